Source: an optimization exercise on an open RTL-to-GDS flow (aim: small area, a short achievable clock period and few clock cycles per item). Production flows keep margins and buffers that such runs may drop.
RTL that was checked went through simulation tests only; none was proved equivalent to the original.
Runs are listed by start time; runs that overlapped did not see each other's results, and the first one shown may already differ from the original design.
Not every run is shown, and edits may drop behaviour that the tests do not exercise.
Function not checked in runs 12 and 16 to 22: the RTL went through the layout flow alone.

### design/flow/run.sh
#!/bin/bash
# synth_recipe.tcl (not shown) runs the flow's synth.tcl, then flattens the netlist and writes it again
# the make line also repeats each setting of config.mk as NAME=value (left out here)
make -C /OpenROAD-flow-scripts/flow DESIGN_CONFIG=/design/flow/config.mk WORK_HOME=/design/flow/orfs CLKGATE_MAP_FILE= SYNTH_SCRIPT=/design/flow/synth_recipe.tcl finish
### design/flow/config.mk
export PLATFORM = sky130hd
export DESIGN_NAME = SME
export DESIGN_NICKNAME = SME
export VERILOG_FILES = /design/flow/design.v
export SDC_FILE = /design/flow/constraint.sdc
export NUM_CORES = 4
export LEC_CHECK = 0
export CAP_MARGIN = 20
export CORE_MARGIN = 2
export CORE_UTILIZATION = 40
export SLEW_MARGIN = 20
### design/flow/constraint.sdc
create_clock -name core_clock -period 5.0 [get_ports {clk}]
set_input_delay 1.0000 -clock core_clock [delete_from_list [all_inputs] [get_ports {clk}]]
set_output_delay 1.0000 -clock core_clock [all_outputs]
set_load 0.01 [all_outputs]
### design/flow/design.v
module SME(clk,reset,chardata,isstring,ispattern,valid,match,match_index);
input clk;
input reset;
input [7:0] chardata;
input isstring;
input ispattern;
output reg match;
output reg [4:0] match_index;
output reg valid;
reg [7:0]string_reg[33:0];
reg [7:0]pattern_reg[7:0];
reg string_reg_e,pattern_reg_e;
reg [3:0]fsm,fsm_next;
reg [5:0]st_conter,st_conter_next;
reg [2:0]pa_conter,pa_conter_next;
reg [5:0]st_conter_reg,st_conter_reg_next;
reg [2:0]pa_conter_reg,pa_conter_reg_next;
reg [5:0]st_reg,st_reg_next;
reg [2:0]pa_reg,pa_reg_next;
reg [5:0]dataA,dataA_next;
reg clear;
reg pa_any;
always@(posedge clk,posedge reset)
begin
	if(reset)
	begin
		fsm <= 4'd1;
		st_conter <= 6'd0;
		pa_conter <= 3'd0;
		st_reg <= 6'd0;
		pa_reg <= 3'd0;
		st_conter_reg <= 6'd0;
		pa_conter_reg <= 3'd0;
		dataA <= 6'd0;
		pa_any <= 1'b0;
	end
	else
	begin
		fsm <= fsm_next;
		st_reg <= st_reg_next;
		pa_reg <= pa_reg_next;
		st_conter_reg <= st_conter_reg_next;
		pa_conter_reg <= pa_conter_reg_next;
		dataA <= dataA_next;
		if(isstring)
		begin
			string_reg[st_conter] <= chardata;
			st_conter <= st_conter + 6'd1;
		end
		if(ispattern)
		begin
			pattern_reg[pa_conter] <= chardata;
			pa_conter <= pa_conter + 3'd1;
			pa_any <= 1'b1;
		end
		if(clear)
		begin
			st_conter <= 6'd0;
			pa_conter <= 3'd0;
			pa_any <= 1'b0;
		end
	end
end
always@(*)
begin
	case(fsm)
		4'd1:  
		begin
			fsm_next = fsm;
			st_reg_next = 6'd0;
			pa_reg_next = 3'd0;
			st_conter_reg_next = st_conter_reg;
			pa_conter_reg_next = pa_conter_reg;
			clear = 1'b0;
			dataA_next = dataA;
			valid = 1'b0;
			match = 1'b0;
			match_index = 5'd0;
			if(!(isstring | ispattern) && pa_any)
			begin
				fsm_next = 4'd2;
				if(st_conter != 6'd0)
					st_conter_reg_next = st_conter;
				pa_conter_reg_next = pa_conter;
				clear = 1'b1;
			end
		end
		4'd2:
		begin
			fsm_next = fsm;
			st_reg_next = st_reg + 6'd1;
			pa_reg_next = pa_reg;
			st_conter_reg_next = st_conter_reg;
			pa_conter_reg_next = pa_conter_reg;
			clear = 1'b0;
			dataA_next = dataA;
			valid = 1'b0;
			match = 1'b0;
			match_index = 5'd0;
			if(st_reg == st_conter_reg)
			begin
				fsm_next = 4'd10;  
			end
			else
			begin
				if(pattern_reg[pa_reg] == 8'h5E && st_reg == 6'd0)   
				begin
					fsm_next = 4'd3;
					pa_reg_next = pa_reg + 3'd1;
					st_reg_next = st_reg;
					dataA_next = st_reg;
				end
				else if(pattern_reg[pa_reg] == 8'h5E && string_reg[st_reg] == 8'h20)   
				begin
					fsm_next = 4'd3;
					st_reg_next = st_reg + 6'd1;
					pa_reg_next = pa_reg + 3'd1;
					dataA_next = st_reg + 6'd1;
				end
				else if(pattern_reg[pa_reg] == 8'h2E)   
				begin
					fsm_next = 4'd3;
					st_reg_next = st_reg;
					dataA_next = st_reg;
				end
				else if(pattern_reg[pa_reg] == string_reg[st_reg])
				begin
					fsm_next = 4'd3;
					st_reg_next = st_reg;
					dataA_next = st_reg;
				end
			end
		end
		4'd3:
		begin
			fsm_next = fsm;
			st_reg_next = st_reg + 6'd1;
			pa_reg_next = pa_reg + 3'd1;
			st_conter_reg_next = st_conter_reg;
			pa_conter_reg_next = pa_conter_reg;
			clear = 1'b0;
			dataA_next = dataA;
			valid = 1'b0;
			match = 1'b0;
			match_index = 5'd0;
			if(pattern_reg[pa_reg] == 8'h24 && st_reg == st_conter_reg)   
			begin
				fsm_next = 4'd11;  
			end
			else if(pattern_reg[pa_reg] == 8'h24 && string_reg[st_reg] == 8'h20)   
			begin
				fsm_next = 4'd11;  
			end
			else if(pattern_reg[pa_reg] == 8'h24 && string_reg[st_reg] == 8'h20)   
			begin
				fsm_next = 4'd11;  
			end
			else if(st_reg == st_conter_reg)
			begin
				fsm_next = 4'd10;  
			end
			else if(pattern_reg[pa_reg] == 8'h2E && pa_reg + 3'd1 == pa_conter_reg)   
			begin
				fsm_next = 4'd11;
			end
			else if(pattern_reg[pa_reg] == 8'h2E)   
			begin
				fsm_next = fsm;
			end
			else if(pattern_reg[pa_reg] != string_reg[st_reg])  
			begin
				fsm_next = 4'd2;
				st_reg_next = dataA + 6'd1;
				pa_reg_next = 3'd0;
			end
			else if(pa_reg + 3'd1 == pa_conter_reg)
			begin
				fsm_next = 4'd11;   
			end
		end
		4'd10:		 
		begin
			fsm_next = 4'd1;
			st_reg_next = 6'd0;
			pa_reg_next = 3'd0;
			st_conter_reg_next = st_conter_reg;
			pa_conter_reg_next = pa_conter_reg;
			clear = 1'b0;
			dataA_next = dataA;
			valid = 1'b1;
			match = 1'b0;
			match_index = 5'd0;
		end
		4'd11:		 
		begin
			fsm_next = 4'd1;
			st_reg_next = 6'd0;
			pa_reg_next = 3'd0;
			st_conter_reg_next = st_conter_reg;
			pa_conter_reg_next = pa_conter_reg;
			clear = 1'b0;
			dataA_next = dataA;
			valid = 1'b1;
			match = 1'b1;
			match_index = dataA[4:0];
		end
		default:
		begin
			fsm_next = 4'd0;
			st_reg_next = 6'd0;
			pa_reg_next = 3'd0;
			st_conter_reg_next = st_conter_reg;
			pa_conter_reg_next = pa_conter_reg;
			clear = 1'b0;
			dataA_next = dataA;
			valid = 1'b0;
			match = 1'b0;
			match_index = 5'd0;
		end
	endcase
end
endmodule
==> impl_summary.log, run 1 <==
[metrics] Hold-fix buffers, CTS: 0
[metrics] fraction of layout instances using a drive strength above 1: 0.1327
[metrics] detailed-route DRC error count: 0
[metrics] Final Hold Violating Endpoints: 0
[metrics] clock tree from TritonCTS: done
[metrics] count of routing violations after the opening detailed-route iteration: ~1300
[metrics] core outline area: ~41000 um^2
[metrics] post-detailed-route via-to-cell ratio: a little over 6
[metrics] remaining global-route overflow: 0
[metrics] Via Count: 10780
[metrics] Syn Inst Count: 1189
[metrics] required time of the worst setup path: 5.46 ns
[metrics] number of post-CTS setup repair buffers: 0
[metrics] post-synthesis net count: approximately 1200
[metrics] Final min period: 4.417 ns
[metrics] global placer's final weighted congestion: just under 0.9
[metrics] summed negative setup slack over all endpoints: 0 ns
[metrics] number of enable-type register cells in the synthesized netlist: around 340
[metrics] number of max-capacitance violations reported: 0
[metrics] flip-flop count of the largest register, all copies and words added: ~270
[metrics] Global Route met1 Usage: 0.3206
[metrics] antenna-violating nets left: 0
[metrics] routed length per instance: between 20 and 30 um
[metrics] Num CTS Buffers: 39
[metrics] path type of the worst setup path: reg -> reg
[metrics] average instance area after synthesis: approximately 14 um^2
[metrics] area growth from synthesis to layout: 12.59%
[metrics] setup repair after global routing missed its margin: no
[metrics] Worst Path Max Fanout: 39
[metrics] antenna violations before repair: 0
[metrics] net total in the final layout: 1245
[metrics] Starting Density: 0.4026
[metrics] path category of the worst min-delay check: reg -> reg
[metrics] footprint of the flip-flops and latches: 11020 um^2
[metrics] overall fraction of global-route tracks in use: 0.2295
[metrics] flip-flop cell with the highest count after synthesis: edfxtp_1
[metrics] element type at the critical path end: flop
[metrics] busiest layer in global routing: met2
[metrics] sequential cell area fraction in the yosys report: 0.6748
[metrics] total wire length: ~48000 um
[metrics] clock transition at the registers of the reported paths: approximately 0.060 ns
[metrics] Final setup violation count: 0
[metrics] status: complete, no violations
[metrics] Worst Path Arrival: roughly 4.9 ns
[metrics] max-slew headroom at the worst pin: 0.2833
[metrics] setup slack after layout: slightly below 0.6 ns
[metrics] count of buffers from port buffering: 18
[metrics] Antenna Diode Count: 0
[metrics] Synth Register Bits: 373
[metrics] startpoint type of the worst setup path: flop
[metrics] yosys warns: 3
[metrics] Max Clock Freq: about 230 MHz
[metrics] Tightest Pin Transition: 1.075 ns
[metrics] worst-skew pair later-pin latency: approximately 0.55 ns
[metrics] deepest level of the CTS H-tree: 2
[metrics] number of top-level pins: 19
[metrics] pin count of the biggest net entering global routing: 54
[metrics] met2 Track Usage GR: 0.3496
[metrics] die height: slightly above 200 um
[metrics] count of unique library cells instantiated by Yosys: 93
[metrics] dpl hpwl: 30430 um
[metrics] met3 capacity usage during global routing: 0.05519
[metrics] maximum clock path buffer count: 3
[metrics] fillcell total: about 3600
[metrics] Max Slew Vio Count: 0
[metrics] area used by multi-input combinational logic: 4827 um^2
[metrics] final worst path period share: 0.8834
[metrics] length of the first detailed-routing pass in iterations: 6
[metrics] number of standard-cell rows in the floorplan: 74
[metrics] Worst Skew: around 0.024 ns
[metrics] clock net sink count: roughly 370
[metrics] hold slack: 0.5019 ns
[metrics] Die Area: 42450 um^2
[metrics] die width: a little over 200 um
[metrics] CTS root buffer: clkbuf_16
[metrics] number of instances resized during post-cts repair: 0
[metrics] global-route wire length before repair: between 70000 and 80000 um
[metrics] worst setup slack after placement: between 0.5 and 0.6 ns
[metrics] number of global-route vias before repair: between 10000 and 15000
[metrics] cell area after synthesis: around 16000 um^2
[metrics] ys async rst share: 0.09920
[final timing paths]
kind                            startpoint               end  slack, ns  cells after the start
worst max-delay path             st_reg[3]         pa_reg[0]       0.58                     13
worst min-delay path              dataA[5]          dataA[5]       0.50                      2
worst max register to register   st_reg[3]         pa_reg[0]       0.58                     13
worst min register to register    dataA[5]          dataA[5]       0.50                      2
max in group asynchronous            reset  st_conter_reg[4]       3.29                      3
min in group asynchronous            reset      pa_conter[1]       1.11                      2
[layout by cell type, fill, tap and decap left out, drive strengths merged, types with 12 or more instances in the layout]
master    n
clkinv   19
a22oi    23
a21oi    21
nor4     23
edfxtp  336
inv      22
ha       21
o21ai    26
and2     27
xnor2    19
buf      50
clkbuf   49
nor3     18
mux2     19
dfrtp    36
nor2     55
nand4    42
nand2    51
a31oi    12
nand3   164
and3     20
[worst max-delay path: stages (launching register included)]
cell	delay, ns
dfrtp_1	0.68
and2_1	0.45
buf_12	0.26
a22oi_1	0.44
o32ai_1	0.26
nor4_1	0.49
buf_4	0.21
and3_1	0.16
a31o_2	0.17
o211ai_1	0.14
a21o_1	0.25
o21a_1	0.22
or3b_1	0.40
o21ai_1	0.14
[per-layer routing]
metal	share of wire	wire, um
met1	0.41	19970
met2	0.46	22010
met5	0	0
met3	0.097	4687
met4	0.032	1566
[cells in the mapped netlist, types with 11 or more instances]
cell	number	area (um^2)
inv_1	21	78.83
nand3_1	163	815.8
a22o_1	11	96.34
edfxtp_1	336	10090
and3_1	20	125.1
nor2_1	55	206.5
xnor2_1	19	166.4
a22oi_1	23	172.7
a21oi_1	19	95.09
buf_2	31	155.2
o21ai_0	17	85.08
ha_1	21	262.8
dfrtp_1	36	900.9
buf_1	12	45.04
nand4_1	42	262.8
mux2_2	14	157.7
nand2_1	51	191.4
nor3_1	18	90.09
nand2b_1	11	68.82
mux2i_1	11	110.1
nor4_1	17	106.4
clkbuf_1	21	78.83
and2_1	26	162.7
[area by class of cell]
cell class	count	area share
Sequential cell	373	0.5994
Multi-Input combinational cell	716	0.2626
Clock buffer	49	0.05799
Tap cell	532	0.03621
Timing Repair Buffer	61	0.02859
Clock inverter	23	0.01096
Inverter	21	0.004288
[kinds of logic after synthesis]
kind of cell / after synthesis / share of synthesized area
compound gates: 170 / 0.08154
xor+xnor: 29 / 0.01556
fa+ha+maj: 21 / 0.01609
buf+inv: 100 / 0.03088
flops: 373 / 0.6748
mux: 30 / 0.02054
simple gates: 466 / 0.1606
[metrics by stage]
stage                     instances  cell area, um^2    util
after detailed placement       1702            17100  0.4216
after global routing           1775            18380  0.4533
after global placement         1702            17100  0.4216
after floorplan                1189            16330       -
after CTS                      1774            18370  0.4529
final                          1775            18380  0.4533
Testbench counts, summed over its fixed seeds: cycles 80,284, items 2,412.
Power of run 1 is not shown: the default activity estimate is doubtful for this run.
==> inputs of run 2 (changes only) <==
==> design/flow/design.v (replaced) <==
module SME(clk,reset,chardata,isstring,ispattern,valid,match,match_index);
input clk;
input reset;
input [7:0] chardata;
input isstring;
input ispattern;
output reg match;
output reg [4:0] match_index;
output reg valid;
reg [6:0] s [0:31];    
reg [5:0] len;         
reg       ps;          
reg       pp;          
reg       pc;          
reg [31:0] d;          
reg [2:0] blm1;        
wire [6:0] c = chardata[6:0];
wire is_dot    = (chardata == 8'h2E);
wire is_caret  = (chardata == 8'h5E);
wire is_dollar = (chardata == 8'h24);
integer k;
reg [31:0] eq, sp, startok, endok, prev, dnext;
reg [5:0] waddr;
always @(*) begin
	for (k = 0; k < 32; k = k + 1) begin
		eq[k] = (s[k] == c);
		sp[k] = (s[k] == 7'h20);
	end
	startok[0] = 1'b1;
	for (k = 1; k < 32; k = k + 1) startok[k] = sp[k-1];
	for (k = 0; k < 31; k = k + 1) endok[k] = sp[k+1] | (len == k + 1);
	endok[31] = 1'b1;
	if (!pp)      prev = 32'hFFFFFFFF;
	else if (pc)  prev = startok;
	else          prev = {d[30:0], 1'b0};
	if (is_dollar) dnext = d & endok;
	else           dnext = prev & (eq | {32{is_dot}});
end
reg [4:0] pe;
reg       any;
always @(*) begin
	pe = 5'd0;
	any = 1'b0;
	for (k = 31; k >= 0; k = k - 1)
		if (d[k]) begin
			pe = k;
			any = 1'b1;
		end
end
always @(posedge clk) begin
	if (isstring)
		for (k = 0; k < 32; k = k + 1)
			if ((ps ? len[4:0] : 5'd0) == k)
				s[k] <= c;
	if (ispattern && !(!pp && is_caret)) begin
		d <= dnext;
		if (!is_dollar)
			blm1 <= (!pp || pc) ? 3'd0 : blm1 + 3'd1;
	end
	match <= any && ({1'b0, pe} < len);
	match_index <= pe - {2'b00, blm1};
end
always @(posedge clk or posedge reset) begin
	if (reset) begin
		len <= 6'd0;
		ps <= 1'b0;
		pp <= 1'b0;
		pc <= 1'b0;
		valid <= 1'b0;
	end else begin
		ps <= isstring;
		pp <= ispattern;
		if (isstring)
			len <= (ps ? len : 6'd0) + 6'd1;
		if (ispattern)
			pc <= !pp && is_caret;
		valid <= pp && !ispattern;
	end
end
endmodule
==> impl_summary.log, run 2 <==
[metrics] flip-flop cell with the highest count after synthesis: edfxtp_1
[metrics] footprint of the flip-flops and latches: a little over 8000 um^2
[metrics] detailed-route DRC error count: 0
[metrics] area used by multi-input combinational logic: between 5000 and 6000 um^2
[metrics] maximum clock path buffer count: 3
[metrics] number of global-route vias before repair: around 8700
[metrics] Worst Path Arrival: 3.44 ns
[metrics] number of post-CTS setup repair buffers: 0
[metrics] post-detailed-route via-to-cell ratio: roughly 5.5
[metrics] Final min period: about 2.9 ns
[metrics] die width: ~190 um
[metrics] CTS root buffer: clkbuf_16
[metrics] net total in the final layout: 1123
[metrics] Worst Path Max Fanout: 6
[metrics] count of routing violations after the opening detailed-route iteration: 840
[metrics] clock transition at the registers of the reported paths: 0.06 ns
[metrics] routed length per instance: approximately 20 um
[metrics] clock tree from TritonCTS: done
[metrics] Hold-fix buffers, CTS: 0
[metrics] yosys warns: 2
[metrics] Via Count: 8650
[metrics] largest area contributor in the netlist: edfxtp_1
[metrics] count of unique library cells instantiated by Yosys: 54
[metrics] source of the worst register-to-register timing path: d[16]
[metrics] worst-skew pair later-pin latency: between 0.5 and 0.6 ns
[metrics] total wire length: approximately 32000 um
[metrics] flip-flop count of the largest register, all copies and words added: approximately 220
[metrics] fillcell total: approximately 3000
[metrics] global placer's final weighted congestion: around 0.86
[metrics] Max Clock Freq: ~340 MHz
[metrics] max incr delay on CP: approximately 0.63 ns
[metrics] Final Hold Violating Endpoints: 0
[metrics] ranking of synthesized cells by instance count: 259 x edfxtp_1, 127 x xor2_1, 101 x xnor2_1, 77 x nand2_1, 69 x o21ai_0
[metrics] commonest cells after routing, fill and taps aside: 259 x edfxtp_1, 127 x xor2_1, 101 x xnor2_1
[metrics] sequential cell area fraction in the yosys report: 0.6042
[metrics] number of max-capacitance violations reported: 0
[metrics] ys async rst share: 0.03636
[metrics] Syn Inst Count: between 1000 and 1500
[metrics] number of top-level pins: 19
[metrics] Num CTS Buffers: 30
[metrics] count of buffers from port buffering: 18
[metrics] antenna-violating nets left: 0
[metrics] antenna violations before repair: 0
[metrics] length of the first detailed-routing pass in iterations: 5
[metrics] critical-path cell with the highest stage delay: or4_1
[metrics] summed negative setup slack over all endpoints: 0 ns
[metrics] overall fraction of global-route tracks in use: 0.1796
[metrics] cell breakdown of the critical path: or4_1, nor2_1, nand2_1, a21oi_1, ha_1, a21o_1, a21oi_1, o22ai_1, nor3_1, a21o_1
[metrics] number of instances resized during post-cts repair: 0
[metrics] dpl hpwl: approximately 20000 um
[metrics] max-slew headroom at the worst pin: 0.3375
[metrics] path type of the worst setup path: reg -> reg
[metrics] cell area after synthesis: between 10000 and 15000 um^2
[metrics] top-area cell type share of the netlist area: 0.5768
[metrics] setup repair after global routing missed its margin: no
[metrics] path category of the worst min-delay check: reg -> reg
[metrics] Tightest Pin Transition: just under 1 ns
[metrics] hold slack: around 0.6 ns
[metrics] Worst Skew: around 0.010 ns
[metrics] most used standard cell by instance count after synthesis: edfxtp_1
[metrics] core outline area: 33360 um^2
[metrics] average instance area after synthesis: 12.43 um^2
[metrics] source of the critical timing path: d[16]
[metrics] deepest level of the CTS H-tree: 1
[metrics] area growth from synthesis to layout: 11.26%
[metrics] global-route wire length before repair: around 50000 um
[metrics] leading cell type in the layout, fill and taps excluded: edfxtp_1
[metrics] Max Slew Vio Count: 0
[metrics] number of standard-cell rows in the floorplan: 67
[metrics] startpoint type of the worst setup path: flop
[metrics] post-synthesis net count: 1112
[metrics] fraction of layout instances using a drive strength above 1: 0.06071
[metrics] final worst path period share: 0.5896
[metrics] die height: about 190 um
[metrics] Starting Density: 0.4041
[metrics] launch point of the worst hold path: len[5]
[metrics] Antenna Diode Count: 0
[metrics] Die Area: approximately 35000 um^2
[metrics] remaining global-route overflow: 0
[metrics] Final setup violation count: 0
[metrics] element type at the critical path end: flop
[metrics] Synth Register Bits: 275
[metrics] clock net sink count: ~280
[metrics] status: complete, no violations
[metrics] pin count of the biggest net entering global routing: 65
[metrics] number of enable-type register cells in the synthesized netlist: about 260
[metrics] top cells by area in the synthesized netlist: edfxtp_1 58%, xor2_1 8.2%, xnor2_1 6.6%
[metrics] required time of the worst setup path: 5.49 ns
## run 2: layout make-up
class / count / share of cell area
inverters: 25 / 0.006255
repair buffers: 33 / 0.01835
flip-flops and latches: 275 / 0.5432
multi-input cells: 731 / 0.3345
clock inverters: 15 / 0.006088
clock buffers: 41 / 0.05421
well taps: 448 / 0.03736
## run 2: logic make-up (layout without fill, tap and decap cells)
kind of cell    after synthesis  after routing  synth area share
compound gates              171            171           0.08407
xor+xnor                    228            228            0.1481
simple gates                316            316            0.1248
buf+inv                      79            114           0.02357
mux                           1              1         0.0007424
flops                       275            275            0.6043
fa+ha+maj                    15             15           0.01448
## run 2: per-layer routing
metal  GRT usage  wire (um)
met1      0.2563      14760
met2      0.2866      14570
met3     0.02602       1683
met4     0.05027        623
met5           0          0
## run 2: final timing paths
| check | endpoint | slack (ns) | cells after the start |
|---|---|---|---|
| setup / recovery | match | 2.05 | 10 |
| hold / removal | len[5] | 0.61 | 1 |
| setup reg to reg | match | 2.05 | 10 |
| hold reg to reg | len[5] | 0.61 | 1 |
| max in group asynchronous | pc | 3.91 | 2 |
| min in group asynchronous | valid | 0.75 | 2 |
## run 2: per-stage QoR
step | setup WS [ns] | cell area (um^2) | utilization | cells
floorplan | 2.007 | 13480 | - | 1085
global placement | 1.631 | 14100 | 0.4225 | 1512
detailed placement | 1.624 | 14100 | 0.4225 | 1512
CTS | 2.088 | 15000 | 0.4496 | 1568
global route | 1.899 | 15000 | 0.4496 | 1568
finish | 2.052 | 15000 | 0.4496 | 1568
## run 2: worst max-delay path: cells and delay by family, from the launching register on
family                   cells  cell delay (ns)
AO/OA/AOI/OAI                5             0.98
flip-flops                   1             0.49
adder cells (fa/ha/maj)      1             0.33
AND/OR/NAND/NOR              4             1.08
Testbench counts for the RTL of run 2, summed over its fixed seeds: cycles 21,057, items 2,412.
Power of run 2 is not shown: the default activity estimate is doubtful for this run.
==> inputs of run 3 (changes only) <==
--- a/design/flow/design.v
+++ b/design/flow/design.v
@@ -21,4 +21,3 @@
 integer k;
-reg [31:0] eq, sp, startok, endok, prev, dnext;
-reg [5:0] waddr;
+reg [31:0] eq, sp, lenis, mask, startok, endok, prev, dnext;
 always @(*) begin
@@ -27,2 +26,4 @@
 		sp[k] = (s[k] == 7'h20);
+		lenis[k] = (len[4:0] == k);
+		mask[k] = (len > k);
 	end
@@ -30,20 +31,14 @@
 	for (k = 1; k < 32; k = k + 1) startok[k] = sp[k-1];
-	for (k = 0; k < 31; k = k + 1) endok[k] = sp[k+1] | (len == k + 1);
+	for (k = 0; k < 31; k = k + 1) endok[k] = sp[k+1] | lenis[k+1];
 	endok[31] = 1'b1;
-	if (!pp)      prev = 32'hFFFFFFFF;
-	else if (pc)  prev = startok;
-	else          prev = {d[30:0], 1'b0};
-	if (is_dollar) dnext = d & endok;
-	else           dnext = prev & (eq | {32{is_dot}});
+	if (!pp)      prev = mask;
+	else if (pc)  prev = startok & mask;
+	else          prev = {d[30:0], 1'b0} & mask;
+	dnext = (prev & (eq | {32{is_dot}})) | ({32{is_dollar}} & d & endok);
 end
 reg [4:0] pe;
-reg       any;
 always @(*) begin
 	pe = 5'd0;
-	any = 1'b0;
 	for (k = 31; k >= 0; k = k - 1)
-		if (d[k]) begin
-			pe = k;
-			any = 1'b1;
-		end
+		if (d[k]) pe = k;
 end
@@ -52,10 +47,8 @@
 		for (k = 0; k < 32; k = k + 1)
-			if ((ps ? len[4:0] : 5'd0) == k)
+			if ((ps ? lenis[k] : (k == 0)))
 				s[k] <= c;
-	if (ispattern && !(!pp && is_caret)) begin
-		d <= dnext;
-		if (!is_dollar)
-			blm1 <= (!pp || pc) ? 3'd0 : blm1 + 3'd1;
-	end
-	match <= any && ({1'b0, pe} < len);
+	d <= dnext;
+	if (!is_dollar)
+		blm1 <= (!pp || pc) ? 3'd0 : blm1 + 3'd1;
+	match <= |d;
 	match_index <= pe - {2'b00, blm1};
@@ -74,4 +67,3 @@
 			len <= (ps ? len : 6'd0) + 6'd1;
-		if (ispattern)
-			pc <= !pp && is_caret;
+		pc <= ispattern && !pp && is_caret;
 		valid <= pp && !ispattern;
==> impl_summary.log, run 3 <==
[metrics] die width: about 190 um
[metrics] critical-path cell with the highest stage delay: clkdlybuf4s50_1
[metrics] ys async rst share: 0.03636
[metrics] startpoint type of the worst setup path: input pin
[metrics] number of max-capacitance violations reported: 0
[metrics] number of post-CTS setup repair buffers: 0
[metrics] Starting Density: 0.4030
[metrics] dpl cell area: about 14000 um^2
[metrics] Worst Skew: 0.02059 ns
[metrics] status: complete, no violations
[metrics] pin count of the biggest net entering global routing: 43
[metrics] setup slack, reg-to-reg: between 2 and 2.5 ns
[metrics] count of buffers from port buffering: 18
[metrics] flip-flop count of the largest register, all copies and words added: approximately 220
[metrics] Tightest Pin Transition: 0.9319 ns
[metrics] detailed-route DRC error count: 0
[metrics] maximum clock path buffer count: 3
[metrics] launch point of the worst hold path: d[0]
[metrics] path type of the worst setup path: in -> reg
[metrics] number of instances resized during post-cts repair: 0
[metrics] Top Family by Delay on Critical Path: simple AND/OR/NAND/NOR gates
[metrics] Syn Inst Count: between 1000 and 1500
[metrics] CTS root buffer: clkbuf_16
[metrics] dpl hpwl: roughly 23000 um
[metrics] Max Clock Freq: between 300 and 400 MHz
[metrics] global placer's final weighted congestion: 0.9198
[metrics] average instance area after synthesis: between 10 and 15 um^2
[metrics] final worst path period share: 0.6313
[metrics] Worst Path Arrival: roughly 3.3 ns
[metrics] cell area after synthesis: about 13000 um^2
[metrics] number of global-route vias before repair: about 9000
[metrics] antenna violations before repair: 0
[metrics] worst-skew pair later-pin latency: 0.56 ns
[metrics] path category of the worst min-delay check: reg -> reg
[metrics] count of routing violations after the opening detailed-route iteration: about 850
[metrics] reg2reg path depth: 3
[metrics] commonest cells after routing, fill and taps aside: 227 x edfxtp_1, 119 x xor2_1, 108 x xnor2_1
[metrics] Die Area: between 30000 and 40000 um^2
[metrics] cell breakdown of the critical path: clkdlybuf4s50_1, nand3_1, or3_1, nor2_1
[metrics] Synth Register Bits: between 200 and 300
[metrics] clock transition at the registers of the reported paths: 0.07 ns
[metrics] Final min period: between 3 and 4 ns
[metrics] setup repair after global routing missed its margin: no
[metrics] Final setup violation count: 0
[metrics] number of cells on the worst hold path: 2
[metrics] number of top-level pins: 19
[metrics] post-synthesis net count: between 1000 and 1500
[metrics] number of buffers and inverters on the critical path: 1
[metrics] flip-flop cell with the highest count after synthesis: edfxtp_1
[metrics] die height: 187.1 um
[metrics] number of standard-cell rows in the floorplan: 67
[metrics] count of unique library cells instantiated by Yosys: 66
[metrics] net total in the final layout: around 1100
[metrics] area growth from synthesis to layout: 12.07%
[metrics] required time of the worst setup path: a little over 5 ns
[metrics] Hold-fix buffers, CTS: 0
[metrics] Via Count: 8992
[metrics] element type at the critical path end: flop
[metrics] routed length per instance: roughly 22 um
[metrics] clock tree from TritonCTS: done
[metrics] total wire length: between 30000 and 40000 um
[metrics] length of the first detailed-routing pass in iterations: 5
[metrics] ranking of synthesized cells by instance count: 227 x edfxtp_1, 119 x xor2_1, 108 x xnor2_1, 66 x nor2_1, 49 x nor4_1
[metrics] top cells by area in the synthesized netlist: edfxtp_1 51%, xor2_1 7.8%, xnor2_1 7.1%
[metrics] Num CTS Buffers: 30
[metrics] endpoint of the worst-slack reg-to-reg timing path: s[22][2]
[metrics] final design area excluding fillers: between 15000 and 20000 um^2
[metrics] Worst Path Max Fanout: 15
[metrics] fraction of layout instances using a drive strength above 1: 0.07841
[metrics] global-route wire length before repair: 53370 um
[metrics] largest area contributor in the netlist: edfxtp_1
[metrics] max incr delay on CP: 0.79 ns
[metrics] sequential cell area fraction in the yosys report: 0.5836
[metrics] remaining global-route overflow: 0
[metrics] core outline area: around 33000 um^2
[metrics] deepest level of the CTS H-tree: 1
[metrics] number of enable-type register cells in the synthesized netlist: 227
[metrics] hold endpoint: d[0]
[metrics] Antenna Diode Count: 0
[metrics] most used standard cell by instance count after synthesis: edfxtp_1
[metrics] Final Hold Violating Endpoints: 0
[metrics] post-detailed-route via-to-cell ratio: between 5 and 6
[metrics] Max Slew Vio Count: 0
[metrics] top-area cell type share of the netlist area: 0.5082
[metrics] summed negative setup slack over all endpoints: 0 ns
[metrics] max-slew headroom at the worst pin: 0.3739
[metrics] leading cell type in the layout, fill and taps excluded: edfxtp_1
[metrics] clock net sink count: ~280
[metrics] yosys warns: 2
[metrics] overall fraction of global-route tracks in use: 0.1956
[metrics] antenna-violating nets left: 0
[metrics] source of the worst register-to-register timing path: len[4]
run 3: logic make-up after synthesis:
kind of cell             after synthesis  synth area share
multiplexers                           7          0.005410
buffers and inverters                 83           0.02966
flip-flops                           275            0.5836
AND/OR/NAND/NOR                      306            0.1297
XOR/XNOR                             227            0.1482
AO/OA/AOI/OAI                        197           0.09729
adder cells (fa/ha/maj)                6          0.006157
run 3: worst max path at each step:
stage	from	end	slack, ns	cells after the start
floorplan	isstring	s[26][0]	2.65	3
global placement	isstring	s[22][2]	1.32	4
detailed placement	isstring	s[22][2]	1.27	4
CTS	isstring	s[22][2]	1.87	4
global route	isstring	s[10][1]	1.74	6
finish	isstring	s[22][2]	1.84	4
run 3: worst register-to-register path, cell delays in order (launching register included):
cell	delay, ns
dfrtp_1	0.94
nand3_1	0.55
or3_1	0.60
nor2_1	0.49
run 3: per-stage QoR:
step | hold slack (ns) | worst slack, ns | util | instances
after floorplan | 0.4627 | 2.648 | - | 1101
after global placement | 0.4837 | 1.316 | 0.4203 | 1527
after detailed placement | 0.4954 | 1.273 | 0.4203 | 1527
after CTS | 0.5027 | 1.871 | 0.4515 | 1583
after global routing | 0.5463 | 1.738 | 0.4517 | 1583
final | 0.4959 | 1.844 | 0.4517 | 1583
run 3: layout make-up:
class,count,area (um^2)
Inverter,21,78.83
Fill cell,3036,18250
Sequential cell,275,7828
Tap cell,448,560.5
Clock buffer,42,867.1
Timing Repair Buffer,40,327.8
Multi-Input combinational cell,743,5199
Clock inverter,14,171.4
run 3: per-layer routing:
layer	wire length, um	global-route usage
met1	15660	0.2832
met3	2145	0.02627
met5	0	0
met4	737	0.05617
met2	15700	0.3081
Testbench counts for the RTL of run 3, summed over its fixed seeds: cycles 21,057, items 2,412.
Power of run 3 is not shown: the default activity estimate is doubtful for this run.
==> inputs of run 4 (changes only) <==
--- a/design/flow/config.mk
+++ b/design/flow/config.mk
@@ -10,2 +10,3 @@
 export CORE_UTILIZATION = 40
+export SETUP_SLACK_MARGIN = 3.0
 export SLEW_MARGIN = 20
==> impl_summary.log, run 4 <==
[metrics] final worst path period share: 0.4774
[metrics] number of standard-cell rows in the floorplan: 67
[metrics] global placer's final weighted congestion: 0.8894
[metrics] Worst Path Max Fanout: 2
[metrics] post-synthesis net count: about 1100
[metrics] flip-flop count of the largest register, all copies and words added: 224
[metrics] die height: 187.1 um
[metrics] number of top-level pins: 19
[metrics] detailed-route DRC error count: 0
[metrics] dpl hpwl: approximately 23000 um
[metrics] most used standard cell by instance count after synthesis: edfxtp_1
[metrics] final design area excluding fillers: 16740 um^2
[metrics] area growth from synthesis to layout: 24.80%
[metrics] startpoint type of the worst setup path: flop
[metrics] Final min period: approximately 2.4 ns
[metrics] path type of the worst setup path: reg -> reg
[metrics] clock net sink count: 275
[metrics] non-filler cells, final: ~1600
[metrics] Max Clock Freq: between 400 and 500 MHz
[metrics] fraction of layout instances using a drive strength above 1: 0.2347
[metrics] number of max-capacitance violations reported: 0
[metrics] Worst Skew: about 0.014 ns
[metrics] status: complete, no violations
[metrics] total wire length: ~40000 um
[metrics] Starting Density: 0.4030
[metrics] Die Area: 35010 um^2
[metrics] Tightest Pin Transition: 0.7754 ns
[metrics] Synth Register Bits: 275
[metrics] core outline area: around 33000 um^2
[metrics] ys async rst share: 0.03636
[metrics] top cells by area in the synthesized netlist: edfxtp_1 51%, xor2_1 7.8%, xnor2_1 7.1%
[metrics] Final setup violation count: 0
[metrics] maximum clock path buffer count: 3
[metrics] Antenna Diode Count: 0
[metrics] clock transition at the registers of the reported paths: approximately 0.060 ns
[metrics] leading cell type in the layout, fill and taps excluded: edfxtp_1
[metrics] number of enable-type register cells in the synthesized netlist: about 230
[metrics] net total in the final layout: around 1200
[metrics] routed length per instance: between 20 and 25 um
[metrics] average instance area after synthesis: approximately 12 um^2
[metrics] Worst Path Arrival: 2.82 ns
[metrics] required time of the worst setup path: about 5.4 ns
[metrics] overall fraction of global-route tracks in use: 0.2085
[metrics] area used by multi-input combinational logic: about 6000 um^2
[metrics] cell area after synthesis: 13410 um^2
[metrics] Num CTS Buffers: 29
[metrics] Max Slew Vio Count: 0
[metrics] antenna-violating nets left: 0
[metrics] max-slew headroom at the worst pin: 0.4831
[metrics] total instance count after detailed placement: about 1500
[metrics] count of unique library cells instantiated by Yosys: 66
[metrics] fillcell total: between 2000 and 3000
[metrics] worst-skew pair later-pin latency: 0.55 ns
[metrics] Final Hold Violating Endpoints: 0
[metrics] commonest cells after routing, fill and taps aside: 227 x edfxtp_1, 119 x xor2_1, 102 x xnor2_1
[metrics] flip-flop cell with the highest count after synthesis: edfxtp_1
[metrics] count of routing violations after the opening detailed-route iteration: 970
[metrics] number of global-route vias before repair: between 9000 and 10000
[metrics] global-route wire length before repair: roughly 56000 um
[metrics] ranking of synthesized cells by instance count: 227 x edfxtp_1, 119 x xor2_1, 108 x xnor2_1, 66 x nor2_1, 49 x nor4_1
[metrics] dpl cell area: 14220 um^2
[metrics] Syn Inst Count: 1101
[metrics] path category of the worst min-delay check: reg -> reg
[metrics] post-detailed-route via-to-cell ratio: 5.844
[metrics] count of buffers from port buffering: 18
[metrics] sequential cell area fraction in the yosys report: 0.5836
[metrics] footprint of the flip-flops and latches: roughly 8000 um^2
[metrics] summed negative setup slack over all endpoints: 0 ns
[metrics] clock tree from TritonCTS: done
[metrics] Via Count: 9566
[metrics] CTS root buffer: clkbuf_16
[metrics] yosys warns: 2
[metrics] element type at the critical path end: flop
[metrics] setup repair after global routing missed its margin: yes
[metrics] largest area contributor in the netlist: edfxtp_1
[metrics] remaining global-route overflow: 0
[metrics] pin count of the biggest net entering global routing: 43
[metrics] deepest level of the CTS H-tree: 1
[metrics] die width: roughly 190 um
[metrics] antenna violations before repair: 0
[metrics] top-area cell type share of the netlist area: 0.5082
[metrics] length of the first detailed-routing pass in iterations: 8
==> run 4: cell count changes in the layout (fill, tap and decap cells not counted), sizes merged <==
cell / before / now
bufinv: 4 / 3
buf: 29 / 83
clkbuf: 42 / 52
bufbuf: 0 / 4
inv: 21 / 20
clkdlybuf4s50: 11 / 2
clkinv: 8 / 5
==> run 4: worst paths after layout <==
path / from / endpoint / slack, ns / cells after the start
min in group asynchronous: reset / len[4] / 0.76 / 2
min: d[22] / d[22] / 0.50 / 2
max in group asynchronous: reset / len[0] / 3.92 / 2
max reg2reg: d[13] / match_index[4] / 2.61 / 11
max: d[13] / match_index[4] / 2.61 / 11
min reg2reg: d[22] / d[22] / 0.50 / 2
==> run 4: final cells by class <==
type,count,share of cell area
Clock buffer,44,0.04970
Clock inverter,9,0.007250
Inverter,21,0.005083
Multi-Input combinational cell,743,0.3545
Sequential cell,275,0.4698
Tap cell,448,0.03349
Timing Repair Buffer,97,0.08020
==> run 4: repair_timing <==
item                                    CTS  global route
hold buffers                              0             0
endpoints found under the setup margin  271           142
hold endpoints to repair                  0             0
setup buffers                            26            24
resized for setup                       160            68
pin swaps                                18            33
cloned                                    4             6
==> run 4: routing by layer <==
metal  track usage  vias to the layer above  share of wire
met1        0.2942                     4746           0.42
met2        0.3353                      428           0.46
met3       0.02777                       99          0.073
li1              -                     4293              -
met4       0.06502                        0          0.039
met5             0                        -              0
==> run 4: stage by stage <==
stage               utilization  hold WS [ns]  setup slack (ns)
finish                   0.5030        0.5006             2.613
global route             0.5030        0.5240             2.546
detailed placement       0.4274        0.5016             1.462
global placement         0.4274        0.4948             1.518
CTS                      0.4823        0.5099             2.677
floorplan                     -        0.4627             2.784
==> run 4: cell families (layout without fill, tap and decap cells) <==
| logic type | Yosys count | in the layout | synth area share |
|---|---|---|---|
| xor+xnor | 227 | 227 | 0.1482 |
| flops | 275 | 275 | 0.5836 |
| buf+inv | 83 | 171 | 0.02966 |
| fa+ha+maj | 6 | 6 | 0.006157 |
| compound gates | 197 | 197 | 0.09729 |
| simple gates | 306 | 306 | 0.1297 |
| mux | 7 | 7 | 0.005410 |
==> run 4: critical path, cell delays in order (launching register included) <==
cell	delay, ns
dfxtp_4	0.36
nor3_2	0.21
o21ai_2	0.12
a2111oi_2	0.38
a221o_1	0.24
ha_2	0.19
inv_2	0.04
fa_2	0.34
a21oi_2	0.16
a21oi_1	0.08
nor2_1	0.09
nor2_1	0.06
Power of run 4 is not shown: the default activity estimate is doubtful for this run.
==> inputs of run 5 (changes only) <==
==> design/flow/design.v (replaced) <==
module SME(clk,reset,chardata,isstring,ispattern,valid,match,match_index);
input clk;
input reset;
input [7:0] chardata;
input isstring;
input ispattern;
output reg match;
output reg [4:0] match_index;
output reg valid;
reg [6:0] s [0:31];    
reg [4:0] o;           
reg       ps;          
reg       pp;          
reg       pc;          
reg [31:0] d;          
reg [2:0] blm1;        
wire [6:0] c = chardata[6:0];
wire is_dot    = (chardata == 8'h2E);
wire is_caret  = (chardata == 8'h5E);
wire is_dollar = (chardata == 8'h24);
wire clr = isstring && !ps;    
integer k;
reg [31:0] eq, sp, vl, mk, startok, endok, prev, dnext;
always @(*) begin
	for (k = 0; k < 32; k = k + 1) begin
		eq[k] = (s[k] == c);
		sp[k] = (s[k] == 7'h20);
		vl[k] = s[k][6] | s[k][5];
		mk[k] = (o == k);
	end
	for (k = 0; k < 32; k = k + 1) begin
		startok[k] = sp[(k + 31) % 32] | mk[k];
		endok[k]   = sp[k] | !vl[k] | mk[k];
	end
	if (!pp)      prev = 32'hFFFFFFFF;
	else if (pc)  prev = startok;
	else          prev = d & ~mk;    
	dnext = (prev & (eq | ({32{is_dot}} & vl))) |
	        ({32{is_dollar}} & {d[0] & endok[0], d[31:1] & endok[31:1]});
end
reg [31:0] up;
reg [4:0] pu, pa;
always @(*) begin
	for (k = 0; k < 32; k = k + 1) up[k] = d[k] && (k > o);
	pu = 5'd0;
	pa = 5'd0;
	for (k = 31; k >= 0; k = k - 1) begin
		if (up[k]) pu = k;
		if (d[k]) pa = k;
	end
end
wire [4:0] pfirst = (|up) ? pu : pa;
always @(posedge clk) begin
	for (k = 0; k < 31; k = k + 1)
		s[k] <= clr ? {2'b00, s[k+1][4:0]} : s[k+1];
	if (isstring)
		s[31] <= c;
	else
		s[31] <= clr ? {2'b00, s[0][4:0]} : s[0];
	o <= clr ? 5'd31 : o - 5'd1;
	d <= dnext;
	if (!is_dollar)
		blm1 <= (!pp || pc) ? 3'd0 : blm1 + 3'd1;
	match <= |d;
	match_index <= pfirst - o - 5'd1 - {2'b00, blm1};
end
always @(posedge clk or posedge reset) begin
	if (reset) begin
		ps <= 1'b0;
		pp <= 1'b0;
		pc <= 1'b0;
		valid <= 1'b0;
	end else begin
		ps <= isstring;
		pp <= ispattern;
		pc <= ispattern && !pp && is_caret;
		valid <= pp && !ispattern;
	end
end
endmodule
--- a/design/flow/config.mk
+++ b/design/flow/config.mk
@@ -10,3 +10,2 @@
 export CORE_UTILIZATION = 40
-export SETUP_SLACK_MARGIN = 3.0
 export SLEW_MARGIN = 20
==> impl_summary.log, run 5 <==
[metrics] antenna-violating nets left: 0
[metrics] most used standard cell by instance count after synthesis: dfxtp_1
[metrics] net total in the final layout: ~1400
[metrics] source of the worst register-to-register timing path: o[0]
[metrics] die height: 182.5 um
[metrics] element type at the critical path end: flop
[metrics] Worst Path Arrival: 4.80 ns
[metrics] number of max-capacitance violations reported: 0
[metrics] dpl hpwl: about 26000 um
[metrics] flip-flop cell with the highest count after synthesis: dfxtp_1
[metrics] leading cell type in the layout, fill and taps excluded: dfxtp_1
[metrics] number of enable-type register cells in the synthesized netlist: 3
[metrics] core outline area: 31470 um^2
[metrics] pin count of the biggest net entering global routing: between 60 and 70
[metrics] post-synthesis net count: ~1400
[metrics] final worst path period share: 0.8676
[metrics] Tightest Pin Transition: about 0.99 ns
[metrics] summed negative setup slack over all endpoints: 0 ns
[metrics] Critical path destination: match_index[4]
[metrics] number of global-route vias before repair: roughly 10000
[metrics] startpoint type of the worst setup path: flop
[metrics] length of the first detailed-routing pass in iterations: 5
[metrics] cell breakdown of the critical path: inv_1, ha_1, nor3_2, buf_4, a211oi_1, nand4_1, nor4_2, nand3_1, o21a_1, fa_1, fa_1, inv_1, a21o_1, a21oi_1, xnor2_1, xnor2_1
[metrics] average instance area after synthesis: roughly 9.4 um^2
[metrics] number of instances resized during post-cts repair: 0
[metrics] count of buffers from port buffering: 18
[metrics] worst-skew pair later-pin latency: 0.57 ns
[metrics] routed length per instance: between 20 and 25 um
[metrics] Final setup violation count: 0
[metrics] setup repair after global routing missed its margin: no
[metrics] global-route wire length before repair: 59680 um
[metrics] count of unique library cells instantiated by Yosys: around 80
[metrics] global placer's final weighted congestion: between 0.9 and 1
[metrics] number of cells on the worst hold path: 0
[metrics] Antenna Diode Count: 0
[metrics] fraction of layout instances using a drive strength above 1: 0.07988
[metrics] Num CTS Buffers: 29
[metrics] count of routing violations after the opening detailed-route iteration: ~900
[metrics] top-area cell type share of the netlist area: 0.4193
[metrics] clock tree from TritonCTS: done
[metrics] overall fraction of global-route tracks in use: 0.2263
[metrics] Syn Inst Count: about 1400
[metrics] remaining global-route overflow: 0
[metrics] antenna violations before repair: 0
[metrics] top cells by area in the synthesized netlist: dfxtp_1 42%, xnor2_1 13%, xor2_1 3.3%
[metrics] number of standard-cell rows in the floorplan: 65
[metrics] CTS root buffer: clkbuf_16
[metrics] max incr delay on CP: ~0.53 ns
[metrics] flip-flop count of the largest register, all copies and words added: around 220
[metrics] largest area contributor in the netlist: dfxtp_1
[metrics] clock transition at the registers of the reported paths: roughly 0.070 ns
[metrics] status: complete, no violations
[metrics] Die Area: 33320 um^2
[metrics] Via Count: just over 10000
[metrics] number of post-CTS setup repair buffers: 0
[metrics] Worst Skew: 0.02815 ns
[metrics] area growth from synthesis to layout: 10.99%
[metrics] Max Slew Vio Count: 0
[metrics] deepest level of the CTS H-tree: 1
[metrics] ranking of synthesized cells by instance count: 267 x dfxtp_1, 183 x xnor2_1, 72 x o21ai_0, 70 x nand2_1, 64 x and2_1
[metrics] required time of the worst setup path: between 5 and 6 ns
[metrics] die width: approximately 180 um
[metrics] maximum clock path buffer count: 3
[metrics] Final min period: ~4.3 ns
[metrics] reg2reg path depth: 16
[metrics] cell area after synthesis: ~13000 um^2
[metrics] ys async rst share: 0.01460
[metrics] endpoint of the worst-slack reg-to-reg timing path: match_index[4]
[metrics] max-slew headroom at the worst pin: 0.3394
[metrics] Worst Path Max Fanout: 12
[metrics] total wire length: between 30000 and 40000 um
[metrics] source of the critical timing path: o[0]
[metrics] clock net sink count: about 270
[metrics] number of top-level pins: 19
[metrics] Final Hold Violating Endpoints: 0
[metrics] Starting Density: 0.4050
[metrics] Hold-fix buffers, CTS: 0
[metrics] yosys warns: 2
[metrics] critical-path cell with the highest stage delay: ha_1
[metrics] Synth Register Bits: around 270
[metrics] path type of the worst setup path: reg -> reg
[metrics] detailed-route DRC error count: 0
[metrics] Max Clock Freq: around 230 MHz
[metrics] post-detailed-route via-to-cell ratio: around 5.7
[metrics] commonest cells after routing, fill and taps aside: 267 x dfxtp_1, 183 x xnor2_1, 72 x o21ai_0
[metrics] setup slack, reg-to-reg: approximately 0.66 ns
[metrics] path category of the worst min-delay check: reg -> reg
[metrics] sequential cell area fraction in the yosys report: 0.4342
## run 5: cell count changes in the layout (fill, tap and decap cells not counted), sizes merged, moves of 49 or more
cell,delta
and2,+61
buf,-49
xor2,-71
dfxtp,+229
xnor2,+75
edfxtp,-224
o21ai,+52
## run 5: cell families after synthesis
kind of cell | after synthesis | share of synthesized area
XOR/XNOR | 231 | 0.1587
AO/OA/AOI/OAI | 311 | 0.1588
buffers and inverters | 106 | 0.03720
adder cells (fa/ha/maj) | 15 | 0.01649
flip-flops | 274 | 0.4342
AND/OR/NAND/NOR | 417 | 0.1876
multiplexers | 8 | 0.007067
## run 5: layout make-up
class / count / area, um^2
flip-flops and latches: 274 / 5539
fillers: 2991 / 17320
clock buffers: 38 / 799.5
well taps: 402 / 503.0
multi-input cells: 982 / 6741
clock inverters: 10 / 113.9
repair buffers: 45 / 347.8
inverters: 28 / 105.1
## run 5: per-layer routing
layer | global-route usage | vias up | share of wire
li1 | - | 4865 | -
met5 | 0 | - | 0
met2 | 0.3515 | 314 | 0.44
met3 | 0.03452 | 56 | 0.060
met1 | 0.3273 | 4983 | 0.48
met4 | 0.05935 | 0 | 0.020
## run 5: critical path: cells and delay by family (launching register included)
family | cells | cell delay (ns)
compound gates | 4 | 0.76
xor+xnor | 2 | 0.26
fa+ha+maj | 3 | 1.51
flops | 1 | 0.32
buf+inv | 3 | 0.38
simple gates | 4 | 1.01
## run 5: stage by stage
stage / instances / utilization / setup slack, ns / hold WS, ns / cell area, um^2
after floorplan: 1362 / - / 1.016 / 0.3573 / 12750
after global placement: 1731 / 0.4205 / 0.7684 / 0.3722 / 13230
after detailed placement: 1731 / 0.4205 / 0.6712 / 0.3713 / 13230
after CTS: 1779 / 0.4495 / 0.7022 / 0.3666 / 14150
after global routing: 1779 / 0.4496 / 0.3346 / 0.3774 / 14150
final: 1779 / 0.4496 / 0.6619 / 0.3644 / 14150
## run 5: worst min-delay path by stage
| stage | to | startpoint | slack [ns] |
|---|---|---|---|
| 2_1_floorplan | s[10][2] | s[11][2] | 0.36 |
| 3_3_place_gp | s[16][0] | s[17][0] | 0.37 |
| 3_5_place_dp | s[17][3] | s[18][3] | 0.37 |
| 4_1_cts | s[24][3] | s[25][3] | 0.37 |
| 5_1_grt | s[24][3] | s[25][3] | 0.38 |
| 6_report | s[24][3] | s[25][3] | 0.36 |
Testbench counts for the RTL of run 5, summed over its fixed seeds: cycles 21,057, items 2,412.
Power of run 5 is not shown: the default activity estimate is doubtful for this run.
==> inputs of run 6 (changes only) <==
==> design/flow/design.v (replaced) <==
module SME(clk,reset,chardata,isstring,ispattern,valid,match,match_index);
input clk;
input reset;
input [7:0] chardata;
input isstring;
input ispattern;
output reg match;
output reg [4:0] match_index;
output reg valid;
reg [6:0] s [0:31];    
reg [5:0] len;         
reg       ps;          
reg       pp;          
reg       pc;          
reg [31:0] d;          
reg [2:0] blm1;        
wire [6:0] c = chardata[6:0];
wire is_dot    = (chardata == 8'h2E);
wire is_caret  = (chardata == 8'h5E);
wire is_dollar = (chardata == 8'h24);
integer k;
reg [31:0] eq, sp, lenis, mask, startok, endok, prev, dnext;
always @(*) begin
	for (k = 0; k < 32; k = k + 1) begin
		eq[k] = (s[k] == c);
		sp[k] = (s[k] == 7'h20);
		lenis[k] = (len[4:0] == k);
		mask[k] = (len > k);
	end
	startok[0] = 1'b1;
	for (k = 1; k < 32; k = k + 1) startok[k] = sp[k-1];
	for (k = 0; k < 31; k = k + 1) endok[k] = sp[k+1] | lenis[k+1];
	endok[31] = 1'b1;
	if (!pp)      prev = mask;
	else if (pc)  prev = startok & mask;
	else          prev = {d[30:0], 1'b0} & mask;
	dnext = (prev & (eq | {32{is_dot}})) | ({32{is_dollar}} & d & endok);
end
function [2:0] pe8;
	input [7:0] x;
	begin
		if (x[0])      pe8 = 3'd0;
		else if (x[1]) pe8 = 3'd1;
		else if (x[2]) pe8 = 3'd2;
		else if (x[3]) pe8 = 3'd3;
		else if (x[4]) pe8 = 3'd4;
		else if (x[5]) pe8 = 3'd5;
		else if (x[6]) pe8 = 3'd6;
		else           pe8 = 3'd7;
	end
endfunction
reg [3:0] anyg, selg;
reg [4:0] idxg [0:3];
reg [4:0] idx;
reg [3:0] dif;
always @(*) begin
	for (k = 0; k < 4; k = k + 1) begin
		anyg[k] = |d[8*k +: 8];
		dif = {1'b0, pe8(d[8*k +: 8])} - {1'b0, blm1};
		idxg[k] = {k[1:0] - {1'b0, dif[3]}, dif[2:0]};
	end
	selg[0] = anyg[0];
	selg[1] = !anyg[0] && anyg[1];
	selg[2] = !anyg[0] && !anyg[1] && anyg[2];
	selg[3] = !anyg[0] && !anyg[1] && !anyg[2];
	idx = ({5{selg[0]}} & idxg[0]) | ({5{selg[1]}} & idxg[1]) |
	      ({5{selg[2]}} & idxg[2]) | ({5{selg[3]}} & idxg[3]);
end
always @(posedge clk) begin
	if (isstring)
		for (k = 0; k < 32; k = k + 1)
			if ((ps ? lenis[k] : (k == 0)))
				s[k] <= c;
	d <= dnext;
	if (!is_dollar)
		blm1 <= (!pp || pc) ? 3'd0 : blm1 + 3'd1;
	match <= |anyg;
	match_index <= idx;
end
always @(posedge clk or posedge reset) begin
	if (reset) begin
		len <= 6'd0;
		ps <= 1'b0;
		pp <= 1'b0;
		pc <= 1'b0;
		valid <= 1'b0;
	end else begin
		ps <= isstring;
		pp <= ispattern;
		if (isstring)
			len <= (ps ? len : 6'd0) + 6'd1;
		pc <= ispattern && !pp && is_caret;
		valid <= pp && !ispattern;
	end
end
endmodule
--- a/design/flow/config.mk
+++ b/design/flow/config.mk
@@ -10,2 +10,3 @@
 export CORE_UTILIZATION = 40
+export SETUP_SLACK_MARGIN = 2.9
 export SLEW_MARGIN = 20
==> impl_summary.log, run 6 <==
[metrics] status: complete, no violations
[metrics] summed negative setup slack over all endpoints: 0 ns
[metrics] busiest layer in global routing: met2
[metrics] die height: between 150 and 200 um
[metrics] max-slew headroom at the worst pin: 0.5480
[metrics] Num CTS Buffers: 34
[metrics] die width: ~190 um
[metrics] routed length per instance: approximately 23 um
[metrics] leading cell type in the layout, fill and taps excluded: edfxtp_1
[metrics] detailed-route DRC error count: 0
[metrics] Die Area: 35450 um^2
[metrics] number of global-route vias before repair: 9143
[metrics] dpl cell area: approximately 14000 um^2
[metrics] clock transition at the registers of the reported paths: 0.06 ns
[metrics] deepest level of the CTS H-tree: 2
[metrics] number of standard-cell rows in the floorplan: 67
[metrics] global placer's final weighted congestion: 0.8305
[metrics] top cells by area in the synthesized netlist: edfxtp_1 50%, xor2_1 8.3%, xnor2_1 6.5%
[metrics] Tightest Pin Transition: around 0.67 ns
[metrics] number of max-capacitance violations reported: 0
[metrics] total wire length: about 37000 um
[metrics] sequential cell area fraction in the yosys report: 0.5762
[metrics] Synth Register Bits: 275
[metrics] CTS root buffer: clkbuf_16
[metrics] clock net sink count: 275
[metrics] Starting Density: 0.4062
[metrics] met2 Track Usage GR: 0.3036
[metrics] pin count of the biggest net entering global routing: 41
[metrics] Via Count: between 9000 and 10000
[metrics] core outline area: approximately 33000 um^2
[metrics] clock tree from TritonCTS: done
[metrics] Worst Skew: roughly 0.0096 ns
[metrics] Hold-fix buffers, CTS: 0
[metrics] remaining global-route overflow: 0
[metrics] number of top-level pins: 19
[metrics] ys async rst share: 0.03636
[metrics] Global Route met1 Usage: 0.2750
[metrics] global-route wire length before repair: 53790 um
[metrics] ranking of synthesized cells by instance count: 227 x edfxtp_1, 129 x xor2_1, 101 x xnor2_1, 84 x nor2_1, 70 x nor4_1
[metrics] count of unique library cells instantiated by Yosys: 64
[metrics] Worst Path Max Fanout: 7
[metrics] antenna violations before repair: 0
[metrics] top-area cell type share of the netlist area: 0.5017
[metrics] setup repair after global routing missed its margin: yes
[metrics] count of buffers from port buffering: 18
[metrics] cell area after synthesis: roughly 14000 um^2
[metrics] met3 capacity usage during global routing: 0.03595
[metrics] Worst Path Arrival: between 2 and 3 ns
[metrics] fraction of layout instances using a drive strength above 1: 0.1968
[metrics] Max Slew Vio Count: 0
[metrics] flip-flop cell with the highest count after synthesis: edfxtp_1
[metrics] number of enable-type register cells in the synthesized netlist: 227
[metrics] flip-flop count of the largest register, all copies and words added: ~220
[metrics] post-synthesis net count: around 1100
[metrics] worst-skew pair later-pin latency: slightly above 0.5 ns
[metrics] Final Hold Violating Endpoints: 0
[metrics] startpoint type of the worst setup path: input pin
[metrics] Syn Inst Count: 1091
[metrics] length of the first detailed-routing pass in iterations: 5
[metrics] area growth from synthesis to layout: 22.28%
[metrics] post-detailed-route via-to-cell ratio: between 5 and 6
[metrics] final design area excluding fillers: about 17000 um^2
[metrics] overall fraction of global-route tracks in use: 0.1954
[metrics] largest area contributor in the netlist: edfxtp_1
[metrics] dpl hpwl: ~22000 um
[metrics] required time of the worst setup path: 5.41 ns
[metrics] net total in the final layout: between 1000 and 1500
[metrics] path category of the worst min-delay check: reg -> reg
[metrics] average instance area after synthesis: around 12 um^2
[metrics] maximum clock path buffer count: 3
[metrics] antenna-violating nets left: 0
[metrics] Final setup violation count: 0
[metrics] most used standard cell by instance count after synthesis: edfxtp_1
[metrics] count of routing violations after the opening detailed-route iteration: just under 700
[metrics] final worst path period share: 0.4282
[metrics] commonest cells after routing, fill and taps aside: 227 x edfxtp_1, 129 x xor2_1, 101 x xnor2_1
[metrics] path type of the worst setup path: in -> reg
[metrics] Max Clock Freq: between 400 and 500 MHz
[metrics] Final min period: about 2.1 ns
[metrics] element type at the critical path end: flop
[metrics] Antenna Diode Count: 0
[metrics] yosys warns: 3
==> run 6: cell count changes after synthesis, sizes merged, moves of 33 or more <==
cell / delta
dfxtp: -229
edfxtp: +224
o21ai: -84
xnor2: -82
xor2: +81
and2: -60
nand2: -51
nor4: +46
nor2: +43
nand3: -36
nand4: -33
==> run 6: cell families after synthesis <==
group	share of synthesized area
simple gates	0.1233
flops	0.5762
xor+xnor	0.1483
compound gates	0.1046
buf+inv	0.02800
fa+ha+maj	0.01879
mux	0.0008288
==> run 6: worst paths after layout <==
kind	cells after the start	endpoint	from	slack [ns]
max	8	d[12]	chardata[0]	2.86
min in group asynchronous	2	pc	reset	0.83
min reg2reg	1	d[31]	d[31]	0.51
max reg2reg	10	match_index[2]	d[13]	2.89
max in group asynchronous	2	len[4]	reset	3.81
min	1	d[31]	d[31]	0.51
==> run 6: timing repair <==
| item | in CTS | in global routing |
|---|---|---|
| endpoints found under the setup margin | 271 | 180 |
| setup buffers | 17 | 31 |
| gates cloned | 2 | 7 |
| pin swaps | 11 | 23 |
| gates resized for setup | 71 | 62 |
==> run 6: per-stage QoR <==
| stage | hold WS (ns) | cells | utilization | setup slack (ns) |
|---|---|---|---|---|
| 6_report | 0.5089 | 1632 | 0.4967 | 2.859 |
| 2_1_floorplan | 0.4363 | 1091 | - | 2.624 |
| 3_5_place_dp | 0.4907 | 1514 | 0.4309 | 1.583 |
| 4_1_cts | 0.5038 | 1594 | 0.4776 | 2.866 |
| 3_3_place_gp | 0.4611 | 1514 | 0.4309 | 1.585 |
| 5_1_grt | 0.5203 | 1632 | 0.4967 | 2.820 |
==> run 6: cell type report <==
class                      instances  area (um^2)
timing repair buffer              95         1176
sequential                       275         7840
clock inverter                    19        203.9
tap                              448        560.5
clock buffer                      42        944.7
fill                            2916        16840
inverter                          20        78.83
multi-input combinational        733         5808
==> run 6: worst max-delay path, stage by stage <==
cell     delay, ns
buf_16        0.12
or3b_4        0.40
buf_6         0.14
nor3_4        0.22
buf_6         0.18
buf_12        0.14
a41oi_1       0.06
o32ai_1       0.29
==> run 6: metal layers <==
layer,vias up,wire [um]
met5,-,0
met4,0,904
met3,76,2161
met2,298,16830
met1,4630,17070
li1,4265,-
Testbench counts for the RTL of run 6, summed over its fixed seeds: cycles 21,057, items 2,412.
Power of run 6 is not shown: the default activity estimate is doubtful for this run.
==> inputs of run 7 (changes only) <==
--- a/design/flow/config.mk
+++ b/design/flow/config.mk
@@ -10,2 +10,3 @@
 export CORE_UTILIZATION = 40
+export CTS_BUF_LIST = sky130_fd_sc_hd__clkbuf_4 sky130_fd_sc_hd__clkbuf_8
 export SETUP_SLACK_MARGIN = 2.9
==> impl_summary.log, run 7 <==
[metrics] status: complete, no violations
[metrics] clock net sink count: between 200 and 300
[metrics] number of standard-cell rows in the floorplan: 67
[metrics] most used standard cell by instance count after synthesis: edfxtp_1
[metrics] antenna violations before repair: 0
[metrics] Final Hold Violating Endpoints: 0
[metrics] worst-skew pair later-pin latency: around 0.57 ns
[metrics] core outline area: 33450 um^2
[metrics] top-area cell type share of the netlist area: 0.5017
[metrics] count of unique library cells instantiated by Yosys: 64
[metrics] ys async rst share: 0.03636
[metrics] antenna-violating nets left: 0
[metrics] CTS root buffer: clkbuf_8
[metrics] Max Clock Freq: 470.5 MHz
[metrics] area growth from synthesis to layout: 18.26%
[metrics] cell area after synthesis: roughly 14000 um^2
[metrics] Via Count: 9087
[metrics] setup repair after global routing missed its margin: yes
[metrics] max incr delay on CP: roughly 0.33 ns
[metrics] startpoint type of the worst setup path: flop
[metrics] ranking of synthesized cells by instance count: 227 x edfxtp_1, 129 x xor2_1, 101 x xnor2_1, 84 x nor2_1, 70 x nor4_1
[metrics] Worst Path Max Fanout: 3
[metrics] Starting Density: 0.4062
[metrics] Top Family by Delay on Critical Path: compound AO/OA/AOI/OAI gates
[metrics] count of routing violations after the opening detailed-route iteration: 548
[metrics] maximum clock path buffer count: 3
[metrics] element type at the critical path end: flop
[metrics] clock transition at the registers of the reported paths: approximately 0.07 ns
[metrics] deepest level of the CTS H-tree: 2
[metrics] Syn Inst Count: roughly 1100
[metrics] Antenna Diode Count: 0
[metrics] Num CTS Buffers: 49
[metrics] sequential cell area fraction in the yosys report: 0.5762
[metrics] Final min period: ~2.1 ns
[metrics] Tightest Pin Transition: 0.6811 ns
[metrics] length of the first detailed-routing pass in iterations: 4
[metrics] flip-flop count of the largest register, all copies and words added: 224
[metrics] Hold-fix buffers, CTS: 0
[metrics] fraction of layout instances using a drive strength above 1: 0.1935
[metrics] commonest cells after routing, fill and taps aside: 227 x edfxtp_1, 129 x xor2_1, 101 x xnor2_1
[metrics] total wire length: around 35000 um
[metrics] detailed-route DRC error count: 0
[metrics] number of enable-type register cells in the synthesized netlist: 227
[metrics] path type of the worst setup path: reg -> reg
[metrics] summed negative setup slack over all endpoints: 0 ns
[metrics] Worst Skew: about 0.018 ns
[metrics] post-synthesis net count: between 1000 and 1500
[metrics] clock tree from TritonCTS: done
[metrics] critical-path cell with the highest stage delay: dfxtp_2
[metrics] routed length per instance: about 21 um
[metrics] Die Area: around 35000 um^2
[metrics] worst setup slack after placement: 1.583 ns
[metrics] yosys warns: 3
[metrics] Synth Register Bits: approximately 280
[metrics] overall fraction of global-route tracks in use: 0.1943
[metrics] net total in the final layout: approximately 1200
[metrics] number of global-route vias before repair: slightly above 9000
[metrics] average instance area after synthesis: between 10 and 15 um^2
[metrics] top cells by area in the synthesized netlist: edfxtp_1 50%, xor2_1 8.3%, xnor2_1 6.5%
[metrics] global placer's final weighted congestion: 0.8305
[metrics] die height: roughly 190 um
[metrics] required time of the worst setup path: 5.42 ns
[metrics] remaining global-route overflow: 0
[metrics] die width: ~190 um
[metrics] post-detailed-route via-to-cell ratio: 5.589
[metrics] largest area contributor in the netlist: edfxtp_1
[metrics] dpl hpwl: about 22000 um
[metrics] number of max-capacitance violations reported: 0
[metrics] max-slew headroom at the worst pin: 0.5418
[metrics] Worst Path Arrival: ~2.6 ns
[metrics] pin count of the biggest net entering global routing: between 40 and 50
[metrics] count of buffers from port buffering: 18
[metrics] global-route wire length before repair: 53610 um
[metrics] Final setup violation count: 0
[metrics] cell breakdown of the critical path: nand2b_4, a21oi_2, nor2_1, o21bai_1, ha_2, inv_2, fa_2, xor2_1, a31oi_1, o221ai_2
[metrics] path category of the worst min-delay check: reg -> reg
[metrics] Max Slew Vio Count: 0
[metrics] number of top-level pins: 19
[metrics] leading cell type in the layout, fill and taps excluded: edfxtp_1
[metrics] setup slack after layout: 2.874 ns
[metrics] flip-flop cell with the highest count after synthesis: edfxtp_1
[metrics] final worst path period share: 0.4251
[metrics] number of buffers and inverters on the critical path: 1
run 7: routing by layer:
metal / routed length, um / vias up / global-route usage
li1: - / 4234 / -
met1: 15840 / 4485 / 0.2720
met2: 15780 / 298 / 0.3063
met3: 2264 / 70 / 0.03557
met4: 824 / 0 / 0.06310
met5: 0 / - / 0
run 7: cell type report:
cell class	instances	area (um^2)
clock buffers	68	854.6
clock inverters	23	230.2
well taps	448	560.5
flip-flops and latches	275	7840
repair buffers	59	742.0
fillers	2985	17380
multi-input cells	733	5761
inverters	20	78.83
run 7: worst paths after layout:
path | depth (start not counted) | endpoint | slack, ns | startpoint
worst max-delay path | 10 | match_index[2] | 2.87 | d[13]
worst min-delay path | 1 | d[31] | 0.51 | d[31]
worst max register to register | 10 | match_index[2] | 2.87 | d[13]
worst min register to register | 1 | d[31] | 0.51 | d[31]
max in group asynchronous | 2 | len[4] | 3.86 | reset
min in group asynchronous | 2 | ps | 0.76 | reset
run 7: cell families (layout without fill, tap and decap cells):
kind of cell               Yosys count  in the layout  synth area share
adders and majority gates           18             18           0.01879
buffers and inverters               83            170           0.02800
DFF                                275            275            0.5762
and+or+nand+nor                    283            283            0.1233
muxes                                1              1         0.0008288
xor gates and xnor gates           230            230            0.1483
AOI/OAI and AO/OA                  201            201            0.1046
run 7: worst register-to-register path, cell delays in order, from the launching register on:
cell      delay (ns)
dfxtp_2         0.33
nand2b_4        0.14
a21oi_2         0.13
nor2_1          0.06
o21bai_1        0.23
ha_2            0.24
inv_2           0.04
fa_2            0.33
xor2_1          0.15
a31oi_1         0.20
o221ai_2        0.14
run 7: timing repair:
| item | 4_1_cts | 5_1_grt |
|---|---|---|
| endpoints found under the setup margin | 270 | 136 |
| endpoints found under the hold margin | 0 | 0 |
| gates cloned | 1 | 2 |
| resized for setup | 80 | 46 |
| buffers inserted | 13 | 5 |
| pin swaps | 8 | 21 |
run 7: through the flow:
step / util / instances / hold slack (ns) / area (um^2)
finish: 0.4803 / 1626 / 0.5062 / 16070
global route: 0.4803 / 1626 / 0.5209 / 16070
CTS: 0.4729 / 1619 / 0.5043 / 15820
detailed placement: 0.4309 / 1514 / 0.4907 / 14410
global placement: 0.4309 / 1514 / 0.4611 / 14410
floorplan: - / 1091 / 0.4363 / 13840
Power of run 7 is not shown: the default activity estimate is doubtful for this run.
==> inputs of run 8 (changes only) <==
--- a/design/flow/config.mk
+++ b/design/flow/config.mk
@@ -11,3 +11,3 @@
 export CTS_BUF_LIST = sky130_fd_sc_hd__clkbuf_4 sky130_fd_sc_hd__clkbuf_8
-export SETUP_SLACK_MARGIN = 2.9
+export SETUP_SLACK_MARGIN = 2.8
 export SLEW_MARGIN = 20
==> impl_summary.log, run 8 <==
[metrics] Tightest Pin Transition: between 0.8 and 0.9 ns
[metrics] Max Slew Vio Count: 0
[metrics] leading cell type in the layout, fill and taps excluded: edfxtp_1
[metrics] number of standard-cell rows in the floorplan: 67
[metrics] count of routing violations after the opening detailed-route iteration: 804
[metrics] Final setup violation count: 0
[metrics] area growth from synthesis to layout: 15.18%
[metrics] setup repair after global routing missed its margin: yes
[metrics] number of top-level pins: 19
[metrics] Die Area: between 30000 and 40000 um^2
[metrics] post-detailed-route via-to-cell ratio: between 5 and 6
[metrics] top-area cell type share of the netlist area: 0.5017
[metrics] Antenna Diode Count: 0
[metrics] Final Hold Violating Endpoints: 0
[metrics] sequential cell area fraction in the yosys report: 0.5762
[metrics] largest area contributor in the netlist: edfxtp_1
[metrics] maximum clock path buffer count: 3
[metrics] Worst Path Max Fanout: 19
[metrics] clock transition at the registers of the reported paths: about 0.06 ns
[metrics] Via Count: 8897
[metrics] length of the first detailed-routing pass in iterations: 5
[metrics] dpl cell area: 14170 um^2
[metrics] clock tree from TritonCTS: done
[metrics] Syn Inst Count: around 1100
[metrics] M1 wire length: between 15000 and 20000 um
[metrics] die height: between 150 and 200 um
[metrics] detailed-route DRC error count: 0
[metrics] commonest cells after routing, fill and taps aside: 227 x edfxtp_1, 129 x xor2_1, 101 x xnor2_1
[metrics] startpoint type of the worst setup path: flop
[metrics] fraction of layout instances using a drive strength above 1: 0.1616
[metrics] element type at the critical path end: flop
[metrics] summed negative setup slack over all endpoints: 0 ns
[metrics] Num CTS Buffers: 44
[metrics] max-slew headroom at the worst pin: 0.4346
[metrics] Max Clock Freq: 448.9 MHz
[metrics] final design area excluding fillers: 15650 um^2
[metrics] most used standard cell by instance count after synthesis: edfxtp_1
[metrics] pin count of the biggest net entering global routing: between 40 and 50
[metrics] Synth Register Bits: between 200 and 300
[metrics] cell area after synthesis: approximately 14000 um^2
[metrics] path type of the worst setup path: reg -> reg
[metrics] ys async rst share: 0.03636
[metrics] average instance area after synthesis: around 12 um^2
[metrics] worst-skew pair later-pin latency: ~0.56 ns
[metrics] top cells by area in the synthesized netlist: edfxtp_1 50%, xor2_1 8.3%, xnor2_1 6.5%
[metrics] ranking of synthesized cells by instance count: 227 x edfxtp_1, 129 x xor2_1, 101 x xnor2_1, 84 x nor2_1, 70 x nor4_1
[metrics] status: complete, no violations
[metrics] clock net sink count: around 280
[metrics] core outline area: about 33000 um^2
[metrics] path category of the worst min-delay check: reg -> reg
[metrics] Final min period: ~2.2 ns
[metrics] total wire length: between 30000 and 40000 um
[metrics] deepest level of the CTS H-tree: 2
[metrics] required time of the worst setup path: between 5 and 6 ns
[metrics] yosys warns: 3
[metrics] overall fraction of global-route tracks in use: 0.1910
[metrics] flip-flop cell with the highest count after synthesis: edfxtp_1
[metrics] Met2 Wirelength: about 16000 um
[metrics] dpl hpwl: between 20000 and 25000 um
[metrics] setup slack, reg-to-reg: 2.77 ns
[metrics] remaining global-route overflow: 0
[metrics] number of enable-type register cells in the synthesized netlist: 227
[metrics] net total in the final layout: approximately 1100
[metrics] antenna-violating nets left: 0
[metrics] post-synthesis net count: about 1100
[metrics] Worst Path Arrival: 2.41 ns
[metrics] Starting Density: 0.4062
[metrics] CTS root buffer: clkbuf_8
[metrics] count of unique library cells instantiated by Yosys: 64
[metrics] global placer's final weighted congestion: about 0.88
[metrics] number of max-capacitance violations reported: 0
[metrics] routed length on met3: 1650 um
[metrics] die width: roughly 190 um
[metrics] global-route wire length before repair: 52850 um
[metrics] Worst Skew: roughly 0.021 ns
[metrics] count of buffers from port buffering: 18
[metrics] highest metal layer with signal wires: met4
[metrics] number of global-route vias before repair: 9186
[metrics] final worst path period share: 0.4456
[metrics] antenna violations before repair: 0
[metrics] routed length per instance: roughly 21 um
[metrics] flip-flop count of the largest register, all copies and words added: between 200 and 250
[metrics] Hold-fix buffers, CTS: 0
==> run 8: cell count changes in the layout (fill, tap and decap cells not counted), moves of 4 or more <==
| cell | delta |
|---|---|
| nor2_2 | +5 |
| bufinv_16 | -4 |
| dlygate4sd2_1 | +7 |
| clkinv_1 | -5 |
| buf_2 | -7 |
| buf_6 | -5 |
| buf_4 | -7 |
| clkbuf_4 | +6 |
| buf_12 | -5 |
| clkbuf_8 | -7 |
==> run 8: repair_timing <==
| action | in CTS | in global routing |
|---|---|---|
| buffers inserted | 7 | 2 |
| resized for setup | 93 | 41 |
| endpoints found under the setup margin | 269 | 95 |
| pin swaps | 8 | 10 |
| gates cloned | 1 | 2 |
==> run 8: kinds of logic (layout without fill, tap and decap cells) <==
kind of cell / Yosys count / count (layout) / synth area share
compound gates: 201 / 201 / 0.1046
flops: 275 / 275 / 0.5762
xor+xnor: 230 / 230 / 0.1483
fa+ha+maj: 18 / 18 / 0.01879
mux: 1 / 1 / 0.0008288
simple gates: 283 / 283 / 0.1233
buf+inv: 83 / 143 / 0.02800
==> run 8: routing by layer <==
| metal | global-route usage | up-vias |
|---|---|---|
| li1 | - | 4184 |
| met1 | 0.2651 | 4413 |
| met2 | 0.3084 | 239 |
| met3 | 0.02943 | 61 |
| met4 | 0.06130 | 0 |
| met5 | 0 | - |
==> run 8: critical path: stages (launching register included) <==
cell     delay, ns
dfrtp_2       0.55
or2_2         0.63
o21a_1        0.29
nor2_2        0.39
==> run 8: layout make-up <==
| type | instances | area, um^2 |
|---|---|---|
| Timing Repair Buffer | 45 | 596.8 |
| Sequential cell | 275 | 7843 |
| Inverter | 20 | 75.07 |
| Multi-Input combinational cell | 733 | 5707 |
| Tap cell | 448 | 560.5 |
| Clock inverter | 12 | 76.32 |
| Clock buffer | 66 | 789.5 |
| Fill cell | 2963 | 17800 |
==> run 8: through the flow <==
stage	utilization	worst slack, ns	std cells	hold WS, ns
floorplan	-	2.612	1091	0.4363
global placement	0.4238	1.707	1509	0.4519
detailed placement	0.4238	1.666	1509	0.4535
CTS	0.4614	2.793	1595	0.4677
global route	0.4678	2.689	1599	0.4992
finish	0.4678	2.772	1599	0.4767
==> run 8: final timing paths <==
| kind | from | end | cells after the start |
|---|---|---|---|
| worst max-delay path | len[1] | s[0][0] | 3 |
| worst min-delay path | d[31] | d[31] | 1 |
| worst max register to register | len[1] | s[0][0] | 3 |
| worst min register to register | d[31] | d[31] | 1 |
| max in group asynchronous | reset | len[4] | 2 |
| min in group asynchronous | reset | len[4] | 2 |
Power of run 8 is not shown: the default activity estimate is doubtful for this run.
==> inputs of run 9 (changes only) <==
==> design/flow/flow/run.sh (new file) <==
#!/bin/bash
set -euo pipefail
cp config.mk my_config.mk
cat >> my_config.mk <<'EOC'
export CTS_ARGS = -sink_clustering_enable -repair_clock_nets -dont_use_dummy_load -sink_clustering_size 16 -sink_clustering_max_diameter 50 -buf_list {sky130_fd_sc_hd__clkbuf_8 sky130_fd_sc_hd__clkbuf_16}
EOC
sed "s#DESIGN_CONFIG=[^ ]*#DESIGN_CONFIG=$PWD/my_config.mk#" standard.sh > my_standard.sh
bash my_standard.sh > standard.log 2>&1
==> design/flow/standard.sh (new file) <==
#!/bin/bash
# synth_recipe.tcl (not shown) runs the flow's synth.tcl, then flattens the netlist and writes it again
# the make line also repeats each setting of config.mk as NAME=value (left out here)
make -C /OpenROAD-flow-scripts/flow DESIGN_CONFIG=/design/flow/config.mk WORK_HOME=/design/flow/orfs CLKGATE_MAP_FILE= SYNTH_SCRIPT=/design/flow/synth_recipe.tcl "${@:-finish}"
--- a/design/flow/config.mk
+++ b/design/flow/config.mk
@@ -11,3 +11,3 @@
 export CTS_BUF_LIST = sky130_fd_sc_hd__clkbuf_4 sky130_fd_sc_hd__clkbuf_8
-export SETUP_SLACK_MARGIN = 2.8
+export SETUP_SLACK_MARGIN = 2.9
 export SLEW_MARGIN = 20
removed: design/flow/run.sh
==> impl_summary.log, run 9 <==
[metrics] status: complete, no violations
[metrics] worst-skew pair later-pin latency: just under 0.6 ns
[metrics] number of top-level pins: 19
[metrics] Syn Inst Count: around 1100
[metrics] maximum clock path buffer count: 3
[metrics] core outline area: 33450 um^2
[metrics] clock tree from TritonCTS: done
[metrics] commonest cells after routing, fill and taps aside: 227 x edfxtp_1, 129 x xor2_1, 101 x xnor2_1
[metrics] sequential cell area fraction in the yosys report: 0.5762
[metrics] fillcell total: between 2000 and 3000
[metrics] Antenna Diode Count: 0
[metrics] Final Hold Violating Endpoints: 0
[metrics] count of routing violations after the opening detailed-route iteration: between 700 and 800
[metrics] total wire length: 36420 um
[metrics] yosys warns: 3
[metrics] number of max-capacitance violations reported: 0
[metrics] post-detailed-route via-to-cell ratio: between 5 and 6
[metrics] max-slew headroom at the worst pin: 0.5357
[metrics] number of enable-type register cells in the synthesized netlist: about 230
[metrics] critical-path cell with the highest stage delay: dfxtp_2
[metrics] flip-flop count of the largest register, all copies and words added: 224
[metrics] Top Family by Delay on Critical Path: compound AO/OA/AOI/OAI gates
[metrics] antenna-violating nets left: 0
[metrics] clock transition at the registers of the reported paths: roughly 0.06 ns
[metrics] path category of the worst min-delay check: reg -> reg
[metrics] Max Slew Vio Count: 0
[metrics] leading cell type in the layout, fill and taps excluded: edfxtp_1
[metrics] cell area after synthesis: 13590 um^2
[metrics] global placer's final weighted congestion: between 0.8 and 0.9
[metrics] ys async rst share: 0.03636
[metrics] clock net sink count: 275
[metrics] detailed-route DRC error count: 0
[metrics] Die Area: between 30000 and 40000 um^2
[metrics] Starting Density: 0.4062
[metrics] number of global-route vias before repair: around 9000
[metrics] ranking of synthesized cells by instance count: 227 x edfxtp_1, 129 x xor2_1, 101 x xnor2_1, 84 x nor2_1, 70 x nor4_1
[metrics] Worst Path Arrival: between 2 and 3 ns
[metrics] average instance area after synthesis: 12.45 um^2
[metrics] count of unique library cells instantiated by Yosys: between 60 and 70
[metrics] area growth from synthesis to layout: 18.07%
[metrics] antenna violations before repair: 0
[metrics] path type of the worst setup path: reg -> reg
[metrics] Num CTS Buffers: 31
[metrics] deepest level of the CTS H-tree: 1
[metrics] pin count of the biggest net entering global routing: 41
[metrics] setup repair after global routing missed its margin: yes
[metrics] cell breakdown of the critical path: nand2b_4, a21oi_2, nor2_1, o21bai_1, ha_2, inv_1, fa_2, xor2_1, a31oi_1, o221ai_2
[metrics] net total in the final layout: around 1200
[metrics] final worst path period share: 0.4341
[metrics] top cells by area in the synthesized netlist: edfxtp_1 50%, xor2_1 8.3%, xnor2_1 6.5%
[metrics] required time of the worst setup path: 5.42 ns
[metrics] post-synthesis net count: 1121
[metrics] die height: around 190 um
[metrics] summed negative setup slack over all endpoints: 0 ns
[metrics] remaining global-route overflow: 0
[metrics] flip-flop cell with the highest count after synthesis: edfxtp_1
[metrics] dpl hpwl: 21880 um
[metrics] fraction of layout instances using a drive strength above 1: 0.1735
[metrics] CTS root buffer: clkbuf_16
[metrics] routed length per instance: ~23 um
[metrics] overall fraction of global-route tracks in use: 0.1922
[metrics] global-route wire length before repair: between 50000 and 60000 um
[metrics] Via Count: 9168
[metrics] max incr delay on CP: approximately 0.34 ns
[metrics] length of the first detailed-routing pass in iterations: 5
[metrics] Synth Register Bits: around 280
[metrics] Worst Skew: between 0.05 and 0.06 ns
[metrics] Tightest Pin Transition: just under 0.7 ns
[metrics] count of buffers from port buffering: 18
[metrics] number of buffers and inverters on the critical path: 1
[metrics] startpoint type of the worst setup path: flop
[metrics] largest area contributor in the netlist: edfxtp_1
[metrics] Final min period: approximately 2.2 ns
[metrics] number of standard-cell rows in the floorplan: 67
[metrics] Max Clock Freq: 460.7 MHz
[metrics] Worst Path Max Fanout: 5
[metrics] Final setup violation count: 0
[metrics] die width: between 150 and 200 um
[metrics] most used standard cell by instance count after synthesis: edfxtp_1
[metrics] top-area cell type share of the netlist area: 0.5017
[metrics] element type at the critical path end: flop
==> run 9: cell count changes in the layout (fill, tap and decap cells not counted), moves of 5 or more <==
cell           delta
clkinv_1          -7
clkbuf_16        +34
clkbuf_8         -48
nor2_2            -9
buf_4            +26
clkbuf_4         -19
buf_2             +5
buf_6             +8
buf_8             -5
nor2_4            +6
dlygate4sd2_1     -7
==> run 9: worst paths after layout <==
kind / start / end / slack, ns / cells after the start
min reg2reg: d[31] / d[31] / 0.49 / 1
min: d[31] / d[31] / 0.49 / 1
min in group asynchronous: reset / valid / 0.78 / 2
max in group asynchronous: reset / len[4] / 3.85 / 2
max reg2reg: d[13] / match_index[2] / 2.83 / 10
max: d[13] / match_index[2] / 2.83 / 10
==> run 9: metrics by stage <==
stage | cell area [um^2] | hold WS, ns | cells | setup slack [ns] | utilization
after global placement | 14410 | 0.4611 | 1514 | 1.585 | 0.4309
after floorplan | 13840 | 0.4363 | 1091 | 2.624 | -
after detailed placement | 14410 | 0.4907 | 1514 | 1.583 | 0.4309
after global routing | 16040 | 0.5218 | 1589 | 2.796 | 0.4796
final | 16040 | 0.4908 | 1589 | 2.829 | 0.4796
after CTS | 15570 | 0.5030 | 1560 | 2.848 | 0.4655
==> run 9: worst reg2reg max path, cell delays in order (launching register included) <==
cell      delay, ns
dfxtp_2        0.34
nand2b_4       0.14
a21oi_2        0.13
nor2_1         0.06
o21bai_1       0.23
ha_2           0.23
inv_1          0.05
fa_2           0.33
xor2_1         0.16
a31oi_1        0.21
o221ai_2       0.14
==> run 9: cell families (layout without fill, tap and decap cells) <==
logic type	Yosys count	in the layout	share of synthesized area
mux	1	1	0.0008288
compound gates	201	201	0.1046
xor+xnor	230	230	0.1483
flops	275	275	0.5762
simple gates	283	283	0.1233
buf+inv	83	133	0.02800
fa+ha+maj	18	18	0.01879
==> run 9: metal layers <==
layer | vias up | track usage | routed length, um
met5 | - | 0.006868 | 0
met4 | 0 | 0.05379 | 986
met3 | 61 | 0.03204 | 2131
met2 | 297 | 0.3053 | 16660
met1 | 4590 | 0.2720 | 16650
li1 | 4220 | - | -
==> run 9: cell type report <==
type,count,area (um^2),share of cell area
inverters,20,78.83,0.004914
repair buffers,82,1016,0.06334
well taps,448,560.5,0.03495
flip-flops and latches,275,7840,0.4888
multi-input cells,733,5769,0.3597
clock buffers,31,775.7,0.04836
==> run 9: timing repair <==
item / 4_1_cts / 5_1_grt
resized for setup: 77 / 51
pin swaps: 8 / 15
setup endpoints to repair: 271 / 146
cloned: 2 / 5
hold buffers: 0 / 0
setup buffers: 13 / 24
Power of run 9 is not shown: the default activity estimate is doubtful for this run.
==> inputs of run 10 (changes only) <==
==> design/flow/flow/run.sh (replaced) <==
#!/bin/bash
set -euo pipefail
cp config.mk my_config.mk
cat >> my_config.mk <<'EOC'
export CTS_ARGS = -sink_clustering_enable -repair_clock_nets -dont_use_dummy_load -sink_clustering_size 12 -sink_clustering_max_diameter 40 -buf_list {sky130_fd_sc_hd__clkbuf_4 sky130_fd_sc_hd__clkbuf_8}
EOC
sed "s#DESIGN_CONFIG=[^ ]*#DESIGN_CONFIG=$PWD/my_config.mk#" standard.sh > my_standard.sh
bash my_standard.sh > standard.log 2>&1
==> impl_summary.log, run 10 <==
[metrics] status: complete, no violations
[metrics] Final setup violation count: 0
[metrics] hold slack: ~0.5 ns
[metrics] Compound-Gate Fraction of Synth Area: 0.1046
[metrics] ranking of synthesized cells by instance count: 227 x edfxtp_1, 129 x xor2_1, 101 x xnor2_1, 84 x nor2_1, 70 x nor4_1
[metrics] path type of the worst setup path: reg -> reg
[metrics] most used standard cell by instance count after synthesis: edfxtp_1
[metrics] Final Hold Violating Endpoints: 0
[metrics] required time of the worst setup path: ~5.4 ns
[metrics] Synth Register Bits: 275
[metrics] fillcell total: approximately 3000
[metrics] worst-skew pair later-pin latency: between 0.5 and 0.6 ns
[metrics] path category of the worst min-delay check: reg -> reg
[metrics] combinational family with the most area after synthesis: XOR/XNOR gates
[metrics] count of routing violations after the opening detailed-route iteration: between 600 and 700
[metrics] area used by multi-input combinational logic: between 5000 and 6000 um^2
[metrics] routed length per instance: 22.60 um
[metrics] final worst path period share: 0.4307
[metrics] overall fraction of global-route tracks in use: 0.1922
[metrics] antenna violations before repair: 0
[metrics] count of unique library cells instantiated by Yosys: between 60 and 70
[metrics] ys async rst share: 0.03636
[metrics] Max Slew Vio Count: 0
[metrics] setup repair after global routing missed its margin: yes
[metrics] die width: about 190 um
[metrics] Worst Path Max Fanout: 5
[metrics] length of the first detailed-routing pass in iterations: 4
[metrics] cell breakdown of the critical path: nor4_1, nand3_1, or2_1, o221ai_1
[metrics] Final min period: 2.153 ns
[metrics] sequential cell area fraction in the yosys report: 0.5762
[metrics] summed negative setup slack over all endpoints: 0 ns
[metrics] Post-Synth Simple-Gate Area: 0.1233
[metrics] die height: 188.3 um
[metrics] area growth from synthesis to layout: 14.85%
[metrics] flip-flop cell with the highest count after synthesis: edfxtp_1
[metrics] core outline area: 33450 um^2
[metrics] share of cell area taken by muxes after synthesis: 0.0008289
[metrics] clock transition at the registers of the reported paths: about 0.070 ns
[metrics] number of enable-type register cells in the synthesized netlist: roughly 230
[metrics] clock tree from TritonCTS: done
[metrics] setup slack after layout: between 2 and 3 ns
[metrics] pin count of the biggest net entering global routing: just over 40
[metrics] remaining global-route overflow: 0
[metrics] number of top-level pins: 19
[metrics] net total in the final layout: 1160
[metrics] count of buffers from port buffering: 18
[metrics] commonest cells after routing, fill and taps aside: 227 x edfxtp_1, 129 x xor2_1, 101 x xnor2_1
[metrics] dpl cell area: approximately 14000 um^2
[metrics] average instance area after synthesis: 12.45 um^2
[metrics] deepest level of the CTS H-tree: 2
[metrics] largest area contributor in the netlist: edfxtp_1
[metrics] number of standard-cell rows in the floorplan: 67
[metrics] leading cell type in the layout, fill and taps excluded: edfxtp_1
[metrics] footprint of the flip-flops and latches: ~8000 um^2
[metrics] dpl hpwl: ~22000 um
[metrics] Die Area: around 35000 um^2
[metrics] worst setup slack after placement: 1.583 ns
[metrics] yosys warns: 3
[metrics] Max Clock Freq: approximately 460 MHz
[metrics] startpoint type of the worst setup path: flop
[metrics] Num CTS Buffers: around 40
[metrics] post-synthesis net count: between 1000 and 1500
[metrics] total wire length: between 30000 and 40000 um
[metrics] fraction of layout instances using a drive strength above 1: 0.1578
[metrics] number of global-route vias before repair: approximately 9000
[metrics] Via Count: ~9000
[metrics] CTS root buffer: clkbuf_8
[metrics] critical-path cell with the highest stage delay: nor4_1
[metrics] Starting Density: 0.4062
[metrics] maximum clock path buffer count: 3
[metrics] final design area excluding fillers: 15600 um^2
[metrics] post-synthesis adder-cell area fraction: 0.01879
[metrics] detailed-route DRC error count: 0
[metrics] max-slew headroom at the worst pin: 0.5180
[metrics] Syn Inst Count: about 1100
[metrics] top-area cell type share of the netlist area: 0.5017
[metrics] top cells by area in the synthesized netlist: edfxtp_1 50%, xor2_1 8.3%, xnor2_1 6.5%
[metrics] number of max-capacitance violations reported: 0
[metrics] global-route wire length before repair: approximately 53000 um
[metrics] Worst Path Arrival: ~2.6 ns
[metrics] cell area after synthesis: approximately 14000 um^2
[metrics] element type at the critical path end: flop
[metrics] Antenna Diode Count: 0
[metrics] antenna-violating nets left: 0
[metrics] post-detailed-route via-to-cell ratio: 5.732
[metrics] share of the synthesized netlist area taken by xor and xnor gates: 0.1483
[metrics] max incr delay on CP: roughly 0.62 ns
[metrics] clock net sink count: 275
[metrics] Tightest Pin Transition: just over 0.7 ns
[metrics] Worst Skew: between 0.05 and 0.06 ns
[metrics] flip-flop count of the largest register, all copies and words added: 224
[metrics] global placer's final weighted congestion: around 0.83
-- run 10: changes by cell type in the layout (fill, tap and decap cells not counted), moves of 3 or more --
| cell | change |
|---|---|
| clkbuf_8 | +41 |
| buf_4 | -21 |
| nor4_1 | +3 |
| nor4_2 | -3 |
| clkbuf_16 | -31 |
| buf_12 | +4 |
| buf_6 | -3 |
-- run 10: timing repair --
item / in CTS / in global routing
endpoints found under the setup margin: 271 / 105
cloned: 1 / 5
resized for setup: 75 / 38
buffers inserted: 12 / 3
hold buffers: 0 / 0
pin swaps: 9 / 15
-- run 10: layer usage --
metal,vias up,share of wire,global-route usage
li1,4179,-,-
met1,4473,0.46,0.2731
met2,311,0.45,0.2948
met3,71,0.063,0.03725
met4,0,0.027,0.06671
met5,-,0,0
-- run 10: through the flow --
step / utilization / std cells
6_report: 0.4665 / 1576
5_1_grt: 0.4665 / 1576
4_1_cts: 0.4583 / 1568
3_5_place_dp: 0.4309 / 1514
3_3_place_gp: 0.4309 / 1514
2_1_floorplan: - / 1091
-- run 10: area by class of cell --
cell class / instances / area share
Multi-Input combinational cell: 733 / 0.3678
Sequential cell: 275 / 0.5024
Clock buffer: 41 / 0.03617
Timing Repair Buffer: 59 / 0.05269
Tap cell: 448 / 0.03593
Inverter: 20 / 0.005052
-- run 10: cell families (layout without fill, tap and decap cells) --
family          Yosys count  after routing
fa+ha+maj                18             18
flops                   275            275
mux                       1              1
xor+xnor                230            230
compound gates          201            201
buf+inv                  83            120
simple gates            283            283
-- run 10: critical path: cells and delay by family, from the launching register on --
family             cells  cell delay [ns]
and+or+nand+nor        3             1.36
DFF                    1             0.35
AOI/OAI and AO/OA      1             0.32
-- run 10: final timing paths --
path / start / end / slack, ns / depth (start not counted)
worst max-delay path: d[17] / match_index[0] / 2.85 / 4
max in group asynchronous: reset / len[4] / 3.84 / 2
worst min register to register: d[31] / d[31] / 0.49 / 1
min in group asynchronous: reset / ps / 0.79 / 2
worst max register to register: d[17] / match_index[0] / 2.85 / 4
worst min-delay path: d[31] / d[31] / 0.49 / 1
Power of run 10 is not shown: the default activity estimate is doubtful for this run.
==> inputs of run 11 (changes only) <==
==> design/flow/flow/run.sh (replaced) <==
#!/bin/bash
set -euo pipefail
cp config.mk my_config.mk
cat >> my_config.mk <<'EOC'
export CTS_ARGS = -sink_clustering_enable -repair_clock_nets -dont_use_dummy_load -buf_list {sky130_fd_sc_hd__clkbuf_4 sky130_fd_sc_hd__clkbuf_8}
EOC
sed "s#DESIGN_CONFIG=[^ ]*#DESIGN_CONFIG=$PWD/my_config.mk#" standard.sh > my_standard.sh
bash my_standard.sh > standard.log 2>&1
==> impl_summary.log, run 11 <==
[metrics] ranking of synthesized cells by instance count: 227 x edfxtp_1, 129 x xor2_1, 101 x xnor2_1, 84 x nor2_1, 70 x nor4_1
[metrics] average instance area after synthesis: 12.45 um^2
[metrics] top cells by area in the synthesized netlist: edfxtp_1 50%, xor2_1 8.3%, xnor2_1 6.5%
[metrics] Synth Register Bits: between 200 and 300
[metrics] max incr delay on CP: ~0.33 ns
[metrics] clock net sink count: between 200 and 300
[metrics] critical-path cell with the highest stage delay: dfxtp_2
[metrics] die height: about 190 um
[metrics] post-detailed-route via-to-cell ratio: 5.666
[metrics] flip-flop count of the largest register, all copies and words added: approximately 220
[metrics] Via Count: about 9000
[metrics] final worst path period share: 0.4221
[metrics] leading cell type in the layout, fill and taps excluded: edfxtp_1
[metrics] deepest level of the CTS H-tree: 2
[metrics] largest area contributor in the netlist: edfxtp_1
[metrics] Final min period: about 2.1 ns
[metrics] number of top-level pins: 19
[metrics] detailed-route DRC error count: 0
[metrics] commonest cells after routing, fill and taps aside: 227 x edfxtp_1, 129 x xor2_1, 101 x xnor2_1
[metrics] fraction of layout instances using a drive strength above 1: 0.1725
[metrics] CTS root buffer: clkbuf_8
[metrics] number of buffers and inverters on the critical path: 1
[metrics] Max Clock Freq: roughly 470 MHz
[metrics] status: complete, no violations
[metrics] pin count of the biggest net entering global routing: between 40 and 50
[metrics] startpoint type of the worst setup path: flop
[metrics] Antenna Diode Count: 0
[metrics] setup slack, reg-to-reg: between 2 and 3 ns
[metrics] Hold-fix buffers, CTS: 0
[metrics] fillcell total: 3012
[metrics] core outline area: ~33000 um^2
[metrics] count of unique library cells instantiated by Yosys: 64
[metrics] Top Family by Delay on Critical Path: compound AO/OA/AOI/OAI gates
[metrics] die width: ~190 um
[metrics] overall fraction of global-route tracks in use: 0.1934
[metrics] maximum clock path buffer count: 3
[metrics] sequential cell area fraction in the yosys report: 0.5762
[metrics] number of standard-cell rows in the floorplan: 67
[metrics] clock tree from TritonCTS: done
[metrics] routed length per instance: 22.18 um
[metrics] area growth from synthesis to layout: 15.25%
[metrics] count of routing violations after the opening detailed-route iteration: roughly 630
[metrics] number of global-route vias before repair: between 9000 and 10000
[metrics] Max Slew Vio Count: 0
[metrics] cell breakdown of the critical path: nand2b_4, a21oi_2, nor2_1, o21bai_1, ha_2, inv_2, fa_2, xor2_1, a31oi_1, o221ai_2
[metrics] post-synthesis net count: around 1100
[metrics] path type of the worst setup path: reg -> reg
[metrics] global placer's final weighted congestion: 0.8305
[metrics] worst-skew pair later-pin latency: ~0.57 ns
[metrics] remaining global-route overflow: 0
[metrics] flip-flop cell with the highest count after synthesis: edfxtp_1
[metrics] Worst Path Arrival: between 2 and 3 ns
[metrics] top-area cell type share of the netlist area: 0.5017
[metrics] net total in the final layout: around 1200
[metrics] Tightest Pin Transition: 0.6873 ns
[metrics] Die Area: 35450 um^2
[metrics] required time of the worst setup path: 5.41 ns
[metrics] antenna violations before repair: 0
[metrics] Worst Path Max Fanout: 3
[metrics] cell area after synthesis: approximately 14000 um^2
[metrics] setup repair after global routing missed its margin: yes
[metrics] Syn Inst Count: approximately 1100
[metrics] global-route wire length before repair: 53300 um
[metrics] summed negative setup slack over all endpoints: 0 ns
[metrics] most used standard cell by instance count after synthesis: edfxtp_1
[metrics] dpl hpwl: 21880 um
[metrics] Num CTS Buffers: 49
[metrics] antenna-violating nets left: 0
[metrics] length of the first detailed-routing pass in iterations: 7
[metrics] Worst Skew: between 0.03 and 0.04 ns
[metrics] Final setup violation count: 0
[metrics] element type at the critical path end: flop
[metrics] count of buffers from port buffering: 18
[metrics] max-slew headroom at the worst pin: 0.5376
[metrics] clock transition at the registers of the reported paths: roughly 0.060 ns
[metrics] number of max-capacitance violations reported: 0
[metrics] utilization after layout: 0.4681
[metrics] total wire length: 35140 um
[metrics] number of enable-type register cells in the synthesized netlist: about 230
[metrics] Final Hold Violating Endpoints: 0
[metrics] ys async rst share: 0.03636
[metrics] path category of the worst min-delay check: reg -> reg
[metrics] yosys warns: 3
[metrics] Starting Density: 0.4062
==> run 11: cell counts after synthesis <==
Identical to the previous run, type by type.
==> run 11: kinds of logic after synthesis <==
logic type,synth area share
adder cells (fa/ha/maj),0.01879
flip-flops,0.5762
buffers and inverters,0.02800
multiplexers,0.0008288
XOR/XNOR,0.1483
AO/OA/AOI/OAI,0.1046
AND/OR/NAND/NOR,0.1233
==> run 11: worst paths after layout <==
check | from | to | cells after the start
worst min-delay path | d[31] | d[31] | 1
worst min register to register | d[31] | d[31] | 1
max in group asynchronous | reset | len[1] | 2
worst max register to register | d[13] | match_index[2] | 10
worst max-delay path | d[13] | match_index[2] | 10
min in group asynchronous | reset | ps | 2
==> run 11: repair_timing <==
| item | 4_1_cts | 5_1_grt |
|---|---|---|
| buffers inserted | 13 | 4 |
| gates resized for setup | 75 | 51 |
| setup endpoints to repair | 271 | 139 |
| pin swaps | 8 | 15 |
| gates cloned | 1 | 3 |
==> run 11: layout make-up <==
type	instances	area, um^2	share of cell area
Clock buffer	49	674.4	0.04307
Multi-Input combinational cell	733	5756	0.3676
Timing Repair Buffer	59	745.7	0.04763
Inverter	20	78.83	0.005034
Sequential cell	275	7843	0.5009
Tap cell	448	560.5	0.03580
==> run 11: stage by stage <==
stage / std cells / cell area, um^2 / hold WS (ns) / worst slack (ns)
after global routing: 1584 / 15660 / 0.5226 / 2.792
after CTS: 1577 / 15420 / 0.5034 / 2.847
after global placement: 1514 / 14410 / 0.4611 / 1.585
after floorplan: 1091 / 13840 / 0.4363 / 2.624
after detailed placement: 1514 / 14410 / 0.4907 / 1.583
final: 1584 / 15660 / 0.4927 / 2.890
==> run 11: routing by layer <==
layer	wire length (um)	up-vias	track usage
li1	-	4192	-
met1	16080	4420	0.2725
met2	16130	296	0.3040
met3	2169	67	0.03576
met4	761	0	0.06010
met5	0	-	0
Power of run 11 is not shown: the default activity estimate is doubtful for this run.
==> inputs of run 12 (changes only) <==
--- a/design/flow/design.v
+++ b/design/flow/design.v
@@ -17,5 +17,5 @@
 wire [6:0] c = chardata[6:0];
-wire is_dot    = (chardata == 8'h2E);
-wire is_caret  = (chardata == 8'h5E);
-wire is_dollar = (chardata == 8'h24);
+wire is_dot    = (c == 7'h2E);
+wire is_caret  = (c == 7'h5E);
+wire is_dollar = (c == 7'h24);
 integer k;
@@ -25,3 +25,3 @@
 		eq[k] = (s[k] == c);
-		sp[k] = (s[k] == 7'h20);
+		sp[k] = !(s[k][6] | (|s[k][4:0]));
 		lenis[k] = (len[4:0] == k);
@@ -33,6 +33,5 @@
 	endok[31] = 1'b1;
-	if (!pp)      prev = mask;
-	else if (pc)  prev = startok & mask;
-	else          prev = {d[30:0], 1'b0} & mask;
-	dnext = (prev & (eq | {32{is_dot}})) | ({32{is_dollar}} & d & endok);
+	prev = (pp ? {d[30:0], pc} : 32'hFFFFFFFF) & mask;
+	dnext = (prev & (eq | {32{is_dot}})) | ({32{is_dollar}} & d & endok) |
+	        ({32{is_caret && !pp}} & sp);
 end
--- a/design/flow/config.mk
+++ b/design/flow/config.mk
@@ -11,3 +11,3 @@
 export CTS_BUF_LIST = sky130_fd_sc_hd__clkbuf_4 sky130_fd_sc_hd__clkbuf_8
-export SETUP_SLACK_MARGIN = 2.9
+export SETUP_SLACK_MARGIN = 3.0
 export SLEW_MARGIN = 20
==> impl_summary.log, run 12 <==
[metrics] global placer's final weighted congestion: roughly 0.81
[metrics] count of routing violations after the opening detailed-route iteration: between 700 and 800
[metrics] area growth from synthesis to layout: 15.32%
[metrics] launch point of the worst hold path: d[31]
[metrics] deepest level of the CTS H-tree: 2
[metrics] max-slew headroom at the worst pin: 0.4603
[metrics] count of buffers from port buffering: 17
[metrics] yosys warns: 3
[metrics] length of the first detailed-routing pass in iterations: 5
[metrics] Via Count: between 8000 and 9000
[metrics] clock transition at the registers of the reported paths: about 0.050 ns
[metrics] CTS root buffer: clkbuf_8
[metrics] Starting Density: 0.4086
[metrics] net total in the final layout: 1129
[metrics] setup slack, reg-to-reg: around 2.9 ns
[metrics] Final setup violation count: 0
[metrics] summed negative setup slack over all endpoints: 0 ns
[metrics] clock net sink count: around 280
[metrics] post-detailed-route via-to-cell ratio: ~5.7
[metrics] Max Clock Freq: between 400 and 500 MHz
[metrics] Final Hold Violating Endpoints: 0
[metrics] number of top-level pins: 19
[metrics] sequential cell area fraction in the yosys report: 0.5858
[metrics] source of the critical timing path: d[5]
[metrics] number of max-capacitance violations reported: 0
[metrics] element type at the critical path end: flop
[metrics] post-synthesis net count: 1093
[metrics] status: complete, no violations
[metrics] most used standard cell by instance count after synthesis: edfxtp_1
[metrics] source of the worst register-to-register timing path: d[5]
[metrics] flip-flop count of the largest register, all copies and words added: 224
[metrics] pin count of the biggest net entering global routing: 47
[metrics] routed length per instance: between 20 and 25 um
[metrics] global-route wire length before repair: 50560 um
[metrics] number of global-route vias before repair: roughly 8700
[metrics] path type of the worst setup path: reg -> reg
[metrics] detailed-route DRC error count: 0
[metrics] Num CTS Buffers: between 40 and 50
[metrics] endpoint of the worst-slack reg-to-reg timing path: match_index[1]
[metrics] Synth Register Bits: about 280
[metrics] Worst Skew: between 0.03 and 0.04 ns
[metrics] reg2reg path depth: 10
[metrics] Final min period: 2.139 ns
[metrics] path category of the worst min-delay check: reg -> reg
[metrics] die height: roughly 190 um
[metrics] Syn Inst Count: approximately 1100
[metrics] core outline area: 32700 um^2
[metrics] top-area cell type share of the netlist area: 0.5102
[metrics] number of enable-type register cells in the synthesized netlist: 227
[metrics] Critical path destination: match_index[1]
[metrics] antenna-violating nets left: 0
[metrics] die width: 186.8 um
[metrics] final worst path period share: 0.4279
[metrics] Max Slew Vio Count: 0
[metrics] top cells by area in the synthesized netlist: edfxtp_1 51%, xor2_1 8.5%, xnor2_1 6.6%
[metrics] ys async rst share: 0.03636
[metrics] Tightest Pin Transition: around 0.81 ns
[metrics] antenna violations before repair: 0
[metrics] Antenna Diode Count: 0
[metrics] commonest cells after routing, fill and taps aside: 227 x edfxtp_1, 129 x xor2_1, 101 x xnor2_1
[metrics] cell area after synthesis: between 10000 and 15000 um^2
[metrics] count of unique library cells instantiated by Yosys: 63
[metrics] remaining global-route overflow: 0
[metrics] setup repair after global routing missed its margin: yes
[metrics] average instance area after synthesis: 12.57 um^2
[metrics] largest area contributor in the netlist: edfxtp_1
[metrics] clock tree from TritonCTS: done
[metrics] leading cell type in the layout, fill and taps excluded: edfxtp_1
[metrics] Worst Path Max Fanout: 3
[metrics] Die Area: ~35000 um^2
[metrics] required time of the worst setup path: ~5.4 ns
[metrics] maximum clock path buffer count: 3
[metrics] ranking of synthesized cells by instance count: 227 x edfxtp_1, 129 x xor2_1, 101 x xnor2_1, 86 x nor2_1, 47 x nor4_1
[metrics] worst-skew pair later-pin latency: approximately 0.57 ns
[metrics] fraction of layout instances using a drive strength above 1: 0.1714
[metrics] dpl hpwl: 19990 um
[metrics] startpoint type of the worst setup path: flop
[metrics] total wire length: approximately 34000 um
[metrics] Worst Path Arrival: between 2 and 3 ns
[metrics] Hold-fix buffers, CTS: 0
[metrics] flip-flop cell with the highest count after synthesis: edfxtp_1
[metrics] number of standard-cell rows in the floorplan: 66
[metrics] overall fraction of global-route tracks in use: 0.1852
-- run 12: worst min-delay path by stage --
stage | to | slack, ns | cells past startpoint
2_1_floorplan | match | 0.44 | 2
5_1_grt | d[31] | 0.56 | 2
3_5_place_dp | d[31] | 0.50 | 2
3_3_place_gp | d[31] | 0.51 | 2
4_1_cts | d[31] | 0.51 | 2
6_report | d[31] | 0.50 | 2
-- run 12: stage by stage --
step / area (um^2) / hold WS, ns / cells / setup WS (ns) / util
after CTS: 15070 / 0.5087 / 1531 / 2.802 / 0.4610
after global routing: 15410 / 0.5619 / 1539 / 2.771 / 0.4712
final: 15410 / 0.5013 / 1539 / 2.861 / 0.4712
after floorplan: 13660 / 0.4362 / 1063 / 2.720 / -
after global placement: 14110 / 0.5071 / 1475 / 1.614 / 0.4314
after detailed placement: 14110 / 0.4962 / 1475 / 1.638 / 0.4314
-- run 12: worst max-delay path: stages, from the launching register on --
cell      delay (ns)
dfxtp_4         0.35
nand2b_4        0.13
a21oi_2         0.10
nor2_1          0.05
o21bai_1        0.18
ha_2            0.21
inv_2           0.04
fa_2            0.39
a21boi_2        0.16
a31oi_1         0.22
o221ai_2        0.14
-- run 12: logic make-up after synthesis --
logic type / Yosys count / share of synthesized area
flip-flops: 275 / 0.5858
adder cells (fa/ha/maj): 18 / 0.01910
buffers and inverters: 81 / 0.02762
AO/OA/AOI/OAI: 191 / 0.1056
XOR/XNOR: 230 / 0.1508
AND/OR/NAND/NOR: 266 / 0.1095
multiplexers: 2 / 0.001592
-- run 12: layout make-up --
| class | instances | area, um^2 |
|---|---|---|
| fillers | 2941 | 17290 |
| flip-flops and latches | 275 | 7851 |
| multi-input cells | 707 | 5577 |
| repair buffers | 51 | 730.7 |
| clock buffers | 45 | 619.3 |
| well taps | 442 | 553.0 |
| inverters | 19 | 77.57 |
-- run 12: metal layers --
layer / wire length, um / share of wire / global-route usage / vias up
met5: 0 / 0 / 0 / -
met4: 688 / 0.020 / 0.05006 / 0
met3: 2007 / 0.059 / 0.02840 / 54
met2: 15640 / 0.46 / 0.2928 / 279
met1: 15790 / 0.46 / 0.2659 / 4404
li1: - / - / - / 4082
-- run 12: repair_timing --
item	4_1_cts	5_1_grt
resized for setup	99	50
pin swaps	7	12
setup buffers	11	3
gates cloned	0	4
setup endpoints to repair	275	131
endpoints found under the hold margin	0	0
Power of run 12 is not shown: the default activity estimate is doubtful for this run.
==> inputs of run 13 (changes only) <==
--- a/design/flow/design.v
+++ b/design/flow/design.v
@@ -75,3 +75,3 @@
 		blm1 <= (!pp || pc) ? 3'd0 : blm1 + 3'd1;
-	match <= |anyg;
+	match <= pp && !ispattern && (|anyg);    
 	match_index <= idx;
--- a/design/flow/config.mk
+++ b/design/flow/config.mk
@@ -11,3 +11,3 @@
 export CTS_BUF_LIST = sky130_fd_sc_hd__clkbuf_4 sky130_fd_sc_hd__clkbuf_8
-export SETUP_SLACK_MARGIN = 3.0
+export SETUP_SLACK_MARGIN = 2.9
 export SLEW_MARGIN = 20
==> impl_summary.log, run 13 <==
[metrics] total instance count after detailed placement: 1496
[metrics] path type of the worst setup path: reg -> reg
[metrics] average instance area after synthesis: about 12 um^2
[metrics] deepest level of the CTS H-tree: 2
[metrics] Hold-fix buffers, CTS: 0
[metrics] CTS root buffer: clkbuf_8
[metrics] Syn Inst Count: between 1000 and 1500
[metrics] startpoint type of the worst setup path: flop
[metrics] pin count of the biggest net entering global routing: 43
[metrics] setup repair after global routing missed its margin: yes
[metrics] count of routing violations after the opening detailed-route iteration: around 660
[metrics] Num CTS Buffers: 45
[metrics] overall fraction of global-route tracks in use: 0.1887
[metrics] sequential cell area fraction in the yosys report: 0.5834
[metrics] detailed-route DRC error count: 0
[metrics] leading cell type in the layout, fill and taps excluded: edfxtp_1
[metrics] core outline area: around 33000 um^2
[metrics] global placer's final weighted congestion: 0.8421
[metrics] Worst Path Max Fanout: 4
[metrics] setup slack after layout: ~2.9 ns
[metrics] Worst Path Arrival: 2.54 ns
[metrics] yosys warns: 3
[metrics] top cells by area in the synthesized netlist: edfxtp_1 51%, xor2_1 8.4%, xnor2_1 6.6%
[metrics] ys async rst share: 0.03636
[metrics] fillcell total: 3006
[metrics] remaining global-route overflow: 0
[metrics] number of top-level pins: 19
[metrics] die width: between 150 and 200 um
[metrics] antenna-violating nets left: 0
[metrics] flip-flop cell with the highest count after synthesis: edfxtp_1
[metrics] routed length per instance: approximately 21 um
[metrics] final worst path period share: 0.4292
[metrics] summed negative setup slack over all endpoints: 0 ns
[metrics] commonest cells after routing, fill and taps aside: 227 x edfxtp_1, 129 x xor2_1, 101 x xnor2_1
[metrics] net total in the final layout: 1149
[metrics] clock tree from TritonCTS: done
[metrics] Via Count: ~8900
[metrics] dpl hpwl: roughly 21000 um
[metrics] count of buffers from port buffering: 17
[metrics] global-route wire length before repair: approximately 52000 um
[metrics] worst-skew pair later-pin latency: ~0.56 ns
[metrics] Worst Skew: 0.04084 ns
[metrics] length of the first detailed-routing pass in iterations: 5
[metrics] count of unique library cells instantiated by Yosys: 62
[metrics] Die Area: ~35000 um^2
[metrics] required time of the worst setup path: around 5.4 ns
[metrics] worst setup slack after placement: approximately 1.5 ns
[metrics] utilization after layout: 0.4637
[metrics] antenna violations before repair: 0
[metrics] number of max-capacitance violations reported: 0
[metrics] fraction of layout instances using a drive strength above 1: 0.1719
[metrics] Starting Density: 0.4031
[metrics] largest area contributor in the netlist: edfxtp_1
[metrics] status: complete, no violations
[metrics] max-slew headroom at the worst pin: 0.4396
[metrics] post-synthesis net count: around 1100
[metrics] Final setup violation count: 0
[metrics] clock transition at the registers of the reported paths: 0.06 ns
[metrics] total wire length: between 30000 and 40000 um
[metrics] number of standard-cell rows in the floorplan: between 60 and 70
[metrics] maximum clock path buffer count: 3
[metrics] Antenna Diode Count: 0
[metrics] non-filler cells, final: 1565
[metrics] post-detailed-route via-to-cell ratio: roughly 5.7
[metrics] clock net sink count: 275
[metrics] most used standard cell by instance count after synthesis: edfxtp_1
[metrics] Final min period: approximately 2.1 ns
[metrics] path category of the worst min-delay check: reg -> reg
[metrics] ranking of synthesized cells by instance count: 227 x edfxtp_1, 129 x xor2_1, 101 x xnor2_1, 68 x nor2_1, 48 x nor4_1
[metrics] area growth from synthesis to layout: 15.01%
[metrics] Tightest Pin Transition: roughly 0.84 ns
[metrics] die height: approximately 190 um
[metrics] flip-flop count of the largest register, all copies and words added: ~220
[metrics] cell area after synthesis: 13420 um^2
[metrics] Final Hold Violating Endpoints: 0
[metrics] number of global-route vias before repair: 9140
[metrics] Synth Register Bits: approximately 280
[metrics] Max Slew Vio Count: 0
[metrics] top-area cell type share of the netlist area: 0.5081
[metrics] number of enable-type register cells in the synthesized netlist: ~230
[metrics] Max Clock Freq: ~470 MHz
[metrics] element type at the critical path end: flop
[run 13: final timing paths]
check,slack [ns],cells after the start,start,endpoint
setup reg to reg,2.85,10,d[13],match_index[2]
min in group asynchronous,0.77,2,reset,len[4]
max in group asynchronous,3.85,2,reset,len[1]
hold reg to reg,0.52,2,d[31],d[31]
hold / removal,0.52,2,d[31],d[31]
setup / recovery,2.85,10,d[13],match_index[2]
[run 13: metrics by stage]
stage          hold slack, ns  instance area, um^2
6_report               0.5151                15430
5_1_grt                0.5590                15430
4_1_cts                0.5183                15150
3_5_place_dp           0.5033                14150
3_3_place_gp           0.4897                14150
2_1_floorplan          0.4737                13670
[run 13: layout make-up]
| class | instances | area [um^2] | share of cell area |
|---|---|---|---|
| Clock buffer | 45 | 619.3 | 0.04014 |
| Inverter | 21 | 88.84 | 0.005757 |
| Tap cell | 448 | 560.5 | 0.03633 |
| Multi-Input combinational cell | 716 | 5625 | 0.3646 |
| Sequential cell | 275 | 7845 | 0.5084 |
| Timing Repair Buffer | 60 | 691.9 | 0.04484 |
[run 13: critical path, cell delays in order, from the launching register on]
cell      delay [ns]
dfxtp_4         0.36
nand2b_1        0.15
a21oi_2         0.12
nor2_1          0.06
o21bai_2        0.20
ha_2            0.22
inv_1           0.05
fa_2            0.33
xor2_1          0.15
a31oi_1         0.19
o221ai_1        0.15
[run 13: cell families (layout without fill, tap and decap cells)]
group,after synthesis,count (layout),share of synthesized area
flops,275,275,0.5834
compound gates,191,191,0.1048
buf+inv,84,126,0.02872
mux,1,1,0.0008393
simple gates,276,276,0.1130
xor+xnor,230,230,0.1501
fa+ha+maj,18,18,0.01902
[run 13: timing repair]
action                                  4_1_cts  5_1_grt
gates resized for setup                      98       39
setup buffers                                12       10
cloned                                        0        1
pin swaps                                     8       13
endpoints found under the setup margin      273       88
[run 13: per-layer routing]
metal,GRT usage,vias to the layer above,part of all wire
met2,0.3058,271,0.47
met3,0.03227,66,0.054
li1,-,4133,-
met4,0.07021,0,0.029
met5,0,-,0
met1,0.2549,4478,0.45
Testbench counts for the RTL of run 13, summed over its fixed seeds: cycles 21,057, items 2,412.
Power of run 13 is not shown: the default activity estimate is doubtful for this run.
==> inputs of run 14 (changes only) <==
==> design/flow/flow/run.sh (replaced) <==
#!/bin/bash
set -euo pipefail
cp config.mk my_config.mk
cat >> my_config.mk <<'EOC'
export CTS_ARGS = -sink_clustering_enable -repair_clock_nets -dont_use_dummy_load -sink_clustering_size 20 -sink_clustering_max_diameter 60 -buf_list {sky130_fd_sc_hd__clkbuf_8}
EOC
sed "s#DESIGN_CONFIG=[^ ]*#DESIGN_CONFIG=$PWD/my_config.mk#" standard.sh > my_standard.sh
bash my_standard.sh > standard.log 2>&1
==> impl_summary.log, run 14 <==
[metrics] clock tree from TritonCTS: done
[metrics] source of the critical timing path: d[5]
[metrics] share of the synthesized netlist area taken by xor and xnor gates: 0.1501
[metrics] Syn Inst Count: roughly 1100
[metrics] dpl hpwl: roughly 21000 um
[metrics] Compound-Gate Fraction of Synth Area: 0.1048
[metrics] post-synthesis net count: 1105
[metrics] average instance area after synthesis: around 12 um^2
[metrics] post-detailed-route via-to-cell ratio: 5.733
[metrics] Die Area: approximately 35000 um^2
[metrics] Final setup violation count: 0
[metrics] ys async rst share: 0.03636
[metrics] number of global-route vias before repair: around 8900
[metrics] count of buffers from port buffering: 17
[metrics] routed length per instance: 21.70 um
[metrics] Final Hold Violating Endpoints: 0
[metrics] sequential cell area fraction in the yosys report: 0.5834
[metrics] clock net sink count: about 280
[metrics] length of the first detailed-routing pass in iterations: 5
[metrics] path type of the worst setup path: reg -> reg
[metrics] source of the worst register-to-register timing path: d[5]
[metrics] maximum clock path buffer count: 3
[metrics] core outline area: 33280 um^2
[metrics] Via Count: 8811
[metrics] Antenna Diode Count: 0
[metrics] ranking of synthesized cells by instance count: 227 x edfxtp_1, 129 x xor2_1, 101 x xnor2_1, 68 x nor2_1, 48 x nor4_1
[metrics] detailed-route DRC error count: 0
[metrics] setup slack after layout: 2.842 ns
[metrics] Post-Synth Simple-Gate Area: 0.1130
[metrics] share of cell area taken by muxes after synthesis: 0.0008393
[metrics] cell area after synthesis: between 10000 and 15000 um^2
[metrics] Worst Skew: about 0.07 ns
[metrics] most used standard cell by instance count after synthesis: edfxtp_1
[metrics] top cells by area in the synthesized netlist: edfxtp_1 51%, xor2_1 8.4%, xnor2_1 6.6%
[metrics] Tightest Pin Transition: slightly above 0.8 ns
[metrics] commonest cells after routing, fill and taps aside: 227 x edfxtp_1, 129 x xor2_1, 101 x xnor2_1
[metrics] worst-skew pair later-pin latency: about 0.57 ns
[metrics] clock transition at the registers of the reported paths: roughly 0.11 ns
[metrics] required time of the worst setup path: about 5.4 ns
[metrics] reg2reg path depth: 11
[metrics] overall fraction of global-route tracks in use: 0.1848
[metrics] Final min period: 2.158 ns
[metrics] CTS root buffer: clkbuf_8
[metrics] combinational family with the most area after synthesis: XOR/XNOR gates
[metrics] final design area excluding fillers: approximately 15000 um^2
[metrics] element type at the critical path end: flop
[metrics] Critical path destination: match_index[2]
[metrics] area growth from synthesis to layout: 11.68%
[metrics] global-route wire length before repair: around 51000 um
[metrics] count of unique library cells instantiated by Yosys: 62
[metrics] antenna-violating nets left: 0
[metrics] Max Slew Vio Count: 0
[metrics] endpoint of the worst-slack reg-to-reg timing path: match_index[2]
[metrics] top-area cell type share of the netlist area: 0.5081
[metrics] max-slew headroom at the worst pin: 0.4535
[metrics] final worst path period share: 0.4317
[metrics] fraction of layout instances using a drive strength above 1: 0.1469
[metrics] remaining global-route overflow: 0
[metrics] utilization after layout: 0.4502
[metrics] leading cell type in the layout, fill and taps excluded: edfxtp_1
[metrics] startpoint type of the worst setup path: flop
[metrics] Worst Path Arrival: about 2.6 ns
[metrics] status: complete, no violations
[metrics] dpl cell area: around 14000 um^2
[metrics] deepest level of the CTS H-tree: 1
[metrics] global placer's final weighted congestion: 0.8421
[metrics] Worst Path Max Fanout: 5
[metrics] Synth Register Bits: approximately 280
[metrics] number of enable-type register cells in the synthesized netlist: roughly 230
[metrics] flip-flop count of the largest register, all copies and words added: approximately 220
[metrics] Max Clock Freq: approximately 460 MHz
[metrics] number of standard-cell rows in the floorplan: 67
[metrics] flip-flop cell with the highest count after synthesis: edfxtp_1
[metrics] Starting Density: 0.4031
[metrics] worst setup slack after placement: 1.533 ns
[metrics] pin count of the biggest net entering global routing: 43
[metrics] net total in the final layout: between 1000 and 1500
[metrics] yosys warns: 3
[metrics] count of routing violations after the opening detailed-route iteration: ~600
[metrics] Num CTS Buffers: 21
[metrics] total wire length: 33350 um
[metrics] setup slack, reg-to-reg: ~2.8 ns
[metrics] summed negative setup slack over all endpoints: 0 ns
[metrics] die height: ~190 um
[metrics] number of top-level pins: 19
[metrics] path category of the worst min-delay check: reg -> reg
[metrics] antenna violations before repair: 0
[metrics] number of max-capacitance violations reported: 0
[metrics] largest area contributor in the netlist: edfxtp_1
[metrics] die width: between 150 and 200 um
[metrics] setup repair after global routing missed its margin: yes
[metrics] post-synthesis adder-cell area fraction: 0.01902
==> run 14: cell types whose count changed in the layout (fill, tap and decap cells not counted), sizes merged <==
cell | before | now
clkbuf | 47 | 23
clkdlybuf4s15 | 4 | 0
clkinv | 1 | 0
inv | 18 | 19
==> run 14: worst min path at each step <==
stage | end | from | cells past startpoint
after floorplan | d[31] | d[31] | 2
after global placement | d[31] | d[31] | 2
after detailed placement | d[31] | d[31] | 2
after CTS | d[31] | d[31] | 2
after global routing | d[31] | d[31] | 2
final | d[31] | d[31] | 2
==> run 14: per-stage QoR <==
step | cells | hold WS, ns
floorplan | 1075 | 0.4737
global placement | 1496 | 0.4897
detailed placement | 1496 | 0.5033
CTS | 1529 | 0.5314
global route | 1537 | 0.5843
finish | 1537 | 0.5258
==> run 14: metal layers <==
metal	track usage	vias up	routed length, um
met2	0.3096	231	15660
met1	0.2585	4459	15500
met4	0.04182	0	634
met3	0.02120	49	1568
li1	-	4072	-
met5	0	-	0
==> run 14: critical path, cell delays in order (launching register included) <==
cell and delay [ns]:
dfxtp_2 0.36, nand2b_1 0.16, a21oi_2 0.16, nor2_1 0.07, o21bai_1 0.13, ha_1 0.16, inv_1 0.06, fa_1 0.37
xnor2_1 0.17, a21oi_1 0.06, a31oi_1 0.19, o221ai_1 0.16
==> run 14: repair_timing <==
action / in CTS / in global routing
gates cloned: 0 / 2
hold buffers: 0 / 0
gates resized for setup: 108 / 25
pin swaps: 8 / 8
endpoints found under the setup margin: 273 / 85
setup buffers: 12 / 6
==> run 14: logic make-up (layout without fill, tap and decap cells) <==
logic type / Yosys count / after routing
AND/OR/NAND/NOR: 276 / 276
flip-flops: 275 / 275
adder cells (fa/ha/maj): 18 / 18
AO/OA/AOI/OAI: 191 / 191
XOR/XNOR: 230 / 230
multiplexers: 1 / 1
buffers and inverters: 84 / 98
==> run 14: cell type report <==
| cell class | instances | area [um^2] |
|---|---|---|
| Fill cell | 3041 | 18300 |
| Sequential cell | 275 | 7840 |
| Multi-Input combinational cell | 716 | 5597 |
| Timing Repair Buffer | 56 | 608.1 |
| Tap cell | 448 | 560.5 |
| Clock buffer | 21 | 289.0 |
| Inverter | 21 | 88.84 |
Power of run 14 is not shown: the default activity estimate is doubtful for this run.
==> inputs of run 15 (changes only) <==
==> design/flow/flow/run.sh (replaced) <==
#!/bin/bash
set -euo pipefail
cp config.mk my_config.mk
cat >> my_config.mk <<'EOC'
export CTS_ARGS = -sink_clustering_enable -repair_clock_nets -dont_use_dummy_load -buf_list {sky130_fd_sc_hd__clkbuf_4 sky130_fd_sc_hd__clkbuf_8}
EOC
sed "s#DESIGN_CONFIG=[^ ]*#DESIGN_CONFIG=$PWD/my_config.mk#" standard.sh > my_standard.sh
bash my_standard.sh > standard.log 2>&1
--- a/design/flow/config.mk
+++ b/design/flow/config.mk
@@ -9,4 +9,5 @@
 export CORE_MARGIN = 2
-export CORE_UTILIZATION = 40
+export CORE_UTILIZATION = 60
 export CTS_BUF_LIST = sky130_fd_sc_hd__clkbuf_4 sky130_fd_sc_hd__clkbuf_8
+export PLACE_DENSITY = 0.75
 export SETUP_SLACK_MARGIN = 2.9
==> impl_summary.log, run 15 <==
[metrics] combinational family with the most area after synthesis: XOR/XNOR gates
[metrics] clock transition at the registers of the reported paths: 0.06 ns
[metrics] max-slew headroom at the worst pin: 0.2806
[metrics] number of max-capacitance violations reported: 0
[metrics] core outline area: 21890 um^2
[metrics] path type of the worst setup path: reg -> reg
[metrics] Synth Register Bits: approximately 280
[metrics] deepest level of the CTS H-tree: 2
[metrics] largest area contributor in the netlist: edfxtp_1
[metrics] total instance count after detailed placement: approximately 1300
[metrics] fraction of layout instances using a drive strength above 1: 0.1593
[metrics] area growth from synthesis to layout: 12.55%
[metrics] source of the worst register-to-register timing path: d[5]
[metrics] post-synthesis adder-cell area fraction: 0.01902
[metrics] flip-flop cell with the highest count after synthesis: edfxtp_1
[metrics] Final setup violation count: 0
[metrics] remaining global-route overflow: 0
[metrics] highest metal layer with signal wires: met4
[metrics] routed length per instance: 23.78 um
[metrics] die width: 153.5 um
[metrics] number of standard-cell rows in the floorplan: 54
[metrics] die height: about 150 um
[metrics] length of the first detailed-routing pass in iterations: 5
[metrics] utilization after layout: 0.6898
[metrics] Worst Path Max Fanout: 4
[metrics] element type at the critical path end: flop
[metrics] required time of the worst setup path: between 5 and 6 ns
[metrics] count of buffers from port buffering: 17
[metrics] Final min period: about 2.2 ns
[metrics] share of cell area taken by muxes after synthesis: 0.0008393
[metrics] reg2reg path depth: 11
[metrics] Post-Synth Simple-Gate Area: 0.1130
[metrics] number of top-level pins: 19
[metrics] clock tree from TritonCTS: done
[metrics] M1 wire length: 13980 um
[metrics] Compound-Gate Fraction of Synth Area: 0.1048
[metrics] routed length on met3: a little under 3000 um
[metrics] startpoint type of the worst setup path: flop
[metrics] Starting Density: 0.6129
[metrics] setup repair after global routing missed its margin: yes
[metrics] status: complete, no violations
[metrics] maximum clock path buffer count: 3
[metrics] Max Slew Vio Count: 0
[metrics] Hold-fix buffers, CTS: 0
[metrics] Via Count: between 8000 and 9000
[metrics] total wire length: around 33000 um
[metrics] Die Area: ~24000 um^2
[metrics] overall fraction of global-route tracks in use: 0.2709
[metrics] Num CTS Buffers: between 40 and 50
[metrics] Met2 Wirelength: roughly 15000 um
[metrics] Tightest Pin Transition: 1.078 ns
[metrics] detailed-route DRC error count: 0
[metrics] setup slack, reg-to-reg: between 2 and 3 ns
[metrics] worst-skew pair later-pin latency: 0.55 ns
[metrics] path category of the worst min-delay check: reg -> reg
[metrics] non-filler cells, final: around 1400
[metrics] yosys warns: 3
[metrics] top-area cell type share of the netlist area: 0.5081
[metrics] most used standard cell by instance count after synthesis: edfxtp_1
[metrics] fillcell total: roughly 1500
[metrics] net total in the final layout: around 1100
[metrics] global placer's final weighted congestion: ~0.87
[metrics] sequential cell area fraction in the yosys report: 0.5834
[metrics] pin count of the biggest net entering global routing: 53
[metrics] endpoint of the worst-slack reg-to-reg timing path: match_index[2]
[metrics] summed negative setup slack over all endpoints: 0 ns
[metrics] commonest cells after routing, fill and taps aside: 227 x edfxtp_1, 129 x xor2_1, 100 x xnor2_1
[metrics] antenna-violating nets left: 0
[metrics] Worst Skew: roughly 0.037 ns
[metrics] share of the synthesized netlist area taken by xor and xnor gates: 0.1501
[metrics] clock net sink count: 275
[metrics] final worst path period share: 0.4328
[metrics] ys async rst share: 0.03636
[metrics] average instance area after synthesis: approximately 12 um^2
[metrics] launch point of the worst hold path: d[7]
[metrics] global-route wire length before repair: between 40000 and 50000 um
[metrics] CTS root buffer: clkbuf_8
[metrics] Final Hold Violating Endpoints: 0
[metrics] number of cells on the worst hold path: 2
[metrics] post-detailed-route via-to-cell ratio: about 6.5
[metrics] Max Clock Freq: approximately 460 MHz
[metrics] area used by multi-input combinational logic: approximately 5600 um^2
[metrics] cell area after synthesis: roughly 13000 um^2
[metrics] post-synthesis net count: about 1100
[metrics] Worst Path Arrival: ~2.6 ns
[metrics] antenna violations before repair: 0
[metrics] top cells by area in the synthesized netlist: edfxtp_1 51%, xor2_1 8.4%, xnor2_1 6.6%
[metrics] flip-flop count of the largest register, all copies and words added: approximately 220
[metrics] Syn Inst Count: around 1100
[metrics] footprint of the flip-flops and latches: approximately 7800 um^2
[metrics] Antenna Diode Count: 0
[metrics] count of routing violations after the opening detailed-route iteration: roughly 1000
[metrics] ranking of synthesized cells by instance count: 227 x edfxtp_1, 129 x xor2_1, 101 x xnor2_1, 68 x nor2_1, 48 x nor4_1
[metrics] hold slack: about 0.55 ns
[metrics] leading cell type in the layout, fill and taps excluded: edfxtp_1
[metrics] number of global-route vias before repair: between 8000 and 9000
[metrics] hold endpoint: d[7]
[metrics] dpl hpwl: about 20000 um
[metrics] number of enable-type register cells in the synthesized netlist: around 230
[metrics] count of unique library cells instantiated by Yosys: a little over 60
run 15: layout make-up:
| type | instances | share of cell area |
|---|---|---|
| tap | 280 | 0.02320 |
| inverter | 21 | 0.005634 |
| multi-input combinational | 716 | 0.3723 |
| sequential | 275 | 0.5198 |
| timing repair buffer | 50 | 0.03994 |
| clock buffer | 43 | 0.03919 |
run 15: layer usage:
metal,vias up,GRT usage
met2,414,0.4239
li1,4108,-
met3,78,0.06116
met1,4371,0.3814
met4,0,0.08737
met5,-,0
run 15: logic make-up after synthesis:
| kind of cell | Yosys count |
|---|---|
| flip-flops | 275 |
| adder cells (fa/ha/maj) | 18 |
| AND/OR/NAND/NOR | 276 |
| buffers and inverters | 84 |
| multiplexers | 1 |
| AO/OA/AOI/OAI | 191 |
| XOR/XNOR | 230 |
run 15: worst max-delay path by stage:
stage          slack [ns]  depth (start not counted)        endpoint        start
2_1_floorplan        2.72                          5         blm1[0]  chardata[6]
3_3_place_gp         1.69                          6           d[15]  chardata[5]
3_5_place_dp         1.63                          6            d[1]  chardata[5]
4_1_cts              2.87                         10  match_index[1]         d[5]
5_1_grt              2.71                         11  match_index[2]         d[5]
6_report             2.84                         11  match_index[2]         d[5]
run 15: critical path, cell delays in order, from the launching register on:
cell      delay, ns
dfxtp_4        0.35
nand2b_4       0.14
a21oi_4        0.20
nor2_2         0.05
o21bai_1       0.13
ha_2           0.20
inv_2          0.05
fa_2           0.35
xnor2_2        0.18
a21oi_2        0.04
a31oi_1        0.19
o221ai_1       0.16
run 15: timing repair:
action	in CTS	in global routing
hold endpoints to repair	0	0
setup buffers	7	6
pin swaps	8	13
resized for setup	91	47
setup endpoints to repair	272	111
cloned	0	3
run 15: stage by stage:
stage / setup slack [ns] / area (um^2)
after floorplan: 2.720 / 13670
after global placement: 1.691 / 13920
after detailed placement: 1.628 / 13920
after CTS: 2.866 / 14830
after global routing: 2.707 / 15100
final: 2.836 / 15100
Power of run 15 is not shown: the default activity estimate is doubtful for this run.
==> inputs of run 16 (changes only) <==
--- a/design/flow/design.v
+++ b/design/flow/design.v
@@ -37,24 +37,25 @@
 end
-function [2:0] pe8;
-	input [7:0] x;
-	begin
-		if (x[0])      pe8 = 3'd0;
-		else if (x[1]) pe8 = 3'd1;
-		else if (x[2]) pe8 = 3'd2;
-		else if (x[3]) pe8 = 3'd3;
-		else if (x[4]) pe8 = 3'd4;
-		else if (x[5]) pe8 = 3'd5;
-		else if (x[6]) pe8 = 3'd6;
-		else           pe8 = 3'd7;
+reg [2:0] tb [0:7];
+reg [7:0] bb;
+reg [3:0] anyg, selg;
+reg [7:0] oh;
+reg [2:0] lo [0:3];
+reg [3:0] br;
+reg [4:0] idx;
+integer j;
+always @(*) begin
+	for (j = 0; j < 8; j = j + 1) begin
+		tb[j] = j - blm1;
+		bb[j] = (j < blm1);
 	end
-endfunction
-reg [3:0] anyg, selg;
-reg [4:0] idxg [0:3];
-reg [4:0] idx;
-reg [3:0] dif;
-always @(*) begin
 	for (k = 0; k < 4; k = k + 1) begin
 		anyg[k] = |d[8*k +: 8];
-		dif = {1'b0, pe8(d[8*k +: 8])} - {1'b0, blm1};
-		idxg[k] = {k[1:0] - {1'b0, dif[3]}, dif[2:0]};
+		for (j = 0; j < 8; j = j + 1)
+			oh[j] = d[8*k + j] && !(|(d[8*k +: 8] & ((8'd1 << j) - 8'd1)));
+		lo[k] = 3'd0;
+		br[k] = 1'b0;
+		for (j = 0; j < 8; j = j + 1) begin
+			lo[k] = lo[k] | ({3{oh[j]}} & tb[j]);
+			br[k] = br[k] | (oh[j] & bb[j]);
+		end
 	end
@@ -64,4 +65,8 @@
 	selg[3] = !anyg[0] && !anyg[1] && !anyg[2];
-	idx = ({5{selg[0]}} & idxg[0]) | ({5{selg[1]}} & idxg[1]) |
-	      ({5{selg[2]}} & idxg[2]) | ({5{selg[3]}} & idxg[3]);
+	idx[2:0] = ({3{selg[0]}} & lo[0]) | ({3{selg[1]}} & lo[1]) |
+	           ({3{selg[2]}} & lo[2]) | ({3{selg[3]}} & lo[3]);
+	idx[4:3] = ({2{selg[0]}} & (br[0] ? 2'd3 : 2'd0)) |
+	           ({2{selg[1]}} & (br[1] ? 2'd0 : 2'd1)) |
+	           ({2{selg[2]}} & (br[2] ? 2'd1 : 2'd2)) |
+	           ({2{selg[3]}} & (br[3] ? 2'd2 : 2'd3));
 end
==> design/flow/flow/run.sh (replaced) <==
#!/bin/bash
set -euo pipefail
cp config.mk my_config.mk
cat >> my_config.mk <<'EOC'
export CTS_ARGS = -sink_clustering_enable -repair_clock_nets -dont_use_dummy_load -sink_clustering_size 16 -sink_clustering_max_diameter 50 -buf_list {sky130_fd_sc_hd__clkbuf_8}
EOC
sed "s#DESIGN_CONFIG=[^ ]*#DESIGN_CONFIG=$PWD/my_config.mk#" standard.sh > my_standard.sh
bash my_standard.sh > standard.log 2>&1
==> design/flow/config.mk (replaced) <==
export PLATFORM = sky130hd
export DESIGN_NAME = SME
export DESIGN_NICKNAME = SME
export VERILOG_FILES = /design/flow/design.v
export SDC_FILE = /design/flow/constraint.sdc
export NUM_CORES = 4
export LEC_CHECK = 0
export CAP_MARGIN = 10
export CORE_MARGIN = 2
export CORE_UTILIZATION = 40
export CTS_BUF_LIST = sky130_fd_sc_hd__clkbuf_8
export SETUP_SLACK_MARGIN = 3.0
export SLEW_MARGIN = 10
==> impl_summary.log, run 16 <==
[metrics] worst-skew pair later-pin latency: approximately 0.60 ns
[metrics] source of the worst register-to-register timing path: blm1[0]
[metrics] Syn Inst Count: around 1200
[metrics] number of cells on the worst hold path: 1
[metrics] remaining global-route overflow: 0
[metrics] global placer's final weighted congestion: between 0.9 and 1
[metrics] final design area excluding fillers: about 16000 um^2
[metrics] required time of the worst setup path: 4.00 ns
[metrics] dpl hpwl: ~23000 um
[metrics] footprint of the flip-flops and latches: 7850 um^2
[metrics] CTS root buffer: clkbuf_8
[metrics] fraction of layout instances using a drive strength above 1: 0.1637
[metrics] highest metal layer with signal wires: met5
[metrics] core outline area: approximately 34000 um^2
[metrics] combinational family with the most area after synthesis: XOR/XNOR gates
[metrics] Worst Path Max Fanout: 1
[metrics] summed negative setup slack over all endpoints: 0 ns
[metrics] Compound-Gate Fraction of Synth Area: 0.1067
[metrics] net total in the final layout: 1274
[metrics] number of buffers and inverters on the critical path: 1
[metrics] routed length on met3: approximately 2600 um
[metrics] number of enable-type register cells in the synthesized netlist: around 230
[metrics] number of max-capacitance violations reported: 0
[metrics] leading cell type in the layout, fill and taps excluded: edfxtp_1
[metrics] overall fraction of global-route tracks in use: 0.1956
[metrics] startpoint type of the worst setup path: flop
[metrics] number of standard-cell rows in the floorplan: 68
[metrics] fillcell total: around 3100
[metrics] antenna-violating nets left: 0
[metrics] count of buffers from port buffering: 17
[metrics] total wire length: roughly 37000 um
[metrics] critical-path cell with the highest stage delay: dfrtp_1
[metrics] top-area cell type share of the netlist area: 0.4909
[metrics] Met2 Wirelength: 16900 um
[metrics] Via Count: 9920
[metrics] flip-flop count of the largest register, all copies and words added: between 200 and 250
[metrics] count of unique library cells instantiated by Yosys: just under 80
[metrics] maximum clock path buffer count: 3
[metrics] M1 wire length: about 17000 um
[metrics] number of top-level pins: 19
[metrics] Tightest Pin Transition: 0.7661 ns
[metrics] instance count on the critical path: 1
[metrics] path category of the worst min-delay check: reg -> reg
[metrics] Starting Density: 0.4039
[metrics] die height: ~190 um
[metrics] Synth Register Bits: around 280
[metrics] die width: 190.3 um
[metrics] Num CTS Buffers: 28
[metrics] flip-flop cell with the highest count after synthesis: edfxtp_1
[metrics] Final min period: roughly 2.1 ns
[metrics] reg2reg path depth: 9
[metrics] share of cell area taken by muxes after synthesis: 0.003064
[metrics] post-synthesis adder-cell area fraction: 0.007209
[metrics] average instance area after synthesis: approximately 11 um^2
[metrics] final worst path period share: 0.4178
[metrics] commonest cells after routing, fill and taps aside: 227 x edfxtp_1, 114 x xor2_1, 111 x xnor2_1
[metrics] Top Family by Delay on Critical Path: flip-flops
[metrics] post-synthesis net count: around 1300
[metrics] area used by multi-input combinational logic: about 6100 um^2
[metrics] clock tree from TritonCTS: done
[metrics] status: complete, no violations
[metrics] deepest level of the CTS H-tree: 1
[metrics] antenna violations before repair: 1
[metrics] cell breakdown of the critical path: buf_2
[metrics] global-route wire length before repair: ~56000 um
[metrics] detailed-route DRC error count: 0
[metrics] post-detailed-route via-to-cell ratio: between 5 and 6
[metrics] length of the first detailed-routing pass in iterations: 5
[metrics] max-slew headroom at the worst pin: 0.4893
[metrics] setup slack, reg-to-reg: ~3 ns
[metrics] sequential cell area fraction in the yosys report: 0.5638
[metrics] share of the synthesized netlist area taken by xor and xnor gates: 0.1432
[metrics] number of global-route vias before repair: roughly 9600
[metrics] pin count of the biggest net entering global routing: 48
[metrics] max incr delay on CP: roughly 0.36 ns
[metrics] largest area contributor in the netlist: edfxtp_1
[metrics] most used standard cell by instance count after synthesis: edfxtp_1
[metrics] routed length per instance: approximately 22 um
[metrics] setup repair after global routing missed its margin: yes
[metrics] launch point of the worst hold path: s[0][1]
[metrics] Worst Path Arrival: between 1 and 1.5 ns
[metrics] Max Clock Freq: around 480 MHz
[metrics] clock net sink count: 275
[metrics] Antenna Diode Count: 0
[metrics] Worst Skew: between 0.08 and 0.09 ns
[metrics] ys async rst share: 0.03636
[metrics] area growth from synthesis to layout: 14.93%
[metrics] element type at the critical path end: primary output
[metrics] path type of the worst setup path: reg -> out
[metrics] dpl cell area: approximately 15000 um^2
[metrics] Die Area: 36220 um^2
[metrics] Max Slew Vio Count: 0
[metrics] Final setup violation count: 0
[metrics] hold endpoint: d[0]
[metrics] Final Hold Violating Endpoints: 0
[metrics] top cells by area in the synthesized netlist: edfxtp_1 49%, xor2_1 7.3%, xnor2_1 7.1%
[metrics] endpoint of the worst-slack reg-to-reg timing path: match_index[2]
[metrics] count of routing violations after the opening detailed-route iteration: roughly 1200
[metrics] ranking of synthesized cells by instance count: 227 x edfxtp_1, 115 x xor2_1, 112 x xnor2_1, 108 x nor2_1, 87 x nand2_1
[metrics] clock transition at the registers of the reported paths: roughly 0.090 ns
[metrics] Post-Synth Simple-Gate Area: 0.1417
[metrics] yosys warns: 4
[metrics] cell area after synthesis: approximately 14000 um^2
## run 16: cell count changes after synthesis, sizes merged, moves of 15 or more
cell / before / now
clkbuf: 23 / 38
a31oi: 4 / 22
nor2: 69 / 108
nand4: 2 / 34
o21ai: 32 / 72
a21oi: 23 / 43
nand2: 21 / 87
nor3: 46 / 18
a41oi: 32 / 3
or4: 21 / 1
## run 16: cells by family (layout without fill, tap and decap cells)
| logic type | count (synthesis) | after routing |
|---|---|---|
| mux | 4 | 4 |
| buf+inv | 106 | 124 |
| fa+ha+maj | 8 | 8 |
| simple gates | 385 | 385 |
| xor+xnor | 227 | 227 |
| flops | 275 | 275 |
| compound gates | 229 | 229 |
## run 16: area by class of cell
| type | count | share of cell area |
|---|---|---|
| clock buffer | 28 | 0.02415 |
| inverter | 28 | 0.007919 |
| multi-input combinational | 853 | 0.3839 |
| sequential | 275 | 0.4919 |
| tap | 455 | 0.03568 |
| timing repair buffer | 68 | 0.05645 |
## run 16: layer usage
layer / GRT usage / up-vias
met4: 0.04681 / 2
met2: 0.3084 / 366
met1: 0.2807 / 4916
met3: 0.03441 / 60
met5: 0 / -
li1: - / 4576
## run 16: worst max path at each step
stage / from / to / slack (ns)
2_1_floorplan: chardata[0] / blm1[0] / 2.73
3_3_place_gp: isstring / s[6][5] / 1.67
3_5_place_dp: isstring / s[6][2] / 1.64
4_1_cts: valid / valid / 2.87
5_1_grt: valid / valid / 2.85
6_report: valid / valid / 2.91
## run 16: repair_timing
item / in CTS / in global routing
endpoints found under the hold margin: 0 / 0
pin swaps: 6 / 11
setup endpoints to repair: 273 / 62
resized for setup: 118 / 51
hold buffers: 0 / 0
buffers inserted: 20 / 9
gates cloned: 0 / 6
## run 16: stage by stage
step           cells  worst slack (ns)  utilization  hold WS (ns)
3_3_place_gp    1644             1.674       0.4263        0.4746
6_report        1707             2.911       0.4643        0.5139
4_1_cts         1692             2.874       0.4513        0.5110
2_1_floorplan   1234             2.735            -        0.4509
5_1_grt         1707             2.853       0.4643        0.5611
3_5_place_dp    1644             1.640       0.4263        0.4787
Power of run 16 is not shown: the default activity estimate is doubtful for this run.
==> inputs of run 17 (changes only) <==
--- a/design/flow/design.v
+++ b/design/flow/design.v
@@ -37,25 +37,96 @@
 end
-reg [2:0] tb [0:7];
-reg [7:0] bb;
+function [2:0] pe8;
+	input [7:0] x;
+	begin
+		if (x[0])      pe8 = 3'd0;
+		else if (x[1]) pe8 = 3'd1;
+		else if (x[2]) pe8 = 3'd2;
+		else if (x[3]) pe8 = 3'd3;
+		else if (x[4]) pe8 = 3'd4;
+		else if (x[5]) pe8 = 3'd5;
+		else if (x[6]) pe8 = 3'd6;
+		else           pe8 = 3'd7;
+	end
+endfunction
+function [3:0] sub8;
+	input [2:0] q, b;
+	begin
+		case ({q, b})
+		6'd0: sub8 = 4'b0000;
+		6'd1: sub8 = 4'b1111;
+		6'd2: sub8 = 4'b1110;
+		6'd3: sub8 = 4'b1101;
+		6'd4: sub8 = 4'b1100;
+		6'd5: sub8 = 4'b1011;
+		6'd6: sub8 = 4'b1010;
+		6'd7: sub8 = 4'b1001;
+		6'd8: sub8 = 4'b0001;
+		6'd9: sub8 = 4'b0000;
+		6'd10: sub8 = 4'b1111;
+		6'd11: sub8 = 4'b1110;
+		6'd12: sub8 = 4'b1101;
+		6'd13: sub8 = 4'b1100;
+		6'd14: sub8 = 4'b1011;
+		6'd15: sub8 = 4'b1010;
+		6'd16: sub8 = 4'b0010;
+		6'd17: sub8 = 4'b0001;
+		6'd18: sub8 = 4'b0000;
+		6'd19: sub8 = 4'b1111;
+		6'd20: sub8 = 4'b1110;
+		6'd21: sub8 = 4'b1101;
+		6'd22: sub8 = 4'b1100;
+		6'd23: sub8 = 4'b1011;
+		6'd24: sub8 = 4'b0011;
+		6'd25: sub8 = 4'b0010;
+		6'd26: sub8 = 4'b0001;
+		6'd27: sub8 = 4'b0000;
+		6'd28: sub8 = 4'b1111;
+		6'd29: sub8 = 4'b1110;
+		6'd30: sub8 = 4'b1101;
+		6'd31: sub8 = 4'b1100;
+		6'd32: sub8 = 4'b0100;
+		6'd33: sub8 = 4'b0011;
+		6'd34: sub8 = 4'b0010;
+		6'd35: sub8 = 4'b0001;
+		6'd36: sub8 = 4'b0000;
+		6'd37: sub8 = 4'b1111;
+		6'd38: sub8 = 4'b1110;
+		6'd39: sub8 = 4'b1101;
+		6'd40: sub8 = 4'b0101;
+		6'd41: sub8 = 4'b0100;
+		6'd42: sub8 = 4'b0011;
+		6'd43: sub8 = 4'b0010;
+		6'd44: sub8 = 4'b0001;
+		6'd45: sub8 = 4'b0000;
+		6'd46: sub8 = 4'b1111;
+		6'd47: sub8 = 4'b1110;
+		6'd48: sub8 = 4'b0110;
+		6'd49: sub8 = 4'b0101;
+		6'd50: sub8 = 4'b0100;
+		6'd51: sub8 = 4'b0011;
+		6'd52: sub8 = 4'b0010;
+		6'd53: sub8 = 4'b0001;
+		6'd54: sub8 = 4'b0000;
+		6'd55: sub8 = 4'b1111;
+		6'd56: sub8 = 4'b0111;
+		6'd57: sub8 = 4'b0110;
+		6'd58: sub8 = 4'b0101;
+		6'd59: sub8 = 4'b0100;
+		6'd60: sub8 = 4'b0011;
+		6'd61: sub8 = 4'b0010;
+		6'd62: sub8 = 4'b0001;
+		6'd63: sub8 = 4'b0000;
+		default: sub8 = 4'd0;
+		endcase
+	end
+endfunction
 reg [3:0] anyg, selg;
-reg [7:0] oh;
-reg [2:0] lo [0:3];
-reg [3:0] br;
+reg [4:0] idxg [0:3];
 reg [4:0] idx;
-integer j;
+reg [3:0] dif;
 always @(*) begin
-	for (j = 0; j < 8; j = j + 1) begin
-		tb[j] = j - blm1;
-		bb[j] = (j < blm1);
-	end
 	for (k = 0; k < 4; k = k + 1) begin
 		anyg[k] = |d[8*k +: 8];
-		for (j = 0; j < 8; j = j + 1)
-			oh[j] = d[8*k + j] && !(|(d[8*k +: 8] & ((8'd1 << j) - 8'd1)));
-		lo[k] = 3'd0;
-		br[k] = 1'b0;
-		for (j = 0; j < 8; j = j + 1) begin
-			lo[k] = lo[k] | ({3{oh[j]}} & tb[j]);
-			br[k] = br[k] | (oh[j] & bb[j]);
-		end
+		dif = sub8(pe8(d[8*k +: 8]), blm1);
+		idxg[k] = {k[1:0] - {1'b0, dif[3]}, dif[2:0]};
 	end
@@ -65,8 +136,4 @@
 	selg[3] = !anyg[0] && !anyg[1] && !anyg[2];
-	idx[2:0] = ({3{selg[0]}} & lo[0]) | ({3{selg[1]}} & lo[1]) |
-	           ({3{selg[2]}} & lo[2]) | ({3{selg[3]}} & lo[3]);
-	idx[4:3] = ({2{selg[0]}} & (br[0] ? 2'd3 : 2'd0)) |
-	           ({2{selg[1]}} & (br[1] ? 2'd0 : 2'd1)) |
-	           ({2{selg[2]}} & (br[2] ? 2'd1 : 2'd2)) |
-	           ({2{selg[3]}} & (br[3] ? 2'd2 : 2'd3));
+	idx = ({5{selg[0]}} & idxg[0]) | ({5{selg[1]}} & idxg[1]) |
+	      ({5{selg[2]}} & idxg[2]) | ({5{selg[3]}} & idxg[3]);
 end
==> impl_summary.log, run 17 <==
[metrics] most used standard cell by instance count after synthesis: edfxtp_1
[metrics] critical-path cell with the highest stage delay: or4_4
[metrics] Final Hold Violating Endpoints: 0
[metrics] count of routing violations after the opening detailed-route iteration: 844
[metrics] max incr delay on CP: 0.54 ns
[metrics] dpl hpwl: around 23000 um
[metrics] commonest cells after routing, fill and taps aside: 227 x edfxtp_1, 127 x xor2_1, 108 x xnor2_1
[metrics] clock transition at the registers of the reported paths: roughly 0.09 ns
[metrics] footprint of the flip-flops and latches: between 7000 and 8000 um^2
[metrics] crit-path most repeated cell: or4_4
[metrics] core outline area: 33620 um^2
[metrics] number of enable-type register cells in the synthesized netlist: 227
[metrics] setup repair after global routing missed its margin: yes
[metrics] path category of the worst min-delay check: reg -> reg
[metrics] startpoint type of the worst setup path: flop
[metrics] leading cell type in the layout, fill and taps excluded: edfxtp_1
[metrics] reg2reg path depth: 6
[metrics] max-slew headroom at the worst pin: 0.4048
[metrics] number of max-capacitance violations reported: 0
[metrics] flip-flop count of the largest register, all copies and words added: about 220
[metrics] cell breakdown of the critical path: or4_4, or4_4, nor2_4, nand2_1, o22ai_2, a211o_1
[metrics] utilization after layout: 0.4664
[metrics] largest area contributor in the netlist: edfxtp_1
[metrics] worst-skew pair later-pin latency: approximately 0.60 ns
[metrics] setup slack after layout: between 2 and 3 ns
[metrics] post-detailed-route via-to-cell ratio: ~5.8
[metrics] area used by multi-input combinational logic: about 6000 um^2
[metrics] final worst path period share: 0.4226
[metrics] overall fraction of global-route tracks in use: 0.1906
[metrics] number of top-level pins: 19
[metrics] sequential cell area fraction in the yosys report: 0.5723
[metrics] launch point of the worst hold path: d[31]
[metrics] deepest level of the CTS H-tree: 1
[metrics] routed length per instance: roughly 23 um
[metrics] status: complete, no violations
[metrics] total wire length: 37170 um
[metrics] pin count of the biggest net entering global routing: 57
[metrics] Starting Density: 0.4069
[metrics] top-area cell type share of the netlist area: 0.4984
[metrics] antenna-violating nets left: 0
[metrics] hold endpoint: d[31]
[metrics] setup slack, reg-to-reg: 2.89 ns
[metrics] length of the first detailed-routing pass in iterations: 5
[metrics] Tightest Pin Transition: roughly 0.9 ns
[metrics] count of buffers from port buffering: 17
[metrics] Final setup violation count: 0
[metrics] Num CTS Buffers: 31
[metrics] net total in the final layout: about 1200
[metrics] worst setup slack after placement: 1.518 ns
[metrics] Synth Register Bits: ~280
[metrics] Antenna Diode Count: 0
[metrics] clock tree from TritonCTS: done
[metrics] cell area after synthesis: between 10000 and 15000 um^2
[metrics] Syn Inst Count: 1171
[metrics] summed negative setup slack over all endpoints: 0 ns
[metrics] Top Family by Delay on Critical Path: simple AND/OR/NAND/NOR gates
[metrics] yosys warns: 3
[metrics] ranking of synthesized cells by instance count: 227 x edfxtp_1, 127 x xor2_1, 108 x xnor2_1, 92 x nor2_1, 67 x nor4_1
[metrics] count of unique library cells instantiated by Yosys: 69
[metrics] CTS root buffer: clkbuf_8
[metrics] ys async rst share: 0.03636
[metrics] antenna violations before repair: 0
[metrics] fraction of layout instances using a drive strength above 1: 0.1557
[metrics] top cells by area in the synthesized netlist: edfxtp_1 50%, xor2_1 8.1%, xnor2_1 6.9%
[metrics] die height: approximately 190 um
[metrics] Final min period: about 2.1 ns
[metrics] Hold-fix buffers, CTS: 0
[metrics] non-filler cells, final: approximately 1600
[metrics] number of global-route vias before repair: 9120
[metrics] number of cells on the worst hold path: 2
[metrics] path type of the worst setup path: reg -> reg
[metrics] required time of the worst setup path: 5.50 ns
[metrics] area growth from synthesis to layout: 14.65%
[metrics] post-synthesis net count: 1191
[metrics] number of buffers and inverters on the critical path: 0
[metrics] fillcell total: between 3000 and 4000
[metrics] Max Clock Freq: ~470 MHz
[metrics] Via Count: around 9600
[metrics] global-route wire length before repair: 53250 um
[metrics] average instance area after synthesis: approximately 12 um^2
[metrics] element type at the critical path end: flop
[metrics] detailed-route DRC error count: 0
[metrics] Die Area: between 30000 and 40000 um^2
[metrics] source of the worst register-to-register timing path: d[1]
[metrics] flip-flop cell with the highest count after synthesis: edfxtp_1
[metrics] maximum clock path buffer count: 3
[metrics] Worst Path Max Fanout: 5
[metrics] number of standard-cell rows in the floorplan: 67
[metrics] endpoint of the worst-slack reg-to-reg timing path: match_index[2]
[metrics] global placer's final weighted congestion: around 0.92
[metrics] Max Slew Vio Count: 0
[metrics] remaining global-route overflow: 0
[metrics] total instance count after detailed placement: 1586
[metrics] die width: 188.9 um
[metrics] clock net sink count: 275
[metrics] Worst Skew: 0.05071 ns
[metrics] Worst Path Arrival: between 2 and 3 ns
## run 17: worst reg2reg max path, delay by kind of cell (launching register included)
family / cells / cell delay, ns
flops: 1 / 0.36
compound gates: 2 / 0.36
simple gates: 4 / 1.29
## run 17: final cells by class
cell class                      instances  area share
Clock buffer                           31     0.02721
Inverter                               24    0.006144
Multi-Input combinational cell        803      0.3760
Sequential cell                       275      0.4999
Tap cell                              448     0.03575
Timing Repair Buffer                   67     0.05450
Timing Repair inverter                  1   0.0004788
## run 17: worst max path at each step
stage | endpoint | from | slack, ns | depth (start not counted)
after CTS | match_index[0] | d[1] | 2.84 | 7
final | match_index[2] | d[1] | 2.89 | 6
after detailed placement | d[14] | chardata[5] | 1.52 | 6
after global placement | s[7][2] | isstring | 1.53 | 4
after floorplan | blm1[0] | chardata[6] | 2.58 | 5
after global routing | match_index[2] | d[10] | 2.83 | 7
## run 17: kinds of logic (layout without fill, tap and decap cells)
group | Yosys count | in the layout | share of synthesized area
AND/OR/NAND/NOR | 329 | 329 | 0.1208
flip-flops | 275 | 275 | 0.5723
XOR/XNOR | 235 | 235 | 0.1505
AO/OA/AOI/OAI | 221 | 221 | 0.1132
buffers and inverters | 93 | 123 | 0.02836
multiplexers | 10 | 10 | 0.007593
adder cells (fa/ha/maj) | 8 | 8 | 0.007319
## run 17: layer usage
metal / vias to the layer above / GRT usage / part of all wire
met3: 66 / 0.02762 / 0.064
met2: 357 / 0.2918 / 0.45
met4: 0 / 0.06010 / 0.027
met1: 4718 / 0.2795 / 0.46
met5: - / 0 / 0
li1: 4419 / - / -
## run 17: timing repair
action / 4_1_cts / 5_1_grt
gates resized for setup: 97 / 47
setup endpoints to repair: 274 / 107
buffers inserted: 23 / 2
cloned: 0 / 7
pin swaps: 7 / 9
## run 17: metrics by stage
| step | hold slack, ns | area, um^2 |
|---|---|---|
| after global routing | 0.5481 | 15680 |
| after detailed placement | 0.5056 | 14460 |
| after CTS | 0.5233 | 15310 |
| final | 0.5211 | 15680 |
| after floorplan | 0.4741 | 13990 |
| after global placement | 0.4923 | 14460 |
Power of run 17 is not shown: the default activity estimate is doubtful for this run.
==> inputs of run 18 (changes only) <==
==> design/flow/design.v (replaced) <==
module SME(clk,reset,chardata,isstring,ispattern,valid,match,match_index);
input clk;
input reset;
input [7:0] chardata;
input isstring;
input ispattern;
output reg match;
output reg [4:0] match_index;
output reg valid;
reg [6:0] s [0:31];    
reg [5:0] len;         
reg       ps;          
reg       pp;          
reg       pc;          
reg [31:0] d;          
reg [2:0] blm1;        
wire [6:0] c = chardata[6:0];
wire is_dot    = (c == 7'h2E);
wire is_caret  = (c == 7'h5E);
wire is_dollar = (c == 7'h24);
integer k;
reg [31:0] eq, sp, lenis, mask, startok, endok, prev, dnext;
always @(*) begin
	for (k = 0; k < 32; k = k + 1) begin
		eq[k] = (s[k] == c);
		sp[k] = !(s[k][6] | (|s[k][4:0]));
		lenis[k] = (len[4:0] == k);
		mask[k] = (len > k);
	end
	startok[0] = 1'b1;
	for (k = 1; k < 32; k = k + 1) startok[k] = sp[k-1];
	for (k = 0; k < 31; k = k + 1) endok[k] = sp[k+1] | lenis[k+1];
	endok[31] = 1'b1;
	prev = (pp ? {d[30:0], pc} : 32'hFFFFFFFF) & mask;
	dnext = (prev & (eq | {32{is_dot}})) | ({32{is_dollar}} & d & endok) |
	        ({32{is_caret && !pp}} & sp);
end
reg [2:0] tb [0:7];
reg [7:0] bb;
reg [3:0] anyg, selg;
reg [7:0] grp, oh;
reg [2:0] lo;
reg       br;
reg [1:0] g;
reg [4:0] idx;
integer j;
always @(*) begin
	for (j = 0; j < 8; j = j + 1) begin
		tb[j] = j - blm1;
		bb[j] = (j < blm1);
	end
	for (k = 0; k < 4; k = k + 1)
		anyg[k] = |d[8*k +: 8];
	selg[0] = anyg[0];
	selg[1] = !anyg[0] && anyg[1];
	selg[2] = !anyg[0] && !anyg[1] && anyg[2];
	selg[3] = !anyg[0] && !anyg[1] && !anyg[2];
	g = {selg[2] | selg[3], selg[1] | selg[3]};
	grp = ({8{selg[0]}} & d[7:0]) | ({8{selg[1]}} & d[15:8]) |
	      ({8{selg[2]}} & d[23:16]) | ({8{selg[3]}} & d[31:24]);
	for (j = 0; j < 8; j = j + 1)
		oh[j] = grp[j] && !(|(grp & ((8'd1 << j) - 8'd1)));
	lo = 3'd0;
	br = 1'b0;
	for (j = 0; j < 8; j = j + 1) begin
		lo = lo | ({3{oh[j]}} & tb[j]);
		br = br | (oh[j] & bb[j]);
	end
	idx = {g - {1'b0, br}, lo};
end
always @(posedge clk) begin
	if (isstring)
		for (k = 0; k < 32; k = k + 1)
			if ((ps ? lenis[k] : (k == 0)))
				s[k] <= c;
	d <= dnext;
	if (!is_dollar)
		blm1 <= (!pp || pc) ? 3'd0 : blm1 + 3'd1;
	match <= pp && !ispattern && (|anyg);    
	match_index <= idx;
end
always @(posedge clk or posedge reset) begin
	if (reset) begin
		len <= 6'd0;
		ps <= 1'b0;
		pp <= 1'b0;
		pc <= 1'b0;
		valid <= 1'b0;
	end else begin
		ps <= isstring;
		pp <= ispattern;
		if (isstring)
			len <= (ps ? len : 6'd0) + 6'd1;
		pc <= ispattern && !pp && is_caret;
		valid <= pp && !ispattern;
	end
end
endmodule
==> impl_summary.log, run 18 <==
[metrics] Final min period: 2.305 ns
[metrics] fraction of layout instances using a drive strength above 1: 0.2095
[metrics] final worst path period share: 0.4610
[metrics] core outline area: around 33000 um^2
[metrics] cell area after synthesis: 13270 um^2
[metrics] length of the first detailed-routing pass in iterations: 5
[metrics] startpoint type of the worst setup path: flop
[metrics] Starting Density: 0.4069
[metrics] clock transition at the registers of the reported paths: about 0.070 ns
[metrics] Num CTS Buffers: 28
[metrics] die width: approximately 190 um
[metrics] Worst Path Arrival: 2.81 ns
[metrics] flip-flop count of the largest register, all copies and words added: 224
[metrics] reg2reg path depth: 8
[metrics] launch point of the worst hold path: d[31]
[metrics] post-detailed-route via-to-cell ratio: between 5 and 6
[metrics] number of standard-cell rows in the floorplan: 66
[metrics] die height: between 150 and 200 um
[metrics] hold endpoint: d[31]
[metrics] status: complete, no violations
[metrics] flip-flop cell with the highest count after synthesis: edfxtp_1
[metrics] count of unique library cells instantiated by Yosys: 66
[metrics] Hold-fix buffers, CTS: 0
[metrics] average instance area after synthesis: approximately 12 um^2
[metrics] ys async rst share: 0.03636
[metrics] largest area contributor in the netlist: edfxtp_1
[metrics] max-slew headroom at the worst pin: 0.4544
[metrics] count of routing violations after the opening detailed-route iteration: 885
[metrics] number of top-level pins: 19
[metrics] summed negative setup slack over all endpoints: 0 ns
[metrics] top-area cell type share of the netlist area: 0.5135
[metrics] overall fraction of global-route tracks in use: 0.2012
[metrics] yosys warns: 3
[metrics] path category of the worst min-delay check: reg -> reg
[metrics] endpoint of the worst-slack reg-to-reg timing path: match_index[4]
[metrics] sequential cell area fraction in the yosys report: 0.5897
[metrics] count of buffers from port buffering: 17
[metrics] clock tree from TritonCTS: done
[metrics] leading cell type in the layout, fill and taps excluded: edfxtp_1
[metrics] Final setup violation count: 0
[metrics] total wire length: between 30000 and 40000 um
[metrics] footprint of the flip-flops and latches: around 7900 um^2
[metrics] element type at the critical path end: flop
[metrics] clock net sink count: 275
[metrics] area used by multi-input combinational logic: 5644 um^2
[metrics] source of the worst register-to-register timing path: d[17]
[metrics] setup repair after global routing missed its margin: yes
[metrics] fillcell total: approximately 2900
[metrics] most used standard cell by instance count after synthesis: edfxtp_1
[metrics] path type of the worst setup path: reg -> reg
[metrics] Syn Inst Count: 1102
[metrics] CTS root buffer: clkbuf_8
[metrics] detailed-route DRC error count: 0
[metrics] Synth Register Bits: around 280
[metrics] area growth from synthesis to layout: 19.96%
[metrics] global-route wire length before repair: roughly 53000 um
[metrics] Max Slew Vio Count: 0
[metrics] Tightest Pin Transition: 0.8183 ns
[metrics] worst-skew pair later-pin latency: 0.59 ns
[metrics] routed length per instance: 22.36 um
[metrics] net total in the final layout: roughly 1200
[metrics] Final Hold Violating Endpoints: 0
[metrics] antenna violations before repair: 1
[metrics] pin count of the biggest net entering global routing: 42
[metrics] deepest level of the CTS H-tree: 1
[metrics] maximum clock path buffer count: 3
[metrics] setup slack, reg-to-reg: between 2 and 3 ns
[metrics] number of max-capacitance violations reported: 0
[metrics] Via Count: approximately 9300
[metrics] required time of the worst setup path: between 5 and 6 ns
[metrics] Worst Skew: approximately 0.044 ns
[metrics] ranking of synthesized cells by instance count: 227 x edfxtp_1, 124 x xor2_1, 102 x xnor2_1, 87 x nor2_1, 68 x nand2_1
[metrics] top cells by area in the synthesized netlist: edfxtp_1 51%, xor2_1 8.2%, xnor2_1 6.7%
[metrics] commonest cells after routing, fill and taps aside: 227 x edfxtp_1, 124 x xor2_1, 102 x xnor2_1
[metrics] Max Clock Freq: roughly 430 MHz
[metrics] global placer's final weighted congestion: 0.8815
[metrics] Worst Path Max Fanout: 7
[metrics] number of cells on the worst hold path: 2
[metrics] number of global-route vias before repair: roughly 9100
[metrics] number of enable-type register cells in the synthesized netlist: around 230
[metrics] remaining global-route overflow: 0
[metrics] Die Area: 34660 um^2
[metrics] post-synthesis net count: 1122
[metrics] antenna-violating nets left: 0
[metrics] dpl hpwl: 20820 um
## run 18: cell types whose count changed in the layout (fill, tap and decap cells not counted), sizes merged, moves of 4 or more
cell    change
buf        +32
or4         -7
xnor2       -6
nor4        +6
nor3        -8
o31ai       -4
nor2        -7
o22ai       -6
bufbuf      +4
o211ai      -5
inv         -5
a32oi       -4
mux2i       -4
o221ai      +6
## run 18: final cells by class
cell class,instances,share of cell area
multi-input cells,748,0.3544
inverters,19,0.004714
well taps,442,0.03473
flip-flops and latches,275,0.4958
clock buffers,28,0.02420
diodes,1,0.0001571
repair buffers,104,0.08596
## run 18: per-stage QoR
| stage | instance area [um^2] | setup slack, ns | util | hold WS, ns | cells |
|---|---|---|---|---|---|
| after floorplan | 13680 | 2.697 | - | 0.4609 | 1102 |
| after global placement | 14140 | 1.547 | 0.4335 | 0.5278 | 1518 |
| after detailed placement | 14140 | 1.553 | 0.4335 | 0.5415 | 1518 |
| after CTS | 15280 | 2.708 | 0.4685 | 0.5539 | 1581 |
| after global routing | 15920 | 2.578 | 0.4881 | 0.5791 | 1616 |
| final | 15920 | 2.695 | 0.4882 | 0.5533 | 1617 |
## run 18: critical path: stages (launching register included)
cell,delay (ns)
dfxtp_2,0.44
nor4_4,0.09
a41o_2,0.30
a221oi_4,0.35
inv_1,0.11
o41a_1,0.42
o41ai_2,0.21
ha_1,0.20
xnor2_1,0.12
## run 18: worst max path at each step
stage | from | endpoint | slack, ns | cells past startpoint
finish | d[17] | match_index[4] | 2.69 | 8
global route | d[19] | match_index[4] | 2.58 | 8
CTS | d[8] | match_index[4] | 2.71 | 8
detailed placement | isstring | s[11][2] | 1.55 | 3
global placement | isstring | s[11][2] | 1.55 | 3
floorplan | chardata[6] | blm1[0] | 2.70 | 5
## run 18: layer usage
| layer | vias to the layer above | global-route usage | routed length (um) |
|---|---|---|---|
| li1 | 4253 | - | - |
| met1 | 4656 | 0.2888 | 16430 |
| met2 | 325 | 0.3230 | 16610 |
| met3 | 69 | 0.02356 | 2227 |
| met4 | 0 | 0.05827 | 891 |
| met5 | - | 0 | 0 |
## run 18: cells by family (layout without fill, tap and decap cells)
logic type	Yosys count	count (layout)	synth area share
xor gates and xnor gates	226	226	0.1491
buffers and inverters	79	151	0.02347
and+or+nand+nor	312	312	0.1217
other	0	1	0
DFF	275	275	0.5897
AOI/OAI and AO/OA	198	198	0.1054
adders and majority gates	8	8	0.007541
muxes	4	4	0.003111
## run 18: repair_timing
action | CTS | global route
cloned | 4 | 6
gates resized for setup | 133 | 49
hold endpoints to repair | 0 | 0
pin swaps | 19 | 15
setup buffers | 31 | 29
endpoints found under the setup margin | 274 | 120
Power of run 18 is not shown: the default activity estimate is doubtful for this run.
==> inputs of run 19 (changes only) <==
--- a/design/flow/design.v
+++ b/design/flow/design.v
@@ -81,8 +81,11 @@
 end
+always @(posedge clk) begin
+	if (isstring)
+		len <= (ps ? len : 6'd0) + 6'd1;
+	pc <= ispattern && !pp && is_caret;
+end
 always @(posedge clk or posedge reset) begin
 	if (reset) begin
-		len <= 6'd0;
 		ps <= 1'b0;
 		pp <= 1'b0;
-		pc <= 1'b0;
 		valid <= 1'b0;
@@ -91,5 +94,2 @@
 		pp <= ispattern;
-		if (isstring)
-			len <= (ps ? len : 6'd0) + 6'd1;
-		pc <= ispattern && !pp && is_caret;
 		valid <= pp && !ispattern;
==> impl_summary.log, run 19 <==
[metrics] required time of the worst setup path: around 5.5 ns
[metrics] net total in the final layout: about 1200
[metrics] status: complete, no violations
[metrics] total wire length: roughly 35000 um
[metrics] maximum clock path buffer count: 3
[metrics] dpl hpwl: 20550 um
[metrics] max-slew headroom at the worst pin: 0.5037
[metrics] clock transition at the registers of the reported paths: roughly 0.070 ns
[metrics] clock net sink count: around 280
[metrics] fillcell total: 2861
[metrics] antenna violations before repair: 1
[metrics] Final setup violation count: 0
[metrics] core outline area: 32540 um^2
[metrics] deepest level of the CTS H-tree: 1
[metrics] path category of the worst min-delay check: reg -> reg
[metrics] number of global-route vias before repair: 8848
[metrics] path type of the worst setup path: reg -> reg
[metrics] utilization after layout: 0.4923
[metrics] summed negative setup slack over all endpoints: 0 ns
[metrics] startpoint type of the worst setup path: flop
[metrics] Die Area: approximately 35000 um^2
[metrics] setup repair after global routing missed its margin: yes
[metrics] average instance area after synthesis: between 10 and 15 um^2
[metrics] routed length per instance: 21.64 um
[metrics] worst-skew pair later-pin latency: 0.62 ns
[metrics] die height: 186.0 um
[metrics] length of the first detailed-routing pass in iterations: 6
[metrics] post-synthesis net count: 1103
[metrics] Max Clock Freq: roughly 460 MHz
[metrics] die width: about 190 um
[metrics] area growth from synthesis to layout: 20.94%
[metrics] count of buffers from port buffering: 17
[metrics] overall fraction of global-route tracks in use: 0.1947
[metrics] number of standard-cell rows in the floorplan: between 60 and 70
[metrics] Max Slew Vio Count: 0
[metrics] Via Count: 9225
[metrics] Worst Skew: just over 0.07 ns
[metrics] pin count of the biggest net entering global routing: 42
[metrics] yosys warns: 3
[metrics] sequential cell area fraction in the yosys report: 0.5929
[metrics] Tightest Pin Transition: ~0.74 ns
[metrics] element type at the critical path end: flop
[metrics] final design area excluding fillers: 16020 um^2
[metrics] count of unique library cells instantiated by Yosys: ~70
[metrics] largest area contributor in the netlist: edfxtp_1
[metrics] post-detailed-route via-to-cell ratio: 5.670
[metrics] Final Hold Violating Endpoints: 0
[metrics] CTS root buffer: clkbuf_8
[metrics] global-route wire length before repair: a little over 50000 um
[metrics] Final min period: approximately 2.2 ns
[metrics] top-area cell type share of the netlist area: 0.5283
[metrics] Num CTS Buffers: 30
[metrics] antenna-violating nets left: 0
[metrics] leading cell type in the layout, fill and taps excluded: edfxtp_1
[metrics] Syn Inst Count: about 1100
[metrics] Worst Path Max Fanout: 4
[metrics] fraction of layout instances using a drive strength above 1: 0.2264
[metrics] global placer's final weighted congestion: approximately 0.87
[metrics] final worst path period share: 0.4383
[metrics] flip-flop count of the largest register, all copies and words added: 224
[metrics] ranking of synthesized cells by instance count: 233 x edfxtp_1, 127 x xor2_1, 103 x xnor2_1, 92 x nor2_1, 64 x nor4_1
[metrics] detailed-route DRC error count: 0
[metrics] dpl cell area: about 14000 um^2
[metrics] number of max-capacitance violations reported: 0
[metrics] commonest cells after routing, fill and taps aside: 233 x edfxtp_1, 127 x xor2_1, 103 x xnor2_1
[metrics] ys async rst share: 0.01091
[metrics] number of top-level pins: 19
[metrics] Synth Register Bits: 275
[metrics] flip-flop cell with the highest count after synthesis: edfxtp_1
[metrics] remaining global-route overflow: 0
[metrics] worst setup slack after placement: 1.664 ns
[metrics] cell area after synthesis: 13240 um^2
[metrics] Worst Path Arrival: approximately 2.7 ns
[metrics] most used standard cell by instance count after synthesis: edfxtp_1
[metrics] clock tree from TritonCTS: done
[metrics] number of enable-type register cells in the synthesized netlist: 233
[metrics] count of routing violations after the opening detailed-route iteration: ~810
[metrics] Starting Density: 0.4071
[metrics] setup slack after layout: approximately 2.8 ns
[metrics] top cells by area in the synthesized netlist: edfxtp_1 53%, xor2_1 8.4%, xnor2_1 6.8%
[run 19: changes by cell type after synthesis, sizes merged, moves of 7 or more]
cell    before  now
o221ai      33   26
nand2       68   51
a21oi       25   12
dfrtp       10    3
clkbuf      40   32
buf         20   27
[run 19: cell families after synthesis]
group           count (synthesis)  synth area share
compound gates                190            0.1046
mux                             1         0.0007558
fa+ha+maj                       8          0.007558
simple gates                  300            0.1176
xor+xnor                      230            0.1521
flops                         275            0.5929
buf+inv                        79           0.02447
[run 19: repair_timing]
action | in CTS | in global routing
setup endpoints to repair | 266 | 120
setup buffers | 49 | 39
pin swaps | 27 | 19
gates resized for setup | 163 | 50
hold buffers | 0 | 0
cloned | 3 | 5
[run 19: final timing paths]
path                        from             end  slack (ns)  cells past startpoint
max                         d[8]  match_index[3]        2.81                     11
min                        d[31]           d[31]        0.54                      2
max reg2reg                 d[8]  match_index[3]        2.81                     11
min reg2reg                d[31]           d[31]        0.54                      2
max in group asynchronous  reset              ps        4.22                      2
min in group asynchronous  reset           valid        0.59                      2
[run 19: final cells by class]
cell class | instances | area (um^2) | area share
flip-flops and latches | 275 | 7906 | 0.4936
multi-input cells | 729 | 5609 | 0.3502
repair buffers | 130 | 1454 | 0.09077
well taps | 442 | 553.0 | 0.03453
clock buffers | 30 | 412.9 | 0.02578
inverters | 20 | 78.83 | 0.004921
diodes | 1 | 2.502 | 0.0001562
[run 19: metal layers]
layer	wire length (um)	global-route usage	up-vias
li1	-	-	4259
met1	15740	0.2746	4554
met5	0	0	-
met3	2272	0.03287	72
met4	936	0.05543	0
met2	16250	0.3099	340
[run 19: metrics by stage]
stage,instances,hold slack [ns]
after global placement,1500,0.5235
after floorplan,1083,0.4609
after detailed placement,1500,0.5278
after CTS,1582,0.5413
final,1627,0.5411
after global routing,1626,0.5399
[run 19: worst max-delay path, cell delays in order, from the launching register on]
cell and delay (ns):
dfxtp_4 0.37, nor4_4 0.39, buf_4 0.18, nand4_1 0.16
o21ai_4 0.25, buf_4 0.15, nor2_1 0.04, nor2_1 0.09
o22ai_1 0.10, o41ai_2 0.07, ha_2 0.32, inv_1 0.05
Power of run 19 is not shown: the default activity estimate is doubtful for this run.
==> inputs of run 20 (changes only) <==
--- a/design/flow/design.v
+++ b/design/flow/design.v
@@ -40,6 +40,5 @@
 reg [3:0] anyg, selg;
-reg [7:0] grp, oh;
-reg [2:0] lo;
-reg       br;
-reg [1:0] g;
+reg [7:0] oh;
+reg [2:0] lo [0:3];
+reg [3:0] br;
 reg [4:0] idx;
@@ -51,4 +50,13 @@
 	end
-	for (k = 0; k < 4; k = k + 1)
+	for (k = 0; k < 4; k = k + 1) begin
 		anyg[k] = |d[8*k +: 8];
+		for (j = 0; j < 8; j = j + 1)
+			oh[j] = d[8*k + j] && !(|(d[8*k +: 8] & ((8'd1 << j) - 8'd1)));
+		lo[k] = 3'd0;
+		br[k] = 1'b0;
+		for (j = 0; j < 8; j = j + 1) begin
+			lo[k] = lo[k] | ({3{oh[j]}} & tb[j]);
+			br[k] = br[k] | (oh[j] & bb[j]);
+		end
+	end
 	selg[0] = anyg[0];
@@ -57,14 +65,8 @@
 	selg[3] = !anyg[0] && !anyg[1] && !anyg[2];
-	g = {selg[2] | selg[3], selg[1] | selg[3]};
-	grp = ({8{selg[0]}} & d[7:0]) | ({8{selg[1]}} & d[15:8]) |
-	      ({8{selg[2]}} & d[23:16]) | ({8{selg[3]}} & d[31:24]);
-	for (j = 0; j < 8; j = j + 1)
-		oh[j] = grp[j] && !(|(grp & ((8'd1 << j) - 8'd1)));
-	lo = 3'd0;
-	br = 1'b0;
-	for (j = 0; j < 8; j = j + 1) begin
-		lo = lo | ({3{oh[j]}} & tb[j]);
-		br = br | (oh[j] & bb[j]);
-	end
-	idx = {g - {1'b0, br}, lo};
+	idx[2:0] = ({3{selg[0]}} & lo[0]) | ({3{selg[1]}} & lo[1]) |
+	           ({3{selg[2]}} & lo[2]) | ({3{selg[3]}} & lo[3]);
+	idx[4:3] = ({2{selg[0]}} & (br[0] ? 2'd3 : 2'd0)) |
+	           ({2{selg[1]}} & (br[1] ? 2'd0 : 2'd1)) |
+	           ({2{selg[2]}} & (br[2] ? 2'd1 : 2'd2)) |
+	           ({2{selg[3]}} & (br[3] ? 2'd2 : 2'd3));
 end
@@ -81,11 +83,8 @@
 end
-always @(posedge clk) begin
-	if (isstring)
-		len <= (ps ? len : 6'd0) + 6'd1;
-	pc <= ispattern && !pp && is_caret;
-end
 always @(posedge clk or posedge reset) begin
 	if (reset) begin
+		len <= 6'd0;
 		ps <= 1'b0;
 		pp <= 1'b0;
+		pc <= 1'b0;
 		valid <= 1'b0;
@@ -94,2 +93,5 @@
 		pp <= ispattern;
+		if (isstring)
+			len <= (ps ? len : 6'd0) + 6'd1;
+		pc <= ispattern && !pp && is_caret;
 		valid <= pp && !ispattern;
--- a/design/flow/config.mk
+++ b/design/flow/config.mk
@@ -11,3 +11,3 @@
 export CTS_BUF_LIST = sky130_fd_sc_hd__clkbuf_8
-export SETUP_SLACK_MARGIN = 3.0
+export SETUP_SLACK_MARGIN = 2.9
 export SLEW_MARGIN = 10
==> impl_summary.log, run 20 <==
[metrics] number of enable-type register cells in the synthesized netlist: approximately 230
[metrics] length of the first detailed-routing pass in iterations: 5
[metrics] sequential cell area fraction in the yosys report: 0.5638
[metrics] clock tree from TritonCTS: done
[metrics] final design area excluding fillers: roughly 16000 um^2
[metrics] path category of the worst min-delay check: reg -> reg
[metrics] antenna violations before repair: 0
[metrics] global-route wire length before repair: about 55000 um
[metrics] number of top-level pins: 19
[metrics] required time of the worst setup path: 5.34 ns
[metrics] net total in the final layout: 1270
[metrics] dpl cell area: around 15000 um^2
[metrics] Worst Path Max Fanout: 24
[metrics] Final min period: approximately 2.1 ns
[metrics] Num CTS Buffers: 30
[metrics] Via Count: between 9000 and 10000
[metrics] Starting Density: 0.4039
[metrics] Final Hold Violating Endpoints: 0
[metrics] antenna-violating nets left: 0
[metrics] post-detailed-route via-to-cell ratio: roughly 5.8
[metrics] count of unique library cells instantiated by Yosys: 78
[metrics] Synth Register Bits: around 280
[metrics] routed length per instance: 22.14 um
[metrics] Worst Path Arrival: roughly 2.4 ns
[metrics] dpl hpwl: 22920 um
[metrics] busiest layer in global routing: met2
[metrics] die width: roughly 190 um
[metrics] most used standard cell by instance count after synthesis: edfxtp_1
[metrics] yosys warns: 4
[metrics] detailed-route DRC error count: 0
[metrics] fraction of layout instances using a drive strength above 1: 0.1450
[metrics] status: complete, no violations
[metrics] core outline area: between 30000 and 40000 um^2
[metrics] fillcell total: ~3100
[metrics] max-slew headroom at the worst pin: 0.4443
[metrics] clock transition at the registers of the reported paths: around 0.070 ns
[metrics] Antenna Diode Count: 0
[metrics] top cells by area in the synthesized netlist: edfxtp_1 49%, xor2_1 7.3%, xnor2_1 7.1%
[metrics] cell area after synthesis: roughly 14000 um^2
[metrics] Max Clock Freq: ~480 MHz
[metrics] number of global-route vias before repair: roughly 9500
[metrics] top-area cell type share of the netlist area: 0.4909
[metrics] ys async rst share: 0.03636
[metrics] flip-flop cell with the highest count after synthesis: edfxtp_1
[metrics] number of max-capacitance violations reported: 0
[metrics] Tightest Pin Transition: roughly 0.83 ns
[metrics] overall fraction of global-route tracks in use: 0.1972
[metrics] number of standard-cell rows in the floorplan: between 60 and 70
[metrics] flip-flop count of the largest register, all copies and words added: between 200 and 250
[metrics] Final setup violation count: 0
[metrics] pin count of the biggest net entering global routing: 44
[metrics] ranking of synthesized cells by instance count: 227 x edfxtp_1, 115 x xor2_1, 112 x xnor2_1, 108 x nor2_1, 87 x nand2_1
[metrics] total wire length: approximately 38000 um
[metrics] worst-skew pair later-pin latency: 0.61 ns
[metrics] maximum clock path buffer count: 3
[metrics] post-synthesis net count: about 1300
[metrics] Global Route met1 Usage: 0.2856
[metrics] deepest level of the CTS H-tree: 1
[metrics] path type of the worst setup path: in -> reg
[metrics] summed negative setup slack over all endpoints: 0 ns
[metrics] largest area contributor in the netlist: edfxtp_1
[metrics] count of routing violations after the opening detailed-route iteration: 1017
[metrics] utilization after layout: 0.4625
[metrics] Max Slew Vio Count: 0
[metrics] count of buffers from port buffering: 17
[metrics] global placer's final weighted congestion: roughly 0.90
[metrics] CTS root buffer: clkbuf_8
[metrics] setup repair after global routing missed its margin: yes
[metrics] average instance area after synthesis: ~11 um^2
[metrics] clock net sink count: between 200 and 300
[metrics] remaining global-route overflow: 0
[metrics] area used by multi-input combinational logic: between 6000 and 7000 um^2
[metrics] Worst Skew: between 0.05 and 0.06 ns
[metrics] area growth from synthesis to layout: 14.49%
[metrics] setup slack after layout: slightly below 3 ns
[metrics] Die Area: about 36000 um^2
[metrics] met3 capacity usage during global routing: 0.02760
[metrics] worst setup slack after placement: around 1.6 ns
[metrics] final worst path period share: 0.4177
[metrics] element type at the critical path end: flop
[metrics] footprint of the flip-flops and latches: a little under 8000 um^2
[metrics] met2 Track Usage GR: 0.3110
[metrics] die height: 190.3 um
[metrics] Syn Inst Count: about 1200
[metrics] leading cell type in the layout, fill and taps excluded: edfxtp_1
[metrics] commonest cells after routing, fill and taps aside: 227 x edfxtp_1, 114 x xor2_1, 111 x xnor2_1
[metrics] Hold-fix buffers, CTS: 0
[metrics] startpoint type of the worst setup path: input pin
==> run 20: changes by cell type after synthesis, sizes merged, moves of 16 or more <==
cell | before | now
a21oi | 12 | 43
a41oi | 33 | 3
nand4 | 7 | 34
nand2 | 51 | 87
o221ai | 26 | 8
o21ai | 52 | 72
nor2 | 92 | 108
==> run 20: logic make-up after synthesis <==
| kind of cell | Yosys count | synth area share |
|---|---|---|
| adder cells (fa/ha/maj) | 8 | 0.007209 |
| AND/OR/NAND/NOR | 385 | 0.1417 |
| buffers and inverters | 106 | 0.03442 |
| AO/OA/AOI/OAI | 229 | 0.1067 |
| multiplexers | 4 | 0.003064 |
| flip-flops | 275 | 0.5638 |
| XOR/XNOR | 227 | 0.1432 |
==> run 20: path summary, 6_finish.rpt <==
check                      depth (start not counted)        endpoint  slack (ns)   startpoint
min reg2reg                                        2           d[31]        0.50        d[31]
max                                                8         blm1[1]        2.91  chardata[0]
min                                                2           d[31]        0.50        d[31]
min in group asynchronous                          2          len[0]        0.74        reset
max reg2reg                                        7  match_index[2]        2.95      blm1[2]
max in group asynchronous                          2          len[3]        3.86        reset
==> run 20: layer usage <==
metal / wire length [um] / part of all wire
met1: 16860 / 0.45
met2: 17340 / 0.46
met3: 2593 / 0.069
met4: 907 / 0.024
met5: 0 / 0
==> run 20: worst max-delay path, stage by stage <==
cell and delay (ns):
buf_12 0.14, nand2b_4 0.17, nor4b_4 0.30, buf_6 0.17, nor3b_4 0.22, buf_4 0.18
clkbuf_16 0.17, inv_4 0.04
==> run 20: stage by stage <==
step                std cells  hold slack [ns]
floorplan                1234           0.4509
global placement         1641           0.4721
detailed placement       1641           0.4751
CTS                      1688           0.4889
global route             1703           0.5069
finish                   1703           0.4962
==> run 20: cell type report <==
| cell class | count | area share |
|---|---|---|
| multi-input cells | 854 | 0.3827 |
| repair buffers | 61 | 0.05525 |
| clock buffers | 30 | 0.02597 |
| inverters | 28 | 0.007477 |
| flip-flops and latches | 275 | 0.4928 |
| well taps | 455 | 0.03581 |
==> run 20: timing repair <==
item                                    CTS  global route
gates resized for setup                 128            36
endpoints found under the setup margin  270            68
pin swaps                                 5             7
gates cloned                              2             9
setup buffers                            15             6
Power of run 20 is not shown: the default activity estimate is doubtful for this run.
==> inputs of run 21 (changes only) <==
--- a/design/flow/design.v
+++ b/design/flow/design.v
@@ -37,25 +37,24 @@
 end
-reg [2:0] tb [0:7];
-reg [7:0] bb;
+function [2:0] pe8;
+	input [7:0] x;
+	begin
+		if (x[0])      pe8 = 3'd0;
+		else if (x[1]) pe8 = 3'd1;
+		else if (x[2]) pe8 = 3'd2;
+		else if (x[3]) pe8 = 3'd3;
+		else if (x[4]) pe8 = 3'd4;
+		else if (x[5]) pe8 = 3'd5;
+		else if (x[6]) pe8 = 3'd6;
+		else           pe8 = 3'd7;
+	end
+endfunction
 reg [3:0] anyg, selg;
-reg [7:0] oh;
-reg [2:0] lo [0:3];
-reg [3:0] br;
+reg [4:0] idxg [0:3];
 reg [4:0] idx;
-integer j;
+reg [3:0] dif;
 always @(*) begin
-	for (j = 0; j < 8; j = j + 1) begin
-		tb[j] = j - blm1;
-		bb[j] = (j < blm1);
-	end
 	for (k = 0; k < 4; k = k + 1) begin
 		anyg[k] = |d[8*k +: 8];
-		for (j = 0; j < 8; j = j + 1)
-			oh[j] = d[8*k + j] && !(|(d[8*k +: 8] & ((8'd1 << j) - 8'd1)));
-		lo[k] = 3'd0;
-		br[k] = 1'b0;
-		for (j = 0; j < 8; j = j + 1) begin
-			lo[k] = lo[k] | ({3{oh[j]}} & tb[j]);
-			br[k] = br[k] | (oh[j] & bb[j]);
-		end
+		dif = {1'b0, pe8(d[8*k +: 8])} - {1'b0, blm1};
+		idxg[k] = {k[1:0] - {1'b0, dif[3]}, dif[2:0]};
 	end
@@ -65,8 +64,4 @@
 	selg[3] = !anyg[0] && !anyg[1] && !anyg[2];
-	idx[2:0] = ({3{selg[0]}} & lo[0]) | ({3{selg[1]}} & lo[1]) |
-	           ({3{selg[2]}} & lo[2]) | ({3{selg[3]}} & lo[3]);
-	idx[4:3] = ({2{selg[0]}} & (br[0] ? 2'd3 : 2'd0)) |
-	           ({2{selg[1]}} & (br[1] ? 2'd0 : 2'd1)) |
-	           ({2{selg[2]}} & (br[2] ? 2'd1 : 2'd2)) |
-	           ({2{selg[3]}} & (br[3] ? 2'd2 : 2'd3));
+	idx = ({5{selg[0]}} & idxg[0]) | ({5{selg[1]}} & idxg[1]) |
+	      ({5{selg[2]}} & idxg[2]) | ({5{selg[3]}} & idxg[3]);
 end
@@ -83,8 +78,11 @@
 end
+always @(posedge clk) begin
+	if (isstring)
+		len <= (ps ? len : 6'd0) + 6'd1;
+	pc <= ispattern && !pp && is_caret;
+end
 always @(posedge clk or posedge reset) begin
 	if (reset) begin
-		len <= 6'd0;
 		ps <= 1'b0;
 		pp <= 1'b0;
-		pc <= 1'b0;
 		valid <= 1'b0;
@@ -93,5 +91,2 @@
 		pp <= ispattern;
-		if (isstring)
-			len <= (ps ? len : 6'd0) + 6'd1;
-		pc <= ispattern && !pp && is_caret;
 		valid <= pp && !ispattern;
--- a/design/flow/config.mk
+++ b/design/flow/config.mk
@@ -11,3 +11,3 @@
 export CTS_BUF_LIST = sky130_fd_sc_hd__clkbuf_8
-export SETUP_SLACK_MARGIN = 2.9
+export SETUP_SLACK_MARGIN = 3.0
 export SLEW_MARGIN = 10
==> impl_summary.log, run 21 <==
[metrics] status: complete, no violations
[metrics] utilization after layout: 0.4680
[metrics] count of buffers from port buffering: 17
[metrics] Tightest Pin Transition: 0.7227 ns
[metrics] dpl hpwl: between 20000 and 25000 um
[metrics] number of standard-cell rows in the floorplan: 67
[metrics] yosys warns: 3
[metrics] Final setup violation count: 0
[metrics] fillcell total: roughly 3000
[metrics] non-filler cells, final: roughly 1600
[metrics] clock net sink count: around 280
[metrics] startpoint type of the worst setup path: flop
[metrics] number of top-level pins: 19
[metrics] Worst Skew: around 0.053 ns
[metrics] path category of the worst min-delay check: reg -> reg
[metrics] summed negative setup slack over all endpoints: 0 ns
[metrics] commonest cells after routing, fill and taps aside: 233 x edfxtp_1, 130 x xor2_1, 103 x xnor2_1
[metrics] length of the first detailed-routing pass in iterations: 5
[metrics] Final min period: ~2.1 ns
[metrics] number of global-route vias before repair: roughly 9000
[metrics] setup repair after global routing missed its margin: yes
[metrics] element type at the critical path end: flop
[metrics] Synth Register Bits: between 200 and 300
[metrics] Die Area: around 35000 um^2
[metrics] flip-flop count of the largest register, all copies and words added: roughly 220
[metrics] path type of the worst setup path: reg -> reg
[metrics] critical-path cell with the highest stage delay: dfxtp_4
[metrics] core outline area: 33280 um^2
[metrics] global placer's final weighted congestion: between 0.8 and 0.9
[metrics] die width: ~190 um
[metrics] post-synthesis net count: roughly 1100
[metrics] Worst Path Max Fanout: 3
[metrics] total wire length: 37690 um
[metrics] global-route wire length before repair: ~55000 um
[metrics] CTS root buffer: clkbuf_8
[metrics] ranking of synthesized cells by instance count: 233 x edfxtp_1, 130 x xor2_1, 103 x xnor2_1, 67 x nor2_1, 45 x nor4_1
[metrics] overall fraction of global-route tracks in use: 0.2036
[metrics] routed length per instance: 24.30 um
[metrics] net total in the final layout: roughly 1100
[metrics] cell area after synthesis: around 13000 um^2
[metrics] reg2reg path depth: 11
[metrics] cell breakdown of the critical path: nand2b_4, a21oi_2, nor2_1, o21bai_1, ha_2, inv_2, fa_2, xnor2_1, a21oi_1, a31oi_1, o221ai_1
[metrics] fraction of layout instances using a drive strength above 1: 0.1723
[metrics] top cells by area in the synthesized netlist: edfxtp_1 52%, xor2_1 8.5%, xnor2_1 6.7%
[metrics] Max Clock Freq: between 400 and 500 MHz
[metrics] post-detailed-route via-to-cell ratio: 5.820
[metrics] ys async rst share: 0.01091
[metrics] number of enable-type register cells in the synthesized netlist: about 230
[metrics] footprint of the flip-flops and latches: roughly 7900 um^2
[metrics] Syn Inst Count: 1058
[metrics] area growth from synthesis to layout: 16.12%
[metrics] antenna-violating nets left: 0
[metrics] die height: approximately 190 um
[metrics] Num CTS Buffers: 29
[metrics] most used standard cell by instance count after synthesis: edfxtp_1
[metrics] Via Count: 9027
[metrics] detailed-route DRC error count: 0
[metrics] sequential cell area fraction in the yosys report: 0.5854
[metrics] area used by multi-input combinational logic: approximately 5600 um^2
[metrics] Worst Path Arrival: approximately 2.5 ns
[metrics] largest area contributor in the netlist: edfxtp_1
[metrics] Starting Density: 0.4031
[metrics] deepest level of the CTS H-tree: 1
[metrics] required time of the worst setup path: about 5.4 ns
[metrics] final worst path period share: 0.4193
[metrics] hold slack: roughly 0.53 ns
[metrics] maximum clock path buffer count: 3
[metrics] number of cells on the worst hold path: 2
[metrics] Max Slew Vio Count: 0
[metrics] number of max-capacitance violations reported: 0
[metrics] count of unique library cells instantiated by Yosys: 63
[metrics] remaining global-route overflow: 0
[metrics] total instance count after detailed placement: around 1500
[metrics] pin count of the biggest net entering global routing: 47
[metrics] flip-flop cell with the highest count after synthesis: edfxtp_1
[metrics] count of routing violations after the opening detailed-route iteration: a little under 700
[metrics] Final Hold Violating Endpoints: 0
[metrics] clock tree from TritonCTS: done
[metrics] max-slew headroom at the worst pin: 0.5182
[metrics] worst-skew pair later-pin latency: around 0.60 ns
[metrics] Antenna Diode Count: 0
[metrics] leading cell type in the layout, fill and taps excluded: edfxtp_1
[metrics] top-area cell type share of the netlist area: 0.5216
[metrics] clock transition at the registers of the reported paths: 0.09 ns
[metrics] max incr delay on CP: about 0.36 ns
[metrics] average instance area after synthesis: about 13 um^2
[metrics] antenna violations before repair: 0
[metrics] Hold-fix buffers, CTS: 0
-- run 21: layout make-up --
class | count | area share
clock buffers | 29 | 0.02562
inverters | 20 | 0.005462
multi-input cells | 704 | 0.3601
flip-flops and latches | 275 | 0.5051
well taps | 448 | 0.03599
repair buffers | 75 | 0.06772
-- run 21: worst paths after layout --
kind / startpoint / endpoint / slack, ns
setup reg to reg: d[5] / match_index[2] / 2.90
setup / recovery: d[5] / match_index[2] / 2.90
hold reg to reg: d[31] / d[31] / 0.53
min in group asynchronous: reset / valid / 0.57
hold / removal: d[31] / d[31] / 0.53
max in group asynchronous: reset / ps / 4.26
-- run 21: stage by stage --
step,cell area (um^2),worst slack (ns)
2_1_floorplan,13560,2.724
6_report,15580,2.903
5_1_grt,15580,2.786
3_5_place_dp,14060,1.327
4_1_cts,15170,2.863
3_3_place_gp,14060,1.344
-- run 21: cell families (layout without fill, tap and decap cells) --
group / Yosys count / in the layout / synth area share
AO/OA/AOI/OAI: 184 / 184 / 0.1017
XOR/XNOR: 233 / 233 / 0.1521
adder cells (fa/ha/maj): 18 / 18 / 0.01903
buffers and inverters: 80 / 124 / 0.02770
flip-flops: 275 / 275 / 0.5854
AND/OR/NAND/NOR: 268 / 269 / 0.1141
-- run 21: worst max-delay path, delay by kind of cell, from the launching register on --
kind | cells | cell delay, ns
AO/OA/AOI/OAI | 5 | 0.66
adder cells (fa/ha/maj) | 2 | 0.53
flip-flops | 1 | 0.36
AND/OR/NAND/NOR | 2 | 0.19
XOR/XNOR | 1 | 0.15
buffers and inverters | 1 | 0.04
-- run 21: metal layers --
| metal | global-route usage | wire (um) | up-vias |
|---|---|---|---|
| li1 | - | - | 4095 |
| met1 | 0.2791 | 16700 | 4568 |
| met2 | 0.3359 | 17640 | 294 |
| met3 | 0.03114 | 2277 | 70 |
| met4 | 0.05922 | 1071 | 0 |
| met5 | 0 | 0 | - |
-- run 21: what timing repair did --
item                                    in CTS  in global routing
hold endpoints to repair                     0                  0
buffers inserted                            25                  7
resized for setup                          134                 48
pin swaps                                   14                 16
endpoints found under the setup margin     274                224
cloned                                       5                  5
Power of run 21 is not shown: the default activity estimate is doubtful for this run.
==> inputs of run 22 (changes only) <==
--- a/design/flow/design.v
+++ b/design/flow/design.v
@@ -37,24 +37,21 @@
 end
-function [2:0] pe8;
-	input [7:0] x;
-	begin
-		if (x[0])      pe8 = 3'd0;
-		else if (x[1]) pe8 = 3'd1;
-		else if (x[2]) pe8 = 3'd2;
-		else if (x[3]) pe8 = 3'd3;
-		else if (x[4]) pe8 = 3'd4;
-		else if (x[5]) pe8 = 3'd5;
-		else if (x[6]) pe8 = 3'd6;
-		else           pe8 = 3'd7;
+reg [2:0] tb [0:7];
+reg [7:0] bb;
+reg [3:0] anyg, selg;
+reg [7:0] ohg [0:3];
+reg [7:0] oh;
+reg [2:0] lo;
+reg       br;
+reg [1:0] g;
+reg [4:0] idx;
+integer j;
+always @(*) begin
+	for (j = 0; j < 8; j = j + 1) begin
+		tb[j] = j - blm1;
+		bb[j] = (j < blm1);
 	end
-endfunction
-reg [3:0] anyg, selg;
-reg [4:0] idxg [0:3];
-reg [4:0] idx;
-reg [3:0] dif;
-always @(*) begin
 	for (k = 0; k < 4; k = k + 1) begin
 		anyg[k] = |d[8*k +: 8];
-		dif = {1'b0, pe8(d[8*k +: 8])} - {1'b0, blm1};
-		idxg[k] = {k[1:0] - {1'b0, dif[3]}, dif[2:0]};
+		for (j = 0; j < 8; j = j + 1)
+			ohg[k][j] = d[8*k + j] && !(|(d[8*k +: 8] & ((8'd1 << j) - 8'd1)));
 	end
@@ -64,4 +61,12 @@
 	selg[3] = !anyg[0] && !anyg[1] && !anyg[2];
-	idx = ({5{selg[0]}} & idxg[0]) | ({5{selg[1]}} & idxg[1]) |
-	      ({5{selg[2]}} & idxg[2]) | ({5{selg[3]}} & idxg[3]);
+	g = {!anyg[0] && !anyg[1], !anyg[0] && (anyg[1] || !anyg[2])};
+	oh = ({8{selg[0]}} & ohg[0]) | ({8{selg[1]}} & ohg[1]) |
+	     ({8{selg[2]}} & ohg[2]) | ({8{selg[3]}} & ohg[3]);
+	lo = 3'd0;
+	br = 1'b0;
+	for (j = 0; j < 8; j = j + 1) begin
+		lo = lo | ({3{oh[j]}} & tb[j]);
+		br = br | (oh[j] & bb[j]);
+	end
+	idx = {g - {1'b0, br}, lo};
 end
==> impl_summary.log, run 22 <==
[metrics] Final Hold Violating Endpoints: 0
[metrics] Via Count: around 9200
[metrics] antenna violations before repair: 1
[metrics] Worst Path Arrival: around 2.7 ns
[metrics] maximum clock path buffer count: 3
[metrics] Final setup violation count: 0
[metrics] max incr delay on CP: ~0.4 ns
[metrics] area growth from synthesis to layout: 18.15%
[metrics] top-area cell type share of the netlist area: 0.5283
[metrics] sequential cell area fraction in the yosys report: 0.5929
[metrics] Num CTS Buffers: 30
[metrics] count of buffers from port buffering: 17
[metrics] fillcell total: between 2000 and 3000
[metrics] required time of the worst setup path: approximately 5.5 ns
[metrics] antenna-violating nets left: 0
[metrics] element type at the critical path end: flop
[metrics] Syn Inst Count: around 1100
[metrics] top cells by area in the synthesized netlist: edfxtp_1 53%, xor2_1 8.2%, xnor2_1 7.0%
[metrics] reg2reg path depth: 10
[metrics] ranking of synthesized cells by instance count: 233 x edfxtp_1, 124 x xor2_1, 106 x xnor2_1, 84 x nor2_1, 70 x nor4_1
[metrics] Final min period: approximately 2.2 ns
[metrics] largest area contributor in the netlist: edfxtp_1
[metrics] detailed-route DRC error count: 0
[metrics] area used by multi-input combinational logic: around 5600 um^2
[metrics] fraction of layout instances using a drive strength above 1: 0.2093
[metrics] status: complete, no violations
[metrics] path type of the worst setup path: reg -> reg
[metrics] Worst Path Max Fanout: 7
[metrics] endpoint of the worst-slack reg-to-reg timing path: match_index[4]
[metrics] number of enable-type register cells in the synthesized netlist: around 230
[metrics] summed negative setup slack over all endpoints: 0 ns
[metrics] source of the critical timing path: d[16]
[metrics] Max Clock Freq: 453.1 MHz
[metrics] total wire length: approximately 37000 um
[metrics] source of the worst register-to-register timing path: d[16]
[metrics] post-synthesis net count: 1116
[metrics] critical-path cell with the highest stage delay: nor4_4
[metrics] flip-flop count of the largest register, all copies and words added: ~220
[metrics] CTS root buffer: clkbuf_8
[metrics] deepest level of the CTS H-tree: 1
[metrics] global placer's final weighted congestion: 1.026
[metrics] overall fraction of global-route tracks in use: 0.2080
[metrics] routed length per instance: 23.04 um
[metrics] pin count of the biggest net entering global routing: 43
[metrics] Die Area: 34580 um^2
[metrics] post-detailed-route via-to-cell ratio: roughly 5.7
[metrics] final worst path period share: 0.4414
[metrics] Max Slew Vio Count: 0
[metrics] cell area after synthesis: ~13000 um^2
[metrics] footprint of the flip-flops and latches: around 7900 um^2
[metrics] number of standard-cell rows in the floorplan: 66
[metrics] Starting Density: 0.4071
[metrics] setup repair after global routing missed its margin: yes
[metrics] yosys warns: 4
[metrics] Global Route met1 Usage: 0.2859
[metrics] cell breakdown of the critical path: nor4_4, nand4b_1, buf_4, nor4_4, a211oi_2, nand2b_1, a21bo_1, nand3_2, ha_4, xor2_2
[metrics] leading cell type in the layout, fill and taps excluded: edfxtp_1
[metrics] met2 Track Usage GR: 0.3374
[metrics] most used standard cell by instance count after synthesis: edfxtp_1
[metrics] dpl hpwl: approximately 21000 um
[metrics] length of the first detailed-routing pass in iterations: 6
[metrics] global-route wire length before repair: around 54000 um
[metrics] clock transition at the registers of the reported paths: 0.09 ns
[metrics] count of routing violations after the opening detailed-route iteration: 1003
[metrics] average instance area after synthesis: approximately 12 um^2
[metrics] clock net sink count: around 280
[metrics] ys async rst share: 0.01091
[metrics] startpoint type of the worst setup path: flop
[metrics] number of top-level pins: 19
[metrics] die height: between 150 and 200 um
[metrics] path category of the worst min-delay check: reg -> reg
[metrics] core outline area: approximately 33000 um^2
[metrics] flip-flop cell with the highest count after synthesis: edfxtp_1
[metrics] commonest cells after routing, fill and taps aside: 233 x edfxtp_1, 123 x xor2_1, 106 x xnor2_1
[metrics] net total in the final layout: about 1200
[metrics] busiest layer in global routing: met2
[metrics] count of unique library cells instantiated by Yosys: between 60 and 70
[metrics] met3 capacity usage during global routing: 0.03561
[metrics] Tightest Pin Transition: 0.8778 ns
[metrics] remaining global-route overflow: 0
[metrics] number of global-route vias before repair: approximately 9100
[metrics] max-slew headroom at the worst pin: 0.4148
[metrics] number of max-capacitance violations reported: 0
[metrics] crit-path most repeated cell: nor4_4
[metrics] setup slack, reg-to-reg: 2.79 ns
[metrics] Worst Skew: 0.04612 ns
[metrics] die width: approximately 190 um
[metrics] Synth Register Bits: about 280
[metrics] clock tree from TritonCTS: done
[metrics] worst-skew pair later-pin latency: ~0.59 ns
[metrics] Critical path destination: match_index[4]
[run 22: metrics by stage]
step           std cells  area, um^2  worst slack, ns  hold slack (ns)    util
3_5_place_dp        1514       13900            1.382           0.4932  0.4273
5_1_grt             1608       15650            2.715           0.5393  0.4808
3_3_place_gp        1514       13900            1.367           0.4906  0.4273
4_1_cts             1585       15220            2.887           0.5120  0.4679
2_1_floorplan       1096       13380            2.736           0.4589       -
6_report            1609       15650            2.793           0.5141  0.4809
[run 22: logic make-up (layout without fill, tap and decap cells)]
group                      count (synthesis)  count (layout)  synth area share
AOI/OAI and AO/OA                        174             174           0.09051
buffers and inverters                     75             145           0.02362
xor gates and xnor gates                 230             230            0.1521
muxes                                      6               6          0.004818
adders and majority gates                  8               8          0.007558
other                                      0               1                 0
and+or+nand+nor                          328             328            0.1285
DFF                                      275             275            0.5929
[run 22: worst min-delay path by stage]
| stage | start | to | depth (start not counted) | slack [ns] |
|---|---|---|---|---|
| global placement | d[31] | d[31] | 2 | 0.49 |
| CTS | d[31] | match | 1 | 0.51 |
| finish | d[31] | match | 1 | 0.51 |
| detailed placement | d[31] | d[31] | 2 | 0.49 |
| floorplan | d[31] | d[31] | 2 | 0.46 |
| global route | d[31] | match | 1 | 0.54 |
[run 22: layout make-up]
type | count | share of cell area
Sequential cell | 275 | 0.5053
Timing Repair Buffer | 96 | 0.07197
Multi-Input combinational cell | 746 | 0.3563
Antenna cell | 1 | 0.0001599
Clock buffer | 30 | 0.02639
Tap cell | 442 | 0.03534
Inverter | 19 | 0.004558
[run 22: worst max-delay path: cells and delay by family, from the launching register on]
family | cells | cell delay, ns
buf+inv | 1 | 0.20
simple gates | 5 | 1.01
compound gates | 2 | 0.30
fa+ha+maj | 1 | 0.14
xor+xnor | 1 | 0.14
flops | 1 | 0.38
[run 22: per-layer routing]
layer | wire length, um | share of wire
met5 | 0 | 0
met4 | 881 | 0.024
met3 | 2690 | 0.073
met2 | 17420 | 0.47
met1 | 16070 | 0.43
[run 22: timing repair]
item,in CTS,in global routing
buffers inserted,36,20
endpoints found under the setup margin,273,158
gates cloned,5,3
hold buffers,0,0
gates resized for setup,157,54
pin swaps,23,20
Power of run 22 is not shown: the default activity estimate is doubtful for this run.
==> inputs of run 23 (changes only) <==
--- a/design/flow/design.v
+++ b/design/flow/design.v
@@ -37,21 +37,24 @@
 end
-reg [2:0] tb [0:7];
-reg [7:0] bb;
+function [2:0] pe8;
+	input [7:0] x;
+	begin
+		if (x[0])      pe8 = 3'd0;
+		else if (x[1]) pe8 = 3'd1;
+		else if (x[2]) pe8 = 3'd2;
+		else if (x[3]) pe8 = 3'd3;
+		else if (x[4]) pe8 = 3'd4;
+		else if (x[5]) pe8 = 3'd5;
+		else if (x[6]) pe8 = 3'd6;
+		else           pe8 = 3'd7;
+	end
+endfunction
 reg [3:0] anyg, selg;
-reg [7:0] ohg [0:3];
-reg [7:0] oh;
-reg [2:0] lo;
-reg       br;
-reg [1:0] g;
+reg [4:0] idxg [0:3];
 reg [4:0] idx;
-integer j;
+reg [3:0] dif;
 always @(*) begin
-	for (j = 0; j < 8; j = j + 1) begin
-		tb[j] = j - blm1;
-		bb[j] = (j < blm1);
-	end
 	for (k = 0; k < 4; k = k + 1) begin
 		anyg[k] = |d[8*k +: 8];
-		for (j = 0; j < 8; j = j + 1)
-			ohg[k][j] = d[8*k + j] && !(|(d[8*k +: 8] & ((8'd1 << j) - 8'd1)));
+		dif = {1'b0, pe8(d[8*k +: 8])} - {1'b0, blm1};
+		idxg[k] = {k[1:0] - {1'b0, dif[3]}, dif[2:0]};
 	end
@@ -61,12 +64,4 @@
 	selg[3] = !anyg[0] && !anyg[1] && !anyg[2];
-	g = {!anyg[0] && !anyg[1], !anyg[0] && (anyg[1] || !anyg[2])};
-	oh = ({8{selg[0]}} & ohg[0]) | ({8{selg[1]}} & ohg[1]) |
-	     ({8{selg[2]}} & ohg[2]) | ({8{selg[3]}} & ohg[3]);
-	lo = 3'd0;
-	br = 1'b0;
-	for (j = 0; j < 8; j = j + 1) begin
-		lo = lo | ({3{oh[j]}} & tb[j]);
-		br = br | (oh[j] & bb[j]);
-	end
-	idx = {g - {1'b0, br}, lo};
+	idx = ({5{selg[0]}} & idxg[0]) | ({5{selg[1]}} & idxg[1]) |
+	      ({5{selg[2]}} & idxg[2]) | ({5{selg[3]}} & idxg[3]);
 end
@@ -83,11 +78,8 @@
 end
-always @(posedge clk) begin
-	if (isstring)
-		len <= (ps ? len : 6'd0) + 6'd1;
-	pc <= ispattern && !pp && is_caret;
-end
 always @(posedge clk or posedge reset) begin
 	if (reset) begin
+		len <= 6'd0;
 		ps <= 1'b0;
 		pp <= 1'b0;
+		pc <= 1'b0;
 		valid <= 1'b0;
@@ -96,2 +88,5 @@
 		pp <= ispattern;
+		if (isstring)
+			len <= (ps ? len : 6'd0) + 6'd1;
+		pc <= ispattern && !pp && is_caret;
 		valid <= pp && !ispattern;
==> impl_summary.log, run 23 <==
[metrics] startpoint type of the worst setup path: flop
[metrics] Num CTS Buffers: 30
[metrics] worst setup slack after placement: ~1.7 ns
[metrics] commonest cells after routing, fill and taps aside: 227 x edfxtp_1, 129 x xor2_1, 101 x xnor2_1
[metrics] Global Route met1 Usage: 0.2580
[metrics] largest area contributor in the netlist: edfxtp_1
[metrics] hold endpoint: d[31]
[metrics] setup slack, reg-to-reg: slightly below 3 ns
[metrics] setup slack after layout: between 2 and 3 ns
[metrics] path category of the worst min-delay check: reg -> reg
[metrics] summed negative setup slack over all endpoints: 0 ns
[metrics] Worst Path Max Fanout: 4
[metrics] Worst Skew: 0.04323 ns
[metrics] clock net sink count: around 280
[metrics] Top Family by Delay on Critical Path: compound AO/OA/AOI/OAI gates
[metrics] max incr delay on CP: 0.37 ns
[metrics] required time of the worst setup path: 5.45 ns
[metrics] number of max-capacitance violations reported: 0
[metrics] element type at the critical path end: flop
[metrics] sequential cell area fraction in the yosys report: 0.5834
[metrics] busiest layer in global routing: met2
[metrics] Hold-fix buffers, CTS: 0
[metrics] Final Hold Violating Endpoints: 0
[metrics] ranking of synthesized cells by instance count: 227 x edfxtp_1, 129 x xor2_1, 101 x xnor2_1, 68 x nor2_1, 48 x nor4_1
[metrics] Tightest Pin Transition: between 0.8 and 0.9 ns
[metrics] Antenna Diode Count: 0
[metrics] top-area cell type share of the netlist area: 0.5081
[metrics] setup repair after global routing missed its margin: yes
[metrics] Starting Density: 0.4031
[metrics] total wire length: about 34000 um
[metrics] Final setup violation count: 0
[metrics] Syn Inst Count: 1075
[metrics] global-route wire length before repair: about 51000 um
[metrics] length of the first detailed-routing pass in iterations: 5
[metrics] average instance area after synthesis: 12.48 um^2
[metrics] cell breakdown of the critical path: nand2b_4, a21oi_4, nor2_1, o21bai_1, ha_2, inv_1, fa_1, xnor2_1, a21oi_1, a31oi_1, o221ai_1
[metrics] detailed-route DRC error count: 0
[metrics] max-slew headroom at the worst pin: 0.4024
[metrics] number of global-route vias before repair: 8906
[metrics] count of routing violations after the opening detailed-route iteration: approximately 670
[metrics] net total in the final layout: 1132
[metrics] routed length per instance: roughly 22 um
[metrics] path type of the worst setup path: reg -> reg
[metrics] flip-flop count of the largest register, all copies and words added: about 220
[metrics] area growth from synthesis to layout: 14.37%
[metrics] antenna violations before repair: 0
[metrics] Final min period: around 2.1 ns
[metrics] die width: between 150 and 200 um
[metrics] flip-flop cell with the highest count after synthesis: edfxtp_1
[metrics] number of standard-cell rows in the floorplan: 67
[metrics] global placer's final weighted congestion: around 0.8
[metrics] count of unique library cells instantiated by Yosys: between 60 and 70
[metrics] launch point of the worst hold path: d[31]
[metrics] Worst Path Arrival: approximately 2.6 ns
[metrics] number of buffers and inverters on the critical path: 1
[metrics] critical-path cell with the highest stage delay: fa_1
[metrics] number of top-level pins: 19
[metrics] number of cells on the worst hold path: 2
[metrics] die height: about 190 um
[metrics] Max Clock Freq: approximately 480 MHz
[metrics] maximum clock path buffer count: 3
[metrics] core outline area: roughly 33000 um^2
[metrics] remaining global-route overflow: 0
[metrics] cell area after synthesis: between 10000 and 15000 um^2
[metrics] met2 Track Usage GR: 0.3063
[metrics] top cells by area in the synthesized netlist: edfxtp_1 51%, xor2_1 8.4%, xnor2_1 6.6%
[metrics] Max Slew Vio Count: 0
[metrics] post-synthesis net count: between 1000 and 1500
[metrics] clock tree from TritonCTS: done
[metrics] utilization after layout: 0.4611
[metrics] endpoint of the worst-slack reg-to-reg timing path: match_index[2]
[metrics] reg2reg path depth: 11
[metrics] Via Count: roughly 8800
[metrics] Synth Register Bits: roughly 280
[metrics] Die Area: between 30000 and 40000 um^2
[metrics] dpl hpwl: 21060 um
[metrics] pin count of the biggest net entering global routing: 44
[metrics] number of enable-type register cells in the synthesized netlist: about 230
[metrics] antenna-violating nets left: 0
[metrics] worst-skew pair later-pin latency: 0.58 ns
[metrics] count of buffers from port buffering: 17
[metrics] ys async rst share: 0.03636
[metrics] yosys warns: 3
[metrics] fraction of layout instances using a drive strength above 1: 0.1727
[metrics] CTS root buffer: clkbuf_8
[metrics] met3 capacity usage during global routing: 0.02458
[metrics] clock transition at the registers of the reported paths: roughly 0.090 ns
[metrics] final worst path period share: 0.4208
[metrics] source of the worst register-to-register timing path: d[5]
[metrics] overall fraction of global-route tracks in use: 0.1860
[metrics] post-detailed-route via-to-cell ratio: 5.691
[metrics] leading cell type in the layout, fill and taps excluded: edfxtp_1
[metrics] deepest level of the CTS H-tree: 1
[metrics] status: complete, no violations
[metrics] most used standard cell by instance count after synthesis: edfxtp_1
-- run 23: changes by cell type after synthesis, moves of 8 or more --
cell	before	now
buf_2	19	35
clkbuf_1	31	23
nand2_1	64	21
nand3_1	41	18
o221ai_1	28	7
nor3_1	13	46
nor2_1	84	68
o2bb2ai_1	0	8
o21ai_0	60	26
nor4_1	70	48
nand2b_1	3	14
o211ai_1	8	17
or4_1	3	21
a32oi_1	0	14
-- run 23: metrics by stage --
stage | instance area [um^2] | cells | hold slack, ns
detailed placement | 14270 | 1494 | 0.5141
floorplan | 13800 | 1075 | 0.4737
global route | 15340 | 1548 | 0.5787
global placement | 14270 | 1494 | 0.4889
finish | 15340 | 1548 | 0.5399
CTS | 14960 | 1532 | 0.5338
-- run 23: what timing repair did --
item | CTS | global route
endpoints found under the hold margin | 0 | 0
setup buffers | 8 | 13
pin swaps | 13 | 16
setup endpoints to repair | 273 | 93
cloned | 0 | 3
resized for setup | 105 | 46
-- run 23: area by class of cell --
type	count	area [um^2]
Fill cell	2973	17940
Sequential cell	275	7859
Tap cell	448	560.5
Timing Repair Buffer	58	729.5
Multi-Input combinational cell	716	5694
Clock buffer	30	412.9
Inverter	21	88.84
-- run 23: worst register-to-register path, stage by stage (launching register included) --
cell	delay [ns]
dfxtp_2	0.33
nand2b_4	0.15
a21oi_4	0.13
nor2_1	0.08
o21bai_1	0.13
ha_2	0.18
inv_1	0.05
fa_1	0.37
xnor2_1	0.14
a21oi_1	0.06
a31oi_1	0.23
o221ai_1	0.16
-- run 23: worst max-delay path by stage --
stage | cells past startpoint | to | from
after floorplan | 5 | blm1[0] | chardata[6]
after global placement | 4 | s[11][6] | isstring
after detailed placement | 4 | s[11][3] | isstring
after CTS | 1 | valid | valid
after global routing | 11 | match_index[2] | d[5]
final | 11 | match_index[2] | d[5]
-- run 23: metal layers --
metal	part of all wire	vias to the layer above	routed length [um]
li1	-	4106	-
met1	0.45	4395	15340
met2	0.47	248	15860
met3	0.056	61	1911
met4	0.025	0	848
met5	0	-	0
-- run 23: kinds of logic after synthesis --
family / share of synthesized area
AND/OR/NAND/NOR: 0.1130
flip-flops: 0.5834
XOR/XNOR: 0.1501
AO/OA/AOI/OAI: 0.1048
buffers and inverters: 0.02872
adder cells (fa/ha/maj): 0.01902
multiplexers: 0.0008393
Testbench counts for the RTL of run 23, summed over its fixed seeds: cycles 21,057, items 2,412.
Power of run 23 is not shown: the default activity estimate is doubtful for this run.
==> inputs of run 24 (changes only) <==
--- a/design/flow/config.mk
+++ b/design/flow/config.mk
@@ -13 +13,2 @@
 export SLEW_MARGIN = 10
+export TNS_END_PERCENT = 10
==> impl_summary.log, run 24 <==
[metrics] status: complete, no violations
[metrics] cell area after synthesis: 13420 um^2
[metrics] post-detailed-route via-to-cell ratio: approximately 5.8
[metrics] net total in the final layout: about 1100
[metrics] overall fraction of global-route tracks in use: 0.1869
[metrics] area growth from synthesis to layout: 12.73%
[metrics] flip-flop count of the largest register, all copies and words added: 224
[metrics] antenna-violating nets left: 0
[metrics] fillcell total: around 3000
[metrics] required time of the worst setup path: around 5.5 ns
[metrics] path type of the worst setup path: in -> reg
[metrics] top-area cell type share of the netlist area: 0.5081
[metrics] remaining global-route overflow: 0
[metrics] Worst Skew: 0.03743 ns
[metrics] clock transition at the registers of the reported paths: about 0.050 ns
[metrics] number of global-route vias before repair: 8693
[metrics] Tightest Pin Transition: ~0.90 ns
[metrics] ranking of synthesized cells by instance count: 227 x edfxtp_1, 129 x xor2_1, 101 x xnor2_1, 68 x nor2_1, 48 x nor4_1
[metrics] Synth Register Bits: roughly 280
[metrics] leading cell type in the layout, fill and taps excluded: edfxtp_1
[metrics] top cells by area in the synthesized netlist: edfxtp_1 51%, xor2_1 8.4%, xnor2_1 6.6%
[metrics] core outline area: roughly 33000 um^2
[metrics] worst-skew pair later-pin latency: between 0.5 and 0.6 ns
[metrics] number of standard-cell rows in the floorplan: 67
[metrics] yosys warns: 3
[metrics] count of routing violations after the opening detailed-route iteration: a little over 800
[metrics] count of buffers from port buffering: 17
[metrics] total wire length: 34700 um
[metrics] global-route wire length before repair: 50960 um
[metrics] post-synthesis net count: between 1000 and 1500
[metrics] most used standard cell by instance count after synthesis: edfxtp_1
[metrics] final design area excluding fillers: between 15000 and 20000 um^2
[metrics] average instance area after synthesis: 12.48 um^2
[metrics] Via Count: ~8900
[metrics] max-slew headroom at the worst pin: 0.3958
[metrics] number of top-level pins: 19
[metrics] number of max-capacitance violations reported: 0
[metrics] Max Clock Freq: 456.5 MHz
[metrics] Antenna Diode Count: 0
[metrics] footprint of the flip-flops and latches: a little under 8000 um^2
[metrics] Die Area: 35020 um^2
[metrics] CTS root buffer: clkbuf_8
[metrics] commonest cells after routing, fill and taps aside: 227 x edfxtp_1, 129 x xor2_1, 101 x xnor2_1
[metrics] Worst Path Arrival: between 2 and 3 ns
[metrics] maximum clock path buffer count: 3
[metrics] length of the first detailed-routing pass in iterations: 5
[metrics] setup repair after global routing missed its margin: yes
[metrics] count of unique library cells instantiated by Yosys: 62
[metrics] Num CTS Buffers: 31
[metrics] Worst Path Max Fanout: 29
[metrics] dpl hpwl: between 20000 and 25000 um
[metrics] antenna violations before repair: 0
[metrics] pin count of the biggest net entering global routing: 47
[metrics] routed length per instance: around 22 um
[metrics] element type at the critical path end: flop
[metrics] Final Hold Violating Endpoints: 0
[metrics] summed negative setup slack over all endpoints: 0 ns
[metrics] flip-flop cell with the highest count after synthesis: edfxtp_1
[metrics] clock net sink count: approximately 280
[metrics] Starting Density: 0.4031
[metrics] Max Slew Vio Count: 0
[metrics] number of enable-type register cells in the synthesized netlist: ~230
[metrics] detailed-route DRC error count: 0
[metrics] largest area contributor in the netlist: edfxtp_1
[metrics] fraction of layout instances using a drive strength above 1: 0.1341
[metrics] startpoint type of the worst setup path: input pin
[metrics] sequential cell area fraction in the yosys report: 0.5834
[metrics] die height: 187.1 um
[metrics] final worst path period share: 0.4381
[metrics] path category of the worst min-delay check: reg -> reg
[metrics] global placer's final weighted congestion: between 0.8 and 0.9
[metrics] deepest level of the CTS H-tree: 1
[metrics] Final setup violation count: 0
[metrics] Syn Inst Count: about 1100
[metrics] die width: about 190 um
[metrics] clock tree from TritonCTS: done
[metrics] dpl cell area: 14080 um^2
[metrics] ys async rst share: 0.03636
[metrics] area used by multi-input combinational logic: between 5000 and 6000 um^2
[metrics] Final min period: ~2.2 ns
[run 24: path summary, 6_finish.rpt]
kind	slack (ns)	startpoint	depth (start not counted)	end
worst max-delay path	2.81	chardata[6]	5	d[27]
max in group asynchronous	3.88	reset	2	len[3]
worst min-delay path	0.52	d[31]	2	d[31]
min in group asynchronous	0.74	reset	2	valid
worst max register to register	2.83	len[4]	4	s[6][2]
worst min register to register	0.52	d[31]	2	d[31]
[run 24: final cells by class]
type	count	share of cell area
repair buffers	53	0.04591
clock buffers	31	0.02821
flip-flops and latches	275	0.5184
inverters	21	0.005625
well taps	448	0.03706
multi-input cells	716	0.3647
[run 24: logic make-up after synthesis]
kind of cell / after synthesis / synth area share
adder cells (fa/ha/maj): 18 / 0.01902
flip-flops: 275 / 0.5834
multiplexers: 1 / 0.0008393
XOR/XNOR: 230 / 0.1501
AO/OA/AOI/OAI: 191 / 0.1048
AND/OR/NAND/NOR: 276 / 0.1130
buffers and inverters: 84 / 0.02872
[run 24: critical path, cell delays in order]
cell and delay [ns]:
buf_8 0.24, nor4bb_1 0.50, nand2b_2 0.23, or4_1 0.58
o221ai_2 0.08
[run 24: stage by stage]
stage / setup WS (ns) / hold WS, ns / std cells / utilization
finish: 2.809 / 0.5217 / 1544 / 0.4545
detailed placement: 1.562 / 0.5078 / 1493 / 0.4231
global placement: 1.519 / 0.4834 / 1493 / 0.4231
global route: 2.668 / 0.5710 / 1544 / 0.4545
CTS: 2.806 / 0.5210 / 1528 / 0.4447
floorplan: 2.720 / 0.4636 / 1075 / -
[run 24: what timing repair did]
item                       CTS  global route
hold buffers                 0             0
pin swaps                    6             5
gates resized for setup     79            31
setup endpoints to repair  274           227
buffers inserted             4            12
gates cloned                 0             4
[run 24: per-layer routing]
layer / vias to the layer above / routed length [um] / global-route usage
li1: 4102 / - / -
met1: 4466 / 15810 / 0.2641
met2: 285 / 16250 / 0.3014
met4: 0 / 812 / 0.05342
met3: 54 / 1818 / 0.02589
met5: - / 0 / 0
Power of run 24 is not shown: the default activity estimate is doubtful for this run.
==> inputs of run 25 (changes only) <==
==> design/flow/flow/run.sh (replaced) <==
#!/bin/bash
set -euo pipefail
cp config.mk my_config.mk
cat >> my_config.mk <<'EOC'
export CTS_ARGS = -sink_clustering_enable -repair_clock_nets -dont_use_dummy_load -sink_clustering_size 22 -sink_clustering_max_diameter 45 -buf_list {sky130_fd_sc_hd__clkbuf_8}
EOC
sed "s#DESIGN_CONFIG=[^ ]*#DESIGN_CONFIG=$PWD/my_config.mk#" standard.sh > my_standard.sh
bash my_standard.sh > standard.log 2>&1
--- a/design/flow/config.mk
+++ b/design/flow/config.mk
@@ -13,2 +13 @@
 export SLEW_MARGIN = 10
-export TNS_END_PERCENT = 10
==> impl_summary.log, run 25 <==
[metrics] Final min period: 2.157 ns
[metrics] Hold-fix buffers, CTS: 0
[metrics] Via Count: slightly below 9000
[metrics] Top Family by Delay on Critical Path: compound AO/OA/AOI/OAI gates
[metrics] setup repair after global routing missed its margin: yes
[metrics] core outline area: 33280 um^2
[metrics] average instance area after synthesis: 12.48 um^2
[metrics] Tightest Pin Transition: around 0.9 ns
[metrics] CTS root buffer: clkbuf_8
[metrics] path type of the worst setup path: reg -> reg
[metrics] die height: 187.1 um
[metrics] worst-skew pair later-pin latency: 0.60 ns
[metrics] endpoint of the worst-slack reg-to-reg timing path: match_index[2]
[metrics] fraction of layout instances using a drive strength above 1: 0.1787
[metrics] Syn Inst Count: between 1000 and 1500
[metrics] max-slew headroom at the worst pin: 0.4017
[metrics] most used standard cell by instance count after synthesis: edfxtp_1
[metrics] number of max-capacitance violations reported: 0
[metrics] flip-flop cell with the highest count after synthesis: edfxtp_1
[metrics] fillcell total: roughly 3000
[metrics] total wire length: approximately 35000 um
[metrics] ranking of synthesized cells by instance count: 227 x edfxtp_1, 129 x xor2_1, 101 x xnor2_1, 68 x nor2_1, 48 x nor4_1
[metrics] number of cells on the worst hold path: 2
[metrics] reg2reg path depth: 10
[metrics] count of buffers from port buffering: 17
[metrics] number of top-level pins: 19
[metrics] Worst Skew: a little under 0.07 ns
[metrics] path category of the worst min-delay check: reg -> reg
[metrics] max incr delay on CP: between 0.3 and 0.4 ns
[metrics] source of the worst register-to-register timing path: d[13]
[metrics] status: complete, no violations
[metrics] count of routing violations after the opening detailed-route iteration: between 600 and 700
[metrics] overall fraction of global-route tracks in use: 0.1856
[metrics] global-route wire length before repair: 51150 um
[metrics] flip-flop count of the largest register, all copies and words added: about 220
[metrics] net total in the final layout: 1140
[metrics] commonest cells after routing, fill and taps aside: 227 x edfxtp_1, 129 x xor2_1, 101 x xnor2_1
[metrics] cell area after synthesis: ~13000 um^2
[metrics] Final setup violation count: 0
[metrics] clock net sink count: 275
[metrics] cell breakdown of the critical path: nand2b_1, a21oi_2, nor2_1, o21bai_2, ha_2, inv_1, fa_2, xor2_1, a31oi_1, o221ai_1
[metrics] final worst path period share: 0.4314
[metrics] antenna-violating nets left: 0
[metrics] Die Area: ~35000 um^2
[metrics] area used by multi-input combinational logic: ~5700 um^2
[metrics] top cells by area in the synthesized netlist: edfxtp_1 51%, xor2_1 8.4%, xnor2_1 6.6%
[metrics] Final Hold Violating Endpoints: 0
[metrics] die width: ~190 um
[metrics] Max Slew Vio Count: 0
[metrics] summed negative setup slack over all endpoints: 0 ns
[metrics] Worst Path Max Fanout: 3
[metrics] Starting Density: 0.4031
[metrics] ys async rst share: 0.03636
[metrics] post-detailed-route via-to-cell ratio: 5.753
[metrics] Worst Path Arrival: 2.61 ns
[metrics] top-area cell type share of the netlist area: 0.5081
[metrics] length of the first detailed-routing pass in iterations: 7
[metrics] remaining global-route overflow: 0
[metrics] pin count of the biggest net entering global routing: 44
[metrics] Antenna Diode Count: 0
[metrics] sequential cell area fraction in the yosys report: 0.5834
[metrics] antenna violations before repair: 0
[metrics] largest area contributor in the netlist: edfxtp_1
[metrics] launch point of the worst hold path: d[31]
[metrics] routed length per instance: ~23 um
[metrics] Synth Register Bits: between 200 and 300
[metrics] number of standard-cell rows in the floorplan: between 60 and 70
[metrics] hold endpoint: d[31]
[metrics] yosys warns: 3
[metrics] post-synthesis net count: approximately 1100
[metrics] required time of the worst setup path: around 5.5 ns
[metrics] footprint of the flip-flops and latches: approximately 7900 um^2
[metrics] Num CTS Buffers: 31
[metrics] count of unique library cells instantiated by Yosys: 62
[metrics] detailed-route DRC error count: 0
[metrics] number of enable-type register cells in the synthesized netlist: 227
[metrics] number of buffers and inverters on the critical path: 1
[metrics] leading cell type in the layout, fill and taps excluded: edfxtp_1
[metrics] dpl hpwl: 21060 um
[metrics] maximum clock path buffer count: 3
[metrics] clock transition at the registers of the reported paths: 0.09 ns
[metrics] Max Clock Freq: 463.6 MHz
[metrics] clock tree from TritonCTS: done
[metrics] deepest level of the CTS H-tree: 1
[metrics] area growth from synthesis to layout: 15.39%
[metrics] global placer's final weighted congestion: a little over 0.8
[metrics] number of global-route vias before repair: 8887
[metrics] startpoint type of the worst setup path: flop
[metrics] element type at the critical path end: flop
[metrics] critical-path cell with the highest stage delay: dfxtp_4
[metrics] setup slack, reg-to-reg: around 2.8 ns
run 25: worst max-delay path by stage:
stage	startpoint	slack [ns]	depth (start not counted)	end
after global routing	d[5]	2.77	10	match_index[1]
final	d[13]	2.84	10	match_index[2]
after global placement	isstring	1.73	4	s[11][6]
after floorplan	chardata[6]	2.72	5	blm1[0]
after detailed placement	isstring	1.75	4	s[11][3]
after CTS	valid	2.89	1	valid
run 25: layer usage:
metal  GRT usage  routed length, um  vias up
li1            -                  -     4118
met2      0.3058              16460      316
met1      0.2568              15340     4459
met5           0                  0        -
met4     0.05098                907        0
met3     0.02702               2389       59
run 25: logic make-up (layout without fill, tap and decap cells):
family                     count (synthesis)  after routing  share of synthesized area
adders and majority gates                 18             18                    0.01902
DFF                                      275            275                     0.5834
buffers and inverters                     84            117                    0.02872
muxes                                      1              1                  0.0008393
xor gates and xnor gates                 230            230                     0.1501
AOI/OAI and AO/OA                        191            191                     0.1048
and+or+nand+nor                          276            276                     0.1130
run 25: area by class of cell:
cell class	instances	share of cell area
flip-flops and latches	275	0.5077
multi-input cells	716	0.3698
repair buffers	64	0.05229
well taps	448	0.03621
clock buffers	31	0.02756
inverters	21	0.005981
repair inverters	1	0.0004849
run 25: timing repair:
action,CTS,global route
setup buffers,10,15
hold endpoints to repair,0,0
pin swaps,13,20
cloned,0,6
gates resized for setup,102,55
setup endpoints to repair,273,148
run 25: tightest hold or removal path, stage by stage (launching register included):
cell and delay, ns:
dfxtp_1 0.35, a22oi_1 0.09, o21ai_1 0.08
run 25: per-stage QoR:
step | cell area, um^2 | utilization | hold WS, ns | worst slack [ns] | cells
after floorplan | 13800 | - | 0.4737 | 2.721 | 1075
after global placement | 14270 | 0.4287 | 0.4889 | 1.735 | 1494
after detailed placement | 14270 | 0.4287 | 0.5141 | 1.748 | 1494
after CTS | 14980 | 0.4501 | 0.5355 | 2.889 | 1535
after global routing | 15480 | 0.4652 | 0.5790 | 2.767 | 1556
final | 15480 | 0.4652 | 0.5456 | 2.843 | 1556
Power of run 25 is not shown: the default activity estimate is doubtful for this run.

## separate check: timing with driven ports
In the flow no input, the clock included, has a driving cell. The finished layouts below were timed again as built, in two steps.
Step 1 assumes that a clkbuf_16 drives the clock port and a buf_2 every other input.
Step 2 also shifts input and output timing later by t, the mid clock arrival at the registers, as if the neighbouring blocks saw the same clock.
Three values: ideal ports, drivers, drivers and shift; two values: the first two.
| run | t (ns) | setup WS [ns] | worst register clock-pin slew, ns |
|---|---|---|---|
| run 1 | 0.596 | 0.583 / 0.583 / 0.583 | 0.07 / 0.07 |
| run 2 | 0.604 | 2.052 / 2.052 / 1.545 | 0.06 / 0.06 |
| run 3 | 0.605 | 1.844 / 1.857 / 1.252 | 0.07 / 0.07 |
| run 4 | 0.595 | 2.613 / 2.613 / 2.304 | 0.06 / 0.06 |
| run 5 | 0.607 | 0.662 / 0.662 / 0.662 | 0.07 / 0.07 |
| run 6 | 0.556 | 2.859 / 2.726 / 2.170 | 0.06 / 0.06 |
| run 7 | 0.611 | 2.874 / 2.874 / 2.301 | 0.07 / 0.07 |
| run 8 | 0.595 | 2.772 / 2.764 / 2.169 | 0.07 / 0.07 |
| run 9 | 0.605 | 2.829 / 2.793 / 2.188 | 0.07 / 0.07 |
| run 10 | 0.582 | 2.847 / 2.766 / 2.184 | 0.08 / 0.08 |
| run 11 | 0.599 | 2.890 / 2.801 / 2.202 | 0.06 / 0.06 |
| run 12 | 0.595 | 2.861 / 2.861 / 2.418 | 0.06 / 0.06 |
| run 13 | 0.586 | 2.854 / 2.854 / 2.340 | 0.06 / 0.06 |
| run 14 | 0.585 | 2.842 / 2.842 / 2.377 | 0.12 / 0.12 |
| run 15 | 0.579 | 2.836 / 2.836 / 2.347 | 0.07 / 0.07 |
| run 16 | 0.604 | 2.911 / 2.866 / 2.340 | 0.09 / 0.09 |
| run 17 | 0.629 | 2.887 / 2.887 / 2.261 | 0.10 / 0.10 |
| run 18 | 0.613 | 2.695 / 2.695 / 2.304 | 0.09 / 0.09 |
| run 19 | 0.624 | 2.808 / 2.808 / 2.315 | 0.10 / 0.10 |
| run 20 | 0.623 | 2.912 / 2.892 / 2.268 | 0.10 / 0.10 |
| run 21 | 0.621 | 2.903 / 2.860 / 2.238 | 0.10 / 0.10 |
| run 22 | 0.610 | 2.793 / 2.793 / 2.225 | 0.09 / 0.09 |
| run 23 | 0.617 | 2.896 / 2.879 / 2.261 | 0.09 / 0.09 |
| run 24 | 0.622 | 2.809 / 2.786 / 2.164 | 0.09 / 0.09 |
| run 25 | 0.621 | 2.843 / 2.809 / 2.187 | 0.10 / 0.10 |
After both steps setup and hold are still met in every run listed. For run 6, which loses most, drivers alone change the setup slack by -0.133 ns; drivers and shift together by -0.689 ns.
